What follows belongs to an exercise in optimizing a design on an open flow for small area, a short achievable clock period and few clock cycles; a production flow would make more cautious choices.
RTL that was checked went through simulation tests only; none was proved equivalent to the original.
Runs are listed by start time; runs that overlapped did not see each other's results, and the first one shown may already differ from the original design.
The series may have gaps, and a smaller design here may also do less where the tests do not look.
For runs 2 to 7 and 19, only the layout was checked, not whether the RTL still works.

--- design.v ---
module controller(
  input clk, rst, start,
  output reg op_ready,
  output reg [3:0] alu1_sel1, alu1_sel2, log1_sel1, log1_sel2, mul1_sel1, mul1_sel2,
  output reg alu1_op,
  output reg [1:0] log1_op,
  output reg mul1_op,
  output reg done_next, result_en,
  output reg reg_alu0_en, reg_alu1_en, reg_alu3_en, reg_alu7_en, reg_alu8_en, reg_alu9_en, reg_log2_en, reg_log6_en, reg_mul4_en, reg_mul5_en
);
reg [3:0] state, next_state;
localparam S_IDLE = 0, S_DONE = 7;
localparam S_CYCLE_1 = 1;
localparam S_CYCLE_2 = 2;
localparam S_CYCLE_3 = 3;
localparam S_CYCLE_4 = 4;
localparam S_CYCLE_5 = 5;
localparam S_CYCLE_6 = 6;
always @(posedge clk or posedge rst) begin
  if (rst) state <= S_IDLE;
  else state <= next_state;
end
always @(*) begin
  op_ready = 1'b0;
  next_state = state;
  reg_alu0_en = 0;
  reg_alu1_en = 0;
  reg_log2_en = 0;
  reg_alu3_en = 0;
  reg_mul4_en = 0;
  reg_mul5_en = 0;
  reg_log6_en = 0;
  reg_alu7_en = 0;
  reg_alu8_en = 0;
  reg_alu9_en = 0;
  alu1_sel1 = 0;
  alu1_sel2 = 0;
  mul1_sel1 = 0;
  mul1_sel2 = 0;
  log1_sel1 = 0;
  log1_sel2 = 0;
  alu1_op = 0;
  mul1_op = 0;
  log1_op = 0;
  result_en = 0;
  done_next = 0;
  case (state)
    S_IDLE: begin
      op_ready = 1'b1;
      if (start) next_state = S_CYCLE_1;
    end
    S_CYCLE_1: begin
      alu1_op = 1'b0;
      alu1_sel1 = 1;
      alu1_sel2 = 2;
      reg_alu1_en = 1'b1;
      log1_op = 2'b01;
      log1_sel1 = 2;
      log1_sel2 = 0;
      reg_log2_en = 1'b1;
      mul1_op = 1'b1;
      mul1_sel1 = 2;
      mul1_sel2 = 1;
      reg_mul5_en = 1'b1;
      next_state = S_CYCLE_2;
    end
    S_CYCLE_2: begin
      alu1_op = 1'b1;
      alu1_sel1 = 0;
      alu1_sel2 = 1;
      reg_alu0_en = 1'b1;
      log1_op = 2'b00;
      log1_sel1 = 1;
      log1_sel2 = 2;
      reg_log6_en = 1'b1;
      next_state = S_CYCLE_3;
    end
    S_CYCLE_3: begin
      alu1_op = 1'b1;
      alu1_sel1 = 4;
      alu1_sel2 = 5;
      reg_alu3_en = 1'b1;
      next_state = S_CYCLE_4;
    end
    S_CYCLE_4: begin
      mul1_op = 1'b1;
      mul1_sel1 = 3;
      mul1_sel2 = 6;
      reg_mul4_en = 1'b1;
      alu1_op = 1'b1;
      alu1_sel1 = 0;
      alu1_sel2 = 9;
      reg_alu7_en = 1'b1;
      next_state = S_CYCLE_5;
    end
    S_CYCLE_5: begin
      alu1_op = 1'b0;
      alu1_sel1 = 8;
      alu1_sel2 = 10;
      reg_alu8_en = 1'b1;
      next_state = S_CYCLE_6;
    end
    S_CYCLE_6: begin
      alu1_op = 1'b0;
      alu1_sel1 = 7;
      alu1_sel2 = 11;
      reg_alu9_en = 1'b1;
      result_en = 1'b1;
      next_state = S_DONE;
    end
    S_DONE: begin
      done_next = 1'b1;
      next_state = S_IDLE;
    end
  endcase
end
endmodule
module datapath(
  input clk, rst,
  input [31:0] i1,
  input [31:0] i2,
  input [31:0] i3,
  input [3:0] alu1_sel1,
  input [3:0] alu1_sel2,
  input [3:0] log1_sel1,
  input [3:0] log1_sel2,
  input [3:0] mul1_sel1,
  input [3:0] mul1_sel2,
  input alu1_op,
  input [1:0] log1_op,
  input mul1_op,
  input done_next,
  input result_en,
  input reg_alu0_en,
  input reg_alu1_en,
  input reg_alu3_en,
  input reg_alu7_en,
  input reg_alu8_en,
  input reg_alu9_en,
  input reg_log2_en,
  input reg_log6_en,
  input reg_mul4_en,
  input reg_mul5_en,
  output reg [31:0] result,
  output reg done
);
wire [31:0] alu1_out;
wire [31:0] alu1_op1, alu1_op2;
wire [31:0] mul1_out;
wire [31:0] mul1_op1, mul1_op2;
wire [31:0] log1_out;
wire [31:0] log1_op1, log1_op2;
reg [31:0] reg_alu0;
reg [31:0] reg_alu1;
reg [31:0] reg_alu3;
reg [31:0] reg_alu7;
reg [31:0] reg_alu8;
reg [31:0] reg_alu9;
reg [31:0] reg_log2;
reg [31:0] reg_log6;
reg [31:0] reg_mul4;
reg [31:0] reg_mul5;
reg [31:0] alu1_op1_reg;
always @(*) begin
  case (alu1_sel1)
    4'd0: alu1_op1_reg = i1;
    4'd1: alu1_op1_reg = i2;
    4'd2: alu1_op1_reg = i3;
    4'd3: alu1_op1_reg = reg_alu0;
    4'd4: alu1_op1_reg = reg_alu1;
    4'd5: alu1_op1_reg = reg_log2;
    4'd6: alu1_op1_reg = reg_alu3;
    4'd7: alu1_op1_reg = reg_mul4;
    4'd8: alu1_op1_reg = reg_mul5;
    4'd9: alu1_op1_reg = reg_log6;
    4'd10: alu1_op1_reg = reg_alu7;
    4'd11: alu1_op1_reg = reg_alu8;
    4'd12: alu1_op1_reg = reg_alu9;
    default: alu1_op1_reg = 0;
  endcase
end
assign alu1_op1 = alu1_op1_reg;
reg [31:0] alu1_op2_reg;
always @(*) begin
  case (alu1_sel2)
    4'd0: alu1_op2_reg = i1;
    4'd1: alu1_op2_reg = i2;
    4'd2: alu1_op2_reg = i3;
    4'd3: alu1_op2_reg = reg_alu0;
    4'd4: alu1_op2_reg = reg_alu1;
    4'd5: alu1_op2_reg = reg_log2;
    4'd6: alu1_op2_reg = reg_alu3;
    4'd7: alu1_op2_reg = reg_mul4;
    4'd8: alu1_op2_reg = reg_mul5;
    4'd9: alu1_op2_reg = reg_log6;
    4'd10: alu1_op2_reg = reg_alu7;
    4'd11: alu1_op2_reg = reg_alu8;
    4'd12: alu1_op2_reg = reg_alu9;
    default: alu1_op2_reg = 0;
  endcase
end
assign alu1_op2 = alu1_op2_reg;
reg [31:0] mul1_op1_reg;
always @(*) begin
  case (mul1_sel1)
    4'd0: mul1_op1_reg = i1;
    4'd1: mul1_op1_reg = i2;
    4'd2: mul1_op1_reg = i3;
    4'd3: mul1_op1_reg = reg_alu0;
    4'd4: mul1_op1_reg = reg_alu1;
    4'd5: mul1_op1_reg = reg_log2;
    4'd6: mul1_op1_reg = reg_alu3;
    4'd7: mul1_op1_reg = reg_mul4;
    4'd8: mul1_op1_reg = reg_mul5;
    4'd9: mul1_op1_reg = reg_log6;
    4'd10: mul1_op1_reg = reg_alu7;
    4'd11: mul1_op1_reg = reg_alu8;
    4'd12: mul1_op1_reg = reg_alu9;
    default: mul1_op1_reg = 0;
  endcase
end
assign mul1_op1 = mul1_op1_reg;
reg [31:0] mul1_op2_reg;
always @(*) begin
  case (mul1_sel2)
    4'd0: mul1_op2_reg = i1;
    4'd1: mul1_op2_reg = i2;
    4'd2: mul1_op2_reg = i3;
    4'd3: mul1_op2_reg = reg_alu0;
    4'd4: mul1_op2_reg = reg_alu1;
    4'd5: mul1_op2_reg = reg_log2;
    4'd6: mul1_op2_reg = reg_alu3;
    4'd7: mul1_op2_reg = reg_mul4;
    4'd8: mul1_op2_reg = reg_mul5;
    4'd9: mul1_op2_reg = reg_log6;
    4'd10: mul1_op2_reg = reg_alu7;
    4'd11: mul1_op2_reg = reg_alu8;
    4'd12: mul1_op2_reg = reg_alu9;
    default: mul1_op2_reg = 0;
  endcase
end
assign mul1_op2 = mul1_op2_reg;
reg [31:0] log1_op1_reg;
always @(*) begin
  case (log1_sel1)
    4'd0: log1_op1_reg = i1;
    4'd1: log1_op1_reg = i2;
    4'd2: log1_op1_reg = i3;
    4'd3: log1_op1_reg = reg_alu0;
    4'd4: log1_op1_reg = reg_alu1;
    4'd5: log1_op1_reg = reg_log2;
    4'd6: log1_op1_reg = reg_alu3;
    4'd7: log1_op1_reg = reg_mul4;
    4'd8: log1_op1_reg = reg_mul5;
    4'd9: log1_op1_reg = reg_log6;
    4'd10: log1_op1_reg = reg_alu7;
    4'd11: log1_op1_reg = reg_alu8;
    4'd12: log1_op1_reg = reg_alu9;
    default: log1_op1_reg = 0;
  endcase
end
assign log1_op1 = log1_op1_reg;
reg [31:0] log1_op2_reg;
always @(*) begin
  case (log1_sel2)
    4'd0: log1_op2_reg = i1;
    4'd1: log1_op2_reg = i2;
    4'd2: log1_op2_reg = i3;
    4'd3: log1_op2_reg = reg_alu0;
    4'd4: log1_op2_reg = reg_alu1;
    4'd5: log1_op2_reg = reg_log2;
    4'd6: log1_op2_reg = reg_alu3;
    4'd7: log1_op2_reg = reg_mul4;
    4'd8: log1_op2_reg = reg_mul5;
    4'd9: log1_op2_reg = reg_log6;
    4'd10: log1_op2_reg = reg_alu7;
    4'd11: log1_op2_reg = reg_alu8;
    4'd12: log1_op2_reg = reg_alu9;
    default: log1_op2_reg = 0;
  endcase
end
assign log1_op2 = log1_op2_reg;
reg [31:0] alu1_out_reg;
always @(*) begin
  case (alu1_op)
    1'b0: alu1_out_reg = alu1_op1 + alu1_op2;
    1'b1: alu1_out_reg = alu1_op1 - alu1_op2;
    default: alu1_out_reg = 0;
  endcase
end
assign alu1_out = alu1_out_reg;
reg [31:0] mul1_out_reg;
always @(*) begin
  case (mul1_op)
    1'b0: mul1_out_reg = mul1_op1 * mul1_op2;
    1'b1: mul1_out_reg = (mul1_op2 == 32'd0) ? 32'hFFFFFFFF : mul1_op1 / mul1_op2;  
    default: mul1_out_reg = 0;
  endcase
end
assign mul1_out = mul1_out_reg;
reg [31:0] log1_out_reg;
always @(*) begin
  case (log1_op)
    2'b00: log1_out_reg = log1_op1 & log1_op2;
    2'b01: log1_out_reg = log1_op1 | log1_op2;
    2'b10: log1_out_reg = log1_op1 ^ log1_op2;
    default: log1_out_reg = 0;
  endcase
end
assign log1_out = log1_out_reg;
always @(posedge clk or posedge rst) begin
  if (rst) begin
    reg_alu0 <= 0;
    reg_alu1 <= 0;
    reg_alu3 <= 0;
    reg_alu7 <= 0;
    reg_alu8 <= 0;
    reg_alu9 <= 0;
    reg_log2 <= 0;
    reg_log6 <= 0;
    reg_mul4 <= 0;
    reg_mul5 <= 0;
    result <= 0;
    done <= 0;
  end else begin
    done <= done_next;
    if (reg_alu0_en) reg_alu0 <= alu1_out;
    if (reg_alu1_en) reg_alu1 <= alu1_out;
    if (reg_log2_en) reg_log2 <= log1_out;
    if (reg_alu3_en) reg_alu3 <= alu1_out;
    if (reg_mul4_en) reg_mul4 <= mul1_out;
    if (reg_mul5_en) reg_mul5 <= mul1_out;
    if (reg_log6_en) reg_log6 <= log1_out;
    if (reg_alu7_en) reg_alu7 <= alu1_out;
    if (reg_alu8_en) reg_alu8 <= alu1_out;
    if (reg_alu9_en) reg_alu9 <= alu1_out;
    if (result_en) result <= alu1_out;
  end
end
endmodule
module expr_unit(
  input clk,
  input rst,
  input start,
  input [31:0] i1,
  input [31:0] i2,
  input [31:0] i3,
  output op_ready,
  output done,
  output [31:0] result
);
wire [3:0] alu1_sel1, alu1_sel2, log1_sel1, log1_sel2, mul1_sel1, mul1_sel2;
wire alu1_op;
wire [1:0] log1_op;
wire mul1_op;
wire done_next, result_en;
wire reg_alu0_en, reg_alu1_en, reg_alu3_en, reg_alu7_en, reg_alu8_en, reg_alu9_en;
wire reg_log2_en, reg_log6_en, reg_mul4_en, reg_mul5_en;
controller u_ctrl(
  .clk(clk), .rst(rst), .start(start),
  .op_ready(op_ready),
  .alu1_sel1(alu1_sel1), .alu1_sel2(alu1_sel2),
  .log1_sel1(log1_sel1), .log1_sel2(log1_sel2),
  .mul1_sel1(mul1_sel1), .mul1_sel2(mul1_sel2),
  .alu1_op(alu1_op), .log1_op(log1_op), .mul1_op(mul1_op),
  .done_next(done_next), .result_en(result_en),
  .reg_alu0_en(reg_alu0_en), .reg_alu1_en(reg_alu1_en), .reg_alu3_en(reg_alu3_en),
  .reg_alu7_en(reg_alu7_en), .reg_alu8_en(reg_alu8_en), .reg_alu9_en(reg_alu9_en),
  .reg_log2_en(reg_log2_en), .reg_log6_en(reg_log6_en),
  .reg_mul4_en(reg_mul4_en), .reg_mul5_en(reg_mul5_en)
);
datapath u_dp(
  .clk(clk), .rst(rst),
  .i1(i1), .i2(i2), .i3(i3),
  .alu1_sel1(alu1_sel1), .alu1_sel2(alu1_sel2),
  .log1_sel1(log1_sel1), .log1_sel2(log1_sel2),
  .mul1_sel1(mul1_sel1), .mul1_sel2(mul1_sel2),
  .alu1_op(alu1_op), .log1_op(log1_op), .mul1_op(mul1_op),
  .done_next(done_next), .result_en(result_en),
  .reg_alu0_en(reg_alu0_en), .reg_alu1_en(reg_alu1_en), .reg_alu3_en(reg_alu3_en),
  .reg_alu7_en(reg_alu7_en), .reg_alu8_en(reg_alu8_en), .reg_alu9_en(reg_alu9_en),
  .reg_log2_en(reg_log2_en), .reg_log6_en(reg_log6_en),
  .reg_mul4_en(reg_mul4_en), .reg_mul5_en(reg_mul5_en),
  .result(result), .done(done)
);
endmodule
--- run.sh ---
#!/bin/bash
# synth_recipe.tcl (not shown) runs the flow's synth.tcl, then flattens the netlist and writes it again
# the make line also repeats each setting of config.mk as NAME=value (left out here)
make -C /OpenROAD-flow-scripts/flow DESIGN_CONFIG=/design/flow/config.mk WORK_HOME=/design/flow/orfs CLKGATE_MAP_FILE= SYNTH_SCRIPT=/design/flow/synth_recipe.tcl finish
--- config.mk ---
export PLATFORM = sky130hd
export DESIGN_NAME = expr_unit
export DESIGN_NICKNAME = expr_unit
export VERILOG_FILES = /design/flow/design.v
export SDC_FILE = /design/flow/constraint.sdc
export NUM_CORES = 4
export LEC_CHECK = 0
export CAP_MARGIN = 20
export CORE_MARGIN = 2
export CORE_UTILIZATION = 40
export SLEW_MARGIN = 20
--- constraint.sdc ---
create_clock -name core_clock -period 90.0 [get_ports {clk}]
set_input_delay 18.0000 -clock core_clock [delete_from_list [all_inputs] [get_ports {clk}]]
set_output_delay 18.0000 -clock core_clock [all_outputs]
set_load 0.01 [all_outputs]
==> results of run 1 <==
per-stage QoR:
stage	instance area (um^2)	setup WS, ns	TNS [ns]	utilization [%]
2_1_floorplan	45600	0.116	0	-
3_3_place_gp	50600	-1.77	-3.53	44.9
3_5_place_dp	50600	-2.08	-4.32	44.9
4_1_cts	52000	0.0100	0	46.1
5_1_grt	53800	-0.552	-1.08	47.6
6_report	53800	3.30	0	47.6
logic make-up after synthesis:
family / Yosys count
adders and majority gates: 566
xor gates and xnor gates: 391
and+or+nand+nor: 2216
DFF: 324
buffers and inverters: 508
AOI/OAI and AO/OA: 2113
muxes: 111
flip-flops by register name, indices dropped and copies added, names as in the netlist:
name	count
u_dp.reg_log2	32
u_dp.reg_mul5	32
u_dp.reg_alu7	32
u_ctrl.state	3
u_dp.reg_alu8	32
u_dp.reg_mul4	32
u_dp.done	1
u_dp.reg_alu1	32
u_dp.reg_alu3	32
u_dp.reg_alu0	32
u_dp.result	32
u_dp.reg_log6	32
layer usage:
metal,up-vias,track usage (%)
met3,428,3.91
met4,0,12.4
li1,23400,-
met5,-,0
met2,2156,52.2
met1,23800,42.5
area by class of cell:
| cell class | count | area [um^2] | share of cell area, % |
|---|---|---|---|
| inverter | 198 | 766 | 1.42 |
| multi-input combinational | 5397 | 37000 | 68.8 |
| sequential | 324 | 8110 | 15.1 |
| clock buffer | 50 | 1030 | 1.92 |
| tap | 1500 | 1880 | 3.49 |
| timing repair buffer | 566 | 4810 | 8.94 |
| clock inverter | 11 | 161 | 0.300 |
critical path, delay by kind of cell:
kind | cells | cell delay [ns]
mux | 6 | 1.85
buf+inv | 37 | 6.29
fa+ha+maj | 32 | 9.62
simple gates | 105 | 20.29
xor+xnor | 1 | 0.08
compound gates | 161 | 30.92
how the worst min path moves through the flow:
stage                                          endpoint  slack [ns]
final                      u_dp.reg_log2[6]$_DFFE_PP0P_        0.47
after global routing       u_dp.reg_log2[3]$_DFFE_PP0P_        0.48
after CTS                 u_dp.reg_log2[27]$_DFFE_PP0P_        0.47
after detailed placement   u_dp.reg_log2[6]$_DFFE_PP0P_        0.46
after global placement     u_dp.reg_log2[6]$_DFFE_PP0P_        0.45
after floorplan            u_dp.reg_log2[4]$_DFFE_PP0P_        0.43
synthesized netlist by cell type, types with 28 or more instances:
library cell	n
nand4_1	51
nand2_1	840
a221oi_1	38
a22o_1	29
nor3_1	187
and2_1	42
a21oi_1	443
inv_1	175
o31ai_1	32
a211oi_1	33
dfrtp_1	324
nor2b_1	92
o21bai_1	41
mux2i_1	32
clkbuf_1	245
a21o_1	180
buf_2	31
o21ai_0	636
o22ai_1	42
mux2_2	77
a31oi_1	73
a22oi_1	110
ha_1	565
nor2_1	567
nand2b_1	52
or3_1	53
o21a_1	141
o211ai_1	39
nand3_1	160
and3_1	42
xor2_1	155
buf_1	29
xnor2_1	236
o221a_2	28
what timing repair did:
action	CTS	global route
gates cloned	0	2
setup endpoints to repair	2	6
pin swaps	4	89
hold endpoints to repair	0	0
gates resized for setup	31	287
buffers inserted	6	64
==> flow_summary.json, run 1 <==
{
  "status": "complete, no violations",
  "start_util_pct": 40.4,
  "wl_met1_um": 81600,
  "syn_nets": 6894,
  "ant_nets": 0,
  "synth_seq_cells": 324,
  "met2_length_um": 88000,
  "async_flop_share_pct": 100,
  "yosys-top-cells-area": "dfrtp_1 18%, ha_1 15%, o21ai_0 7.0%",
  "io_pins": 133,
  "synth-xor-area-share_pct": 7.51,
  "antenna_found_initial": 0,
  "regToRegStartpoint": "u_ctrl.state[2]$_DFFE_PP0P_",
  "place_inst": 7912,
  "diodes": 0,
  "worst_setup_path_end_kind": "register",
  "worst_path_most_repeated_cell": "ha_1",
  "cts.path.max_buffers": 3,
  "holdPathStages": 2,
  "slew_viol_final": 0,
  "wl_per_cell_um": 24.1,
  "required_ns": 90.42,
  "worstHoldStart": "u_dp.reg_log2[6]$_DFFE_PP0P_",
  "final-hold-violation-count": 0,
  "cp-start-kind": "primary input",
  "drv_cap": 0,
  "finClkSkew_ns": 0.0356,
  "dp_hpwl_um": 147000,
  "synthAdderAreaFrac_pct": 15.5,
  "crit_end": "u_dp.reg_mul5[0]$_DFFE_PP0P_",
  "syn_inst": 6229,
  "worst_pin_slew_ns": 1.11,
  "mostFrequentLayoutCells": "833 x nand2_1, 598 x o21ai_0, 555 x ha_1",
  "synth_top_flop_cell": "dfrtp_1",
  "nets": 7186,
  "r2r_cells": 343,
  "fmax_ghz": 0.0115,
  "ys_types": 100,
  "muxShareOfSynthArea_pct": 2.70,
  "synth_top_area_share_pct": 17.8,
  "period_needed_ns": 86.70,
  "slowest_delay_ns": 0.61,
  "cts_max_level": 2,
  "finalWeightedCongestion": 0.985,
  "vias_per_cell": 6.19,
  "grt_max_degree": 145,
  "route.vias.total": 49800,
  "syn_to_final_growth_pct": 17.8,
  "r2r_slack_ns": 18.66,
  "critPathSlowestCell": "or4b_2",
  "crit_type": "primary input to register",
  "cts_tree": "built",
  "cts_buffers": 34,
  "crit_arrival_ns": 87.11,
  "dieArea_um2": 117000,
  "synth_area_leader_cell": "dfrtp_1",
  "die_h_um": 342,
  "cp-startpoint": "i2[0]",
  "final_cells": 8046,
  "min_path_type": "register to register",
  "fp-row-count": 123,
  "fin_crit_sh_pct": 96.3,
  "synth-compound-area-share_pct": 29.9,
  "max-slew-margin-rel_pct": 25.5,
  "synth_enable_flop_cells": 0,
  "top_layer": "met4",
  "drt-pass1-iter-count": 6,
  "r2r_end": "u_dp.reg_mul5[0]$_DFFE_PP0P_",
  "hold_slack_ns": 0.467,
  "drt_iter0_markers": 5020,
  "core_area_um2": 113000,
  "syn_avg_cell_area_um2": 7.32,
  "die_w_um": 342,
  "synth.cell_area_um2": 45600,
  "fill_cells": 11400,
  "final-setup-viol-count": 0,
  "synth_simple_gate_area_share_pct": 22.2,
  "clkSinkCount": 324,
  "drc": 0,
  "routed_wl_um": 194000,
  "met3_length_um": 15500,
  "hold_buffers": 0,
  "synth-seq-area-share_pct": 17.8,
  "synth_top_family_by_area": "compound AO/OA/AOI/OAI gates",
  "path_clk_slew_ns": 0.06,
  "drive_gt1_share_pct": 14.5,
  "grt.total_usage_pct": 31.8,
  "first_global_vias": 46700,
  "final_common_cell": "nand2_1",
  "portBuffers": 132,
  "grt_pass1_wl_um": 290000,
  "root_buffer": "clkbuf_16",
  "clk_latency_ns": 0.55,
  "overflow": 0,
  "ys.warnings.count": 2,
  "crit_fanout": 20
}
Testbench counts, summed over its fixed seeds: cycles 4,096.
Power of run 1 is not shown: default switching activity piles up to over one toggle a cycle in this logic, so the estimate is an artifact.
==> inputs of run 2 (changes only) <==
==> design.v (replaced) <==
module expr_unit(
  input clk,
  input rst,
  input start,
  input [31:0] i1,
  input [31:0] i2,
  input [31:0] i3,
  output op_ready,
  output done,
  output [31:0] result
);
localparam K  = 8;           
localparam NC = 32 / K;      
reg s_idle, s_pre, s_div, s_fin, done_r;
reg [2:0] cnt;
reg [31:0] qa;    
reg [31:0] qc;    
reg [31:0] b;     
reg [31:0] d1;    
reg [31:0] r1, r2;
reg [31:0] res;
assign op_ready = s_idle;
assign done = done_r;
assign result = res;
wire [31:0] x1  = qa - b;
wire [31:0] d1n = b - (qa & ~qc);
wire [31:0] e   = qa - (b & qc);
wire z1 = (d1n == 32'd0);
wire z2 = (b == 32'd0);
function [31:0] above;
  input [31:0] d;
  integer p;
  begin
    above[31] = 1'b0;
    for (p = 30; p >= 0; p = p - 1) above[p] = above[p+1] | d[p+1];
  end
endfunction
function [NC-1:0] needc;
  input [31:0] x, d;
  reg [31:0] da;
  integer c;
  begin
    da = above(d);
    for (c = 0; c < NC; c = c + 1) needc[c] = |((x >> (K*c)) & ~da);
  end
endfunction
wire [NC-1:0] need = (z1 ? {NC{1'b0}} : needc(x1, d1n)) | (z2 ? {NC{1'b0}} : needc(qc, b));
reg [2:0] ncyc;
reg [31:0] r1i, r2i, q1i, q2i;
integer c;
always @(*) begin
  ncyc = 3'd0;
  for (c = 0; c < NC; c = c + 1) if (need[c]) ncyc = c + 1;
  r1i = 32'd0; r2i = 32'd0; q1i = 32'd0; q2i = 32'd0;
  for (c = 1; c <= NC; c = c + 1)
    if (ncyc == c) begin
      r1i = x1 >> (K*c);
      r2i = qc >> (K*c);
      q1i = x1 << (32 - K*c);
      q2i = qc << (32 - K*c);
    end
  if (z1) q1i = 32'hFFFFFFFF;
  if (z2) q2i = 32'hFFFFFFFF;
end
function [63:0] steps;    
  input [31:0] r, q, d;
  reg [32:0] t;
  reg [33:0] df;
  integer s;
  begin
    for (s = 0; s < K; s = s + 1) begin
      t = {r, q[31]};
      df = {1'b0, t} - {2'b00, d};
      q = {q[30:0], ~df[33]};
      r = df[33] ? t[31:0] : df[31:0];
    end
    steps = {r, q};
  end
endfunction
wire [63:0] st1 = steps(r1, qa, d1);
wire [63:0] st2 = steps(r2, qc, b);
always @(posedge clk or posedge rst) begin
  if (rst) begin
    s_idle <= 1'b1;
    s_pre <= 1'b0;
    s_div <= 1'b0;
    s_fin <= 1'b0;
    done_r <= 1'b0;
  end else begin
    s_idle <= (s_idle & ~start) | s_fin;
    s_pre <= s_idle & start;
    s_div <= (s_pre & (ncyc != 3'd0)) | (s_div & (cnt != 3'd1));
    s_fin <= (s_pre & (ncyc == 3'd0)) | (s_div & (cnt == 3'd1));
    done_r <= s_fin;
  end
end
always @(posedge clk) begin
  b <= i2;
  if (s_idle) begin
    qa <= i1;
    qc <= i3;
  end else if (s_pre) begin
    qa <= q1i;
    qc <= q2i;
  end else begin
    qa <= st1[31:0];
    qc <= st2[31:0];
  end
  if (s_pre) begin
    r1 <= r1i;
    r2 <= r2i;
    d1 <= d1n;
    cnt <= ncyc;
  end else begin
    r1 <= st1[63:32];
    r2 <= st2[63:32];
    cnt <= cnt - 3'd1;
  end
  if (s_pre) res <= e;
  else if (s_fin) res <= res + qa + qc;
end
endmodule
==> run 2 against run 1 <==
Still clean; setup slack improved by 53 ns; non-clock buffer count down 321; clock skew is 0.020 ns lower; wire length shrank 5.4%; critical path type is now register to register; largest cell class unchanged.
==> flow_summary.json, run 2 <==
{
  "die_w_um": 348,
  "final_common_cell": "ha_1",
  "dp_hpwl_um": 147000,
  "drt_iter0_markers": 4258,
  "first_global_vias": 46900,
  "routed_wl_um": 184000,
  "vias_per_cell": 6.22,
  "ys_types": 109,
  "ant_nets": 0,
  "ys.warnings.count": 1,
  "holdPathStages": 0,
  "cts_buffers": 31,
  "yosys-top-cells-area": "ha_1 18%, xnor2_1 6.2%, edfxtp_1 6.1%",
  "fin_crit_sh_pct": 37.4,
  "wl_per_cell_um": 23.3,
  "synth.cell_area_um2": 47300,
  "critPathSlowestCell": "a221oi_1",
  "cts_tree": "built",
  "cts_setup_buffers": 0,
  "route.vias.total": 49000,
  "synth-seq-area-share_pct": 11.9,
  "syn_to_final_growth_pct": 9.67,
  "slew_viol_final": 0,
  "fin_setup_tns_ns": 0,
  "clk_latency_ns": 0.62,
  "slowest_delay_ns": 0.74,
  "r2r_cells": 123,
  "worst_setup_path_end_kind": "register",
  "grt_pass1_wl_um": 277000,
  "diodes": 0,
  "cts_resized": 0,
  "hold_buffers": 0,
  "cts.path.max_buffers": 3,
  "die_h_um": 348,
  "final-setup-viol-count": 0,
  "finalWeightedCongestion": 1.00,
  "dieArea_um2": 121000,
  "synth_common_cells": "669 x ha_1, 542 x a21oi_1, 516 x nand2_1",
  "async_flop_share_pct": 2.16,
  "drv_cap": 0,
  "crit_fanout": 38,
  "min_path_type": "register to register",
  "setup_ws_ns": 56.34,
  "synth_top_area_share_pct": 17.7,
  "crit_arrival_ns": 34.17,
  "synth_most_common_cell": "ha_1",
  "io_pins": 133,
  "root_buffer": "clkbuf_16",
  "grt.total_usage_pct": 29.2,
  "nets": 7133,
  "antenna_found_initial": 2,
  "cts_max_level": 1,
  "syn_nets": 7006,
  "fmax_ghz": 0.0297,
  "finClkSkew_ns": 0.0151,
  "crit_type": "register to register",
  "worst_pin_slew_ns": 1.10,
  "max-slew-margin-rel_pct": 24.9,
  "synth_top_flop_cell": "dfxtp_1",
  "period_needed_ns": 33.66,
  "grt_max_degree": 101,
  "cp-start-kind": "register",
  "status": "complete, no violations",
  "drc": 0,
  "path_clk_slew_ns": 0.06,
  "synth_enable_flop_cells": 96,
  "overflow": 0,
  "dp_slack_ns": 56.72,
  "final-hold-violation-count": 0,
  "required_ns": 90.51,
  "mostFrequentLayoutCells": "669 x ha_1, 541 x a21oi_1, 516 x nand2_1",
  "drive_gt1_share_pct": 7.89,
  "drt-pass1-iter-count": 14,
  "syn_avg_cell_area_um2": 7.65,
  "synth_seq_cells": 232,
  "portBuffers": 132,
  "grt_setup_unrepaired": "no",
  "core_area_um2": 118000,
  "start_util_pct": 40.2,
  "clkSinkCount": 232,
  "synth_area_leader_cell": "ha_1",
  "syn_inst": 6187,
  "fp-row-count": 126
}
[run 2: cell count changes in the layout (fill, tap and decap cells not counted), sizes merged, moves of 104 or more]
| cell | delta |
|---|---|
| nand2 | -324 |
| ha | +104 |
| buf | -319 |
| dfxtp | +131 |
| o21ai | -187 |
| dfrtp | -320 |
| inv | +166 |
| mux2 | +168 |
[run 2: worst paths after layout]
| kind | slack, ns | to | startpoint |
|---|---|---|---|
| setup / recovery | 56.34 | r1[19]$_DFF_P_ | d1[1]$_DFFE_PP_ |
| hold / removal | 0.48 | done_r$_DFF_PP0_ | s_fin$_DFF_PP0_ |
| setup reg to reg | 56.34 | r1[19]$_DFF_P_ | d1[1]$_DFFE_PP_ |
| hold reg to reg | 0.48 | done_r$_DFF_PP0_ | s_fin$_DFF_PP0_ |
| max in group asynchronous | 72.18 | s_idle$_DFF_PP1_ | rst |
| min in group asynchronous | 17.58 | s_fin$_DFF_PP0_ | rst |
[run 2: cells by family after synthesis]
family / after synthesis / synth area share (%)
xor+xnor: 486 / 8.99
compound gates: 2107 / 29.4
mux: 329 / 7.65
buf+inv: 503 / 4.12
fa+ha+maj: 720 / 19.8
simple gates: 1810 / 18.1
flops: 232 / 11.9
[run 2: metrics by stage]
| stage | instance area, um^2 | utilization (%) | hold WS, ns | cells |
|---|---|---|---|---|
| global placement | 50800 | 43.2 | 0.426 | 7814 |
| finish | 51900 | 44.1 | 0.479 | 7875 |
| CTS | 51900 | 44.1 | 0.472 | 7872 |
| detailed placement | 50800 | 43.2 | 0.443 | 7814 |
| global route | 51900 | 44.1 | 0.498 | 7875 |
| floorplan | 47300 | - | 0.361 | 6187 |
[run 2: worst max-delay path: cells and delay by family (launching register included)]
kind	cells	cell delay, ns
AOI/OAI and AO/OA	70	21.09
adders and majority gates	8	2.24
buffers and inverters	10	2.53
DFF	1	0.66
muxes	6	2.15
and+or+nand+nor	29	4.68
[run 2: cell type report]
type / instances / area (um^2)
fill: 11900 / 65900
multi-input combinational: 5452 / 39800
sequential: 232 / 5640
timing repair buffer: 245 / 2180
tap: 1536 / 1920
inverter: 352 / 1320
clock buffer: 42 / 900
clock inverter: 16 / 155
[run 2: layer usage]
layer | vias up | wire length [um] | global-route usage, %
met5 | - | 0 | 0
met4 | 0 | 9930 | 13.4
met3 | 434 | 13900 | 3.43
met2 | 2077 | 81300 | 47.8
met1 | 23200 | 78600 | 38.2
li1 | 23300 | - | -
Power of run 2 is left out for the same reason.
==> inputs of run 3 (changes only) <==
==> design.v (replaced) <==
module expr_unit(
  input clk,
  input rst,
  input start,
  input [31:0] i1,
  input [31:0] i2,
  input [31:0] i3,
  output op_ready,
  output done,
  output [31:0] result
);
localparam K  = 4;                  
localparam NC = (32 + K - 1) / K;   
localparam CW = $clog2(NC + 1);
localparam DW = 31 + K;             
reg s_idle, s_pre, s_div, done_r;
reg [CW-1:0] cnt1, cnt2;
reg [31:0] qa;         
reg [31:0] qc;         
reg [DW-1:0] b;        
reg [DW-1:0] ds1;      
reg [31:0] q1, q2;     
reg [31:0] res;
assign op_ready = s_idle;
assign done = done_r;
assign result = res;
function [31:0] carries;
  input [31:0] g_in, p_in;
  input cin;
  reg [32:0] g, p;
  integer l, i, j;
  begin
    g = {g_in, cin};
    p = {p_in, 1'b0};
    for (l = 0; l < 6; l = l + 1)
      for (i = 32; i >= 0; i = i - 1)
        if ((i >> l) & 1) begin
          j = ((i >> l) << l) - 1;
          g[i] = g[i] | (p[i] & g[j]);
          p[i] = p[i] & p[j];
        end
    carries = g[32:1];
  end
endfunction
function [32:0] add_fast;
  input [31:0] x, y;
  input cin;
  reg [31:0] c;
  begin
    c = carries(x & y, x ^ y, cin);
    add_fast = {c[31], (x ^ y) ^ {c[30:0], cin}};
  end
endfunction
function [31:0] sub_small;
  input [31:0] x, y;
  reg c;
  integer i;
  begin
    c = 1'b1;
    for (i = 0; i < 32; i = i + 1) begin
      sub_small[i] = x[i] ^ ~y[i] ^ c;
      c = (x[i] & ~y[i]) | (x[i] & c) | (~y[i] & c);
    end
  end
endfunction
function [31:0] add3;
  input [31:0] x, y, z;
  reg [31:0] s, c;
  reg [32:0] t;
  begin
    s = x ^ y ^ z;
    c = (x & y) | (x & z) | (y & z);
    t = add_fast(s, {c[30:0], 1'b0}, 1'b0);
    add3 = t[31:0];
  end
endfunction
function [5:0] width;   
  input [31:0] x;
  integer i;
  begin
    width = 6'd0;
    for (i = 0; i < 32; i = i + 1) if (x[i]) width = i + 1;
  end
endfunction
function [CW-1:0] ncyc;
  input [31:0] x, d;
  reg [6:0] n;
  begin
    n = {1'b0, width(x)} - {1'b0, width(d)} + 7'd1;
    if (n[6] || n == 7'd0) ncyc = {CW{1'b0}};
    else ncyc = (n + K - 1) / K;
  end
endfunction
function [DW-1:0] align;
  input [31:0] d;
  input [CW-1:0] c;
  reg [CW-1:0] m;
  reg [DW-1:0] v;
  integer i;
  begin
    m = c - 1'b1;
    v = {{(DW-32){1'b0}}, d} << (K - 1);
    for (i = 0; i < CW; i = i + 1) if (m[i]) v = v << (K << i);
    align = v;
  end
endfunction
function [32+DW+K-1:0] steps;   
  input [31:0] r;
  input [DW-1:0] ds;
  reg [K-1:0] qb;
  reg [32:0] df;
  reg ovf;
  integer s;
  begin
    for (s = 0; s < K; s = s + 1) begin
      ovf = |(ds >> 32);
      df = add_fast(r, ~ds[31:0], 1'b1);
      qb[K-1-s] = ~ovf & df[32];
      if (qb[K-1-s]) r = df[31:0];
      ds = ds >> 1;
    end
    steps = {r, ds, qb};
  end
endfunction
wire [31:0] bb  = b[31:0];
wire [32:0] x1w  = add_fast(qa, ~bb, 1'b1);
wire [32:0] d1w  = add_fast(bb, ~(qa & ~qc), 1'b1);
wire [31:0] x1  = x1w[31:0];
wire [31:0] d1n = d1w[31:0];
wire [31:0] e   = sub_small(qa, bb & qc);
wire z1 = (d1n == 32'd0);
wire z2 = (bb == 32'd0);
wire [CW-1:0] c1 = z1 ? {CW{1'b0}} : ncyc(x1, d1n);
wire [CW-1:0] c2 = z2 ? {CW{1'b0}} : ncyc(qc, bb);
wire go_div = (c1 != 0) | (c2 != 0) | z1 | z2;
wire act1 = cnt1 != 0;
wire act2 = cnt2 != 0;
wire last = (cnt1 <= 1) & (cnt2 <= 1);
wire [32+DW+K-1:0] st1 = steps(qa, ds1);
wire [32+DW+K-1:0] st2 = steps(qc, b);
wire [31:0] q1n = act1 ? {q1[31-K:0], st1[K-1:0]} : q1;
wire [31:0] q2n = act2 ? {q2[31-K:0], st2[K-1:0]} : q2;
always @(posedge clk or posedge rst) begin
  if (rst) begin
    s_idle <= 1'b1;
    s_pre <= 1'b0;
    s_div <= 1'b0;
    done_r <= 1'b0;
  end else begin
    s_idle <= (s_idle & ~start) | (s_pre & ~go_div) | (s_div & last);
    s_pre <= s_idle & start;
    s_div <= (s_pre & go_div) | (s_div & ~last);
    done_r <= (s_pre & ~go_div) | (s_div & last);
  end
end
always @(posedge clk) begin
  if (s_idle) qa <= i1;
  else if (s_pre) qa <= x1;
  else qa <= st1[32+DW+K-1:DW+K];
  if (s_idle | s_pre) qc <= i3;
  else qc <= st2[32+DW+K-1:DW+K];
  if (s_idle) b <= {{(DW-32){1'b0}}, i2};
  else if (s_pre) b <= align(bb, c2);
  else b <= st2[DW+K-1:K];
  if (s_pre) ds1 <= align(d1n, c1);
  else ds1 <= st1[DW+K-1:K];
  if (s_pre) begin
    q1 <= {32{z1}};
    q2 <= {32{z2}};
    cnt1 <= c1;
    cnt2 <= c2;
  end else begin
    q1 <= q1n;
    q2 <= q2n;
    if (act1) cnt1 <= cnt1 - 1'b1;
    if (act2) cnt2 <= cnt2 - 1'b1;
  end
  if (s_pre) res <= e;
  else if (s_div & last) res <= add3(res, q1n, q2n);
end
endmodule
==> run 3 against run 2 <==
Still clean; die area down 32%; utilization up 0.71 points; clock skew up 0.016 ns.
==> flow_summary.json, run 3 <==
{
  "status": "complete, no violations",
  "synth_top_area_share_pct": 15.8,
  "grt_pass1_wl_um": 176000,
  "wl_per_cell_um": 22.6,
  "slowest_delay_ns": 0.78,
  "core_area_um2": 78900,
  "die_w_um": 286,
  "finClkSkew_ns": 0.0315,
  "nets": 4646,
  "grt_max_degree": 111,
  "fmax_ghz": 0.0474,
  "clk_latency_ns": 0.57,
  "drc": 0,
  "synth-xor-area-share_pct": 6.79,
  "holdPathStages": 2,
  "first_global_vias": 29200,
  "min_path_type": "register to register",
  "finalWeightedCongestion": 0.988,
  "ant_nets": 0,
  "dp_hpwl_um": 92200,
  "start_util_pct": 40.4,
  "syn_inst": 3966,
  "final-hold-violation-count": 0,
  "crit_fanout": 32,
  "grt.total_usage_pct": 27.7,
  "worst_path_most_repeated_cell": "a21oi_1",
  "critPathTopFamily": "compound AO/OA/AOI/OAI gates",
  "clkSinkCount": 242,
  "synth_simple_gate_area_share_pct": 18.1,
  "path_clk_slew_ns": 0.06,
  "root_buffer": "clkbuf_16",
  "crit_buf_inv": 5,
  "synth.cell_area_um2": 31900,
  "dieArea_um2": 81900,
  "antenna_found_initial": 3,
  "final_common_cell": "ha_1",
  "largestRegisters": "b (35), ds1 (35)",
  "synth-seq-area-share_pct": 16.6,
  "crit_type": "register to register",
  "die_h_um": 286,
  "worst_pin_slew_ns": 1.09,
  "cts_buffers": 34,
  "max-slew-margin-rel_pct": 26.4,
  "fp-row-count": 103,
  "grt_setup_unrepaired": "no",
  "fin_crit_sh_pct": 23.4,
  "muxShareOfSynthArea_pct": 7.04,
  "final-setup-viol-count": 0,
  "required_ns": 90.28,
  "slew_viol_final": 0,
  "cts_resized": 0,
  "synth_area_leader_cell": "ha_1",
  "overflow": 0,
  "route.vias.total": 30400,
  "synth-compound-area-share_pct": 23.4,
  "hold_buffers": 0,
  "drt-pass1-iter-count": 7,
  "syn_nets": 4582,
  "routed_wl_um": 116000,
  "cp-start-kind": "register",
  "cts_tree": "built",
  "ys_types": 103,
  "syn_avg_cell_area_um2": 8.03,
  "drive_gt1_share_pct": 6.31,
  "drv_cap": 0,
  "cts_setup_buffers": 0,
  "synthAdderAreaFrac_pct": 23.0,
  "worst_setup_path_end_kind": "register",
  "async_flop_share_pct": 1.65,
  "synth_common_cells": "402 x ha_1, 376 x nor2_1, 335 x nand2_1",
  "synth_most_common_cell": "ha_1",
  "fin_setup_tns_ns": 0,
  "yosys-top-cells-area": "ha_1 16%, dfxtp_1 12%, fa_1 7.2%",
  "synth_top_flop_cell": "dfxtp_1",
  "synth_enable_flop_cells": 41,
  "io_pins": 133,
  "cp_num_cells": 81,
  "synth_seq_cells": 242,
  "cts_max_level": 2,
  "syn_to_final_growth_pct": 10.9,
  "vias_per_cell": 5.96,
  "r2r_cells": 81,
  "critPathSlowestCell": "dfxtp_1",
  "drt_iter0_markers": 2795,
  "synth_top_family_by_area": "compound AO/OA/AOI/OAI gates",
  "mostFrequentLayoutCells": "402 x ha_1, 372 x nor2_1, 334 x nand2_1",
  "period_needed_ns": 21.10,
  "cts.path.max_buffers": 3,
  "portBuffers": 132,
  "ys.warnings.count": 1,
  "crit_arrival_ns": 21.38
}
run 3: kinds of logic after synthesis:
logic type,Yosys count
muxes,194
adders and majority gates,517
DFF,242
and+or+nand+nor,1225
buffers and inverters,407
AOI/OAI and AO/OA,1134
xor gates and xnor gates,247
run 3: area by class of cell:
type	count	area (um^2)
tap	1050	1310
antenna	1	2.50
inverter	266	998
sequential	242	5280
multi-input combinational	3317	25000
timing repair buffer	169	1610
clock inverter	14	131
fill	7973	43500
clock buffer	47	971
run 3: path summary, 6_finish.rpt:
kind	startpoint	endpoint	slack, ns
max in group asynchronous	rst	s_idle$_DFF_PP1_	72.05
min in group asynchronous	rst	done_r$_DFF_PP0_	17.71
hold reg to reg	s_div$_DFF_PP0_	s_div$_DFF_PP0_	0.51
setup / recovery	b[1]$_DFF_P_	res[29]$_DFFE_PP_	68.90
hold / removal	s_div$_DFF_PP0_	s_div$_DFF_PP0_	0.51
setup reg to reg	b[1]$_DFF_P_	res[29]$_DFFE_PP_	68.90
run 3: worst reg2reg max path, delay by kind of cell, from the launching register on:
kind | cells | cell delay (ns)
compound gates | 43 | 11.58
simple gates | 20 | 3.87
fa+ha+maj | 11 | 3.16
buf+inv | 5 | 1.13
flops | 1 | 0.78
xor+xnor | 1 | 0.16
mux | 1 | 0.09
run 3: stage by stage:
stage | setup slack, ns | cell area [um^2] | cells | hold WS, ns | util (%)
floorplan | 71.42 | 31900 | 3966 | 0.432 | -
global placement | 69.59 | 34200 | 5044 | 0.462 | 43.4
detailed placement | 69.39 | 34200 | 5044 | 0.472 | 43.4
CTS | 69.27 | 35300 | 5105 | 0.490 | 44.8
global route | 67.44 | 35300 | 5105 | 0.534 | 44.8
finish | 68.90 | 35300 | 5106 | 0.507 | 44.8
run 3: per-layer routing:
| layer | up-vias | wire length [um] | track usage, % |
|---|---|---|---|
| li1 | 14500 | - | - |
| met1 | 14400 | 50300 | 36.7 |
| met2 | 1188 | 52000 | 45.3 |
| met3 | 285 | 7860 | 3.65 |
| met4 | 2 | 5310 | 11.6 |
| met5 | - | 7 | 0 |
Power of run 3 is left out for the same reason.
==> inputs of run 4 (changes only) <==
--- a/design.v
+++ b/design.v
@@ -9,7 +9,7 @@
   output done,
   output [31:0] result
 );
-localparam K  = 4;                  
+localparam K  = 3;                  
 localparam NC = (32 + K - 1) / K;   
 localparam CW = $clog2(NC + 1);
 localparam DW = 31 + K;             
@@ -19,7 +19,7 @@
 reg [31:0] qc;         
 reg [DW-1:0] b;        
 reg [DW-1:0] ds1;      
-reg [31:0] q1, q2;     
+reg z1r, z2r;          
 reg [31:0] res;
 assign op_ready = s_idle;
 assign done = done_r;
@@ -104,28 +104,29 @@
     align = v;
   end
 endfunction
-function [32+DW+K-1:0] steps;   
+function [32+32+DW+K-1:0] steps;   
   input [31:0] r;
   input [DW-1:0] ds;
   reg [K-1:0] qb;
   reg [32:0] df;
+  reg [31:0] df0;
   reg ovf;
   integer s;
   begin
     for (s = 0; s < K; s = s + 1) begin
       ovf = |(ds >> 32);
       df = add_fast(r, ~ds[31:0], 1'b1);
+      if (s == 0) df0 = df[31:0];
       qb[K-1-s] = ~ovf & df[32];
       if (qb[K-1-s]) r = df[31:0];
       ds = ds >> 1;
     end
-    steps = {r, ds, qb};
+    steps = {df0, r, ds, qb};
   end
 endfunction
 wire [31:0] bb  = b[31:0];
-wire [32:0] x1w  = add_fast(qa, ~bb, 1'b1);
 wire [32:0] d1w  = add_fast(bb, ~(qa & ~qc), 1'b1);
-wire [31:0] x1  = x1w[31:0];
+wire [31:0] x1;         
 wire [31:0] d1n = d1w[31:0];
 wire [31:0] e   = sub_small(qa, bb & qc);
 wire z1 = (d1n == 32'd0);
@@ -135,11 +136,22 @@
 wire go_div = (c1 != 0) | (c2 != 0) | z1 | z2;
 wire act1 = cnt1 != 0;
 wire act2 = cnt2 != 0;
-wire last = (cnt1 <= 1) & (cnt2 <= 1);
-wire [32+DW+K-1:0] st1 = steps(qa, ds1);
-wire [32+DW+K-1:0] st2 = steps(qc, b);
-wire [31:0] q1n = act1 ? {q1[31-K:0], st1[K-1:0]} : q1;
-wire [31:0] q2n = act2 ? {q2[31-K:0], st2[K-1:0]} : q2;
+wire last = s_div & (cnt1 <= 1) & (cnt2 <= 1);
+wire [32+32+DW+K-1:0] st1 = steps(qa, ds1);
+assign x1 = st1[32+32+DW+K-1:32+DW+K];
+wire [32+32+DW+K-1:0] st2 = steps(qc, b);
+function [31:0] place;
+  input [CW-1:0] cnt;
+  input [K-1:0] qb;
+  input neg;
+  integer j;
+  begin
+    for (j = 0; j < 32; j = j + 1)
+      place[j] = ((cnt == j / K + 1) & qb[j % K]) | neg;
+  end
+endfunction
+wire [31:0] p1 = place(cnt1, st1[K-1:0], z1r & last);
+wire [31:0] p2 = place(cnt2, st2[K-1:0], z2r & last);
 always @(posedge clk or posedge rst) begin
   if (rst) begin
     s_idle <= 1'b1;
@@ -147,10 +159,10 @@
     s_div <= 1'b0;
     done_r <= 1'b0;
   end else begin
-    s_idle <= (s_idle & ~start) | (s_pre & ~go_div) | (s_div & last);
+    s_idle <= (s_idle & ~start) | (s_pre & ~go_div) | last;
     s_pre <= s_idle & start;
     s_div <= (s_pre & go_div) | (s_div & ~last);
-    done_r <= (s_pre & ~go_div) | (s_div & last);
+    done_r <= (s_pre & ~go_div) | last;
   end
 end
 always @(posedge clk) begin
@@ -162,20 +174,19 @@
   if (s_idle) b <= {{(DW-32){1'b0}}, i2};
   else if (s_pre) b <= align(bb, c2);
   else b <= st2[DW+K-1:K];
-  if (s_pre) ds1 <= align(d1n, c1);
+  if (s_idle) ds1 <= {{(DW-32){1'b0}}, i2};
+  else if (s_pre) ds1 <= align(d1n, c1);
   else ds1 <= st1[DW+K-1:K];
   if (s_pre) begin
-    q1 <= {32{z1}};
-    q2 <= {32{z2}};
     cnt1 <= c1;
     cnt2 <= c2;
+    z1r <= z1;
+    z2r <= z2;
   end else begin
-    q1 <= q1n;
-    q2 <= q2n;
     if (act1) cnt1 <= cnt1 - 1'b1;
     if (act2) cnt2 <= cnt2 - 1'b1;
   end
   if (s_pre) res <= e;
-  else if (s_div & last) res <= add3(res, q1n, q2n);
+  else res <= add3(res, p1, p2);
 end
 endmodule
--- a/config.mk
+++ b/config.mk
@@ -5,6 +5,7 @@
 export SDC_FILE = /design/flow/constraint.sdc
 export NUM_CORES = 4
 export LEC_CHECK = 0
+export ABC_AREA = 1
 export CAP_MARGIN = 20
 export CORE_MARGIN = 2
 export CORE_UTILIZATION = 40
==> run 4 against run 3 <==
Sequential share of layout area is 1.9 points lower; via count is 13% lower; critical path type is now register to output pin; clock skew is 0.014 ns lower; synthesized cell count is 1.2% higher; still clean on timing, DRC and antenna; non-clock buffer count is 11 lower; setup slack better by 0.89 ns; sequential cell count is 64 lower; register-to-register slack better by 2.3 ns.
==> flow_summary.json, run 4 <==
{
  "syn_nets": 4539,
  "routed_wl_um": 90200,
  "ys.warnings.count": 1,
  "path_clk_slew_ns": 0.08,
  "fin_crit_sh_pct": 22.5,
  "slowest_delay_ns": 0.66,
  "drt_iter0_markers": 2192,
  "core_area_um2": 63200,
  "nets": 4592,
  "grt_pass1_wl_um": 141000,
  "synth_common_cells": "1157 x nand2_1, 510 x inv_1, 359 x nand3_1",
  "finalWeightedCongestion": 0.960,
  "async_flop_share_pct": 2.25,
  "wl_per_cell_um": 18.3,
  "route.vias.total": 26500,
  "syn_avg_cell_area_um2": 6.39,
  "antenna_found_initial": 2,
  "synth-seq-area-share_pct": 14.4,
  "period_needed_ns": 20.21,
  "overflow": 0,
  "max-slew-margin-rel_pct": 34.6,
  "min_path_type": "register to register",
  "worst_pin_slew_ns": 0.980,
  "fp-row-count": 92,
  "ant_nets": 0,
  "final_common_cell": "nand2_1",
  "worst_setup_path_end_kind": "output pin",
  "mostFrequentLayoutCells": "1156 x nand2_1, 510 x inv_1, 358 x nand3_1",
  "synth_area_leader_cell": "nand2_1",
  "die_h_um": 257,
  "synth_most_common_cell": "nand2_1",
  "portBuffers": 132,
  "required_ns": 72.00,
  "synth_seq_cells": 178,
  "syn_inst": 4012,
  "clk_latency_ns": 0.52,
  "drt-pass1-iter-count": 6,
  "cp-start-kind": "register",
  "first_global_vias": 24700,
  "clkSinkCount": 178,
  "crit_arrival_ns": 2.21,
  "synth.cell_area_um2": 25600,
  "io_pins": 133,
  "fin_setup_tns_ns": 0,
  "synth_enable_flop_cells": 10,
  "syn_to_final_growth_pct": 10.4,
  "drive_gt1_share_pct": 3.63,
  "multiInputGateArea_um2": 19500,
  "vias_per_cell": 5.37,
  "die_w_um": 257,
  "crit_chain": "buf_4, clkdlybuf4s50_1",
  "cts_resized": 0,
  "crit_type": "register to output pin",
  "grt.total_usage_pct": 27.2,
  "ys_types": 66,
  "fill_cells": 6804,
  "stdcell_area_um2": 28300,
  "drv_cap": 0,
  "seqCellArea_um2": 3680,
  "cts_buffers": 17,
  "finClkSkew_ns": 0.0173,
  "placed_cell_area_um2": 27700,
  "dp_slack_ns": 70.29,
  "cts_setup_buffers": 0,
  "cts_tree": "built",
  "fmax_ghz": 0.0495,
  "drc": 0,
  "yosys-top-cells-area": "nand2_1 17%, ha_1 16%, dfxtp_1 13%",
  "critPathSlowestCell": "clkdlybuf4s50_1",
  "root_buffer": "clkbuf_16",
  "start_util_pct": 40.5,
  "final-hold-violation-count": 0,
  "crit_fanout": 67,
  "grt_max_degree": 72,
  "largestRegisters": "b (34), ds1 (34)",
  "synth_top_area_share_pct": 16.9,
  "final-setup-viol-count": 0,
  "dp_hpwl_um": 72900,
  "hold_buffers": 0,
  "cts.path.max_buffers": 2,
  "grt_setup_unrepaired": "no",
  "synth_top_flop_cell": "dfxtp_1",
  "status": "complete, no violations",
  "slew_viol_final": 0,
  "cts_max_level": 4,
  "dieArea_um2": 66100,
  "setup_ws_ns": 69.79
}
run 4: cell count changes in the layout (fill, tap and decap cells not counted), sizes merged, moves of 84 or more:
cell	change
a21oi	-93
inv	+254
mux2i	-93
nand2	+833
nand3	+293
nor2	-163
nor3	-84
o21ai	+90
xnor2	-98
run 4: cell type report:
type	count	area share [%]
tap	846	3.74
clock buffer	21	1.66
sequential	178	13.0
inverter	521	6.91
timing repair buffer	158	5.36
antenna	4	0.0354
clock inverter	11	0.349
multi-input combinational	3189	68.9
run 4: cells by family after synthesis:
logic type,share of synthesized area [%]
AOI/OAI and AO/OA,16.8
muxes,0.156
buffers and inverters,9.70
and+or+nand+nor,31.0
adders and majority gates,23.9
DFF,14.4
xor gates and xnor gates,4.09
run 4: final timing paths:
| path | from | end | slack (ns) | cells after the start |
|---|---|---|---|---|
| hold / removal | ds1[33]$_SDFF_PP0_ | ds1[30]$_DFF_P_ | 0.48 | 2 |
| setup / recovery | s_idle$_DFF_PP1_ | op_ready | 69.79 | 2 |
| max in group asynchronous | rst | s_idle$_DFF_PP1_ | 71.98 | 2 |
| setup reg to reg | b[2]$_DFF_P_ | res[24]$_DFF_P_ | 71.23 | 128 |
| min in group asynchronous | rst | s_pre$_DFF_PP0_ | 17.79 | 2 |
| hold reg to reg | ds1[33]$_SDFF_PP0_ | ds1[30]$_DFF_P_ | 0.48 | 2 |
run 4: worst max-delay path: cells and delay by family, from the launching register on:
kind / cells / cell delay, ns
buffers and inverters: 2 / 1.18
flip-flops: 1 / 0.52
run 4: per-stage QoR:
step,hold slack [ns],instances,utilization [%]
final,0.480,4928,44.8
after global routing,0.496,4924,44.7
after CTS,0.478,4924,44.7
after detailed placement,0.459,4892,43.8
after global placement,0.456,4892,43.8
after floorplan,0.435,4012,-
run 4: routing by layer:
metal | track usage (%) | vias to the layer above | part of all wire (%)
met5 | 0 | - | 0
met4 | 9.66 | 0 | 3.5
met3 | 3.85 | 110 | 5.9
met2 | 44.0 | 750 | 45
met1 | 36.9 | 12200 | 46
li1 | - | 13400 | -
Power of run 4 is left out for the same reason.
==> inputs of run 5 (changes only) <==
--- a/design.v
+++ b/design.v
@@ -9,7 +9,7 @@
   output done,
   output [31:0] result
 );
-localparam K  = 3;                  
+localparam K  = 4;                  
 localparam NC = (32 + K - 1) / K;   
 localparam CW = $clog2(NC + 1);
 localparam DW = 31 + K;             
==> run 5 against run 4 <==
Synthesized cell count is 7.9% higher; sequential cell count is 2 higher; largest cell class unchanged; critical path type is now register to register; maximum frequency is 1.3% lower; clock skew hardly changed; die area is 8.9% higher; clock-buffer cell count is 1 higher; highest routed layer unchanged; first-iteration DRC count is 13% higher; still clean on timing, DRC and antenna.
==> flow_summary.json, run 5 <==
{
  "required_ns": 90.37,
  "final-hold-violation-count": 0,
  "wl_per_cell_um": 18.5,
  "synth_seq_cells": 180,
  "cts_resized": 0,
  "overflow": 0,
  "placed_cell_area_um2": 30100,
  "cts.path.max_buffers": 2,
  "syn_nets": 4916,
  "worstHoldStart": "ds1[19]$_DFF_P_",
  "worst_path_most_repeated_cell": "nand2_1",
  "path_clk_slew_ns": 0.07,
  "grt_pass1_wl_um": 153000,
  "crit_type": "register to register",
  "r2r_slack_ns": 69.52,
  "cts_tree": "built",
  "ys.warnings.count": 1,
  "worst_setup_path_end_kind": "register",
  "synth-seq-area-share_pct": 13.3,
  "die_h_um": 268,
  "syn_inst": 4329,
  "routed_wl_um": 98200,
  "core_area_um2": 68800,
  "drt-pass1-iter-count": 5,
  "dp_hpwl_um": 80200,
  "period_needed_ns": 20.48,
  "drt_iter0_markers": 2469,
  "dieArea_um2": 72000,
  "async_flop_share_pct": 2.22,
  "synth_top_area_share_pct": 16.9,
  "ys_types": 65,
  "final-setup-viol-count": 0,
  "route.vias.total": 28700,
  "mostFrequentLayoutCells": "1155 x nand2_1, 519 x inv_1, 408 x o21ai_0",
  "slew_viol_final": 0,
  "fmax_ghz": 0.0488,
  "nets": 4960,
  "die_w_um": 268,
  "portBuffers": 132,
  "crit_fanout": 59,
  "final_common_cell": "nand2_1",
  "cts_setup_buffers": 0,
  "synth_top_flop_cell": "dfxtp_1",
  "yosys-top-cells-area": "ha_1 17%, nand2_1 16%, dfxtp_1 12%",
  "cp-start-kind": "register",
  "fp-row-count": 96,
  "synth.cell_area_um2": 27900,
  "synth_most_common_cell": "nand2_1",
  "grt.total_usage_pct": 27.6,
  "finClkSkew_ns": 0.0176,
  "cts_max_level": 4,
  "slowest_delay_ns": 0.60,
  "largestRegisters": "b (35), ds1 (35)",
  "syn_avg_cell_area_um2": 6.46,
  "crit_arrival_ns": 20.85,
  "critPathTopFamily": "compound AO/OA/AOI/OAI gates",
  "drv_cap": 0,
  "cts_buffers": 17,
  "start_util_pct": 40.6,
  "worst_pin_slew_ns": 1.07,
  "io_pins": 133,
  "fin_crit_sh_pct": 22.8,
  "root_buffer": "clkbuf_16",
  "drive_gt1_share_pct": 3.19,
  "clkSinkCount": 180,
  "syn_to_final_growth_pct": 9.82,
  "fin_setup_tns_ns": 0,
  "holdPathStages": 2,
  "r2r_cells": 118,
  "min_to": "ds1[15]$_DFF_P_",
  "min_path_type": "register to register",
  "drc": 0,
  "synth_enable_flop_cells": 10,
  "r2r_end": "res[26]$_DFF_P_",
  "grt_setup_unrepaired": "no",
  "critPathSlowestCell": "dfxtp_1",
  "status": "complete, no violations",
  "vias_per_cell": 5.40,
  "finalWeightedCongestion": 0.984,
  "hold_buffers": 0,
  "antenna_found_initial": 1,
  "crit_buf_inv": 13,
  "max-slew-margin-rel_pct": 28.7,
  "clk_latency_ns": 0.52,
  "regToRegStartpoint": "b[2]$_DFF_P_",
  "synth_area_leader_cell": "ha_1",
  "ant_nets": 0,
  "stdcell_area_um2": 30700,
  "first_global_vias": 27200,
  "synth_common_cells": "1156 x nand2_1, 520 x inv_1, 408 x o21ai_0",
  "grt_max_degree": 83
}
-- run 5: kinds of logic after synthesis --
logic type | count (synthesis) | share of synthesized area, %
AND/OR/NAND/NOR | 1965 | 29.8
AO/OA/AOI/OAI | 868 | 17.7
buffers and inverters | 665 | 9.23
adder cells (fa/ha/maj) | 488 | 24.8
flip-flops | 180 | 13.3
XOR/XNOR | 155 | 4.86
multiplexers | 8 | 0.287
-- run 5: stage by stage --
stage / instances / hold slack, ns / setup WS [ns] / utilization, %
floorplan: 4329 / 0.436 / 71.46 / -
global placement: 5285 / 0.464 / 69.76 / 43.7
detailed placement: 5285 / 0.470 / 69.53 / 43.7
CTS: 5317 / 0.473 / 69.45 / 44.6
global route: 5317 / 0.519 / 67.01 / 44.6
finish: 5318 / 0.474 / 69.52 / 44.6
-- run 5: how the worst max path moves through the flow --
stage                           startpoint              end  slack (ns)  depth (start not counted)
final                         b[2]$_DFF_P_  res[26]$_DFF_P_       69.52                        118
after global routing          b[2]$_DFF_P_  res[26]$_DFF_P_       67.01                        123
after CTS                     b[2]$_DFF_P_  res[26]$_DFF_P_       69.45                        118
after detailed placement      b[2]$_DFF_P_  res[26]$_DFF_P_       69.53                        118
after global placement        b[2]$_DFF_P_  res[26]$_DFF_P_       69.76                        118
after floorplan           s_idle$_DFF_PP1_         op_ready       71.46                          0
-- run 5: tightest hold or removal path, delay by kind of cell (launching register included) --
kind / cells / cell delay [ns]
flops: 1 / 0.33
simple gates: 2 / 0.13
-- run 5: routing by layer --
| layer | GRT usage [%] | vias up | part of all wire, % |
|---|---|---|---|
| met2 | 43.3 | 879 | 43 |
| met4 | 11.6 | 0 | 4.3 |
| met5 | 0 | - | 0 |
| li1 | - | 14400 | - |
| met3 | 3.11 | 123 | 5.7 |
| met1 | 38.2 | 13300 | 47 |
-- run 5: layout make-up --
| type | count | area [um^2] |
|---|---|---|
| fillers | 7282 | 38100 |
| multi-input cells | 3484 | 21700 |
| well taps | 931 | 1160 |
| diodes | 1 | 2.50 |
| repair buffers | 161 | 1540 |
| inverters | 529 | 1990 |
| clock inverters | 10 | 156 |
| clock buffers | 22 | 454 |
| flip-flops and latches | 180 | 3720 |
Power of run 5 is left out for the same reason.
==> inputs of run 6 (changes only) <==
--- a/config.mk
+++ b/config.mk
@@ -8,5 +8,6 @@
 export ABC_AREA = 1
 export CAP_MARGIN = 20
 export CORE_MARGIN = 2
-export CORE_UTILIZATION = 40
+export CORE_UTILIZATION = 65
+export PLACE_DENSITY = 0.8
 export SLEW_MARGIN = 20
==> run 6 against run 5 <==
Non-clock buffer count increased by 1; utilization is 27 points higher; clock skew about the same; via count grew 4.1%; sequential share of layout area increased by 0.20 points; maximum frequency decreased by 0.83%; sequential cell count unchanged; cell area decreased by 1.7%; final cell count shrank 7.3%; critical path type unchanged.
==> flow_summary.json, run 6 <==
{
  "async_flop_share_pct": 2.22,
  "synth_top_area_share_pct": 16.9,
  "synth-seq-area-share_pct": 13.3,
  "vias_per_cell": 6.07,
  "crit_arrival_ns": 21.04,
  "fill_cells": 3898,
  "worst_pin_slew_ns": 1.03,
  "regToRegStartpoint": "b[3]$_DFF_P_",
  "nets": 4961,
  "drt_iter0_markers": 3025,
  "fp-row-count": 75,
  "routed_wl_um": 96200,
  "clk_latency_ns": 0.52,
  "ys.warnings.count": 1,
  "setup_ws_ns": 69.35,
  "largestRegisters": "b (35), ds1 (35)",
  "final-setup-viol-count": 0,
  "grt_max_degree": 75,
  "cts_setup_buffers": 0,
  "syn_inst": 4329,
  "period_needed_ns": 20.65,
  "worst_setup_path_end_kind": "register",
  "wl_per_cell_um": 19.5,
  "root_buffer": "clkbuf_16",
  "crit_fanout": 44,
  "fin_crit_sh_pct": 22.9,
  "synth_enable_flop_cells": 10,
  "first_global_vias": 27400,
  "core_area_um2": 42200,
  "drt-pass1-iter-count": 7,
  "synth_top_flop_cell": "dfxtp_1",
  "r2r_end": "res[31]$_DFF_P_",
  "cts.path.max_buffers": 2,
  "slowest_delay_ns": 0.65,
  "syn_nets": 4916,
  "route.vias.total": 29900,
  "mostFrequentLayoutCells": "1154 x nand2_1, 519 x inv_1, 408 x o21ai_0",
  "portBuffers": 132,
  "postLayoutCoreUtil_pct": 71.5,
  "synth_most_common_cell": "nand2_1",
  "clkSinkCount": 180,
  "holdPathStages": 2,
  "io_pins": 133,
  "cts_resized": 0,
  "overflow": 0,
  "grt_setup_unrepaired": "no",
  "final-hold-violation-count": 0,
  "yosys-top-cells-area": "ha_1 17%, nand2_1 16%, dfxtp_1 12%",
  "dp_slack_ns": 69.98,
  "hold_buffers": 0,
  "hold_slack_ns": 0.488,
  "synth_seq_cells": 180,
  "dieArea_um2": 44700,
  "cts_buffers": 17,
  "fmax_ghz": 0.0484,
  "drc": 0,
  "ant_nets": 0,
  "synth.cell_area_um2": 27900,
  "die_h_um": 211,
  "finalWeightedCongestion": 1.02,
  "critPathSlowestCell": "dfxtp_1",
  "grt_pass1_wl_um": 150000,
  "crit_type": "register to register",
  "grt.total_usage_pct": 43.7,
  "drive_gt1_share_pct": 3.28,
  "cp-start-kind": "register",
  "path_clk_slew_ns": 0.08,
  "synth_area_leader_cell": "ha_1",
  "syn_avg_cell_area_um2": 6.46,
  "dp_hpwl_um": 77300,
  "finClkSkew_ns": 0.0176,
  "die_w_um": 211,
  "ys_types": 65,
  "min_to": "ds1[13]$_DFF_P_",
  "synth_common_cells": "1156 x nand2_1, 520 x inv_1, 408 x o21ai_0",
  "max-slew-margin-rel_pct": 31.2,
  "start_util_pct": 66.2,
  "worstHoldStart": "ds1[17]$_DFF_P_",
  "fin_setup_tns_ns": 0,
  "cts_tree": "built",
  "min_path_type": "register to register",
  "r2r_cells": 111,
  "drv_cap": 0,
  "slew_viol_final": 0,
  "antenna_found_initial": 4,
  "required_ns": 90.39,
  "worst_path_most_repeated_cell": "nand2_1",
  "status": "complete, no violations",
  "syn_to_final_growth_pct": 8.01,
  "final_common_cell": "nand2_1",
  "r2r_slack_ns": 69.35,
  "cts_max_level": 4
}
run 6: worst max path at each step:
stage                       to        startpoint  slack (ns)
2_1_floorplan         op_ready  s_idle$_DFF_PP1_       71.46
3_3_place_gp   res[31]$_DFF_P_      b[2]$_DFF_P_       70.47
3_5_place_dp   res[31]$_DFF_P_      b[2]$_DFF_P_       69.98
4_1_cts        res[31]$_DFF_P_      b[2]$_DFF_P_       69.90
5_1_grt        res[26]$_DFF_P_      b[3]$_DFF_P_       67.26
6_report       res[31]$_DFF_P_      b[3]$_DFF_P_       69.35
run 6: cell families after synthesis:
group                    synth area share [%]
AND/OR/NAND/NOR                          29.8
multiplexers                            0.287
buffers and inverters                    9.23
flip-flops                               13.3
XOR/XNOR                                 4.86
adder cells (fa/ha/maj)                  24.8
AO/OA/AOI/OAI                            17.7
run 6: layout make-up:
class / count / area (um^2) / share of cell area, %
clock inverter: 12 / 144 / 0.477
inverter: 529 / 1990 / 6.59
antenna: 2 / 5.00 / 0.0166
timing repair buffer: 162 / 1550 / 5.14
tap: 539 / 674 / 2.23
multi-input combinational: 3484 / 21700 / 71.8
clock buffer: 20 / 437 / 1.45
sequential: 180 / 3720 / 12.3
run 6: layer usage:
metal	vias to the layer above	wire length (um)	track usage (%)
met5	-	16	0
met2	1562	40100	66.4
met1	13500	38900	56.4
met4	2	6310	25.7
li1	14400	-	-
met3	342	10900	10.8
run 6: through the flow:
| stage | instance area [um^2] | cells |
|---|---|---|
| 3_5_place_dp | 29600 | 4894 |
| 5_1_grt | 30200 | 4926 |
| 4_1_cts | 30200 | 4926 |
| 6_report | 30200 | 4928 |
| 2_1_floorplan | 27900 | 4329 |
| 3_3_place_gp | 29600 | 4893 |
run 6: worst max-delay path, delay by kind of cell, from the launching register on:
| family | cells | cell delay [ns] |
|---|---|---|
| AOI/OAI and AO/OA | 37 | 7.95 |
| and+or+nand+nor | 51 | 4.92 |
| buffers and inverters | 13 | 3.55 |
| adders and majority gates | 10 | 3.32 |
| DFF | 1 | 0.65 |
Power of run 6 is left out for the same reason.
==> inputs of run 7 (changes only) <==
--- a/design.v
+++ b/design.v
@@ -14,14 +14,15 @@
 localparam CW = $clog2(NC + 1);
 localparam DW = 31 + K;             
 reg s_idle, s_pre, s_div, done_r;
-reg [CW-1:0] cnt1, cnt2;
+reg rdy_r;             
+reg [CW-1:0] cnt;      
+reg [CW-1:0] cnx;      
 reg [31:0] qa;         
+reg [DW-1:0] ds1;      
+reg [31:0] b;          
 reg [31:0] qc;         
-reg [DW-1:0] b;        
-reg [DW-1:0] ds1;      
-reg z1r, z2r;          
 reg [31:0] res;
-assign op_ready = s_idle;
+assign op_ready = rdy_r;
 assign done = done_r;
 assign result = res;
 function [31:0] carries;
@@ -61,17 +62,6 @@
       sub_small[i] = x[i] ^ ~y[i] ^ c;
       c = (x[i] & ~y[i]) | (x[i] & c) | (~y[i] & c);
     end
-  end
-endfunction
-function [31:0] add3;
-  input [31:0] x, y, z;
-  reg [31:0] s, c;
-  reg [32:0] t;
-  begin
-    s = x ^ y ^ z;
-    c = (x & y) | (x & z) | (y & z);
-    t = add_fast(s, {c[30:0], 1'b0}, 1'b0);
-    add3 = t[31:0];
   end
 endfunction
 function [5:0] width;   
@@ -124,69 +114,85 @@
     steps = {df0, r, ds, qb};
   end
 endfunction
-wire [31:0] bb  = b[31:0];
-wire [32:0] d1w  = add_fast(bb, ~(qa & ~qc), 1'b1);
-wire [31:0] x1;         
-wire [31:0] d1n = d1w[31:0];
-wire [31:0] e   = sub_small(qa, bb & qc);
-wire z1 = (d1n == 32'd0);
-wire z2 = (bb == 32'd0);
-wire [CW-1:0] c1 = z1 ? {CW{1'b0}} : ncyc(x1, d1n);
-wire [CW-1:0] c2 = z2 ? {CW{1'b0}} : ncyc(qc, bb);
-wire go_div = (c1 != 0) | (c2 != 0) | z1 | z2;
-wire act1 = cnt1 != 0;
-wire act2 = cnt2 != 0;
-wire last = s_div & (cnt1 <= 1) & (cnt2 <= 1);
-wire [32+32+DW+K-1:0] st1 = steps(qa, ds1);
-assign x1 = st1[32+32+DW+K-1:32+DW+K];
-wire [32+32+DW+K-1:0] st2 = steps(qc, b);
 function [31:0] place;
   input [CW-1:0] cnt;
   input [K-1:0] qb;
-  input neg;
   integer j;
   begin
     for (j = 0; j < 32; j = j + 1)
-      place[j] = ((cnt == j / K + 1) & qb[j % K]) | neg;
+      place[j] = (cnt == j / K + 1) & qb[j % K];
   end
 endfunction
-wire [31:0] p1 = place(cnt1, st1[K-1:0], z1r & last);
-wire [31:0] p2 = place(cnt2, st2[K-1:0], z2r & last);
+function [31:0] sub_e;
+  input [31:0] x, y;
+  input clr0, cin;
+  reg [31:0] ny;
+  reg c;
+  integer i;
+  begin
+    ny = ~y;
+    ny[0] = ny[0] & ~clr0;
+    c = cin;
+    for (i = 0; i < 32; i = i + 1) begin
+      sub_e[i] = x[i] ^ ny[i] ^ c;
+      c = (x[i] & ny[i]) | (x[i] & c) | (ny[i] & c);
+    end
+  end
+endfunction
+wire [32+32+DW+K-1:0] st = steps(qa, ds1);
+wire [31:0] x1 = st[32+32+DW+K-1:32+DW+K];    
+wire [31:0] st_r = st[32+DW+K-1:DW+K];
+wire [DW-1:0] st_ds = st[DW+K-1:K];
+wire [K-1:0] st_q = st[K-1:0];
+wire [32:0] d1w = add_fast(b, ~(qa & ~qc), 1'b1);
+wire [31:0] d1n = d1w[31:0];
+wire z1 = (d1n == 32'd0);
+wire z2 = (b == 32'd0);
+wire [CW-1:0] c1 = z1 ? {CW{1'b0}} : ncyc(x1, d1n);
+wire [CW-1:0] c2 = z2 ? {CW{1'b0}} : ncyc(qc, b);
+wire first1 = c1 != 0;                  
+wire go_div = first1 | (c2 != 0);
+wire [31:0] e = sub_e(qa, b & qc, z1 & z2, ~z1 & ~z2);
+wire lastc = cnt == 1;                  
+wire swap = s_div & lastc & (cnx != 0);
+wire last = s_div & lastc & (cnx == 0);
+wire al_d1 = s_pre & first1;
+wire [DW-1:0] al = align(al_d1 ? d1n : b, al_d1 ? c1 : (s_pre ? c2 : cnx));
 always @(posedge clk or posedge rst) begin
   if (rst) begin
     s_idle <= 1'b1;
+    rdy_r <= 1'b1;
     s_pre <= 1'b0;
     s_div <= 1'b0;
     done_r <= 1'b0;
   end else begin
     s_idle <= (s_idle & ~start) | (s_pre & ~go_div) | last;
+    rdy_r <= (rdy_r & ~start) | (s_pre & ~go_div) | last;
     s_pre <= s_idle & start;
     s_div <= (s_pre & go_div) | (s_div & ~last);
     done_r <= (s_pre & ~go_div) | last;
   end
 end
 always @(posedge clk) begin
+  b <= i2;
+  qc <= i3;
   if (s_idle) qa <= i1;
-  else if (s_pre) qa <= x1;
-  else qa <= st1[32+DW+K-1:DW+K];
-  if (s_idle | s_pre) qc <= i3;
-  else qc <= st2[32+DW+K-1:DW+K];
-  if (s_idle) b <= {{(DW-32){1'b0}}, i2};
-  else if (s_pre) b <= align(bb, c2);
-  else b <= st2[DW+K-1:K];
+  else if (al_d1) qa <= x1;
+  else if (s_pre | swap) qa <= qc;
+  else qa <= st_r;
   if (s_idle) ds1 <= {{(DW-32){1'b0}}, i2};
-  else if (s_pre) ds1 <= align(d1n, c1);
-  else ds1 <= st1[DW+K-1:K];
+  else if (s_pre | swap) ds1 <= al;
+  else ds1 <= st_ds;
   if (s_pre) begin
-    cnt1 <= c1;
-    cnt2 <= c2;
-    z1r <= z1;
-    z2r <= z2;
+    cnt <= first1 ? c1 : c2;
+    cnx <= first1 ? c2 : {CW{1'b0}};
+  end else if (swap) begin
+    cnt <= cnx;
+    cnx <= {CW{1'b0}};
   end else begin
-    if (act1) cnt1 <= cnt1 - 1'b1;
-    if (act2) cnt2 <= cnt2 - 1'b1;
+    cnt <= cnt - 1'b1;
   end
   if (s_pre) res <= e;
-  else res <= add3(res, p1, p2);
+  else res <= res + place(cnt, st_q);
 end
 endmodule
--- a/config.mk
+++ b/config.mk
@@ -8,6 +8,5 @@
 export ABC_AREA = 1
 export CAP_MARGIN = 20
 export CORE_MARGIN = 2
-export CORE_UTILIZATION = 65
-export PLACE_DENSITY = 0.8
+export CORE_UTILIZATION = 40
 export SLEW_MARGIN = 20
==> run 7 against run 6 <==
Still clean on timing, DRC and antenna; via count decreased by 27%; final cell count decreased by 19%; clock skew increased by 0.0015 ns; setup slack improved by 0.10 ns; sequential cell count decreased by 4; clock-buffer cell count decreased by 2; cell area decreased by 24%; wire length decreased by 13%; critical path depth decreased by 6; first-iteration DRC count decreased by 30%; critical path type unchanged; critical endpoint is now res[28]$_DFF_P_; largest cell class unchanged; highest routed layer is now met4.
==> flow_summary.json, run 7 <==
{
  "status": "complete, no violations",
  "die_h_um": 230,
  "top_register": "ds1",
  "cts_setup_buffers": 0,
  "final_common_cell": "nand2_1",
  "setup_ws_ns": 69.45,
  "syn_avg_cell_area_um2": 6.29,
  "nets": 3682,
  "stdcell_area_um2": 22800,
  "drt-pass1-iter-count": 6,
  "drt_iter0_markers": 2122,
  "finClkSkew_ns": 0.0191,
  "largest_reg_flops": 35,
  "crit_fanout": 60,
  "fin_crit_sh_pct": 22.8,
  "placed_cell_area_um2": 22200,
  "synth_top_area_share_pct": 16.4,
  "clk_latency_ns": 0.50,
  "synth-seq-area-share_pct": 17.6,
  "cp-start-kind": "register",
  "antenna_found_initial": 4,
  "synth_most_common_cell": "nand2_1",
  "final-hold-violation-count": 0,
  "yosys-top-cells-area": "dfxtp_1 16%, nand2_1 16%, ha_1 13%",
  "async_flop_share_pct": 2.84,
  "synth_seq_cells": 176,
  "worst_setup_path_end_kind": "register",
  "die_w_um": 230,
  "critPathSlowestCell": "clkinv_1",
  "cts.path.max_buffers": 2,
  "grt_pass1_wl_um": 125000,
  "period_needed_ns": 20.55,
  "route.vias.total": 21900,
  "ant_nets": 0,
  "synth_area_leader_cell": "dfxtp_1",
  "synth_top_flop_cell": "dfxtp_1",
  "cts_tree": "built",
  "grt_setup_unrepaired": "no",
  "r2r_end": "res[28]$_DFF_P_",
  "ys.warnings.count": 1,
  "finalWeightedCongestion": 0.991,
  "cts_resized": 0,
  "synth.cell_area_um2": 20400,
  "synth_enable_flop_cells": 4,
  "overflow": 0,
  "crit_arrival_ns": 20.90,
  "cts_max_level": 4,
  "portBuffers": 132,
  "path_clk_slew_ns": 0.07,
  "syn_nets": 3612,
  "core_area_um2": 50200,
  "dp_hpwl_um": 68000,
  "wl_per_cell_um": 20.9,
  "worstHoldStart": "rdy_r$_DFF_PP1_",
  "routed_wl_um": 83500,
  "grt.total_usage_pct": 31.6,
  "fin_setup_tns_ns": 0,
  "final-setup-viol-count": 0,
  "grt_max_degree": 78,
  "regToRegStartpoint": "ds1[4]$_DFF_P_",
  "vias_per_cell": 5.48,
  "required_ns": 90.35,
  "synth_common_cells": "882 x nand2_1, 447 x inv_1, 273 x nor2_1",
  "slew_viol_final": 0,
  "min_to": "rdy_r$_DFF_PP1_",
  "dieArea_um2": 52700,
  "clkSinkCount": 176,
  "cts_buffers": 17,
  "max-slew-margin-rel_pct": 32.9,
  "drv_cap": 0,
  "fill_cells": 5285,
  "fmax_ghz": 0.0487,
  "slowest_delay_ns": 0.72,
  "drc": 0,
  "worst_pin_slew_ns": 1.01,
  "root_buffer": "clkbuf_16",
  "first_global_vias": 20800,
  "min_path_type": "register to register",
  "hold_buffers": 0,
  "worst_path_most_repeated_cell": "nand2_1",
  "fp-row-count": 82,
  "io_pins": 133,
  "syn_to_final_growth_pct": 12.0,
  "mostFrequentLayoutCells": "880 x nand2_1, 447 x inv_1, 272 x nor2_1",
  "syn_inst": 3240,
  "ys_types": 63,
  "holdPathStages": 2,
  "crit_type": "register to register",
  "dp_slack_ns": 69.76,
  "r2r_cells": 105,
  "drive_gt1_share_pct": 3.85,
  "start_util_pct": 40.6,
  "r2r_slack_ns": 69.45
}
==> run 7: cell count changes in the layout (fill, tap and decap cells not counted), moves of 33 or more <==
cell | previous run | this run
inv_1 | 519 | 447
xor2_1 | 98 | 48
o211ai_1 | 52 | 19
nor2_1 | 316 | 272
nand2_1 | 1154 | 880
o21ai_0 | 408 | 240
fa_1 | 111 | 58
nand3_1 | 309 | 260
ha_1 | 377 | 215
a21oi_1 | 243 | 202
==> run 7: per-layer routing <==
metal / vias to the layer above / GRT usage [%] / wire length (um)
li1: 10700 / - / -
met1: 10100 / 41.3 / 36200
met2: 907 / 52.0 / 38000
met3: 156 / 3.82 / 5290
met4: 0 / 14.0 / 4030
met5: - / 0 / 0
==> run 7: critical path, delay by kind of cell, from the launching register on <==
kind	cells	cell delay [ns]
flops	1	0.30
fa+ha+maj	10	3.19
compound gates	28	6.46
simple gates	55	6.32
buf+inv	12	3.99
==> run 7: kinds of logic after synthesis <==
kind of cell | after synthesis | synth area share, %
AOI/OAI and AO/OA | 573 | 15.8
DFF | 176 | 17.6
muxes | 5 | 0.246
and+or+nand+nor | 1571 | 32.9
adders and majority gates | 273 | 18.9
buffers and inverters | 552 | 10.5
xor gates and xnor gates | 90 | 3.91
==> run 7: worst max path at each step <==
stage	slack, ns	startpoint	endpoint	cells past startpoint
global route	67.36	ds1[2]$_DFF_P_	res[30]$_DFF_P_	104
floorplan	71.47	rdy_r$_DFF_PP1_	op_ready	0
CTS	69.73	ds1[4]$_DFF_P_	res[28]$_DFF_P_	105
global placement	70.40	ds1[4]$_DFF_P_	res[28]$_DFF_P_	105
finish	69.45	ds1[4]$_DFF_P_	res[28]$_DFF_P_	105
detailed placement	69.76	ds1[2]$_DFF_P_	res[28]$_DFF_P_	104
==> run 7: stage by stage <==
step           hold WS [ns]  util (%)  std cells
3_3_place_gp          0.472      44.3       3963
4_1_cts               0.503      45.4       3995
6_report              0.492      45.5       3997
5_1_grt               0.505      45.4       3995
3_5_place_dp          0.489      44.3       3963
2_1_floorplan         0.453         -       3240
==> run 7: layout make-up <==
type                            count  area (um^2)  area share [%]
Sequential cell                   176         3590            15.8
Inverter                          458         1720            7.54
Timing Repair Buffer              145         1420            6.22
Antenna cell                        2         5.00          0.0219
Clock buffer                       18          439            1.93
Multi-Input combinational cell   2512        14600            64.2
Clock inverter                     14          144           0.631
Tap cell                          672          841            3.69
Power of run 7 is left out for the same reason.
==> inputs of run 8 (changes only) <==
--- a/design.v
+++ b/design.v
@@ -11,7 +11,7 @@
 );
 localparam K  = 4;                  
 localparam NC = (32 + K - 1) / K;   
-localparam CW = $clog2(NC + 1);
+localparam CW = NC < 2 ? 1 : NC < 4 ? 2 : NC < 8 ? 3 : NC < 16 ? 4 : 5;
 localparam DW = 31 + K;             
 reg s_idle, s_pre, s_div, done_r;
 reg rdy_r;             
@@ -20,8 +20,7 @@
 reg [31:0] qa;         
 reg [DW-1:0] ds1;      
 reg [31:0] b;          
-reg [31:0] qc;         
-reg [31:0] res;
+reg [31:0] res;        
 assign op_ready = rdy_r;
 assign done = done_r;
 assign result = res;
@@ -123,41 +122,27 @@
       place[j] = (cnt == j / K + 1) & qb[j % K];
   end
 endfunction
-function [31:0] sub_e;
-  input [31:0] x, y;
-  input clr0, cin;
-  reg [31:0] ny;
-  reg c;
-  integer i;
-  begin
-    ny = ~y;
-    ny[0] = ny[0] & ~clr0;
-    c = cin;
-    for (i = 0; i < 32; i = i + 1) begin
-      sub_e[i] = x[i] ^ ny[i] ^ c;
-      c = (x[i] & ny[i]) | (x[i] & c) | (ny[i] & c);
-    end
-  end
-endfunction
 wire [32+32+DW+K-1:0] st = steps(qa, ds1);
 wire [31:0] x1 = st[32+32+DW+K-1:32+DW+K];    
 wire [31:0] st_r = st[32+DW+K-1:DW+K];
 wire [DW-1:0] st_ds = st[DW+K-1:K];
 wire [K-1:0] st_q = st[K-1:0];
-wire [32:0] d1w = add_fast(b, ~(qa & ~qc), 1'b1);
+wire [32:0] d1w = add_fast(b, ~(qa & ~res), 1'b1);
 wire [31:0] d1n = d1w[31:0];
 wire z1 = (d1n == 32'd0);
 wire z2 = (b == 32'd0);
 wire [CW-1:0] c1 = z1 ? {CW{1'b0}} : ncyc(x1, d1n);
-wire [CW-1:0] c2 = z2 ? {CW{1'b0}} : ncyc(qc, b);
+wire [CW-1:0] c2 = z2 ? {CW{1'b0}} : ncyc(res, b);
 wire first1 = c1 != 0;                  
 wire go_div = first1 | (c2 != 0);
-wire [31:0] e = sub_e(qa, b & qc, z1 & z2, ~z1 & ~z2);
 wire lastc = cnt == 1;                  
 wire swap = s_div & lastc & (cnx != 0);
 wire last = s_div & lastc & (cnx == 0);
 wire al_d1 = s_pre & first1;
 wire [DW-1:0] al = align(al_d1 ? d1n : b, al_d1 ? c1 : (s_pre ? c2 : cnx));
+wire [31:0] nbc = {~(b[31:1] & res[31:1]), ~(b[0] & res[0]) & ~(z1 & z2)};
+wire [32:0] acc = add_fast(s_pre ? qa : res, s_pre ? nbc : place(cnt, st_q),
+                           s_pre & ~z1 & ~z2);
 always @(posedge clk or posedge rst) begin
   if (rst) begin
     s_idle <= 1'b1;
@@ -175,10 +160,9 @@
 end
 always @(posedge clk) begin
   b <= i2;
-  qc <= i3;
   if (s_idle) qa <= i1;
   else if (al_d1) qa <= x1;
-  else if (s_pre | swap) qa <= qc;
+  else if (s_pre | swap) qa <= i3;
   else qa <= st_r;
   if (s_idle) ds1 <= {{(DW-32){1'b0}}, i2};
   else if (s_pre | swap) ds1 <= al;
@@ -192,7 +176,7 @@
   end else begin
     cnt <= cnt - 1'b1;
   end
-  if (s_pre) res <= e;
-  else res <= res + place(cnt, st_q);
+  if (s_idle) res <= i3;
+  else res <= acc[31:0];
 end
 endmodule
==> run 8 against run 7 <==
Still clean on timing, DRC and antenna; clock skew grew 0.0012 ns; final cell count shrank 2.0%; utilization rose by 0.23 points; critical path depth shrank 104; cell area down 4.1%; synthesized area decreased by 4.6%; sequential share of layout area is 2.2 points lower; highest routed layer unchanged.
==> flow_summary.json, run 8 <==
{
  "crit_chain": "clkdlybuf4s50_1",
  "regToRegStartpoint": "ds1[2]$_DFF_P_",
  "placed_cell_area_um2": 21300,
  "root_buffer": "clkbuf_16",
  "critPathSlowestCell": "clkdlybuf4s50_1",
  "r2r_end": "res[22]$_DFF_P_",
  "ant_nets": 0,
  "r2r_slack_ns": 71.19,
  "fin_crit_sh_pct": 21.8,
  "start_util_pct": 40.6,
  "syn_nets": 3563,
  "critPathTopFamily": "buffers and inverters",
  "r2r_cells": 96,
  "clk_latency_ns": 0.50,
  "crit_arrival_ns": 1.59,
  "crit_type": "register to output pin",
  "fmax_ghz": 0.0511,
  "fin_setup_tns_ns": 0,
  "min_path_type": "register to register",
  "portBuffers": 132,
  "first_global_vias": 21000,
  "top_register": "ds1",
  "syn_inst": 3219,
  "cts.path.max_buffers": 2,
  "dp_hpwl_um": 65900,
  "synth.cell_area_um2": 19400,
  "final-hold-violation-count": 0,
  "dieArea_um2": 50400,
  "cts_resized": 0,
  "slew_viol_final": 0,
  "synth_common_cells": "921 x nand2_1, 418 x inv_1, 291 x o21ai_0",
  "path_clk_slew_ns": 0.06,
  "synth_top_flop_cell": "dfxtp_1",
  "die_h_um": 224,
  "finClkSkew_ns": 0.0203,
  "synth_seq_cells": 144,
  "cts_setup_buffers": 0,
  "max-slew-margin-rel_pct": 36.8,
  "min_to": "rdy_r$_DFF_PP1_",
  "grt_max_degree": 70,
  "required_ns": 72.00,
  "ys.warnings.count": 1,
  "postLayoutCoreUtil_pct": 45.7,
  "wl_per_cell_um": 21.0,
  "cp-start-kind": "register",
  "grt.total_usage_pct": 32.5,
  "grt_pass1_wl_um": 123000,
  "drv_cap": 0,
  "antenna_found_initial": 2,
  "overflow": 0,
  "diodes": 0,
  "synth_enable_flop_cells": 4,
  "clkSinkCount": 144,
  "worst_setup_path_end_kind": "output pin",
  "nets": 3632,
  "fp-row-count": 80,
  "synth-seq-area-share_pct": 15.2,
  "status": "complete, no violations",
  "holdPathStages": 2,
  "final_common_cell": "nand2_1",
  "routed_wl_um": 82200,
  "crit_fanout": 8,
  "route.vias.total": 22100,
  "worst_pin_slew_ns": 0.947,
  "cts_max_level": 4,
  "synth_most_common_cell": "nand2_1",
  "cts_buffers": 17,
  "hold_buffers": 0,
  "drt_iter0_markers": 2186,
  "hold_slack_ns": 0.487,
  "yosys-top-cells-area": "nand2_1 18%, dfxtp_1 14%, ha_1 14%",
  "vias_per_cell": 5.66,
  "mostFrequentLayoutCells": "920 x nand2_1, 417 x inv_1, 291 x o21ai_0",
  "synth_area_leader_cell": "nand2_1",
  "crit_buf_inv": 1,
  "async_flop_share_pct": 3.47,
  "core_area_um2": 47800,
  "io_pins": 133,
  "cts_tree": "built",
  "largest_reg_flops": 35,
  "synth_top_area_share_pct": 17.8,
  "ys_types": 65,
  "syn_to_final_growth_pct": 12.5,
  "syn_avg_cell_area_um2": 6.04,
  "drt-pass1-iter-count": 8,
  "stdcell_area_um2": 21900,
  "finalWeightedCongestion": 0.977,
  "die_w_um": 224,
  "period_needed_ns": 19.59,
  "slowest_delay_ns": 0.60,
  "grt_setup_unrepaired": "no",
  "drc": 0,
  "drive_gt1_share_pct": 4.76,
  "final-setup-viol-count": 0,
  "worstHoldStart": "rdy_r$_DFF_PP1_"
}
## run 8: per-stage QoR
step,setup slack [ns],std cells
2_1_floorplan,71.47,3219
3_3_place_gp,70.71,3883
3_5_place_dp,70.71,3884
4_1_cts,70.39,3916
5_1_grt,69.35,3916
6_report,70.41,3916
## run 8: per-layer routing
metal / global-route usage (%) / part of all wire (%) / wire [um] / up-vias
met5: 0 / 0 / 0 / -
met4: 14.5 / 4.2 / 3450 / 0
met3: 4.17 / 7.5 / 6130 / 165
met2: 50.6 / 44 / 35800 / 950
met1: 44.7 / 45 / 36800 / 10300
li1: - / - / - / 10700
## run 8: cell type report
type / count / area, um^2
clock buffers: 24 / 513
clock inverters: 8 / 75.1
fillers: 5205 / 26000
inverters: 428 / 1610
multi-input cells: 2541 / 14400
flip-flops and latches: 144 / 2960
well taps: 615 / 769
repair buffers: 156 / 1520
## run 8: worst max path at each step
| stage | from | endpoint | cells after the start |
|---|---|---|---|
| detailed placement | i3[25] | qa[25]$_DFF_P_ | 6 |
| CTS | res[31]$_DFF_P_ | result[31] | 1 |
| floorplan | rdy_r$_DFF_PP1_ | op_ready | 0 |
| global route | ds1[2]$_DFF_P_ | res[22]$_DFF_P_ | 96 |
| global placement | i3[25] | qa[25]$_DFF_P_ | 6 |
| finish | res[31]$_DFF_P_ | result[31] | 1 |
## run 8: cells by family after synthesis
family	after synthesis	synth area share (%)
compound gates	650	19.2
mux	2	0.103
buf+inv	534	10.7
flops	144	15.2
fa+ha+maj	245	17.0
simple gates	1558	34.0
xor+xnor	86	3.92
Testbench counts for the RTL of run 8, summed over its fixed seeds: cycles 2,756.
Power of run 8 is left out for the same reason.
==> inputs of run 9 (changes only) <==
--- a/config.mk
+++ b/config.mk
@@ -6,7 +6,7 @@
 export NUM_CORES = 4
 export LEC_CHECK = 0
 export ABC_AREA = 1
-export CAP_MARGIN = 20
+export CAP_MARGIN = 50
 export CORE_MARGIN = 2
 export CORE_UTILIZATION = 40
-export SLEW_MARGIN = 20
+export SLEW_MARGIN = 80
==> run 9 against run 8 <==
Maximum frequency about the same; worst hold slack got worse by 0.0088 ns; critical path depth is the same; wire length rose by 1.0%; synthesized cell count unchanged; still clean on timing, DRC and antenna.
==> flow_summary.json, run 9 <==
{
  "drt_iter0_markers": 2036,
  "grt_pass1_wl_um": 124000,
  "required_ns": 72.00,
  "fin_crit_sh_pct": 21.8,
  "drv_cap": 0,
  "crit_fanout": 3,
  "synth-seq-area-share_pct": 15.2,
  "drive_gt1_share_pct": 11.3,
  "ant_nets": 0,
  "grt_max_degree": 42,
  "io_pins": 133,
  "fmax_ghz": 0.0510,
  "syn_avg_cell_area_um2": 6.04,
  "finalWeightedCongestion": 0.977,
  "final_common_cell": "nand2_1",
  "period_needed_ns": 19.59,
  "synth_most_common_cell": "nand2_1",
  "overflow": 0,
  "final-hold-violation-count": 0,
  "async_flop_share_pct": 3.47,
  "vias_per_cell": 5.64,
  "grt.total_usage_pct": 32.7,
  "routed_wl_um": 83000,
  "critPathSlowestCell": "clkdlybuf4s50_1",
  "syn_to_final_growth_pct": 20.9,
  "finClkSkew_ns": 0.0159,
  "crit_arrival_ns": 1.59,
  "nets": 3681,
  "top_register": "ds1",
  "syn_nets": 3563,
  "status": "complete, no violations",
  "min_path_type": "register to register",
  "synth_top_area_share_pct": 17.8,
  "r2r_slack_ns": 73.33,
  "cts_resized": 0,
  "cp-start-kind": "register",
  "synth_common_cells": "921 x nand2_1, 418 x inv_1, 291 x o21ai_0",
  "path_clk_slew_ns": 0.07,
  "synth_top_flop_cell": "dfxtp_1",
  "slowest_delay_ns": 0.60,
  "synth_seq_cells": 144,
  "grt_setup_unrepaired": "no",
  "portBuffers": 132,
  "dp_hpwl_um": 68300,
  "syn_inst": 3219,
  "worst_pin_slew_ns": 0.327,
  "cts_setup_buffers": 0,
  "hold_buffers": 0,
  "ys.warnings.count": 1,
  "clkSinkCount": 144,
  "antenna_found_initial": 2,
  "synth.cell_area_um2": 19400,
  "drt-pass1-iter-count": 6,
  "die_h_um": 224,
  "mostFrequentLayoutCells": "916 x nand2_1, 389 x inv_1, 239 x nor2_1",
  "clk_latency_ns": 0.50,
  "cts_buffers": 17,
  "route.vias.total": 22400,
  "drc": 0,
  "die_w_um": 224,
  "slew_viol_final": 0,
  "root_buffer": "clkbuf_16",
  "yosys-top-cells-area": "nand2_1 18%, dfxtp_1 14%, ha_1 14%",
  "worst_setup_path_end_kind": "output pin",
  "max-slew-margin-rel_pct": 78.0,
  "largest_reg_flops": 35,
  "cts_tree": "built",
  "first_global_vias": 21300,
  "synth_enable_flop_cells": 4,
  "cts_max_level": 4,
  "crit_chain": "clkdlybuf4s50_1",
  "crit_buf_inv": 1,
  "dieArea_um2": 50400,
  "start_util_pct": 40.6,
  "fp-row-count": 80,
  "wl_per_cell_um": 20.9,
  "ys_types": 65,
  "critPathTopFamily": "buffers and inverters",
  "core_area_um2": 47800,
  "cts.path.max_buffers": 2,
  "final-setup-viol-count": 0,
  "synth_area_leader_cell": "nand2_1",
  "crit_type": "register to output pin",
  "fin_setup_tns_ns": 0
}
run 9: cell type report:
| type | instances | area (um^2) |
|---|---|---|
| Clock inverter | 13 | 135 |
| Multi-Input combinational cell | 2541 | 15400 |
| Clock buffer | 19 | 453 |
| Antenna cell | 1 | 2.50 |
| Sequential cell | 144 | 2980 |
| Inverter | 428 | 1620 |
| Tap cell | 615 | 769 |
| Fill cell | 4932 | 24400 |
| Timing Repair Buffer | 205 | 2160 |
run 9: metrics by stage:
step	hold WS (ns)	setup WS (ns)	utilization, %	instances	cell area, um^2
after floorplan	0.453	71.47	-	3219	19400
after global placement	0.461	70.71	44.4	3883	21200
after detailed placement	0.471	70.86	47.2	3930	22600
after CTS	0.483	70.38	48.4	3962	23200
after global routing	0.505	70.39	49.1	3965	23500
final	0.479	70.41	49.1	3966	23500
run 9: final timing paths:
kind | startpoint | to | cells after the start
hold reg to reg | rdy_r$_DFF_PP1_ | rdy_r$_DFF_PP1_ | 2
setup reg to reg | ds1[2]$_DFF_P_ | res[22]$_DFF_P_ | 99
hold / removal | rdy_r$_DFF_PP1_ | rdy_r$_DFF_PP1_ | 2
setup / recovery | res[18]$_DFF_P_ | result[18] | 1
min in group asynchronous | rst | s_pre$_DFF_PP0_ | 2
max in group asynchronous | rst | rdy_r$_DFF_PP1_ | 2
run 9: worst register-to-register path: cells and delay by family (launching register included):
kind | cells | cell delay [ns]
DFF | 1 | 0.40
adders and majority gates | 9 | 3.18
AOI/OAI and AO/OA | 31 | 5.43
buffers and inverters | 15 | 2.42
and+or+nand+nor | 44 | 5.16
run 9: logic make-up after synthesis:
kind of cell	count (synthesis)	synth area share, %
compound gates	650	19.2
fa+ha+maj	245	17.0
simple gates	1558	34.0
buf+inv	534	10.7
mux	2	0.103
xor+xnor	86	3.92
flops	144	15.2
run 9: metal layers:
metal  routed length [um]  vias to the layer above  global-route usage [%]
met3                 5880                      168                    4.68
met5                   13                        -                       0
met2                36600                      851                    51.8
met4                 3280                        2                    13.1
met1                37200                    10500                    44.7
li1                     -                    10800                       -
Power of run 9 is left out for the same reason.
==> inputs of run 10 (changes only) <==
--- a/design.v
+++ b/design.v
@@ -63,6 +63,29 @@
     end
   end
 endfunction
+function [31:0] sub_bk;
+  input [31:0] x, y;
+  reg [32:0] g, p, pp;
+  integer l, i;
+  begin
+    g = {x & ~y, 1'b1};
+    pp = {x ^ ~y, 1'b0};
+    p = pp;
+    for (l = 0; l < 6; l = l + 1)
+      for (i = 0; i < 33; i = i + 1)
+        if ((i + 1) % (2 << l) == 0) begin
+          g[i] = g[i] | (p[i] & g[i - (1 << l)]);
+          p[i] = p[i] & p[i - (1 << l)];
+        end
+    for (l = 4; l >= 0; l = l - 1)
+      for (i = 0; i < 33; i = i + 1)
+        if ((i + 1) % (2 << l) == (1 << l) && i > (1 << l)) begin
+          g[i] = g[i] | (p[i] & g[i - (1 << l)]);
+          p[i] = p[i] & p[i - (1 << l)];
+        end
+    sub_bk = pp[32:1] ^ g[31:0];
+  end
+endfunction
 function [5:0] width;   
   input [31:0] x;
   integer i;
@@ -127,8 +150,7 @@
 wire [31:0] st_r = st[32+DW+K-1:DW+K];
 wire [DW-1:0] st_ds = st[DW+K-1:K];
 wire [K-1:0] st_q = st[K-1:0];
-wire [32:0] d1w = add_fast(b, ~(qa & ~res), 1'b1);
-wire [31:0] d1n = d1w[31:0];
+wire [31:0] d1n = sub_bk(b, qa & ~res);
 wire z1 = (d1n == 32'd0);
 wire z2 = (b == 32'd0);
 wire [CW-1:0] c1 = z1 ? {CW{1'b0}} : ncyc(x1, d1n);
--- a/config.mk
+++ b/config.mk
@@ -6,7 +6,7 @@
 export NUM_CORES = 4
 export LEC_CHECK = 0
 export ABC_AREA = 1
-export CAP_MARGIN = 50
+export CAP_MARGIN = 20
 export CORE_MARGIN = 2
 export CORE_UTILIZATION = 40
-export SLEW_MARGIN = 80
+export SLEW_MARGIN = 20
==> run 10 against run 9 <==
Clock-buffer cell count is the same; die area decreased by 3.2%; sequential cell count did not move; setup slack got worse by 0.044 ns; cell area decreased by 9.7%; synthesized area decreased by 3.2%; highest routed layer unchanged; synthesized cell count down 4.7%; sequential share of layout area rose by 1.2 points; still clean on timing, DRC and antenna.
==> flow_summary.json, run 10 <==
{
  "async_flop_share_pct": 3.47,
  "cts_buffers": 17,
  "largest_reg_flops": 35,
  "clk_latency_ns": 0.50,
  "status": "complete, no violations",
  "synth_area_leader_cell": "nand2_1",
  "top_register": "ds1",
  "synth_most_common_cell": "nand2_1",
  "final-setup-viol-count": 0,
  "die_w_um": 221,
  "synth_common_cells": "828 x nand2_1, 393 x inv_1, 292 x o21ai_0",
  "synth_seq_cells": 144,
  "synth-seq-area-share_pct": 15.7,
  "drv_cap": 0,
  "slew_viol_final": 0,
  "r2r_slack_ns": 71.42,
  "r2r_cells": 83,
  "syn_nets": 3422,
  "drive_gt1_share_pct": 3.24,
  "ys_types": 66,
  "path_clk_slew_ns": 0.07,
  "holdPathStages": 2,
  "routed_wl_um": 79200,
  "fmax_ghz": 0.0509,
  "start_util_pct": 40.5,
  "hold_buffers": 0,
  "period_needed_ns": 19.64,
  "first_global_vias": 20100,
  "clkSinkCount": 144,
  "dieArea_um2": 48800,
  "yosys-top-cells-area": "nand2_1 17%, dfxtp_1 14%, ha_1 14%",
  "grt_pass1_wl_um": 119000,
  "crit_chain": "clkdlybuf4s50_1",
  "finClkSkew_ns": 0.0118,
  "grt.total_usage_pct": 32.5,
  "root_buffer": "clkbuf_16",
  "syn_to_final_growth_pct": 12.9,
  "cts_tree": "built",
  "min_path_type": "register to register",
  "cts_max_level": 4,
  "io_pins": 133,
  "ys.warnings.count": 1,
  "syn_avg_cell_area_um2": 6.13,
  "ant_nets": 0,
  "synth_top_flop_cell": "dfxtp_1",
  "drc": 0,
  "cts_setup_buffers": 0,
  "crit_type": "register to output pin",
  "wl_per_cell_um": 21.1,
  "dp_hpwl_um": 62900,
  "fin_setup_tns_ns": 0,
  "cp_num_cells": 1,
  "vias_per_cell": 5.67,
  "drt_iter0_markers": 2316,
  "crit_buf_inv": 1,
  "cp-start-kind": "register",
  "synth.cell_area_um2": 18800,
  "critPathTopFamily": "buffers and inverters",
  "overflow": 0,
  "syn_inst": 3067,
  "crit_arrival_ns": 1.64,
  "grt_max_degree": 67,
  "max-slew-margin-rel_pct": 28.0,
  "critPathSlowestCell": "clkdlybuf4s50_1",
  "nets": 3491,
  "grt_setup_unrepaired": "no",
  "required_ns": 72.00,
  "synth_enable_flop_cells": 4,
  "core_area_um2": 46500,
  "crit_fanout": 6,
  "worst_setup_path_end_kind": "output pin",
  "synth_top_area_share_pct": 16.5,
  "finalWeightedCongestion": 0.983,
  "final_common_cell": "nand2_1",
  "portBuffers": 132,
  "cts.path.max_buffers": 2,
  "mostFrequentLayoutCells": "827 x nand2_1, 392 x inv_1, 292 x o21ai_0",
  "slowest_delay_ns": 0.61,
  "fin_crit_sh_pct": 21.8,
  "cts_resized": 0,
  "route.vias.total": 21300,
  "final-hold-violation-count": 0,
  "worst_pin_slew_ns": 1.08,
  "antenna_found_initial": 3,
  "drt-pass1-iter-count": 6,
  "hold_slack_ns": 0.492,
  "fp-row-count": 79,
  "die_h_um": 221
}
[run 10: cell count changes in the layout (fill, tap and decap cells not counted), moves of 21 or more]
cell,before,now
o21ai_1,75,33
nor2_2,26,1
nor2_1,239,268
nor3_1,13,34
a21oi_2,26,1
nand2_1,916,827
inv_2,35,7
o21ai_2,28,5
o21ai_0,197,292
[run 10: logic make-up (layout without fill, tap and decap cells)]
| logic type | Yosys count | after routing | synth area share [%] |
|---|---|---|---|
| flops | 144 | 144 | 15.7 |
| compound gates | 633 | 633 | 18.7 |
| fa+ha+maj | 256 | 256 | 18.7 |
| buf+inv | 500 | 581 | 10.3 |
| mux | 3 | 3 | 0.160 |
| other cells | 0 | 2 | 0 |
| simple gates | 1437 | 1437 | 31.9 |
| xor+xnor | 94 | 94 | 4.42 |
[run 10: routing by layer]
metal  share of wire [%]  vias up  track usage [%]
met3                 7.9      130             4.49
met5               0.016        -                0
met1                  45    10100             45.9
li1                    -    10200                -
met4                 3.0        2             10.5
met2                  44      849             51.0
[run 10: area by class of cell]
type,instances,area [um^2]
antenna,2,5.00
clock buffer,19,464
timing repair buffer,149,1450
multi-input combinational,2423,13900
inverter,401,1510
fill,4940,25200
sequential,144,2960
tap,607,759
clock inverter,12,154
[run 10: worst paths after layout]
| check | startpoint | endpoint |
|---|---|---|
| worst max-delay path | res[3]$_DFF_P_ | result[3] |
| worst min-delay path | rdy_r$_DFF_PP1_ | rdy_r$_DFF_PP1_ |
| worst max register to register | ds1[2]$_DFF_P_ | res[28]$_DFF_P_ |
| worst min register to register | rdy_r$_DFF_PP1_ | rdy_r$_DFF_PP1_ |
| max in group asynchronous | rst | rdy_r$_DFF_PP1_ |
| min in group asynchronous | rst | s_div$_DFF_PP0_ |
[run 10: through the flow]
stage	worst slack (ns)	utilization [%]	cell area [um^2]	cells
after global placement	70.82	44.3	20600	3724
after detailed placement	70.86	44.3	20600	3724
final	70.36	45.7	21200	3757
after global routing	70.16	45.7	21200	3755
after floorplan	71.47	-	18800	3067
after CTS	70.34	45.7	21200	3755
Testbench counts for the RTL of run 10, summed over its fixed seeds: cycles 2,756.
Power of run 10 is left out for the same reason.
==> inputs of run 11 (changes only) <==
==> flow/run.sh (new file) <==
#!/bin/bash
# The standard layout, except that the port buffers the standard flow's flow inserts are
# sky130_fd_sc_hd__buf_1 instead of the delay buffer buffer_ports picks by
# default. Every port still gets its buffer.
set -euo pipefail
bash standard.sh "BUFFER_PORTS_ARGS=-buffer_cell sky130_fd_sc_hd__buf_1" finish > standard.log 2>&1
==> standard.sh (new file) <==
#!/bin/bash
# synth_recipe.tcl (not shown) runs the flow's synth.tcl, then flattens the netlist and writes it again
# the make line also repeats each setting of config.mk as NAME=value (left out here)
make -C /OpenROAD-flow-scripts/flow DESIGN_CONFIG=/design/flow/config.mk WORK_HOME=/design/flow/orfs CLKGATE_MAP_FILE= SYNTH_SCRIPT=/design/flow/synth_recipe.tcl "${@:-finish}"
--- a/config.mk
+++ b/config.mk
@@ -9,4 +9,5 @@
 export CAP_MARGIN = 20
 export CORE_MARGIN = 2
 export CORE_UTILIZATION = 40
+export CTS_BUF_LIST = sky130_fd_sc_hd__clkbuf_8
 export SLEW_MARGIN = 20
removed: run.sh
==> run 11 against run 10 <==
Die area did not move; worst hold slack got worse by 0.0029 ns; setup slack better by 0.30 ns; maximum frequency grew 1.5%; synthesized area is the same; sequential cell count did not move; wire length decreased by 0.82%; cell area decreased by 4.8%; largest cell class unchanged.
==> flow_summary.json, run 11 <==
{
  "worst_setup_path_end_kind": "output pin",
  "synth_enable_flop_cells": 4,
  "fill_cells": 5126,
  "cts_max_level": 4,
  "dp_slack_ns": 71.21,
  "drive_gt1_share_pct": 3.27,
  "fin_setup_tns_ns": 0,
  "max-slew-margin-rel_pct": 21.6,
  "portBuffers": 132,
  "syn_avg_cell_area_um2": 6.13,
  "grt_pass1_wl_um": 117000,
  "top_register": "ds1",
  "antenna_found_initial": 1,
  "finalWeightedCongestion": 0.990,
  "ys.warnings.count": 1,
  "overflow": 0,
  "required_ns": 72.00,
  "die_h_um": 221,
  "drv_cap": 0,
  "yosys-top-cells-area": "nand2_1 17%, dfxtp_1 14%, ha_1 14%",
  "min_path_type": "register to register",
  "finClkSkew_ns": 0.0229,
  "seqCellArea_um2": 2960,
  "crit_fanout": 8,
  "crit_type": "register to output pin",
  "path_clk_slew_ns": 0.09,
  "fin_crit_sh_pct": 21.5,
  "start_util_pct": 40.5,
  "grt_max_degree": 95,
  "cts_setup_buffers": 0,
  "final_cells": 3759,
  "mostFrequentLayoutCells": "827 x nand2_1, 393 x inv_1, 292 x o21ai_0",
  "route.vias.total": 21200,
  "period_needed_ns": 19.34,
  "stdcell_area_um2": 20200,
  "io_pins": 133,
  "place_inst": 3724,
  "drt_iter0_markers": 2294,
  "slowest_delay_ns": 0.56,
  "crit_arrival_ns": 1.34,
  "drc": 0,
  "synth_most_common_cell": "nand2_1",
  "critPathTopFamily": "flip-flops",
  "vias_per_cell": 5.63,
  "cts.path.max_buffers": 2,
  "cts_resized": 0,
  "synth_top_area_share_pct": 16.5,
  "cts_tree": "built",
  "crit_buf_inv": 1,
  "syn_nets": 3422,
  "async_flop_share_pct": 3.47,
  "synth_area_leader_cell": "nand2_1",
  "setup_ws_ns": 70.66,
  "grt.total_usage_pct": 32.4,
  "multiInputGateArea_um2": 13900,
  "cts_buffers": 17,
  "nets": 3491,
  "crit_chain": "buf_1",
  "clkSinkCount": 144,
  "status": "complete, no violations",
  "worst_pin_slew_ns": 1.18,
  "core_area_um2": 46500,
  "cp-start-kind": "register",
  "synth_top_flop_cell": "dfxtp_1",
  "routed_wl_um": 78500,
  "fmax_ghz": 0.0517,
  "synth_seq_cells": 144,
  "final-setup-viol-count": 0,
  "ant_nets": 0,
  "synth.cell_area_um2": 18800,
  "drt-pass1-iter-count": 6,
  "synth_common_cells": "828 x nand2_1, 393 x inv_1, 292 x o21ai_0",
  "placed_cell_area_um2": 19800,
  "hold_buffers": 0,
  "slew_viol_final": 0,
  "dp_hpwl_um": 62800,
  "syn_inst": 3067,
  "fp-row-count": 79,
  "die_w_um": 221,
  "ys_types": 66,
  "grt_setup_unrepaired": "no",
  "critPathSlowestCell": "dfxtp_1",
  "root_buffer": "clkbuf_8",
  "synth-seq-area-share_pct": 15.7,
  "final-hold-violation-count": 0,
  "first_global_vias": 20100,
  "wl_per_cell_um": 20.9,
  "dieArea_um2": 48800,
  "largest_reg_flops": 35,
  "final_common_cell": "nand2_1",
  "syn_to_final_growth_pct": 7.49,
  "clk_latency_ns": 0.60
}
## run 11: metrics by stage
stage	hold slack, ns	utilization (%)
floorplan	0.474	-
global placement	0.461	42.6
detailed placement	0.484	42.6
CTS	0.498	43.5
global route	0.525	43.5
finish	0.490	43.5
## run 11: final timing paths
| check | startpoint | to | slack, ns | depth (start not counted) |
|---|---|---|---|---|
| hold / removal | rdy_r$_DFF_PP1_ | rdy_r$_DFF_PP1_ | 0.49 | 2 |
| setup / recovery | res[31]$_DFF_P_ | result[31] | 70.66 | 1 |
| min in group asynchronous | rst | s_div$_DFF_PP0_ | 17.27 | 2 |
| setup reg to reg | ds1[2]$_DFF_P_ | res[28]$_DFF_P_ | 71.69 | 102 |
| max in group asynchronous | rst | rdy_r$_DFF_PP1_ | 72.49 | 2 |
| hold reg to reg | rdy_r$_DFF_PP1_ | rdy_r$_DFF_PP1_ | 0.49 | 2 |
## run 11: tightest hold or removal path, delay by kind of cell, from the launching register on
| kind | cells | cell delay (ns) |
|---|---|---|
| AO/OA/AOI/OAI | 1 | 0.07 |
| flip-flops | 1 | 0.38 |
| buffers and inverters | 1 | 0.04 |
## run 11: layout make-up
cell class	count	share of cell area, %
Timing Repair Buffer	149	3.08
Inverter	401	7.45
Sequential cell	144	14.6
Clock inverter	14	0.898
Clock buffer	18	1.23
Tap cell	607	3.76
Multi-Input combinational cell	2423	68.9
Antenna cell	3	0.0371
## run 11: logic make-up after synthesis
group / after synthesis / synth area share, %
compound gates: 633 / 18.7
xor+xnor: 94 / 4.42
fa+ha+maj: 256 / 18.7
buf+inv: 500 / 10.3
flops: 144 / 15.7
mux: 3 / 0.160
simple gates: 1437 / 31.9
## run 11: layer usage
layer | global-route usage [%] | vias up | routed length, um
li1 | - | 10200 | -
met1 | 44.5 | 9886 | 35000
met2 | 50.3 | 887 | 33900
met3 | 4.56 | 137 | 6380
met4 | 14.3 | 0 | 3300
met5 | 0 | - | 0
Power of run 11 is left out for the same reason.
==> inputs of run 12 (changes only) <==
--- a/config.mk
+++ b/config.mk
@@ -9,5 +9,4 @@
 export CAP_MARGIN = 20
 export CORE_MARGIN = 2
 export CORE_UTILIZATION = 40
-export CTS_BUF_LIST = sky130_fd_sc_hd__clkbuf_8
 export SLEW_MARGIN = 20
==> run 12 against run 11 <==
Global-route usage increased by 0.055 points; sequential share of layout area decreased by 0.14 points; sequential cell count unchanged; worst hold slack got worse by 0.0021 ns; critical endpoint unchanged; final cell count about the same; synthesized cell count unchanged; maximum frequency increased by 0.47%; cell area increased by 0.94%; critical path type unchanged; critical path depth unchanged; via count increased by 0.29%; still clean on timing, DRC and antenna; synthesized area unchanged.
==> flow_summary.json, run 12 <==
{
  "synth_top_flop_cell": "dfxtp_1",
  "crit_chain": "buf_1",
  "drv_cap": 0,
  "drt-pass1-iter-count": 6,
  "finClkSkew_ns": 0.0151,
  "wl_per_cell_um": 20.9,
  "route.vias.total": 21200,
  "dieArea_um2": 48800,
  "crit_arrival_ns": 1.25,
  "synth.cell_area_um2": 18800,
  "fill_cells": 5095,
  "top_register": "ds1",
  "required_ns": 72.00,
  "synth_common_cells": "828 x nand2_1, 393 x inv_1, 292 x o21ai_0",
  "finalWeightedCongestion": 0.990,
  "seqCellArea_um2": 2960,
  "r2r_cells": 102,
  "routed_wl_um": 78700,
  "synth_area_leader_cell": "nand2_1",
  "drc": 0,
  "ant_nets": 0,
  "vias_per_cell": 5.65,
  "synth-xor-area-share_pct": 4.42,
  "grt.total_usage_pct": 32.4,
  "muxShareOfSynthArea_pct": 0.160,
  "holdPathStages": 2,
  "synth-seq-area-share_pct": 15.7,
  "dp_hpwl_um": 62800,
  "fp-row-count": 79,
  "critPathTopFamily": "flip-flops",
  "mostFrequentLayoutCells": "827 x nand2_1, 392 x inv_1, 292 x o21ai_0",
  "synth_top_family_by_area": "simple AND/OR/NAND/NOR gates",
  "crit_type": "register to output pin",
  "fmax_ghz": 0.0520,
  "final-setup-viol-count": 0,
  "cts_max_level": 4,
  "portBuffers": 132,
  "top_layer": "met4",
  "crit_buf_inv": 1,
  "syn_avg_cell_area_um2": 6.13,
  "fin_crit_sh_pct": 21.4,
  "largest_reg_flops": 35,
  "first_global_vias": 20100,
  "clk_latency_ns": 0.51,
  "synth_seq_cells": 144,
  "die_h_um": 221,
  "synthAdderAreaFrac_pct": 18.7,
  "hold_buffers": 0,
  "yosys-top-cells-area": "nand2_1 17%, dfxtp_1 14%, ha_1 14%",
  "synth_most_common_cell": "nand2_1",
  "met2_length_um": 34000,
  "synth_enable_flop_cells": 4,
  "met3_length_um": 6380,
  "period_needed_ns": 19.25,
  "cts_setup_buffers": 0,
  "grt_pass1_wl_um": 118000,
  "status": "complete, no violations",
  "cts_buffers": 17,
  "multiInputGateArea_um2": 13900,
  "ys.warnings.count": 1,
  "cts_resized": 0,
  "synth-compound-area-share_pct": 18.7,
  "overflow": 0,
  "start_util_pct": 40.5,
  "cts.path.max_buffers": 2,
  "ys_types": 66,
  "syn_to_final_growth_pct": 8.49,
  "die_w_um": 221,
  "critPathSlowestCell": "dfxtp_1",
  "final_common_cell": "nand2_1",
  "drt_iter0_markers": 2287,
  "core_area_um2": 46500,
  "synth_simple_gate_area_share_pct": 31.9,
  "root_buffer": "clkbuf_16",
  "worst_setup_path_end_kind": "output pin",
  "crit_fanout": 8,
  "grt_setup_unrepaired": "no",
  "worst_pin_slew_ns": 1.16,
  "cts_tree": "built",
  "final-hold-violation-count": 0,
  "drive_gt1_share_pct": 3.27,
  "clkSinkCount": 144,
  "path_clk_slew_ns": 0.06,
  "nets": 3491,
  "cp_num_cells": 1,
  "antenna_found_initial": 0,
  "cp-start-kind": "register",
  "syn_nets": 3422,
  "min_path_type": "register to register",
  "max-slew-margin-rel_pct": 22.6,
  "synth_top_area_share_pct": 16.5,
  "async_flop_share_pct": 3.47,
  "slew_viol_final": 0,
  "fin_setup_tns_ns": 0,
  "grt_max_degree": 95,
  "syn_inst": 3067,
  "wl_met1_um": 34900,
  "slowest_delay_ns": 0.55,
  "io_pins": 133
}
==> run 12: changes by cell type in the layout (fill, tap and decap cells not counted), sizes merged <==
cell    delta
diode      -1
clkbuf     +1
inv        -1
==> run 12: cell families (layout without fill, tap and decap cells) <==
logic type	after synthesis	count (layout)
compound gates	633	633
xor+xnor	94	94
fa+ha+maj	256	256
buf+inv	500	582
flops	144	144
mux	3	3
other cells	0	2
simple gates	1437	1437
==> run 12: through the flow <==
step	utilization [%]	area (um^2)	instances	setup slack (ns)	hold WS, ns
after floorplan	-	18800	3067	71.47	0.474
after global placement	42.6	19800	3724	71.17	0.461
after detailed placement	42.6	19800	3724	71.21	0.484
after CTS	43.9	20400	3756	70.73	0.495
after global routing	43.9	20400	3756	70.32	0.521
final	43.9	20400	3758	70.75	0.487
==> run 12: routing by layer <==
layer	up-vias	GRT usage, %
met5	-	0
met4	0	14.7
met3	161	4.78
met2	878	50.4
met1	9946	44.3
li1	10200	-
==> run 12: area by class of cell <==
type	instances	area share (%)
antenna	2	0.0245
clock buffer	19	2.17
clock inverter	13	0.871
inverter	401	7.39
multi-input combinational	2423	68.3
sequential	144	14.5
tap	607	3.72
timing repair buffer	149	3.05
==> run 12: final timing paths <==
| check | start | endpoint | slack [ns] |
|---|---|---|---|
| min in group asynchronous | rst | s_pre$_DFF_PP0_ | 17.35 |
| hold reg to reg | rdy_r$_DFF_PP1_ | rdy_r$_DFF_PP1_ | 0.49 |
| setup / recovery | res[31]$_DFF_P_ | result[31] | 70.75 |
| max in group asynchronous | rst | rdy_r$_DFF_PP1_ | 72.41 |
| setup reg to reg | ds1[2]$_DFF_P_ | res[28]$_DFF_P_ | 71.67 |
| hold / removal | rdy_r$_DFF_PP1_ | rdy_r$_DFF_PP1_ | 0.49 |
Power of run 12 is left out for the same reason.
==> inputs of run 13 (changes only) <==
--- a/config.mk
+++ b/config.mk
@@ -9,4 +9,6 @@
 export CAP_MARGIN = 20
 export CORE_MARGIN = 2
 export CORE_UTILIZATION = 40
+export CTS_CLUSTER_DIAMETER = 100
+export CTS_CLUSTER_SIZE = 40
 export SLEW_MARGIN = 20
==> run 13 against run 12 <==
Still clean; synthesized cell count stayed put; register-to-register slack about the same; utilization unchanged; sequential share of layout area stayed put; critical path type unchanged; largest cell class unchanged.
==> flow_summary.json, run 13 <==
{
  "cts.path.max_buffers": 2,
  "cts_setup_buffers": 0,
  "cts_buffers": 17,
  "synth_enable_flop_cells": 4,
  "top_register": "ds1",
  "antenna_found_initial": 0,
  "grt.total_usage_pct": 32.4,
  "async_flop_share_pct": 3.47,
  "regToRegStartpoint": "ds1[2]$_DFF_P_",
  "drc": 0,
  "worstHoldStart": "rdy_r$_DFF_PP1_",
  "route.vias.total": 21200,
  "finalWeightedCongestion": 0.990,
  "io_pins": 133,
  "yosys-top-cells-area": "nand2_1 17%, dfxtp_1 14%, ha_1 14%",
  "finClkSkew_ns": 0.0151,
  "syn_nets": 3422,
  "period_needed_ns": 19.25,
  "dp_hpwl_um": 62800,
  "drv_cap": 0,
  "clk_latency_ns": 0.51,
  "mostFrequentLayoutCells": "827 x nand2_1, 392 x inv_1, 292 x o21ai_0",
  "grt_setup_unrepaired": "no",
  "min_path_type": "register to register",
  "fin_crit_sh_pct": 21.4,
  "slew_viol_final": 0,
  "ys_types": 66,
  "overflow": 0,
  "worst_pin_slew_ns": 1.16,
  "fin_setup_tns_ns": 0,
  "final_cells": 3758,
  "fill_cells": 5095,
  "die_h_um": 221,
  "crit_buf_inv": 1,
  "cts_resized": 0,
  "portBuffers": 132,
  "crit_type": "register to output pin",
  "clkSinkCount": 144,
  "fp-row-count": 79,
  "synth_most_common_cell": "nand2_1",
  "cp-startpoint": "res[31]$_DFF_P_",
  "crit_chain": "buf_1",
  "grt_pass1_wl_um": 118000,
  "synth_top_area_share_pct": 16.5,
  "slowest_delay_ns": 0.55,
  "ys.warnings.count": 1,
  "grt_max_degree": 95,
  "final-setup-viol-count": 0,
  "hold_buffers": 0,
  "worst_setup_path_end_kind": "output pin",
  "crit_fanout": 8,
  "cts_tree": "built",
  "drive_gt1_share_pct": 3.27,
  "synth_common_cells": "828 x nand2_1, 393 x inv_1, 292 x o21ai_0",
  "synth_seq_cells": 144,
  "largest_reg_flops": 35,
  "vias_per_cell": 5.65,
  "placed_cell_area_um2": 19800,
  "required_ns": 72.00,
  "start_util_pct": 40.5,
  "critPathTopFamily": "flip-flops",
  "stdcell_area_um2": 20400,
  "wl_per_cell_um": 20.9,
  "synth_area_leader_cell": "nand2_1",
  "syn_to_final_growth_pct": 8.49,
  "syn_avg_cell_area_um2": 6.13,
  "syn_inst": 3067,
  "final_common_cell": "nand2_1",
  "first_global_vias": 20100,
  "status": "complete, no violations",
  "drt_iter0_markers": 2287,
  "drt-pass1-iter-count": 6,
  "final-hold-violation-count": 0,
  "die_w_um": 221,
  "synth_top_flop_cell": "dfxtp_1",
  "critPathSlowestCell": "dfxtp_1",
  "crit_arrival_ns": 1.25,
  "cts_max_level": 4,
  "place_inst": 3724,
  "synth-seq-area-share_pct": 15.7,
  "ant_nets": 0,
  "fmax_ghz": 0.0520,
  "max-slew-margin-rel_pct": 22.6,
  "nets": 3491,
  "synth.cell_area_um2": 18800,
  "cp-start-kind": "register",
  "path_clk_slew_ns": 0.06,
  "dieArea_um2": 48800,
  "root_buffer": "clkbuf_16",
  "core_area_um2": 46500,
  "routed_wl_um": 78700
}
run 13: cell counts after synthesis:
Identical to the previous run, type by type.
run 13: per-layer routing:
metal | share of wire (%) | global-route usage, %
met4 | 4.4 | 14.7
met3 | 8.1 | 4.78
met5 | 0 | 0
met1 | 44 | 44.3
met2 | 43 | 50.4
run 13: cell type report:
class / count / area, um^2 / share of cell area [%]
inverters: 401 / 1510 / 7.39
clock inverters: 13 / 178 / 0.871
repair buffers: 149 / 623 / 3.05
multi-input cells: 2423 / 13900 / 68.3
well taps: 607 / 759 / 3.72
flip-flops and latches: 144 / 2960 / 14.5
clock buffers: 19 / 443 / 2.17
diodes: 2 / 5.00 / 0.0245
run 13: path summary, 6_finish.rpt:
check	slack [ns]	to	cells after the start
min reg2reg	0.49	rdy_r$_DFF_PP1_	2
max reg2reg	71.67	res[28]$_DFF_P_	102
max in group asynchronous	72.41	rdy_r$_DFF_PP1_	2
min in group asynchronous	17.35	s_pre$_DFF_PP0_	2
min	0.49	rdy_r$_DFF_PP1_	2
max	70.75	result[31]	1
run 13: cells by family after synthesis:
| logic type | Yosys count | synth area share (%) |
|---|---|---|
| AOI/OAI and AO/OA | 633 | 18.7 |
| and+or+nand+nor | 1437 | 31.9 |
| muxes | 3 | 0.160 |
| buffers and inverters | 500 | 10.3 |
| adders and majority gates | 256 | 18.7 |
| xor gates and xnor gates | 94 | 4.42 |
| DFF | 144 | 15.7 |
run 13: tightest hold or removal path, stage by stage (launching register included):
cell     delay, ns
dfstp_2       0.37
inv_1         0.04
o21ai_0       0.07
run 13: through the flow:
step	hold slack [ns]	setup WS, ns	util (%)
2_1_floorplan	0.474	71.47	-
3_3_place_gp	0.461	71.17	42.6
3_5_place_dp	0.484	71.21	42.6
4_1_cts	0.495	70.73	43.9
5_1_grt	0.521	70.32	43.9
6_report	0.487	70.75	43.9
Power of run 13 is left out for the same reason.
==> inputs of run 14 (changes only) <==
--- a/config.mk
+++ b/config.mk
@@ -9,6 +9,6 @@
 export CAP_MARGIN = 20
 export CORE_MARGIN = 2
 export CORE_UTILIZATION = 40
-export CTS_CLUSTER_DIAMETER = 100
-export CTS_CLUSTER_SIZE = 40
+export CTS_CLUSTER_DIAMETER = 200
+export CTS_CLUSTER_SIZE = 80
 export SLEW_MARGIN = 20
==> run 14 against run 13 <==
Wire length is the same; clock skew is the same; clock-buffer cell count did not move; global-route usage unchanged; first-iteration DRC count unchanged; setup slack did not move; register-to-register slack about the same; maximum frequency did not move; critical path type unchanged; synthesized cell count did not move.
==> flow_summary.json, run 14 <==
{
  "status": "complete, no violations",
  "fmax_ghz": 0.0520,
  "ys.warnings.count": 1,
  "root_buffer": "clkbuf_16",
  "routed_wl_um": 78700,
  "final-setup-viol-count": 0,
  "cts_setup_buffers": 0,
  "synth_seq_cells": 144,
  "synth_area_leader_cell": "nand2_1",
  "drt-pass1-iter-count": 6,
  "ys_types": 66,
  "mostFrequentLayoutCells": "827 x nand2_1, 392 x inv_1, 292 x o21ai_0",
  "slowest_delay_ns": 0.55,
  "drv_cap": 0,
  "finalWeightedCongestion": 0.990,
  "die_h_um": 221,
  "clk_latency_ns": 0.51,
  "route.vias.total": 21200,
  "largest_reg_flops": 35,
  "path_clk_slew_ns": 0.06,
  "yosys-top-cells-area": "nand2_1 17%, dfxtp_1 14%, ha_1 14%",
  "cp-start-kind": "register",
  "final-hold-violation-count": 0,
  "required_ns": 72.00,
  "crit_chain": "buf_1",
  "finClkSkew_ns": 0.0151,
  "synth_top_flop_cell": "dfxtp_1",
  "synth-seq-area-share_pct": 15.7,
  "crit_type": "register to output pin",
  "worst_pin_slew_ns": 1.16,
  "wl_per_cell_um": 20.9,
  "vias_per_cell": 5.65,
  "synth_common_cells": "828 x nand2_1, 393 x inv_1, 292 x o21ai_0",
  "postLayoutCoreUtil_pct": 43.9,
  "grt.total_usage_pct": 32.4,
  "crit_buf_inv": 1,
  "fin_setup_tns_ns": 0,
  "async_flop_share_pct": 3.47,
  "synth_most_common_cell": "nand2_1",
  "io_pins": 133,
  "drt_iter0_markers": 2287,
  "overflow": 0,
  "first_global_vias": 20100,
  "start_util_pct": 40.5,
  "synth_top_area_share_pct": 16.5,
  "top_register": "ds1",
  "cts_buffers": 17,
  "dp_hpwl_um": 62800,
  "syn_avg_cell_area_um2": 6.13,
  "cts_resized": 0,
  "antenna_found_initial": 0,
  "critPathTopFamily": "flip-flops",
  "final_common_cell": "nand2_1",
  "cts_max_level": 4,
  "portBuffers": 132,
  "hold_slack_ns": 0.487,
  "die_w_um": 221,
  "fin_crit_sh_pct": 21.4,
  "syn_inst": 3067,
  "max-slew-margin-rel_pct": 22.6,
  "period_needed_ns": 19.25,
  "grt_pass1_wl_um": 118000,
  "slew_viol_final": 0,
  "clkSinkCount": 144,
  "min_path_type": "register to register",
  "drive_gt1_share_pct": 3.27,
  "hold_buffers": 0,
  "grt_max_degree": 95,
  "nets": 3491,
  "syn_to_final_growth_pct": 8.49,
  "crit_arrival_ns": 1.25,
  "grt_setup_unrepaired": "no",
  "worst_setup_path_end_kind": "output pin",
  "drc": 0,
  "crit_fanout": 8,
  "synth_enable_flop_cells": 4,
  "dieArea_um2": 48800,
  "cts_tree": "built",
  "synth.cell_area_um2": 18800,
  "cts.path.max_buffers": 2,
  "fp-row-count": 79,
  "critPathSlowestCell": "dfxtp_1",
  "ant_nets": 0,
  "syn_nets": 3422,
  "core_area_um2": 46500
}
==> run 14: cell counts in the layout (fill, tap and decap cells not counted) <==
Identical to the previous run, type by type.
==> run 14: per-stage QoR <==
step                      std cells  instance area (um^2)  setup WS, ns
after global placement         3724                 19800         71.17
after global routing           3756                 20400         70.32
after detailed placement       3724                 19800         71.21
final                          3758                 20400         70.75
after CTS                      3756                 20400         70.73
after floorplan                3067                 18800         71.47
==> run 14: routing by layer <==
| metal | GRT usage, % | vias to the layer above | part of all wire, % |
|---|---|---|---|
| met5 | 0 | - | 0 |
| met4 | 14.7 | 0 | 4.4 |
| met3 | 4.78 | 161 | 8.1 |
| met2 | 50.4 | 878 | 43 |
| met1 | 44.3 | 9946 | 44 |
| li1 | - | 10200 | - |
==> run 14: cell type report <==
cell class | instances | area (um^2)
inverters | 401 | 1510
well taps | 607 | 759
flip-flops and latches | 144 | 2960
clock inverters | 13 | 178
multi-input cells | 2423 | 13900
repair buffers | 149 | 623
diodes | 2 | 5.00
clock buffers | 19 | 443
fillers | 5095 | 26100
==> run 14: path summary, 6_finish.rpt <==
check                                startpoint         endpoint  slack (ns)  cells past startpoint
min in group asynchronous                   rst  s_pre$_DFF_PP0_       17.35                      2
worst max register to register   ds1[2]$_DFF_P_  res[28]$_DFF_P_       71.67                    102
worst min-delay path            rdy_r$_DFF_PP1_  rdy_r$_DFF_PP1_        0.49                      2
worst min register to register  rdy_r$_DFF_PP1_  rdy_r$_DFF_PP1_        0.49                      2
worst max-delay path            res[31]$_DFF_P_       result[31]       70.75                      1
max in group asynchronous                   rst  rdy_r$_DFF_PP1_       72.41                      2
==> run 14: worst reg2reg max path, delay by kind of cell, from the launching register on <==
| family | cells | cell delay (ns) |
|---|---|---|
| fa+ha+maj | 9 | 3.52 |
| compound gates | 24 | 5.69 |
| buf+inv | 15 | 2.47 |
| flops | 1 | 0.40 |
| simple gates | 54 | 6.11 |
==> run 14: logic make-up (layout without fill, tap and decap cells) <==
family | after synthesis | count (layout) | synth area share [%]
fa+ha+maj | 256 | 256 | 18.7
mux | 3 | 3 | 0.160
simple gates | 1437 | 1437 | 31.9
flops | 144 | 144 | 15.7
other cells | 0 | 2 | 0
compound gates | 633 | 633 | 18.7
xor+xnor | 94 | 94 | 4.42
buf+inv | 500 | 582 | 10.3
Power of run 14 is left out for the same reason.
==> inputs of run 15 (changes only) <==
--- a/design.v
+++ b/design.v
@@ -19,7 +19,7 @@
 reg [CW-1:0] cnx;      
 reg [31:0] qa;         
 reg [DW-1:0] ds1;      
-reg [31:0] b;          
+wire [31:0] b = ds1[31:0];    
 reg [31:0] res;        
 assign op_ready = rdy_r;
 assign done = done_r;
@@ -161,7 +161,7 @@
 wire swap = s_div & lastc & (cnx != 0);
 wire last = s_div & lastc & (cnx == 0);
 wire al_d1 = s_pre & first1;
-wire [DW-1:0] al = align(al_d1 ? d1n : b, al_d1 ? c1 : (s_pre ? c2 : cnx));
+wire [DW-1:0] al = align(al_d1 ? d1n : i2, al_d1 ? c1 : (s_pre ? c2 : cnx));
 wire [31:0] nbc = {~(b[31:1] & res[31:1]), ~(b[0] & res[0]) & ~(z1 & z2)};
 wire [32:0] acc = add_fast(s_pre ? qa : res, s_pre ? nbc : place(cnt, st_q),
                            s_pre & ~z1 & ~z2);
@@ -181,7 +181,6 @@
   end
 end
 always @(posedge clk) begin
-  b <= i2;
   if (s_idle) qa <= i1;
   else if (al_d1) qa <= x1;
   else if (s_pre | swap) qa <= i3;
--- a/config.mk
+++ b/config.mk
@@ -9,6 +9,4 @@
 export CAP_MARGIN = 20
 export CORE_MARGIN = 2
 export CORE_UTILIZATION = 40
-export CTS_CLUSTER_DIAMETER = 200
-export CTS_CLUSTER_SIZE = 80
 export SLEW_MARGIN = 20
==> run 15 against run 14 <==
Still clean on timing, DRC and antenna; final cell count is 1.8% lower; clock-buffer cell count is 9 lower; global-route usage is 1.5 points lower; synthesized area is 2.6% lower; first-iteration DRC count is 8.0% lower; wire length is 6.7% lower; maximum frequency is 2.5% lower; sequential share of layout area is 2.7 points lower; synthesized cell count is 1.6% lower; cell area is 4.0% lower; critical path depth is 95 higher; utilization is 0.65 points lower.
==> flow_summary.json, run 15 <==
{
  "syn_inst": 3018,
  "finalWeightedCongestion": 0.988,
  "fill_cells": 4951,
  "diodes": 0,
  "hold_buffers": 0,
  "portBuffers": 132,
  "grt_max_degree": 69,
  "final_cells": 3689,
  "synth.cell_area_um2": 18300,
  "syn_avg_cell_area_um2": 6.07,
  "synth_seq_cells": 112,
  "grt.total_usage_pct": 30.9,
  "first_global_vias": 20100,
  "die_h_um": 218,
  "crit_type": "register to register",
  "ys.warnings.count": 1,
  "slowest_delay_ns": 0.63,
  "min_to": "rdy_r$_DFF_PP1_",
  "dp_hpwl_um": 58600,
  "largest_reg_flops": 35,
  "r2r_end": "res[30]$_DFF_P_",
  "holdPathStages": 2,
  "grt_pass1_wl_um": 113000,
  "r2r_cells": 96,
  "grt_setup_unrepaired": "no",
  "worstHoldStart": "rdy_r$_DFF_PP1_",
  "seqCellArea_um2": 2320,
  "crit_arrival_ns": 20.05,
  "dieArea_um2": 47500,
  "period_needed_ns": 19.75,
  "fin_setup_tns_ns": 0,
  "synth_common_cells": "840 x nand2_1, 366 x inv_1, 275 x o21ai_0",
  "max-slew-margin-rel_pct": 32.9,
  "largestRegisters": "ds1 (35), qa (32), res (32)",
  "drc": 0,
  "antenna_found_initial": 0,
  "vias_per_cell": 5.65,
  "root_buffer": "clkbuf_16",
  "place_inst": 3673,
  "wl_per_cell_um": 19.9,
  "fmax_ghz": 0.0506,
  "clkSinkCount": 112,
  "die_w_um": 218,
  "worst_path_most_repeated_cell": "nand2_1",
  "syn_nets": 3373,
  "cts_buffers": 9,
  "drt-pass1-iter-count": 6,
  "ant_nets": 0,
  "drv_cap": 0,
  "cts_tree": "built",
  "status": "complete, no violations",
  "required_ns": 90.30,
  "fin_crit_sh_pct": 21.9,
  "syn_to_final_growth_pct": 6.97,
  "crit_fanout": 59,
  "cts.path.max_buffers": 2,
  "cts_resized": 0,
  "slew_viol_final": 0,
  "finClkSkew_ns": 0.0119,
  "synth-seq-area-share_pct": 12.6,
  "critPathTopFamily": "compound AO/OA/AOI/OAI gates",
  "final-setup-viol-count": 0,
  "synth_area_leader_cell": "nand2_1",
  "route.vias.total": 20800,
  "cts_setup_buffers": 0,
  "regToRegStartpoint": "ds1[8]$_DFF_P_",
  "drive_gt1_share_pct": 4.50,
  "final-hold-violation-count": 0,
  "overflow": 0,
  "synth_enable_flop_cells": 4,
  "critPathSlowestCell": "dfxtp_1",
  "r2r_slack_ns": 70.25,
  "worst_setup_path_end_kind": "register",
  "cp-start-kind": "register",
  "top_register": "ds1",
  "clk_latency_ns": 0.41,
  "routed_wl_um": 73400,
  "path_clk_slew_ns": 0.08,
  "io_pins": 133,
  "min_path_type": "register to register",
  "yosys-top-cells-area": "nand2_1 17%, ha_1 15%, dfxtp_1 11%",
  "multiInputGateArea_um2": 14100,
  "worst_pin_slew_ns": 1.00,
  "drt_iter0_markers": 2103,
  "cts_max_level": 3,
  "synth_top_flop_cell": "dfxtp_1",
  "synth_top_area_share_pct": 17.2,
  "final_common_cell": "nand2_1",
  "fp-row-count": 78,
  "core_area_um2": 45300,
  "synth_most_common_cell": "nand2_1",
  "async_flop_share_pct": 4.46,
  "nets": 3439,
  "ys_types": 65,
  "crit_buf_inv": 12,
  "mostFrequentLayoutCells": "840 x nand2_1, 366 x inv_1, 275 x o21ai_0",
  "start_util_pct": 40.4
}
## run 15: cell count changes in the layout (fill, tap and decap cells not counted), moves of 7 or more
cell       change
inv_1         -26
nand2_2       +11
nand3_2        +9
clkbuf_16      -8
nor2_1        -41
nand3_1        +7
nand2_1       +13
dfxtp_1       -32
o21ai_0       -17
a21oi_2       +16
## run 15: how the worst max path moves through the flow
stage,from,to,slack (ns),cells past startpoint
detailed placement,ds1[8]$_DFF_P_,res[30]$_DFF_P_,70.63,96
floorplan,i2[5],ds1[16]$_DFF_P_,71.36,8
CTS,ds1[8]$_DFF_P_,res[30]$_DFF_P_,70.56,97
global placement,i2[5],ds1[28]$_DFF_P_,70.92,9
finish,ds1[8]$_DFF_P_,res[30]$_DFF_P_,70.25,96
global route,ds1[8]$_DFF_P_,res[30]$_DFF_P_,68.82,98
## run 15: per-layer routing
metal	global-route usage [%]	part of all wire (%)	wire [um]	up-vias
li1	-	-	-	10100
met1	41.8	44	32600	9767
met2	49.9	44	32500	805
met3	2.79	6.9	5100	134
met4	14.1	4.5	3300	0
met5	0	0	0	-
## run 15: per-stage QoR
stage                     area [um^2]  hold WS (ns)  util [%]  setup slack, ns
after floorplan                 18300         0.453         -            71.36
after global placement          19300         0.460      42.6            70.92
after detailed placement        19300         0.489      42.6            70.63
after CTS                       19600         0.495      43.3            70.56
after global routing            19600         0.521      43.3            68.82
final                           19600         0.493      43.3            70.25
## run 15: cell type report
type / instances / share of cell area [%]
Inverter: 379 / 7.27
Timing Repair Buffer: 155 / 3.41
Multi-Input combinational cell: 2427 / 72.1
Sequential cell: 112 / 11.8
Clock inverter: 6 / 0.364
Clock buffer: 10 / 1.22
Tap cell: 600 / 3.83
## run 15: tightest hold or removal path, stage by stage (launching register included)
cell and delay (ns):
dfstp_2 0.38, inv_1 0.04, o21ai_0 0.07
## run 15: cells by family after synthesis
| group | after synthesis | share of synthesized area (%) |
|---|---|---|
| adder cells (fa/ha/maj) | 256 | 19.2 |
| XOR/XNOR | 90 | 4.47 |
| AO/OA/AOI/OAI | 652 | 20.2 |
| multiplexers | 2 | 0.109 |
| AND/OR/NAND/NOR | 1427 | 33.0 |
| flip-flops | 112 | 12.6 |
| buffers and inverters | 479 | 10.4 |
Testbench counts for the RTL of run 15, summed over its fixed seeds: cycles 2,756.
Power of run 15 is left out for the same reason.
==> inputs of run 16 (changes only) <==
--- a/design.v
+++ b/design.v
@@ -19,7 +19,7 @@
 reg [CW-1:0] cnx;      
 reg [31:0] qa;         
 reg [DW-1:0] ds1;      
-wire [31:0] b = ds1[31:0];    
+reg [31:0] b;          
 reg [31:0] res;        
 assign op_ready = rdy_r;
 assign done = done_r;
@@ -161,7 +161,7 @@
 wire swap = s_div & lastc & (cnx != 0);
 wire last = s_div & lastc & (cnx == 0);
 wire al_d1 = s_pre & first1;
-wire [DW-1:0] al = align(al_d1 ? d1n : i2, al_d1 ? c1 : (s_pre ? c2 : cnx));
+wire [DW-1:0] al = align(al_d1 ? d1n : b, al_d1 ? c1 : (s_pre ? c2 : cnx));
 wire [31:0] nbc = {~(b[31:1] & res[31:1]), ~(b[0] & res[0]) & ~(z1 & z2)};
 wire [32:0] acc = add_fast(s_pre ? qa : res, s_pre ? nbc : place(cnt, st_q),
                            s_pre & ~z1 & ~z2);
@@ -181,6 +181,7 @@
   end
 end
 always @(posedge clk) begin
+  b <= i2;
   if (s_idle) qa <= i1;
   else if (al_d1) qa <= x1;
   else if (s_pre | swap) qa <= i3;
==> flow/run.sh (replaced) <==
#!/bin/bash
# The standard layout with two changes to how it is made:
# - the port buffers are sky130_fd_sc_hd__buf_1 instead of the delay buffer
#   buffer_ports picks by default (every port still gets its buffer);
# - timing repair aims for 70.7 ns of setup slack at the design's 90 ns
#   clock, so it also speeds up paths that already meet 90 ns.
set -euo pipefail
bash standard.sh "BUFFER_PORTS_ARGS=-buffer_cell sky130_fd_sc_hd__buf_1" \
  SETUP_SLACK_MARGIN=70.7 finish > standard.log 2>&1
==> run 16 against run 15 <==
Still clean; setup slack better by 0.57 ns; cell area is 4.2% higher; maximum frequency increased by 3.0%; largest cell class unchanged; first-iteration DRC count increased by 5.4%; register-to-register slack gained 1.9 ns; critical path depth shrank 95; via count up 2.2%; worst hold slack worse by 0.0052 ns.
==> flow_summary.json, run 16 <==
{
  "wl_per_cell_um": 20.9,
  "top_register": "ds1",
  "drv_cap": 0,
  "final-setup-viol-count": 0,
  "slowest_delay_ns": 0.49,
  "critPathSlowestCell": "dfxtp_1",
  "drive_gt1_share_pct": 3.33,
  "cp-start-kind": "register",
  "final_cells": 3759,
  "syn_nets": 3422,
  "portBuffers": 132,
  "fill_cells": 5096,
  "drt_iter0_markers": 2216,
  "start_util_pct": 40.5,
  "synth_seq_cells": 144,
  "cts_tree": "built",
  "cts_resized": 0,
  "period_needed_ns": 19.18,
  "syn_to_final_growth_pct": 8.53,
  "path_clk_slew_ns": 0.07,
  "largest_reg_flops": 35,
  "syn_inst": 3067,
  "finalWeightedCongestion": 0.990,
  "final_common_cell": "nand2_1",
  "finClkSkew_ns": 0.0141,
  "yosys-top-cells-area": "nand2_1 17%, dfxtp_1 14%, ha_1 14%",
  "final-hold-violation-count": 0,
  "crit_fanout": 6,
  "cts_buffers": 17,
  "core_area_um2": 46500,
  "drc": 0,
  "root_buffer": "clkbuf_16",
  "cts.path.max_buffers": 2,
  "crit_buf_inv": 1,
  "status": "complete, no violations",
  "hold_buffers": 0,
  "grt_pass1_wl_um": 118000,
  "worst_setup_path_end_kind": "output pin",
  "crit_type": "register to output pin",
  "synth_most_common_cell": "nand2_1",
  "max-slew-margin-rel_pct": 22.9,
  "crit_end": "result[3]",
  "die_w_um": 221,
  "cp_num_cells": 1,
  "dieArea_um2": 48800,
  "slew_viol_final": 0,
  "synth_common_cells": "828 x nand2_1, 393 x inv_1, 292 x o21ai_0",
  "die_h_um": 221,
  "cts_max_level": 4,
  "synth_top_flop_cell": "dfxtp_1",
  "r2r_cells": 96,
  "r2r_end": "res[28]$_DFF_P_",
  "synth-seq-area-share_pct": 15.7,
  "crit_chain": "buf_1",
  "ant_nets": 0,
  "nets": 3491,
  "fin_crit_sh_pct": 21.3,
  "synth_top_area_share_pct": 16.5,
  "r2r_slack_ns": 72.12,
  "antenna_found_initial": 0,
  "dp_hpwl_um": 62800,
  "crit_arrival_ns": 1.18,
  "route.vias.total": 21300,
  "mostFrequentLayoutCells": "827 x nand2_1, 392 x inv_1, 291 x o21ai_0",
  "synth_enable_flop_cells": 4,
  "place_inst": 3724,
  "clk_latency_ns": 0.51,
  "grt_max_degree": 95,
  "clkSinkCount": 144,
  "cp-startpoint": "res[3]$_DFF_P_",
  "ys_types": 66,
  "async_flop_share_pct": 3.47,
  "worst_pin_slew_ns": 1.16,
  "overflow": 0,
  "fp-row-count": 79,
  "cts_setup_buffers": 0,
  "required_ns": 72.00,
  "fin_setup_tns_ns": 0,
  "critPathTopFamily": "flip-flops",
  "vias_per_cell": 5.66,
  "synth.cell_area_um2": 18800,
  "drt-pass1-iter-count": 6,
  "synth_area_leader_cell": "nand2_1",
  "grt.total_usage_pct": 32.4,
  "regToRegStartpoint": "ds1[2]$_DFF_P_",
  "grt_setup_unrepaired": "no",
  "routed_wl_um": 78600,
  "first_global_vias": 20100,
  "fmax_ghz": 0.0521,
  "ys.warnings.count": 1,
  "syn_avg_cell_area_um2": 6.13,
  "min_path_type": "register to register",
  "io_pins": 133
}
run 16: cell types whose count changed in the layout (fill, tap and decap cells not counted), moves of 13 or more:
cell     previous run  this run
o21ai_0           275       291
nor2_1            226       267
a21oi_2            17         1
nand2_1           840       827
inv_1             366       392
dfxtp_1           103       134
run 16: kinds of logic (layout without fill, tap and decap cells):
group | after synthesis | in the layout | synth area share (%)
AO/OA/AOI/OAI | 633 | 633 | 18.7
XOR/XNOR | 94 | 94 | 4.42
adder cells (fa/ha/maj) | 256 | 256 | 18.7
buffers and inverters | 500 | 582 | 10.3
flip-flops | 144 | 144 | 15.7
multiplexers | 3 | 3 | 0.160
other | 0 | 3 | 0
AND/OR/NAND/NOR | 1437 | 1437 | 31.9
run 16: metal layers:
| layer | track usage (%) | vias up | share of wire [%] |
|---|---|---|---|
| li1 | - | 10200 | - |
| met2 | 50.4 | 912 | 43 |
| met4 | 14.7 | 0 | 4.4 |
| met3 | 4.78 | 162 | 8.1 |
| met1 | 44.3 | 9973 | 44 |
| met5 | 0 | - | 0 |
run 16: layout make-up:
type,count,area (um^2),share of cell area (%)
sequential,144,2960,14.5
tap,607,759,3.72
clock inverter,13,178,0.871
clock buffer,19,443,2.17
antenna,3,7.51,0.0368
timing repair buffer,149,623,3.05
multi-input combinational,2423,13900,68.3
inverter,401,1510,7.38
run 16: worst min path at each step:
stage                     cells after the start  slack (ns)            start               to
after floorplan                               2        0.47  rdy_r$_DFF_PP1_  rdy_r$_DFF_PP1_
after global placement                        2        0.46  rdy_r$_DFF_PP1_  rdy_r$_DFF_PP1_
after detailed placement                      2        0.48  rdy_r$_DFF_PP1_  rdy_r$_DFF_PP1_
after CTS                                     2        0.49  rdy_r$_DFF_PP1_  rdy_r$_DFF_PP1_
after global routing                          2        0.52  rdy_r$_DFF_PP1_  rdy_r$_DFF_PP1_
final                                         2        0.49  rdy_r$_DFF_PP1_  rdy_r$_DFF_PP1_
run 16: through the flow:
step | util, % | setup WS, ns | cell area (um^2) | hold slack (ns)
after detailed placement | 42.6 | 71.21 | 19800 | 0.484
after global routing | 43.9 | 70.76 | 20400 | 0.521
after global placement | 42.6 | 71.17 | 19800 | 0.461
after CTS | 43.9 | 70.73 | 20400 | 0.495
after floorplan | - | 71.47 | 18800 | 0.474
final | 43.9 | 70.82 | 20400 | 0.488
Testbench counts for the RTL of run 16, summed over its fixed seeds: cycles 2,756.
Power of run 16 is left out for the same reason.
==> inputs of run 17 (changes only) <==
--- a/design.v
+++ b/design.v
@@ -19,7 +19,7 @@
 reg [CW-1:0] cnx;      
 reg [31:0] qa;         
 reg [DW-1:0] ds1;      
-reg [31:0] b;          
+wire [31:0] b = ds1[31:0];    
 reg [31:0] res;        
 assign op_ready = rdy_r;
 assign done = done_r;
@@ -161,7 +161,7 @@
 wire swap = s_div & lastc & (cnx != 0);
 wire last = s_div & lastc & (cnx == 0);
 wire al_d1 = s_pre & first1;
-wire [DW-1:0] al = align(al_d1 ? d1n : b, al_d1 ? c1 : (s_pre ? c2 : cnx));
+wire [DW-1:0] al = align(al_d1 ? d1n : i2, al_d1 ? c1 : (s_pre ? c2 : cnx));
 wire [31:0] nbc = {~(b[31:1] & res[31:1]), ~(b[0] & res[0]) & ~(z1 & z2)};
 wire [32:0] acc = add_fast(s_pre ? qa : res, s_pre ? nbc : place(cnt, st_q),
                            s_pre & ~z1 & ~z2);
@@ -181,7 +181,6 @@
   end
 end
 always @(posedge clk) begin
-  b <= i2;
   if (s_idle) qa <= i1;
   else if (al_d1) qa <= x1;
   else if (s_pre | swap) qa <= i3;
==> run 17 against run 16 <==
Non-clock buffer count is 11 higher; still clean; sequential cell count is 32 lower; maximum frequency is 0.25% higher; final cell count is 1.7% lower; worst hold slack better by 0.0049 ns; global-route usage is 1.5 points lower; first-iteration DRC count is 13% lower; critical endpoint is now result[17]; critical path depth stayed put; synthesized cell count is 1.6% lower; largest cell class unchanged.
==> flow_summary.json, run 17 <==
{
  "fp-row-count": 78,
  "synth-xor-area-share_pct": 4.47,
  "drive_gt1_share_pct": 5.07,
  "syn_avg_cell_area_um2": 6.07,
  "synth_area_leader_cell": "nand2_1",
  "drt-pass1-iter-count": 6,
  "die_h_um": 218,
  "first_global_vias": 20100,
  "hold_slack_ns": 0.492,
  "grt.total_usage_pct": 30.9,
  "vias_per_cell": 5.65,
  "synthAdderAreaFrac_pct": 19.2,
  "critPathTopFamily": "flip-flops",
  "drt_iter0_markers": 1931,
  "clkSinkCount": 112,
  "finalWeightedCongestion": 0.988,
  "worst_setup_path_end_kind": "output pin",
  "fin_setup_tns_ns": 0,
  "fin_crit_sh_pct": 21.3,
  "status": "complete, no violations",
  "root_buffer": "clkbuf_16",
  "start_util_pct": 40.4,
  "cts_buffers": 9,
  "fmax_ghz": 0.0523,
  "final_common_cell": "nand2_1",
  "synth_top_family_by_area": "simple AND/OR/NAND/NOR gates",
  "crit_fanout": 3,
  "syn_to_final_growth_pct": 7.57,
  "async_flop_share_pct": 4.46,
  "critPathSlowestCell": "dfxtp_1",
  "final-hold-violation-count": 0,
  "synth-seq-area-share_pct": 12.6,
  "synth_top_flop_cell": "dfxtp_1",
  "ys.warnings.count": 1,
  "dieArea_um2": 47500,
  "largest_reg_flops": 35,
  "core_area_um2": 45300,
  "io_pins": 133,
  "crit_type": "register to output pin",
  "finClkSkew_ns": 0.0104,
  "antenna_found_initial": 0,
  "synth-compound-area-share_pct": 20.2,
  "wl_per_cell_um": 19.9,
  "clk_latency_ns": 0.41,
  "slowest_delay_ns": 0.39,
  "synth_simple_gate_area_share_pct": 33.0,
  "cp-start-kind": "register",
  "crit_buf_inv": 1,
  "max-slew-margin-rel_pct": 34.6,
  "routed_wl_um": 73600,
  "final-setup-viol-count": 0,
  "cts_tree": "built",
  "nets": 3444,
  "synth_enable_flop_cells": 4,
  "crit_arrival_ns": 1.14,
  "syn_nets": 3373,
  "ys_types": 65,
  "overflow": 0,
  "place_inst": 3673,
  "min_path_type": "register to register",
  "die_w_um": 218,
  "dp_hpwl_um": 58600,
  "diodes": 0,
  "mostFrequentLayoutCells": "840 x nand2_1, 365 x inv_1, 274 x o21ai_0",
  "syn_inst": 3018,
  "synth.cell_area_um2": 18300,
  "grt_pass1_wl_um": 113000,
  "route.vias.total": 20900,
  "slew_viol_final": 0,
  "grt_max_degree": 69,
  "drc": 0,
  "drv_cap": 0,
  "cts.path.max_buffers": 2,
  "crit_chain": "buf_1",
  "synth_top_area_share_pct": 17.2,
  "ant_nets": 0,
  "grt_setup_unrepaired": "no",
  "final_cells": 3694,
  "yosys-top-cells-area": "nand2_1 17%, ha_1 15%, dfxtp_1 11%",
  "period_needed_ns": 19.14,
  "path_clk_slew_ns": 0.09,
  "synth_seq_cells": 112,
  "top_register": "ds1",
  "synth_common_cells": "840 x nand2_1, 366 x inv_1, 275 x o21ai_0",
  "muxShareOfSynthArea_pct": 0.109,
  "largestRegisters": "ds1 (35), qa (32), res (32)",
  "required_ns": 72.00,
  "cts_max_level": 3,
  "synth_most_common_cell": "nand2_1",
  "worst_pin_slew_ns": 0.976,
  "portBuffers": 132
}
## run 17: cell count changes in the layout (fill, tap and decap cells not counted), sizes merged, moves of 5 or more
cell    delta
nor2      -42
clkbuf     -9
nand2     +27
a31oi      +5
nand3     +17
nor4       -6
xor2       -5
o21ai      -6
dfxtp     -32
inv       -27
a21o       +5
a21oi     +20
buf       +11
## run 17: area by class of cell
cell class | count | area (um^2)
fill | 4941 | 25600
multi-input combinational | 2427 | 14200
sequential | 112 | 2320
inverter | 379 | 1430
tap | 600 | 751
timing repair buffer | 160 | 729
clock buffer | 10 | 239
clock inverter | 6 | 71.3
## run 17: cells by family after synthesis
group                    Yosys count
AO/OA/AOI/OAI                    652
XOR/XNOR                          90
adder cells (fa/ha/maj)          256
buffers and inverters            479
flip-flops                       112
multiplexers                       2
AND/OR/NAND/NOR                 1427
## run 17: final timing paths
kind	startpoint	endpoint	cells after the start	slack (ns)
worst max-delay path	res[17]$_DFF_P_	result[17]	1	70.87
worst min-delay path	rdy_r$_DFF_PP1_	rdy_r$_DFF_PP1_	2	0.49
worst max register to register	ds1[8]$_DFF_P_	res[30]$_DFF_P_	97	72.02
worst min register to register	rdy_r$_DFF_PP1_	rdy_r$_DFF_PP1_	2	0.49
max in group asynchronous	rst	rdy_r$_DFF_PP1_	2	72.32
min in group asynchronous	rst	s_pre$_DFF_PP0_	2	17.44
## run 17: through the flow
step	utilization, %	instance area (um^2)	worst slack [ns]
after floorplan	-	18300	71.36
after global placement	42.6	19300	70.92
after detailed placement	42.6	19300	70.63
after CTS	43.3	19600	70.74
after global routing	43.5	19700	70.71
final	43.5	19700	70.87
## run 17: what timing repair did
| item | CTS | global route |
|---|---|---|
| hold buffers | 0 | 0 |
| endpoints found under the setup margin | 11 | 25 |
| setup buffers | 0 | 5 |
| gates cloned | 0 | 0 |
| hold endpoints to repair | 0 | 0 |
| pin swaps | 0 | 1 |
| gates resized for setup | 1 | 22 |
## run 17: metal layers
metal | global-route usage [%] | wire, um
met1 | 41.8 | 32500
met2 | 49.9 | 32700
met3 | 2.82 | 5080
met4 | 14.1 | 3250
met5 | 0 | 0
Testbench counts for the RTL of run 17, summed over its fixed seeds: cycles 2,756.
Power of run 17 is left out for the same reason.
==> inputs of run 18 (changes only) <==
==> flow/run.sh (replaced) <==
#!/bin/bash
# The standard layout with two changes to how it is made:
# - the port buffers are sky130_fd_sc_hd__buf_1 instead of the delay buffer
#   buffer_ports picks by default (every port still gets its buffer);
# - timing repair aims for 71.2 ns of setup slack at the design's 90 ns
#   clock, so it also speeds up paths that already meet 90 ns.
set -euo pipefail
bash standard.sh "BUFFER_PORTS_ARGS=-buffer_cell sky130_fd_sc_hd__buf_1" \
  SETUP_SLACK_MARGIN=71.2 finish > standard.log 2>&1
==> run 18 against run 17 <==
Still clean on timing, DRC and antenna; non-clock buffer count grew 31; setup slack gained 0.089 ns; utilization grew 1.3 points; first-iteration DRC count grew 6.6%; critical path depth is the same; final cell count grew 0.84%; clock-buffer cell count is the same; sequential cell count is the same; clock skew grew 0.0021 ns; die area is the same; cell area grew 3.0%; critical endpoint is now op_ready; highest routed layer unchanged.
==> flow_summary.json, run 18 <==
{
  "drv_cap": 0,
  "final_common_cell": "nand2_1",
  "nets": 3475,
  "fill_cells": 4880,
  "synth_top_area_share_pct": 17.2,
  "fp-row-count": 78,
  "grt_max_degree": 69,
  "status": "complete, no violations",
  "crit_type": "register to output pin",
  "worst_setup_path_end_kind": "output pin",
  "start_util_pct": 40.4,
  "dieArea_um2": 47500,
  "drive_gt1_share_pct": 8.29,
  "regToRegStartpoint": "ds1[8]$_DFF_P_",
  "ys.warnings.count": 1,
  "syn_inst": 3018,
  "postLayoutCoreUtil_pct": 44.8,
  "r2r_cells": 98,
  "fin_setup_tns_ns": 0,
  "dp_slack_ns": 70.63,
  "syn_to_final_growth_pct": 10.8,
  "fin_crit_sh_pct": 21.2,
  "antenna_found_initial": 0,
  "portBuffers": 132,
  "io_pins": 133,
  "finClkSkew_ns": 0.0125,
  "vias_per_cell": 5.64,
  "setup_ws_ns": 70.95,
  "routed_wl_um": 74200,
  "wl_per_cell_um": 19.9,
  "root_buffer": "clkbuf_16",
  "ant_nets": 0,
  "min_path_type": "register to register",
  "cts_max_level": 3,
  "async_flop_share_pct": 4.46,
  "diodes": 0,
  "worst_pin_slew_ns": 1.01,
  "clk_latency_ns": 0.41,
  "ys_types": 65,
  "final-hold-violation-count": 0,
  "route.vias.total": 21000,
  "cp-startpoint": "rdy_r$_DFF_PP1_",
  "synth_enable_flop_cells": 4,
  "period_needed_ns": 19.05,
  "critPathTopFamily": "flip-flops",
  "grt_setup_unrepaired": "yes",
  "synth_common_cells": "840 x nand2_1, 366 x inv_1, 275 x o21ai_0",
  "worstHoldStart": "rdy_r$_DFF_PP1_",
  "finalWeightedCongestion": 0.988,
  "required_ns": 72.00,
  "cp-start-kind": "register",
  "crit_chain": "buf_6",
  "r2r_end": "res[30]$_DFF_P_",
  "crit_buf_inv": 1,
  "crit_end": "op_ready",
  "drt_iter0_markers": 2059,
  "top_register": "ds1",
  "cp_num_cells": 1,
  "syn_avg_cell_area_um2": 6.07,
  "grt.total_usage_pct": 31.2,
  "r2r_slack_ns": 72.49,
  "yosys-top-cells-area": "nand2_1 17%, ha_1 15%, dfxtp_1 11%",
  "hold_buffers": 0,
  "clkSinkCount": 112,
  "drt-pass1-iter-count": 6,
  "slew_viol_final": 0,
  "crit_fanout": 2,
  "path_clk_slew_ns": 0.08,
  "seqCellArea_um2": 2400,
  "synth-seq-area-share_pct": 12.6,
  "grt_pass1_wl_um": 114000,
  "cts.path.max_buffers": 2,
  "slowest_delay_ns": 0.55,
  "fmax_ghz": 0.0525,
  "die_w_um": 218,
  "multiInputGateArea_um2": 14200,
  "synth_top_flop_cell": "dfxtp_1",
  "cts_tree": "built",
  "largest_reg_flops": 35,
  "overflow": 0,
  "first_global_vias": 20200,
  "hold_slack_ns": 0.499,
  "dp_hpwl_um": 58600,
  "synth.cell_area_um2": 18300,
  "drc": 0,
  "core_area_um2": 45300,
  "crit_arrival_ns": 1.05,
  "mostFrequentLayoutCells": "839 x nand2_1, 363 x inv_1, 273 x o21ai_0",
  "synth_seq_cells": 112,
  "largestRegisters": "ds1 (35), qa (32), res (32)",
  "die_h_um": 218,
  "synth_area_leader_cell": "nand2_1",
  "final-setup-viol-count": 0,
  "critPathSlowestCell": "dfstp_2",
  "synth_most_common_cell": "nand2_1",
  "syn_nets": 3373,
  "max-slew-margin-rel_pct": 32.3,
  "cts_buffers": 9
}
==> run 18: cell count changes in the layout (fill, tap and decap cells not counted), moves of 2 or more <==
cell     delta
buf_6      +33
dfxtp_1    -32
o21ai_2     -2
dfxtp_2    +16
inv_1       -2
o21ai_4     +2
buf_4      +31
buf_1      -34
dfxtp_4    +16
==> run 18: cells by family (layout without fill, tap and decap cells) <==
family | Yosys count | count (layout) | synth area share (%)
AO/OA/AOI/OAI | 652 | 652 | 20.2
AND/OR/NAND/NOR | 1427 | 1427 | 33.0
buffers and inverters | 479 | 586 | 10.4
XOR/XNOR | 90 | 90 | 4.47
flip-flops | 112 | 112 | 12.6
multiplexers | 2 | 2 | 0.109
adder cells (fa/ha/maj) | 256 | 256 | 19.2
==> run 18: stage by stage <==
step	area, um^2	instances
final	20300	3725
after detailed placement	19300	3673
after global placement	19300	3673
after floorplan	18300	3018
after CTS	20100	3716
after global routing	20300	3725
==> run 18: worst reg2reg max path: cells and delay by family, from the launching register on <==
kind,cells,cell delay (ns)
fa+ha+maj,9,3.47
flops,1,0.49
simple gates,45,5.55
buf+inv,13,1.96
compound gates,31,5.98
==> run 18: layout make-up <==
class                           instances  area share (%)
Multi-Input combinational cell       2427            69.9
Sequential cell                       112            11.8
Inverter                              379            7.06
Timing Repair Buffer                  191            5.97
Tap cell                              600            3.70
Clock buffer                           10            1.18
Clock inverter                          6           0.352
==> run 18: layer usage <==
metal / wire, um / global-route usage [%]
met1: 32900 / 41.8
met3: 5080 / 3.05
met2: 32800 / 50.3
met4: 3460 / 14.4
met5: 0 / 0
==> run 18: worst min path at each step <==
stage	to	slack [ns]	cells past startpoint
6_report	rdy_r$_DFF_PP1_	0.50	2
5_1_grt	rdy_r$_DFF_PP1_	0.53	2
4_1_cts	rdy_r$_DFF_PP1_	0.50	2
3_5_place_dp	rdy_r$_DFF_PP1_	0.49	2
3_3_place_gp	rdy_r$_DFF_PP1_	0.46	2
2_1_floorplan	s_div$_DFF_PP0_	0.45	2
==> run 18: what timing repair did <==
item                       4_1_cts  5_1_grt
setup endpoints to repair       52       60
buffers inserted                27        9
pin swaps                        0        2
gates resized for setup        123       28
Power of run 18 is left out for the same reason.
==> inputs of run 19 (changes only) <==
--- a/design.v
+++ b/design.v
@@ -18,7 +18,7 @@
 reg [CW-1:0] cnt;      
 reg [CW-1:0] cnx;      
 reg [31:0] qa;         
-reg [DW-1:0] ds1;      
+reg [31:0] ds1;        
 wire [31:0] b = ds1[31:0];    
 reg [31:0] res;        
 assign op_ready = rdy_r;
@@ -103,37 +103,39 @@
     else ncyc = (n + K - 1) / K;
   end
 endfunction
-function [DW-1:0] align;
+function [31:0] align;
   input [31:0] d;
   input [CW-1:0] c;
   reg [CW-1:0] m;
-  reg [DW-1:0] v;
+  reg [31:0] v;
   integer i;
   begin
     m = c - 1'b1;
-    v = {{(DW-32){1'b0}}, d} << (K - 1);
+    v = d;
     for (i = 0; i < CW; i = i + 1) if (m[i]) v = v << (K << i);
     align = v;
   end
 endfunction
-function [32+32+DW+K-1:0] steps;   
+function [32+32+K-1:0] steps;   
   input [31:0] r;
-  input [DW-1:0] ds;
+  input [31:0] dsr;
+  input sub;
+  reg [DW-1:0] ds;
   reg [K-1:0] qb;
   reg [32:0] df;
-  reg [31:0] df0;
   reg ovf;
   integer s;
   begin
+    ds = {dsr, {(K-1){1'b0}}};
     for (s = 0; s < K; s = s + 1) begin
       ovf = |(ds >> 32);
       df = add_fast(r, ~ds[31:0], 1'b1);
-      if (s == 0) df0 = df[31:0];
-      qb[K-1-s] = ~ovf & df[32];
+      if (s < K - 1) qb[K-1-s] = ~(ovf | sub) & df[32];
+      else qb[K-1-s] = (~ovf & df[32]) | sub;
       if (qb[K-1-s]) r = df[31:0];
       ds = ds >> 1;
     end
-    steps = {df0, r, ds, qb};
+    steps = {r, dsr >> K, qb};
   end
 endfunction
 function [31:0] place;
@@ -145,10 +147,10 @@
       place[j] = (cnt == j / K + 1) & qb[j % K];
   end
 endfunction
-wire [32+32+DW+K-1:0] st = steps(qa, ds1);
-wire [31:0] x1 = st[32+32+DW+K-1:32+DW+K];    
-wire [31:0] st_r = st[32+DW+K-1:DW+K];
-wire [DW-1:0] st_ds = st[DW+K-1:K];
+wire [32+32+K-1:0] st = steps(qa, ds1, s_pre);
+wire [31:0] st_r = st[32+32+K-1:32+K];
+wire [31:0] x1 = st_r;                   
+wire [31:0] st_ds = st[32+K-1:K];
 wire [K-1:0] st_q = st[K-1:0];
 wire [31:0] d1n = sub_bk(b, qa & ~res);
 wire z1 = (d1n == 32'd0);
@@ -161,7 +163,8 @@
 wire swap = s_div & lastc & (cnx != 0);
 wire last = s_div & lastc & (cnx == 0);
 wire al_d1 = s_pre & first1;
-wire [DW-1:0] al = align(al_d1 ? d1n : i2, al_d1 ? c1 : (s_pre ? c2 : cnx));
+wire [31:0] al = align(al_d1 ? d1n : i2,
+                       al_d1 ? c1 : s_pre ? c2 : swap ? cnx : {{(CW-1){1'b0}}, 1'b1});
 wire [31:0] nbc = {~(b[31:1] & res[31:1]), ~(b[0] & res[0]) & ~(z1 & z2)};
 wire [32:0] acc = add_fast(s_pre ? qa : res, s_pre ? nbc : place(cnt, st_q),
                            s_pre & ~z1 & ~z2);
@@ -182,11 +185,9 @@
 end
 always @(posedge clk) begin
   if (s_idle) qa <= i1;
-  else if (al_d1) qa <= x1;
-  else if (s_pre | swap) qa <= i3;
-  else qa <= st_r;
-  if (s_idle) ds1 <= {{(DW-32){1'b0}}, i2};
-  else if (s_pre | swap) ds1 <= al;
+  else if ((s_pre & ~first1) | swap) qa <= i3;
+  else qa <= st_r;               
+  if (s_idle | s_pre | swap) ds1 <= al;
   else ds1 <= st_ds;
   if (s_pre) begin
     cnt <= first1 ? c1 : c2;
==> flow/run.sh (replaced) <==
#!/bin/bash
# The standard layout with two changes to how it is made:
# - the port buffers are sky130_fd_sc_hd__buf_1 instead of the delay buffer
#   buffer_ports picks by default (every port still gets its buffer);
# - timing repair aims for 70.7 ns of setup slack at the design's 90 ns
#   clock, so it also speeds up paths that already meet 90 ns.
set -euo pipefail
bash standard.sh "BUFFER_PORTS_ARGS=-buffer_cell sky130_fd_sc_hd__buf_1" \
  SETUP_SLACK_MARGIN=70.7 finish > standard.log 2>&1
==> run 19 against run 18 <==
Global-route usage is 0.38 points higher; maximum frequency shrank 0.48%; setup slack got worse by 0.092 ns; cell area decreased by 0.64%.
==> flow_summary.json, run 19 <==
{
  "status": "complete, no violations",
  "synth_area_leader_cell": "nand2_1",
  "synth_most_common_cell": "nand2_1",
  "ant_nets": 0,
  "crit_type": "register to output pin",
  "die_h_um": 214,
  "drt-pass1-iter-count": 7,
  "ys_types": 69,
  "top_layer": "met4",
  "core_area_um2": 43200,
  "final-hold-violation-count": 0,
  "cts.path.max_buffers": 2,
  "fp-row-count": 76,
  "route.vias.total": 20500,
  "fin_crit_sh_pct": 21.3,
  "crit_fanout": 3,
  "required_ns": 72.00,
  "yosys-top-cells-area": "nand2_1 18%, ha_1 15%, dfxtp_1 11%",
  "cp-start-kind": "register",
  "antenna_found_initial": 0,
  "final-setup-viol-count": 0,
  "diodes": 0,
  "largestRegisters": "ds1 (32), qa (32), res (32)",
  "clkSinkCount": 109,
  "synth_common_cells": "855 x nand2_1, 352 x inv_1, 274 x o21ai_0",
  "nets": 3392,
  "synth.cell_area_um2": 17600,
  "vias_per_cell": 5.63,
  "dieArea_um2": 45600,
  "grt_max_degree": 67,
  "synth-seq-area-share_pct": 12.8,
  "ys.warnings.count": 1,
  "mostFrequentLayoutCells": "845 x nand2_1, 337 x inv_1, 266 x o21ai_0",
  "drive_gt1_share_pct": 8.85,
  "critPathTopFamily": "flip-flops",
  "dp_hpwl_um": 56300,
  "syn_to_final_growth_pct": 14.8,
  "grt_pass1_wl_um": 109000,
  "root_buffer": "clkbuf_16",
  "place_inst": 3548,
  "max-slew-margin-rel_pct": 37.4,
  "period_needed_ns": 19.14,
  "routed_wl_um": 73800,
  "slew_viol_final": 0,
  "placed_cell_area_um2": 18500,
  "syn_avg_cell_area_um2": 6.05,
  "final_cells": 3635,
  "synth_top_flop_cell": "dfxtp_1",
  "first_global_vias": 19200,
  "drt_iter0_markers": 1883,
  "crit_buf_inv": 1,
  "slowest_delay_ns": 0.52,
  "clk_latency_ns": 0.42,
  "syn_inst": 2902,
  "worst_setup_path_end_kind": "output pin",
  "min_path_type": "register to register",
  "synth_top_area_share_pct": 18.3,
  "fin_setup_tns_ns": 0,
  "start_util_pct": 40.7,
  "wl_met1_um": 31100,
  "synth_enable_flop_cells": 4,
  "wl_per_cell_um": 20.3,
  "drv_cap": 0,
  "drc": 0,
  "portBuffers": 132,
  "fmax_ghz": 0.0523,
  "stdcell_area_um2": 20200,
  "met3_length_um": 5550,
  "cts_tree": "built",
  "async_flop_share_pct": 4.59,
  "syn_nets": 3249,
  "io_pins": 133,
  "synth_seq_cells": 109,
  "final_common_cell": "nand2_1",
  "grt.total_usage_pct": 31.6,
  "cts_max_level": 3,
  "die_w_um": 214,
  "crit_chain": "buf_1",
  "crit_arrival_ns": 1.14,
  "overflow": 0,
  "worst_pin_slew_ns": 0.930,
  "finalWeightedCongestion": 0.956,
  "grt_setup_unrepaired": "no",
  "finClkSkew_ns": 0.0155,
  "critPathSlowestCell": "dfxtp_1",
  "path_clk_slew_ns": 0.09,
  "met2_length_um": 32900,
  "cts_buffers": 9
}
## run 19: final cells by class
class                           count  area [um^2]
Tap cell                          585          732
Sequential cell                   109         2290
Fill cell                        4600        23000
Multi-Input combinational cell   2351        14000
Inverter                          359         1420
Clock inverter                      6         70.1
Timing Repair inverter              1         7.51
Clock buffer                       10          229
Timing Repair Buffer              214         1440
## run 19: metrics by stage
| stage | setup WS (ns) | hold slack, ns | utilization (%) |
|---|---|---|---|
| floorplan | 71.30 | 0.465 | - |
| global placement | 67.69 | 0.463 | 42.9 |
| detailed placement | 67.21 | 0.477 | 42.9 |
| CTS | 70.70 | 0.489 | 44.5 |
| global route | 70.45 | 0.521 | 46.7 |
| finish | 70.86 | 0.482 | 46.7 |
## run 19: repair_timing
item / 4_1_cts / 5_1_grt
buffers inserted: 9 / 47
gates resized for setup: 57 / 87
hold buffers: 0 / 0
pin swaps: 2 / 19
endpoints found under the setup margin: 90 / 81
gates cloned: 4 / 11
## run 19: kinds of logic after synthesis
group / count (synthesis) / share of synthesized area [%]
AO/OA/AOI/OAI: 573 / 18.8
multiplexers: 1 / 0.0570
other: 1 / 0.0214
buffers and inverters: 445 / 9.90
AND/OR/NAND/NOR: 1445 / 35.0
XOR/XNOR: 80 / 4.10
flip-flops: 109 / 12.8
adder cells (fa/ha/maj): 248 / 19.3
## run 19: final timing paths
check	from	to	slack, ns	cells after the start
setup / recovery	res[14]$_DFF_P_	result[14]	70.86	1
hold / removal	rdy_r$_DFF_PP1_	rdy_r$_DFF_PP1_	0.48	2
setup reg to reg	ds1[14]$_DFF_P_	ds1[24]$_DFF_P_	72.01	128
hold reg to reg	rdy_r$_DFF_PP1_	rdy_r$_DFF_PP1_	0.48	2
max in group asynchronous	rst	rdy_r$_DFF_PP1_	72.33	2
min in group asynchronous	rst	done_r$_DFF_PP0_	17.44	2
## run 19: per-layer routing
metal	vias up	global-route usage, %
li1	9896	-
met1	9539	40.4
met2	862	51.2
met3	180	5.11
met4	0	16.2
met5	-	0
Power of run 19 is left out for the same reason.
==> inputs of run 20 (changes only) <==
==> design.v: back to that of run 15 <==
--- a/config.mk
+++ b/config.mk
@@ -9,4 +9,5 @@
 export CAP_MARGIN = 20
 export CORE_MARGIN = 2
 export CORE_UTILIZATION = 40
+export CTS_BUF_LIST = sky130_fd_sc_hd__clkbuf_8 sky130_fd_sc_hd__clkbuf_16
 export SLEW_MARGIN = 20
==> run 20 against run 19 <==
Still clean; global-route usage down 0.61 points; worst hold slack better by 0.010 ns; utilization down 3.2 points; setup slack better by 0.0031 ns; non-clock buffer count down 54; synthesized area up 4.3%; clock skew down 0.0051 ns; via count up 1.9%; clock-buffer cell count unchanged; critical path type unchanged.
==> flow_summary.json, run 20 <==
{
  "status": "complete, no violations",
  "dieArea_um2": 47500,
  "yosys-top-cells-area": "nand2_1 17%, ha_1 15%, dfxtp_1 11%",
  "max-slew-margin-rel_pct": 34.6,
  "mostFrequentLayoutCells": "840 x nand2_1, 365 x inv_1, 274 x o21ai_0",
  "grt_max_degree": 69,
  "finClkSkew_ns": 0.0104,
  "drt-pass1-iter-count": 6,
  "clk_latency_ns": 0.41,
  "crit_end": "result[17]",
  "syn_to_final_growth_pct": 7.57,
  "period_needed_ns": 19.14,
  "grt_setup_unrepaired": "no",
  "synth_area_leader_cell": "nand2_1",
  "syn_avg_cell_area_um2": 6.07,
  "syn_inst": 3018,
  "nets": 3444,
  "core_area_um2": 45300,
  "crit_type": "register to output pin",
  "crit_buf_inv": 1,
  "antenna_found_initial": 0,
  "async_flop_share_pct": 4.46,
  "synth_seq_cells": 112,
  "critPathSlowestCell": "dfxtp_1",
  "portBuffers": 132,
  "regToRegStartpoint": "ds1[8]$_DFF_P_",
  "diodes": 0,
  "start_util_pct": 40.4,
  "routed_wl_um": 73600,
  "synth_enable_flop_cells": 4,
  "cts_max_level": 3,
  "synth_common_cells": "840 x nand2_1, 366 x inv_1, 275 x o21ai_0",
  "die_h_um": 218,
  "grt.total_usage_pct": 30.9,
  "crit_chain": "buf_1",
  "synth_top_area_share_pct": 17.2,
  "r2r_slack_ns": 72.02,
  "min_path_type": "register to register",
  "fin_setup_tns_ns": 0,
  "final-setup-viol-count": 0,
  "drc": 0,
  "ys.warnings.count": 1,
  "worst_setup_path_end_kind": "output pin",
  "drv_cap": 0,
  "synth_most_common_cell": "nand2_1",
  "final-hold-violation-count": 0,
  "slowest_delay_ns": 0.39,
  "cp_num_cells": 1,
  "crit_fanout": 3,
  "io_pins": 133,
  "overflow": 0,
  "finalWeightedCongestion": 0.988,
  "root_buffer": "clkbuf_16",
  "path_clk_slew_ns": 0.09,
  "top_register": "ds1",
  "largest_reg_flops": 35,
  "r2r_cells": 97,
  "fp-row-count": 78,
  "cts_buffers": 9,
  "critPathTopFamily": "flip-flops",
  "crit_arrival_ns": 1.14,
  "first_global_vias": 20100,
  "fin_crit_sh_pct": 21.3,
  "wl_per_cell_um": 19.9,
  "worst_pin_slew_ns": 0.976,
  "drive_gt1_share_pct": 5.07,
  "die_w_um": 218,
  "holdPathStages": 2,
  "cts.path.max_buffers": 2,
  "cp-start-kind": "register",
  "slew_viol_final": 0,
  "ys_types": 65,
  "hold_buffers": 0,
  "clkSinkCount": 112,
  "synth-seq-area-share_pct": 12.6,
  "r2r_end": "res[30]$_DFF_P_",
  "final_common_cell": "nand2_1",
  "grt_pass1_wl_um": 113000,
  "dp_slack_ns": 70.63,
  "syn_nets": 3373,
  "largestRegisters": "ds1 (35), qa (32), res (32)",
  "fmax_ghz": 0.0523,
  "cp-startpoint": "res[17]$_DFF_P_",
  "synth_top_flop_cell": "dfxtp_1",
  "required_ns": 72.00,
  "dp_hpwl_um": 58600,
  "route.vias.total": 20900,
  "fill_cells": 4941,
  "ant_nets": 0,
  "vias_per_cell": 5.65,
  "synth.cell_area_um2": 18300,
  "postLayoutCoreUtil_pct": 43.5,
  "drt_iter0_markers": 1931,
  "cts_tree": "built",
  "setup_ws_ns": 70.87
}
## run 20: repair_timing
action,4_1_cts,5_1_grt
resized for setup,1,22
endpoints found under the hold margin,0,0
cloned,0,0
setup buffers,0,5
pin swaps,0,1
endpoints found under the setup margin,11,25
## run 20: cell families after synthesis
group,synth area share [%]
compound gates,20.2
xor+xnor,4.47
fa+ha+maj,19.2
buf+inv,10.4
flops,12.6
mux,0.109
simple gates,33.0
## run 20: per-stage QoR
step / hold slack (ns) / area (um^2) / instances
2_1_floorplan: 0.453 / 18300 / 3018
3_3_place_gp: 0.460 / 19300 / 3673
3_5_place_dp: 0.489 / 19300 / 3673
4_1_cts: 0.495 / 19600 / 3689
5_1_grt: 0.521 / 19700 / 3694
6_report: 0.492 / 19700 / 3694
## run 20: routing by layer
layer	vias up	GRT usage [%]	share of wire, %
met5	-	0	0
met4	0	14.1	4.4
met3	131	2.82	6.9
met2	759	49.9	44
met1	9846	41.8	44
li1	10100	-	-
## run 20: area by class of cell
type,count,area (um^2),share of cell area (%)
inverter,379,1430,7.25
tap,600,751,3.81
timing repair buffer,160,729,3.70
clock buffer,10,239,1.21
multi-input combinational,2427,14200,71.9
clock inverter,6,71.3,0.362
sequential,112,2320,11.8
## run 20: how the worst min path moves through the flow
stage / from / end / slack, ns
floorplan: s_div$_DFF_PP0_ / s_div$_DFF_PP0_ / 0.45
detailed placement: rdy_r$_DFF_PP1_ / rdy_r$_DFF_PP1_ / 0.49
finish: rdy_r$_DFF_PP1_ / rdy_r$_DFF_PP1_ / 0.49
global route: rdy_r$_DFF_PP1_ / rdy_r$_DFF_PP1_ / 0.52
CTS: rdy_r$_DFF_PP1_ / rdy_r$_DFF_PP1_ / 0.49
global placement: rdy_r$_DFF_PP1_ / rdy_r$_DFF_PP1_ / 0.46
## run 20: tightest hold or removal path, stage by stage (launching register included)
cell     delay [ns]
dfstp_2        0.38
inv_1          0.04
o21ai_0        0.07
Testbench counts for the RTL of run 20, summed over its fixed seeds: cycles 2,756.
Power of run 20 is left out for the same reason.
==> inputs of run 21 (changes only) <==
--- a/design.v
+++ b/design.v
@@ -63,13 +63,14 @@
     end
   end
 endfunction
-function [31:0] sub_bk;
+function [31:0] add_bk;
   input [31:0] x, y;
+  input cin;
   reg [32:0] g, p, pp;
   integer l, i;
   begin
-    g = {x & ~y, 1'b1};
-    pp = {x ^ ~y, 1'b0};
+    g = {x & y, cin};
+    pp = {x ^ y, 1'b0};
     p = pp;
     for (l = 0; l < 6; l = l + 1)
       for (i = 0; i < 33; i = i + 1)
@@ -83,7 +84,7 @@
           g[i] = g[i] | (p[i] & g[i - (1 << l)]);
           p[i] = p[i] & p[i - (1 << l)];
         end
-    sub_bk = pp[32:1] ^ g[31:0];
+    add_bk = pp[32:1] ^ g[31:0];
   end
 endfunction
 function [5:0] width;   
@@ -150,7 +151,7 @@
 wire [31:0] st_r = st[32+DW+K-1:DW+K];
 wire [DW-1:0] st_ds = st[DW+K-1:K];
 wire [K-1:0] st_q = st[K-1:0];
-wire [31:0] d1n = sub_bk(b, qa & ~res);
+wire [31:0] d1n = add_bk(b, ~(qa & ~res), 1'b1);
 wire z1 = (d1n == 32'd0);
 wire z2 = (b == 32'd0);
 wire [CW-1:0] c1 = z1 ? {CW{1'b0}} : ncyc(x1, d1n);
@@ -163,8 +164,8 @@
 wire al_d1 = s_pre & first1;
 wire [DW-1:0] al = align(al_d1 ? d1n : i2, al_d1 ? c1 : (s_pre ? c2 : cnx));
 wire [31:0] nbc = {~(b[31:1] & res[31:1]), ~(b[0] & res[0]) & ~(z1 & z2)};
-wire [32:0] acc = add_fast(s_pre ? qa : res, s_pre ? nbc : place(cnt, st_q),
-                           s_pre & ~z1 & ~z2);
+wire [31:0] acc = add_bk(s_pre ? qa : res, s_pre ? nbc : place(cnt, st_q),
+                         s_pre & ~z1 & ~z2);
 always @(posedge clk or posedge rst) begin
   if (rst) begin
     s_idle <= 1'b1;
--- a/config.mk
+++ b/config.mk
@@ -9,5 +9,4 @@
 export CAP_MARGIN = 20
 export CORE_MARGIN = 2
 export CORE_UTILIZATION = 40
-export CTS_BUF_LIST = sky130_fd_sc_hd__clkbuf_8 sky130_fd_sc_hd__clkbuf_16
 export SLEW_MARGIN = 20
==> run 21 against run 20 <==
Global-route usage grew 0.78 points; critical path type unchanged; sequential share of layout area about the same; non-clock buffer count up 1; synthesized cell count down 1.5%; critical endpoint is now result[31]; highest routed layer unchanged; critical path depth unchanged.
==> flow_summary.json, run 21 <==
{
  "status": "complete, no violations",
  "first_global_vias": 19800,
  "synth_top_area_share_pct": 16.9,
  "ys_types": 67,
  "syn_avg_cell_area_um2": 6.14,
  "period_needed_ns": 19.12,
  "crit_arrival_ns": 1.12,
  "max-slew-margin-rel_pct": 29.5,
  "path_clk_slew_ns": 0.09,
  "slew_viol_final": 0,
  "r2r_cells": 97,
  "top_register": "ds1",
  "cts.path.max_buffers": 2,
  "cts_tree": "built",
  "min_path_type": "register to register",
  "root_buffer": "clkbuf_16",
  "grt.total_usage_pct": 31.7,
  "final-setup-viol-count": 0,
  "cts_buffers": 9,
  "ant_nets": 0,
  "largestRegisters": "ds1 (35), qa (32), res (32)",
  "required_ns": 72.00,
  "synth_most_common_cell": "nand2_1",
  "grt_pass1_wl_um": 115000,
  "critPathSlowestCell": "dfxtp_1",
  "crit_chain": "buf_1",
  "fin_setup_tns_ns": 0,
  "overflow": 0,
  "synth_seq_cells": 112,
  "fp-row-count": 78,
  "cts_max_level": 3,
  "synth_common_cells": "820 x nand2_1, 359 x inv_1, 274 x o21ai_0",
  "clkSinkCount": 112,
  "antenna_found_initial": 0,
  "drive_gt1_share_pct": 3.84,
  "syn_inst": 2973,
  "met3_length_um": 5570,
  "worst_pin_slew_ns": 1.06,
  "critPathTopFamily": "flip-flops",
  "synth-seq-area-share_pct": 12.7,
  "wl_per_cell_um": 20.7,
  "synth_area_leader_cell": "nand2_1",
  "drt-pass1-iter-count": 6,
  "fmax_ghz": 0.0523,
  "synth_enable_flop_cells": 4,
  "portBuffers": 132,
  "diodes": 0,
  "start_util_pct": 40.4,
  "grt_max_degree": 100,
  "grt_setup_unrepaired": "no",
  "finalWeightedCongestion": 1.05,
  "core_area_um2": 45200,
  "final-hold-violation-count": 0,
  "die_h_um": 218,
  "fin_crit_sh_pct": 21.2,
  "mostFrequentLayoutCells": "819 x nand2_1, 357 x inv_1, 272 x o21ai_0",
  "r2r_end": "res[30]$_DFF_P_",
  "finClkSkew_ns": 0.0150,
  "syn_nets": 3339,
  "holdPathStages": 2,
  "cp-start-kind": "register",
  "routed_wl_um": 75500,
  "drt_iter0_markers": 2051,
  "nets": 3406,
  "crit_buf_inv": 1,
  "drc": 0,
  "syn_to_final_growth_pct": 7.31,
  "synth_top_flop_cell": "dfxtp_1",
  "async_flop_share_pct": 4.46,
  "io_pins": 133,
  "ys.warnings.count": 1,
  "crit_fanout": 8,
  "regToRegStartpoint": "ds1[4]$_DFF_P_",
  "dp_hpwl_um": 60400,
  "r2r_slack_ns": 72.13,
  "synth.cell_area_um2": 18300,
  "dieArea_um2": 47400,
  "route.vias.total": 20700,
  "drv_cap": 0,
  "vias_per_cell": 5.67,
  "slowest_delay_ns": 0.53,
  "largest_reg_flops": 35,
  "top_layer": "met4",
  "yosys-top-cells-area": "nand2_1 17%, ha_1 15%, dfxtp_1 11%",
  "worstHoldStart": "rdy_r$_DFF_PP1_",
  "min_to": "rdy_r$_DFF_PP1_",
  "final_common_cell": "nand2_1",
  "clk_latency_ns": 0.40,
  "worst_setup_path_end_kind": "output pin",
  "die_w_um": 218,
  "wl_met1_um": 33300,
  "met2_length_um": 32800,
  "crit_type": "register to output pin"
}
==> run 21: timing repair <==
| action | CTS | global route |
|---|---|---|
| gates resized for setup | 0 | 16 |
| hold buffers | 0 | 0 |
| setup endpoints to repair | 0 | 21 |
| setup buffers | 0 | 2 |
==> run 21: kinds of logic (layout without fill, tap and decap cells) <==
family	count (synthesis)	in the layout	share of synthesized area, %
simple gates	1403	1403	32.5
xor+xnor	98	98	4.74
compound gates	616	616	19.1
mux	2	2	0.110
flops	112	112	12.7
buf+inv	475	547	10.4
fa+ha+maj	267	267	20.5
==> run 21: worst max-delay path by stage <==
stage / endpoint / cells after the start / from / slack [ns]
3_5_place_dp: ds1[8]$_DFF_P_ / 7 / i2[1] / 70.75
2_1_floorplan: ds1[15]$_DFF_P_ / 8 / i2[0] / 71.34
6_report: result[31] / 1 / res[31]$_DFF_P_ / 70.88
4_1_cts: result[31] / 1 / res[31]$_DFF_P_ / 70.87
5_1_grt: res[30]$_DFF_P_ / 93 / ds1[4]$_DFF_P_ / 70.69
3_3_place_gp: ds1[8]$_DFF_P_ / 7 / i2[1] / 70.73
==> run 21: worst reg2reg max path, delay by kind of cell, from the launching register on <==
kind | cells | cell delay, ns
AOI/OAI and AO/OA | 28 | 5.91
xor gates and xnor gates | 1 | 0.15
adders and majority gates | 10 | 3.48
buffers and inverters | 11 | 1.97
DFF | 1 | 0.53
and+or+nand+nor | 47 | 5.75
==> run 21: area by class of cell <==
class                           count  area (um^2)
Inverter                          370         1400
Timing Repair Buffer              161          748
Multi-Input combinational cell   2386        14100
Clock buffer                       10          229
Fill cell                        4945        25600
Clock inverter                      6         67.6
Tap cell                          600          751
Sequential cell                   112         2320
==> run 21: stage by stage <==
step           util, %  std cells  setup WS [ns]  instance area [um^2]  hold WS (ns)
2_1_floorplan        -       2973          71.34                 18300         0.474
3_3_place_gp      42.5       3626          70.73                 19200         0.460
3_5_place_dp      42.5       3626          70.75                 19200         0.472
4_1_cts           43.2       3642          70.87                 19500         0.486
5_1_grt           43.3       3645          70.69                 19600         0.498
6_report          43.3       3645          70.88                 19600         0.481
==> run 21: routing by layer <==
metal  track usage [%]  vias to the layer above
met1              43.9                     9687
met4              16.0                        0
met3              2.79                      147
met2              49.2                      851
li1                  -                     9975
met5                 0                        -
Testbench counts for the RTL of run 21, summed over its fixed seeds: cycles 2,756.
Power of run 21 is left out for the same reason.
==> inputs of run 22 (changes only) <==
--- a/config.mk
+++ b/config.mk
@@ -8,5 +8,5 @@
 export ABC_AREA = 1
 export CAP_MARGIN = 20
 export CORE_MARGIN = 2
-export CORE_UTILIZATION = 40
+export CORE_UTILIZATION = 55
 export SLEW_MARGIN = 20
==> run 22 against run 21 <==
Utilization rose by 16 points; cell area fell by 1.3%; critical endpoint unchanged; final cell count fell by 4.6%; synthesized cell count did not move; via count rose by 1.8%; highest routed layer is now met5; register-to-register slack got worse by 0.16 ns; clock skew rose by 0.0035 ns; largest cell class unchanged.
==> flow_summary.json, run 22 <==
{
  "status": "complete, no violations",
  "fin_setup_tns_ns": 0,
  "overflow": 0,
  "cp-start-kind": "register",
  "min_path_type": "register to register",
  "synth_seq_cells": 112,
  "max-slew-margin-rel_pct": 30.4,
  "route.vias.total": 21000,
  "syn_inst": 2973,
  "synth.cell_area_um2": 18300,
  "use_met3_pct": 7.26,
  "io_pins": 133,
  "path_clk_slew_ns": 0.09,
  "crit_chain": "buf_1",
  "final_common_cell": "nand2_1",
  "syn_nets": 3339,
  "use_met2_pct": 63.8,
  "fmax_ghz": 0.0523,
  "synth_most_common_cell": "nand2_1",
  "antenna_found_initial": 1,
  "nets": 3397,
  "crit_buf_inv": 1,
  "final-hold-violation-count": 0,
  "postLayoutCoreUtil_pct": 59.2,
  "grt.total_usage_pct": 42.0,
  "cts.path.max_buffers": 2,
  "syn_avg_cell_area_um2": 6.14,
  "slowest_delay_ns": 0.53,
  "ys.warnings.count": 1,
  "yosys-top-cells-area": "nand2_1 17%, ha_1 15%, dfxtp_1 11%",
  "synth-seq-area-share_pct": 12.7,
  "finClkSkew_ns": 0.0185,
  "syn_to_final_growth_pct": 5.87,
  "fp-row-count": 66,
  "drive_gt1_share_pct": 3.46,
  "cts_max_level": 3,
  "routed_wl_um": 72600,
  "crit_type": "register to output pin",
  "slew_viol_final": 0,
  "synth_enable_flop_cells": 4,
  "diodes": 0,
  "top_register": "ds1",
  "cts_tree": "built",
  "synth_top_area_share_pct": 16.9,
  "use_met1_pct": 56.2,
  "cts_buffers": 9,
  "crit_arrival_ns": 1.12,
  "worst_pin_slew_ns": 1.04,
  "clkSinkCount": 112,
  "hold_buffers": 0,
  "required_ns": 72.00,
  "synth_top_flop_cell": "dfxtp_1",
  "critPathTopFamily": "flip-flops",
  "synth_area_leader_cell": "nand2_1",
  "fin_crit_sh_pct": 21.2,
  "final-setup-viol-count": 0,
  "mostFrequentLayoutCells": "819 x nand2_1, 358 x inv_1, 271 x o21ai_0",
  "worst_setup_path_end_kind": "output pin",
  "finalWeightedCongestion": 1.06,
  "largestRegisters": "ds1 (35), qa (32), res (32)",
  "critPathSlowestCell": "dfxtp_1",
  "cts_setup_buffers": 0,
  "grt_pass1_wl_um": 110000,
  "first_global_vias": 19800,
  "async_flop_share_pct": 4.46,
  "wl_per_cell_um": 20.9,
  "vias_per_cell": 6.05,
  "synth_common_cells": "820 x nand2_1, 359 x inv_1, 274 x o21ai_0",
  "ys_types": 67,
  "start_util_pct": 56.0,
  "grt_setup_unrepaired": "no",
  "cts_resized": 0,
  "die_h_um": 186,
  "crit_fanout": 8,
  "die_w_um": 186,
  "period_needed_ns": 19.12,
  "top_usage_layer": "met2",
  "dp_hpwl_um": 57400,
  "drt_iter0_markers": 2494,
  "drt-pass1-iter-count": 6,
  "root_buffer": "clkbuf_16",
  "dieArea_um2": 34700,
  "drc": 0,
  "clk_latency_ns": 0.40,
  "ant_nets": 0,
  "grt_max_degree": 99,
  "portBuffers": 132,
  "largest_reg_flops": 35,
  "core_area_um2": 32600,
  "drv_cap": 0
}
[run 22: logic make-up after synthesis]
family | synth area share (%)
XOR/XNOR | 4.74
multiplexers | 0.110
flip-flops | 12.7
AND/OR/NAND/NOR | 32.5
buffers and inverters | 10.4
AO/OA/AOI/OAI | 19.1
adder cells (fa/ha/maj) | 20.5
[run 22: layout make-up]
class                   instances  area [um^2]
repair buffers                152          658
well taps                     442          553
multi-input cells            2386        14100
inverters                     370         1390
fillers                      3368        13300
clock buffers                  11          254
flip-flops and latches        112         2320
clock inverters                 5         77.6
[run 22: through the flow]
step | cells | hold slack [ns] | cell area (um^2) | setup slack [ns]
after floorplan | 2973 | 0.474 | 18300 | 71.34
after global placement | 3462 | 0.462 | 19000 | 70.71
after detailed placement | 3462 | 0.471 | 19000 | 70.73
after CTS | 3478 | 0.489 | 19300 | 70.88
after global routing | 3478 | 0.507 | 19300 | 70.73
final | 3478 | 0.480 | 19300 | 70.88
[run 22: worst paths after layout]
check / from / endpoint / slack [ns] / depth (start not counted)
max reg2reg: ds1[5]$_DFF_P_ / res[30]$_DFF_P_ / 71.97 / 90
min: rdy_r$_DFF_PP1_ / rdy_r$_DFF_PP1_ / 0.48 / 2
max in group asynchronous: rst / rdy_r$_DFF_PP1_ / 72.27 / 2
min reg2reg: rdy_r$_DFF_PP1_ / rdy_r$_DFF_PP1_ / 0.48 / 2
max: res[31]$_DFF_P_ / result[31] / 70.88 / 1
min in group asynchronous: rst / s_pre$_DFF_PP0_ / 17.48 / 2
[run 22: metal layers]
metal	up-vias	part of all wire, %
li1	9953	-
met1	9766	41
met2	1091	42
met3	228	10
met4	2	6.0
met5	-	0.012
Power of run 22 is left out for the same reason.

port drivers added, routing unchanged:
The results above use ideal ports. As a check the final layouts listed here were re-extracted and re-timed, cells and wires unchanged.
Step 1 sets driving cells, clkbuf_16 on the clock port and buf_2 on the other inputs (assumed; they add their load-dependent delay and slew).
Step 2 moves the port delays by t, midway between the first and last clock arrival at a register: inputs arrive t later, outputs are due t later. That takes back most of the time a late clock gives input paths.
Slacks: ideal ports / drivers / drivers and shift; pairs: ideal ports / drivers.
run	t, ns	slack for setup (ns)	worst slew at a driven data input, ns	cell pins on the clock port's net
run 1	0.587	3.304 / 3.335 / 2.748	0.04	1
run 2	0.681	56.339 / 56.339 / 56.339	0.06	1
run 3	0.629	68.902 / 68.902 / 68.902	0.07	1
run 4	0.571	69.792 / 69.732 / 70.302	0.06	1
run 5	0.570	69.518 / 69.518 / 69.518	0.05	1
run 6	0.569	69.347 / 69.347 / 69.347	0.07	1
run 7	0.540	69.450 / 69.450 / 69.450	0.12	1
run 8	0.542	70.413 / 70.360 / 70.653	0.07	1
run 9	0.549	70.406 / 70.353 / 70.775	0.07	1
run 10	0.540	70.362 / 70.311 / 70.755	0.09	1
run 11	0.639	70.661 / 70.611 / 71.056	0.05	1
run 12	0.558	70.752 / 70.698 / 71.047	0.05	1
run 13	0.558	70.752 / 70.698 / 71.047	0.05	1
run 14	0.558	70.752 / 70.698 / 71.047	0.05	1
run 15	0.458	70.249 / 70.249 / 70.249	0.05	1
run 16	0.560	70.816 / 70.763 / 71.068	0.05	1
run 17	0.459	70.865 / 70.811 / 70.841	0.05	1
run 18	0.460	70.954 / 70.899 / 70.870	0.05	1
run 19	0.464	70.862 / 70.808 / 70.910	0.05	1
run 20	0.459	70.865 / 70.811 / 70.841	0.05	1
run 21	0.443	70.878 / 70.824 / 70.670	0.06	1
run 22	0.448	70.880 / 70.825 / 70.652	0.07	1
After both steps every run listed still meets setup and hold. The setup slack of run 1, which loses most, moves by +0.031 ns with the drivers and by -0.556 ns with both steps.
